Background: an optimization exercise with open tools, aiming at small area. Do not read the settings as production practice. Where RTL was checked, it was by simulation tests only, not by an equivalence proof against the original. Runs are listed by start time; runs that overlapped did not see each other's results, and the first one shown may already differ from the original design. Not every run is shown, and edits may drop behaviour that the tests do not exercise. No functional check of the RTL was part of runs 5, 11 and 12. The clock cells of runs 5 to 16 come from the design's own scripts or RTL, not from TritonCTS. No driver is modelled on the clock port, so clock power and skew are understated where the tree is cut down; a real chip needs a root buffer or a tree. No activity file was given, so power comes from the tool's default toggle rates.

[design.v]
`timescale 1ns / 1ps
module taxi(
    input CLK,  
    input RST,  
	 input SW0,	 
	 input [1:0] SW,
	 input BTN1,	 
	 input BTN2,	 
	 input BTN3,	 
	 output [1:0] LD6_7,
    output [7:0] DISP1, 
    output [3:0] AN1,
	 output [3:0] LD0_3,
	 output LD5
    );
wire [31:0] N1 = 6;
wire [31:0] N2 = 3;
wire [31:0] N_second = 15;
reg [31:0] cnt1;
reg [31:0] cnt2;
reg [31:0] cnt3;
reg [31:0] count;
reg [7:0] DISP2;
reg [3:0] AN2;
reg [7:0] list [9:0];
reg [31:0] glow [15:0];
reg [5:0] one;
reg [5:0] two;
reg [5:0] three;
reg [5:0] four;
reg [9:0] m;
reg [31:0] km;
reg [7:0] min;
reg [3:0] thousand;
reg [5:0] t_one;
reg [5:0] t_two;
reg [5:0] t_three;
reg [5:0] t_four;
reg [5:0] t_thousand;
reg flag;
initial begin
	list[0] = 8'b11000000;	 
	list[1] = 8'b11111001;	 
	list[2] = 8'b10100100;	 
	list[3] = 8'b10110000;	 
	list[4] = 8'b10011001;	 
	list[5] = 8'b10010010;	 
	list[6] = 8'b10000010;	 
	list[7] = 8'b11111000;	 
	list[8] = 8'b10000000;	 
	list[9] = 8'b10010000;	 
	glow[0] = 4;
	glow[1] = 8;
	glow[2] = 12;
	glow[3] = 16;  
	glow[4] = 1;
	glow[5] = 2;
	glow[6] = 4; 
	glow[7] = 8;  
	glow[8] = 2;
	glow[9] = 4;
	glow[10] = 8;
	glow[11] = 16;  
	glow[12] = 3;
	glow[13] = 6;
	glow[14] = 12;
	glow[15] = 24;  
end
reg BTN3_q;
wire BTN3_rise = BTN3 & ~BTN3_q;
always @ (posedge CLK) begin
	BTN3_q <= BTN3 & ~RST;
end
always @ (posedge CLK) begin
if (RST) begin
	flag <= 1'b0;
	t_thousand <= 0;
	t_one <= 0;
	t_two <= 0;
	t_three <= 0;
	t_four <= 0;
end
else if (BTN3_rise) begin
	if (BTN1) begin
		t_thousand <= 4'b0000;
		t_one <= 0;
		t_two <= 0;
		t_three <= 0;
		t_four <= 0;
	end
	if (!flag) begin
		if (t_four + four > 9) begin
			t_four <= t_four + four - 10;
			if (t_three + three + 1 > 9) begin
				t_three <= t_three + three - 9;
				if (t_two + two + 1 > 9) begin
					t_two <= t_two + two - 9;
					if (t_one + one + 1 > 9) begin
						t_one <= t_one + one - 9;
						if (t_thousand + thousand + 1 > 4'b1111) begin
							t_thousand <= t_thousand + thousand - 4'b1110;
						end
						else
							t_thousand <= t_thousand + thousand;
					end
					else t_one <= t_one + one + 1;
				end
				else t_two <= t_two + two + 1;
			end
			else t_three <= t_three + three + 1;
		end
		else begin
			t_four <= t_four + four;
			if (t_three + three > 9) begin
				t_three <= t_three + three - 10;
				if (t_two + two + 1 > 9) begin
					t_two <= t_two + two - 9;
					if (t_one + one + 1 > 9) begin
						t_one <= t_one + one - 9;
						if (t_thousand + thousand + 1 > 4'b1111) begin
							t_thousand <= t_thousand + thousand - 4'b1110;
						end
						else
							t_thousand <= t_thousand + thousand;
					end
					else t_one <= t_one + one + 1;
				end
				else t_two <= t_two + two + 1;
			end
			else begin
				t_three <= t_three + three;
				if (t_two + two > 9) begin
					t_two <= t_two + two - 10;
					if (t_one + one + 1 > 9) begin
						t_one <= t_one + one - 9;
						if (t_thousand + thousand + 1 > 4'b1111) begin
							t_thousand <= t_thousand + thousand - 4'b1110;
						end
						else
							t_thousand <= t_thousand + thousand;
					end
					else t_one <= t_one + one + 1;
				end
				else begin
					t_two <= t_two + two;
					if (t_one + one > 9) begin
						t_one <= t_one + one - 10;
						if (t_thousand + thousand + 1 > 4'b1111) begin
							t_thousand <= t_thousand + thousand - 4'b1110;
						end
						else
							t_thousand <= t_thousand + thousand;
					end
					else begin
						t_one <= t_one + one;
						if (t_thousand + thousand > 4'b1111) begin
							t_thousand <= t_thousand + thousand - 4'b1111;
						end
						else
							t_thousand <= t_thousand + thousand;
					end
				end
			end
		end
	end
	flag <= ~flag;
end
end
always @ (posedge CLK) begin
if (RST) begin
	cnt1 <= 0;
	count <= 0;
	AN2 <= 4'b1111;
	DISP2 <= 8'b1111_1111;
end
else begin
		if(cnt1 >= N1 - 1) begin
			cnt1 <= 0;
			if (SW == 2'b00) begin  
				if (!BTN2) begin
					case (count%4)
						0: begin
								if (!flag) begin
									if (one == 0) AN2 <= 4'b1111;
									else begin
										AN2 <= 4'b1110;
										DISP2 <= list[one];
									end
								end
								else begin
									AN2 <= 4'b1110;
									DISP2 <= 8'b1011_1111;
								end
							end 
						(glow[4+SW]): begin
								if (!flag) begin
									if ((one == 0)&&(two == 0)) AN2 <= 4'b1111;
									else begin
										AN2 <= 4'b1101;
										DISP2 <= list[two];
									end
								end
								else begin
									AN2 <= 4'b1101;
									DISP2 <= 8'b1011_1111;
								end
							end 
						(glow[8+SW]): begin
								if (!flag) begin
									AN2 <= 4'b1011;
									DISP2 <= list[three]&8'b01111111;
								end
								else begin
									AN2 <= 4'b1011;
									DISP2 <= 8'b1011_1111;
								end
							end 
						(glow[12+SW]): begin
								if (!flag) begin
									AN2 <= 4'b0111;
									DISP2 <= list[four];
								end
								else begin
									AN2 <= 4'b0111;
									DISP2 <= 8'b1011_1111;
								end
							end 
						default: begin  
							AN2 <= 4'b1111;
						end
					endcase
					if (count >= 2**30)
						count <= 0;
					else
						count <= count + 1;
				end
				else begin
					case (count%4)
						0: begin
								if (t_one == 0) AN2 <= 4'b1111;
								else begin
									AN2 <= 4'b1110;
									DISP2 <= list[t_one];
								end
							end 
						(glow[4+SW]): begin
								if ((t_one == 0)&&(t_two == 0)) AN2 <= 4'b1111;
								else begin
									AN2 <= 4'b1101;
									DISP2 <= list[t_two];
								end
							end 
						(glow[8+SW]): begin
								AN2 <= 4'b1011;
								DISP2 <= list[t_three]&8'b01111111;
							end 
						(glow[12+SW]): begin
								AN2 <= 4'b0111;
								DISP2 <= list[t_four];
							end 
						default: begin  
							AN2 <= 4'b1111;
						end
					endcase
					if (count >= 2**30)
						count <= 0;
					else
						count <= count + 1;
				end
			end
			if (SW == 2'b01) begin  
				if (!BTN2) begin
					case (count%8)
						0: begin
								if (!flag) begin
									if (one == 0) AN2 <= 4'b1111;
									else begin
										AN2 <= 4'b1110;
										DISP2 <= list[one];
									end
								end
								else begin
									AN2 <= 4'b1110;
									DISP2 <= 8'b1011_1111;
								end
							end 
						(glow[4+SW]): begin
								if (!flag) begin
									if ((one == 0)&&(two == 0)) AN2 <= 4'b1111;
									else begin
										AN2 <= 4'b1101;
										DISP2 <= list[two];
									end
								end
								else begin
									AN2 <= 4'b1101;
									DISP2 <= 8'b1011_1111;
								end
							end 
						(glow[8+SW]): begin
								if (!flag) begin
									AN2 <= 4'b1011;
									DISP2 <= list[three]&8'b01111111;
								end
								else begin
									AN2 <= 4'b1011;
									DISP2 <= 8'b1011_1111;
								end
							end 
						(glow[12+SW]): begin
								if (!flag) begin
									AN2 <= 4'b0111;
									DISP2 <= list[four];
								end
								else begin
									AN2 <= 4'b0111;
									DISP2 <= 8'b1011_1111;
								end
							end 
						default: begin  
							AN2 <= 4'b1111;
						end
					endcase
					if (count >= 2**30)
						count <= 0;
					else
						count <= count + 1;
				end
				else begin
					case (count%8)
						0: begin
								if (t_one == 0) AN2 <= 4'b1111;
								else begin
									AN2 <= 4'b1110;
									DISP2 <= list[t_one];
								end
							end 
						(glow[4+SW]): begin
								if ((t_one == 0)&&(t_two == 0)) AN2 <= 4'b1111;
								else begin
									AN2 <= 4'b1101;
									DISP2 <= list[t_two];
								end
							end 
						(glow[8+SW]): begin
								AN2 <= 4'b1011;
								DISP2 <= list[t_three]&8'b01111111;
							end 
						(glow[12+SW]): begin
								AN2 <= 4'b0111;
								DISP2 <= list[t_four];
							end 
						default: begin  
							AN2 <= 4'b1111;
						end
					endcase
					if (count >= 2**30)
						count <= 0;
					else
						count <= count + 1;
				end
			end
			if (SW == 2'b10) begin  
				if (!BTN2) begin
					case (count%16)
						0: begin
								if (!flag) begin
									if (one == 0) AN2 <= 4'b1111;
									else begin
										AN2 <= 4'b1110;
										DISP2 <= list[one];
									end
								end
								else begin
									AN2 <= 4'b1110;
									DISP2 <= 8'b1011_1111;
								end
							end 
						(glow[4+SW]): begin
								if (!flag) begin
									if ((one == 0)&&(two == 0)) AN2 <= 4'b1111;
									else begin
										AN2 <= 4'b1101;
										DISP2 <= list[two];
									end
								end
								else begin
									AN2 <= 4'b1101;
									DISP2 <= 8'b1011_1111;
								end
							end 
						(glow[8+SW]): begin
								if (!flag) begin
									AN2 <= 4'b1011;
									DISP2 <= list[three]&8'b01111111;
								end
								else begin
									AN2 <= 4'b1011;
									DISP2 <= 8'b1011_1111;
								end
							end 
						(glow[12+SW]): begin
								if (!flag) begin
									AN2 <= 4'b0111;
									DISP2 <= list[four];
								end
								else begin
									AN2 <= 4'b0111;
									DISP2 <= 8'b1011_1111;
								end
							end 
						default: begin  
							AN2 <= 4'b1111;
						end
					endcase
					if (count >= 2**30)
						count <= 0;
					else
						count <= count + 1;
				end
				else begin
					case (count%16)
						0: begin
								if (t_one == 0) AN2 <= 4'b1111;
								else begin
									AN2 <= 4'b1110;
									DISP2 <= list[t_one];
								end
							end 
						(glow[4+SW]): begin
								if ((t_one == 0)&&(t_two == 0)) AN2 <= 4'b1111;
								else begin
									AN2 <= 4'b1101;
									DISP2 <= list[t_two];
								end
							end 
						(glow[8+SW]): begin
								AN2 <= 4'b1011;
								DISP2 <= list[t_three]&8'b01111111;
							end 
						(glow[12+SW]): begin
								AN2 <= 4'b0111;
								DISP2 <= list[t_four];
							end 
						default: begin  
							AN2 <= 4'b1111;
						end
					endcase
					if (count >= 2**30)
						count <= 0;
					else
						count <= count + 1;
				end
			end
			if (SW == 2'b11) begin  
				if (!BTN2) begin
					case (count%32)
						0: begin
								if (!flag) begin
									if (one == 0) AN2 <= 4'b1111;
									else begin
										AN2 <= 4'b1110;
										DISP2 <= list[one];
									end
								end
								else begin
									AN2 <= 4'b1110;
									DISP2 <= 8'b1011_1111;
								end
							end 
						(glow[4+SW]): begin
								if (!flag) begin
									if ((one == 0)&&(two == 0)) AN2 <= 4'b1111;
									else begin
										AN2 <= 4'b1101;
										DISP2 <= list[two];
									end
								end
								else begin
									AN2 <= 4'b1101;
									DISP2 <= 8'b1011_1111;
								end
							end 
						(glow[8+SW]): begin
								if (!flag) begin
									AN2 <= 4'b1011;
									DISP2 <= list[three]&8'b01111111;
								end
								else begin
									AN2 <= 4'b1011;
									DISP2 <= 8'b1011_1111;
								end
							end 
						(glow[12+SW]): begin
								if (!flag) begin
									AN2 <= 4'b0111;
									DISP2 <= list[four];
								end
								else begin
									AN2 <= 4'b0111;
									DISP2 <= 8'b1011_1111;
								end
							end 
						default: begin  
							AN2 <= 4'b1111;
						end
					endcase
					if (count >= 2**30)
						count <= 0;
					else
						count <= count + 1;
				end
				else begin
					case (count%32)
						0: begin
								if (t_one == 0) AN2 <= 4'b1111;
								else begin
									AN2 <= 4'b1110;
									DISP2 <= list[t_one];
								end
							end 
						(glow[4+SW]): begin
								if ((t_one == 0)&&(t_two == 0)) AN2 <= 4'b1111;
								else begin
									AN2 <= 4'b1101;
									DISP2 <= list[t_two];
								end
							end 
						(glow[8+SW]): begin
								AN2 <= 4'b1011;
								DISP2 <= list[t_three]&8'b01111111;
							end 
						(glow[12+SW]): begin
								AN2 <= 4'b0111;
								DISP2 <= list[t_four];
							end 
						default: begin  
							AN2 <= 4'b1111;
						end
					endcase
					if (count >= 2**30)
						count <= 0;
					else
						count <= count + 1;
				end
			end
		end
		else
			cnt1 <= cnt1+1;
end
end
always @ (posedge CLK) begin
if (RST) begin
	one <= 0;
	two <= 1;
	three <= 0;
	four <= 0;
	thousand <= 4'b0000;
	cnt2 <= 0;
	cnt3 <= 0;
	m <= 0;
	km <= 0;
	min <= 0;
end
else begin
	if (!flag) begin
		if (!SW0) begin
			if (cnt2==N2-1) begin
				cnt2 <= 0;
				if (m == 999) begin
					m <= 0;
					km <= km + 1;
					if (km<=3) begin  
						one <= 0;
						two <= 1;
						three <= 0;
						four <= 0;
					end
					else begin
						if (km<=10) begin  
							if (four + 4 > 9) begin
								four <= four - 6;
								if (three + 3 > 9) begin
									three <= three - 7;
									if (two == 9) begin
										two <= 0;
										if (one == 9) begin
											one <= 0;
											if (thousand == 4'b1111) begin
												thousand <= 4'b0000;
											end
											else
												thousand <= thousand + 1;
										end
										else one <= one + 1;
									end
									else two <= two + 1;
								end
								else three <= three + 3;
							end
							else begin
								four <= four + 4;	
								if (three + 2 > 9) begin
									three <= three - 8;
									if (two == 9) begin
										two <= 0;
										if (one == 9) begin
											one <= 0;
											if (thousand == 4'b1111) begin
												thousand <= 4'b0000;
											end
											else
												thousand <= thousand + 1;
										end
										else one <= one + 1;
									end
									else two <= two + 1;
								end
								else three <= three + 2;
							end
						end
						else begin  
							if (four + 6 > 9) begin
								four <= four - 4;
								if (three + 4 > 9) begin
									three <= three - 6;
									if (two == 9) begin
										two <= 0;
										if (one == 9) begin
											one <= 0;
											if (thousand == 4'b1111) begin
												thousand <= 4'b0000;
											end
											else
												thousand <= thousand + 1;
										end
										else one <= one + 1;
									end
									else two <= two + 1;
								end
								else three <= three + 4;
							end
							else begin
								four <= four + 6;
								if (three + 3 > 9) begin
									three <= three - 7;
									if (two == 9) begin
										two <= 0;
										if (one == 9) begin
											one <= 0;
											if (thousand == 4'b1111) begin
												thousand <= 4'b0000;
											end
											else
												thousand <= thousand + 1;
										end
										else one <= one + 1;
									end
									else two <= two + 1;
								end
								else three <= three + 3;
							end
						end
					end
				end
				else
					m <= m + 1;
			end
			else
				cnt2 <= cnt2+1;
		end
		else begin
			if (cnt3==N_second-1) begin
				cnt3 <= 0;
				if (min == 59) begin
					min <= 0;
					if (four + 5 > 9) begin
						four <= four - 5;
						if (three == 9) begin
							three <= 0;
							if (two == 9) begin
								two <= 0;
								if (one == 9) begin
									one <= 0;
									if (thousand == 4'b1111) begin
										thousand <= 4'b0000;
									end
									else
										thousand <= thousand + 1;
								end
								else one <= one + 1;
							end
							else two <= two + 1;
						end
						else three <= three + 1;
					end
					else four <= four + 5;
				end
				else
					min <= min + 1;
			end
			else
				cnt3 <= cnt3 + 1;
		end
	end
	else begin
		one <= 0;
		two <= 1;
		three <= 0;
		four <= 0;
		thousand <= 4'b0000;
		cnt2 <= 0;
		cnt3 <= 0;
		m <= 0;
		km <= 0;
	end
end
end
assign AN1 = AN2;
assign DISP1 = DISP2;
assign LD0_3 = thousand;
assign LD6_7 = SW;
assign LD5 = SW0;
endmodule
[constraint.sdc]
create_clock -name core_clock -period 10.0 [get_ports {CLK}]
set_input_delay 2.0000 -clock core_clock [delete_from_list [all_inputs] [get_ports {CLK}]]
set_output_delay 2.0000 -clock core_clock [all_outputs]
set_load 0.01 [all_outputs]
[run.sh]
#!/bin/bash
# synth_recipe.tcl (not shown) runs the flow's synth.tcl, then flattens the netlist and writes it again
# the make line also repeats each setting of config.mk as NAME=value (left out here)
make -C /OpenROAD-flow-scripts/flow DESIGN_CONFIG=/design/flow/config.mk WORK_HOME=/design/flow/orfs CLKGATE_MAP_FILE= SYNTH_SCRIPT=/design/flow/synth_recipe.tcl finish
[config.mk]
export PLATFORM = sky130hd
export DESIGN_NAME = taxi
export DESIGN_NICKNAME = taxi
export VERILOG_FILES = /design/flow/design.v
export SDC_FILE = /design/flow/constraint.sdc
export NUM_CORES = 8
export LEC_CHECK = 0
export CAP_MARGIN = 20
export CORE_MARGIN = 2
export CORE_UTILIZATION = 40
export SLEW_MARGIN = 20
==> run notes, run 1 <==
- The final weighted congestion in routability-driven placement is 1.040.
- Static timing analysis puts the maximum clock frequency at 141.0 MHz.
- On the final layout, the worst clock skew is 38.10 ps.
- After filler insertion, the fill cell instance count of the layout stands at 5354.
- Of all flip-flops after synthesis, the portion carrying an async set or reset was 0%.
- For this design, the CTS-stage hold fixing added 0 buffers.
- The mean area per synthesized cell is 7.481 µm².
- The later pin in the worst-skew pair is clocked with a latency of 570 ps.
- Input and output buffers added on the ports amount to 26.
- The relative slew slack is 25.92%.
- The slew of the pin with the lowest slew margin is 1107 ps.
- The end of the critical path is DISP2[4]$_SDFFE_PP1P_.
- In this run the remaining antenna-violating nets after routing total 0.
- The area growth from synthesis to layout is 10.40%.
- TritonCTS created 37 clock buffers.
- Along the worst path, the maximum fanout reaches 15.
- The class of the most critical setup path is primary input to register.
- For the worst setup path, the data arrival time is 7520 ps.
- The number of hold violations in the final report is 0.
- The final max-slew violation count is 0.
- The starting density of the core is 40.51%.
- After global routing the overflow that remains totals 0.
- The total power of the final layout is 3307 µW.
- The flow ran to the end and the layout has no timing, DRC or antenna violations.
- The number of H-tree branching levels is 2.
- The clock edge transition at the registers on the reported setup and hold paths is 60 ps.
- Adding up every negative setup slack in the final design gives 0 ps.
- Row generation in the floorplan step produced 85 rows.
- The final setup violation count is 0.
- Power spread over the standard cell area amounts to 137.1 nW/µm².
- The number of cells traversed by the worst register-to-register path is 17.
- The number of buffers between clock root and the deepest sink is 3.
- The area of the die is 56490 µm².
- The count of distinct cell types in the synthesized netlist is 96.
- The number of antenna violations at the first check in global routing is 1.
- Counting I/O delays and the setup requirement, the final critical path takes 7092 ps.
- Of the available clock period, the critical path in the final layout requires 70.92%.
- Sorting the synthesized cells by area gives the leading types as dfxtp_1 27%, ha_1 7.9%, nor2_1 6.4%, nand2_1 5.0%, a21oi_1 4.9%.
- The data required time at the worst endpoint is 10430 ps.
- The number of max-cap violations is 0.
- The floorplan step set the die height to 237.7 µm.
- The overall routing resource usage is 28.91%.
- The largest net degree at the start of global routing is 58.
- TritonCTS built the clock tree.
- In the routed design, unresolved DRC markers number 0.
- The net count of the finished layout is 3050.
- The area used by multi-input combinational logic is 14960 µm².
- The share of Yosys cell area claimed by the top area cell type is 27.49%.
- In this run the post-CTS setup repair buffer count came out at 0.
- The post-synthesis cell count is 2920.
- The worst register-to-register path has a setup slack of 4710 ps.
- The via count of the first global-routing pass is 21280.
- The first global-routing pass estimated 127100 µm of wire.
- Synthesis inferred 300 register bits.
- Dividing the detail-routed via count by the number of cells gives 6.279.
- Setup repair after global routing left no endpoint under its margin.
- The detailed placement HPWL is 61970 µm.
- The number of placed instances, taps included, is 3557.
- The sequential cell area is 6007 µm².
- The violation count after the first detailed-routing iteration is 2668.
- The finished layout holds 3624 standard cells, fillers aside.
- For this run, the number of Yosys warnings is 1.
- Dividing the detail-routed wire length by the instance count gives 23.07 µm.
- The sequential share of the synthesized area is 27.49%.
- The total via count in the routed design is 22760.
- In this run the horizontal extent of the chip is 237.7 µm.
- The clock sink count is 300.
- The netlist area before placement is 21840 µm².
- The worst setup path startpoint is SW[1].
- The worst hold path class is register to register.
- The cell taking the most area after synthesis is dfxtp_1.
- The main flop type after synthesis is dfxtp_1.
- The top-level port count is 27.
- For this block, the routed nets add up to 83620 µm of wire.
- For this run, the detailed router's first-pass iteration total came to 8.
- VDD sags by at most 0.09881 mV.
- The worst flop-to-flop path startpoint is one[0]$_SDFFE_PN0P_.
- The clock root buffer master is clkbuf_16.
- The post-cts sizing count is 0.
- In this run the static leakage power is 0.009344 µW.
- The post-route netlist has 5.466% of its cells at a drive strength greater than 1.
- The area of the core is 53920 µm².
- The number of flops mapped to enable cells by yosys is 0.
- Cells fill 44.72% of the core in the end.
- STA classifies the critical path startpoint as a primary input.
- The sort of element at the end of the critical path is a register.
-- cells by family after synthesis --
family          Yosys count  share of synthesized area, %
compound gates          814                         24.83
buf+inv                 276                         4.834
simple gates           1163                         25.32
xor+xnor                183                         7.338
other cells               1                       0.01717
flops                   300                         27.49
mux                      41                         1.902
fa+ha+maj               142                         8.271
-- worst min-delay path by stage --
stage | slack, ps | startpoint | endpoint | depth (start not counted)
5_1_grt | 510 | count[30]$_SDFFE_PP0P_ | count[30]$_SDFFE_PP0P_ | 2
3_5_place_dp | 460 | count[30]$_SDFFE_PP0P_ | count[30]$_SDFFE_PP0P_ | 2
6_report | 460 | count[30]$_SDFFE_PP0P_ | count[30]$_SDFFE_PP0P_ | 2
4_1_cts | 470 | count[30]$_SDFFE_PP0P_ | count[30]$_SDFFE_PP0P_ | 2
2_1_floorplan | 430 | count[30]$_SDFFE_PP0P_ | count[30]$_SDFFE_PP0P_ | 2
3_3_place_gp | 440 | count[30]$_SDFFE_PP0P_ | count[30]$_SDFFE_PP0P_ | 2
-- placed cells by master, fill, tap and decap left out, drive strengths merged, types with 28 or more instances in the layout --
cell / instances
or3: 44
o22ai: 28
nand4: 59
inv: 117
nor4: 52
xor2: 109
conb: 28
nand3: 88
nor3: 87
ha: 138
o211ai: 32
a31oi: 34
nand2: 293
clkbuf: 49
and3: 35
xnor2: 74
a21oi: 217
dfxtp: 300
o21ai: 179
nor2: 373
mux2i: 37
buf: 48
-- cells in the mapped netlist (10+ instances only) --
cell,instances
or3_1,44
and2_1,19
a221oi_1,18
o22ai_1,28
and3_1,35
inv_1,114
nand2b_1,17
o221ai_1,23
clkbuf_1,139
a21o_1,23
or2_2,13
a21boi_0,10
o21ai_0,169
and4_1,11
a22oi_1,23
nand3_1,88
xor2_1,109
nand4_1,59
nor4_1,50
o31ai_1,25
or4_1,12
ha_1,138
o311ai_0,16
nand2_1,293
mux2i_1,37
o211ai_1,32
nor3_1,85
a32oi_1,12
a21oi_1,216
o21a_1,10
o21ai_1,10
nor2b_1,25
a22o_1,10
a31oi_1,34
nor2_1,372
a211oi_1,22
buf_1,10
xnor2_1,74
dfxtp_1,300
-- metrics by stage --
stage | setup WS (ps) | hold slack, ps | area [µm²]
after floorplan | 4453 | 432.3 | 21940
after global placement | 2754 | 442.3 | 22870
after detailed placement | 2660 | 458.2 | 22870
after CTS | 3215 | 466.4 | 24110
after global routing | 2458 | 506.2 | 24110
final | 2908 | 461.7 | 24120
-- report_power, final --
group          switching [µW]  internal (µW)  leakage, µW
logic                     483            217      0.00632
clock network             552            796     0.000587
registers                42.9           1220      0.00243
total                    1080           2230      0.00934
-- per-layer routing --
metal	routed length [µm]	track usage, %	up-vias
met2	36350	45.18	1146
met4	4598	14.88	0
li1	-	-	10550
met5	0	0	-
met1	34830	37.13	10820
met3	7848	6.747	238
-- critical path: stages --
cell             delay, ps
clkdlybuf4s50_1        740
inv_1                  160
ha_1                   470
xnor2_1                860
nand3_1                680
a2111oi_0              500
o21ai_0                170
a31oi_1                400
a21o_1                 180
a222oi_1               140
o311ai_1               330
o211ai_1               180
o31a_1                 160
a2111oi_0              480
nor2_1                  80
-- final cells by class --
cell class	count	area share, %
Multi-Input combinational cell	2371	62.02
Timing Repair Buffer	73	2.522
Clock buffer	49	4.322
Tap cell	696	3.611
Antenna cell	1	0.01038
Inverter	117	1.821
Clock inverter	17	0.7886
Sequential cell	300	24.91
==> run 2, diff against run 1 <==
==> design.v (replaced) <==
`timescale 1ns / 1ps
module bcd_add (
    input [3:0] t, input [3:0] f, input cin,
    output [3:0] n, output cout
    );
wire [4:0] s = t + f + cin;
assign cout = s > 9;
assign n = cout ? s - 10 : s;
endmodule
module totals (
    input CLK, input RST, input add, input clr,
    input [3:0] one, input [3:0] two, input [3:0] three, input [3:0] four,
    output reg [3:0] t1, output reg [3:0] t2, output reg [3:0] t3, output reg [3:0] t4
    );
wire c4, c3, c2, c1;
wire [3:0] n1, n2, n3, n4;
bcd_add a4 (.t(t4), .f(four), .cin(1'b0), .n(n4), .cout(c4));
bcd_add a3 (.t(t3), .f(three), .cin(c4), .n(n3), .cout(c3));
bcd_add a2 (.t(t2), .f(two), .cin(c3), .n(n2), .cout(c2));
bcd_add a1 (.t(t1), .f(one), .cin(c2), .n(n1), .cout(c1));
wire en2 = ~(c4 & ~c3);
wire en1 = en2 & ~(c3 & ~c2);
always @(posedge CLK) begin
    if (RST) begin
        t1 <= 0; t2 <= 0; t3 <= 0; t4 <= 0;
    end else begin
        if (add) t4 <= n4; else if (clr) t4 <= 0;
        if (add) t3 <= n3; else if (clr) t3 <= 0;
        if (add & en2) t2 <= n2; else if (clr) t2 <= 0;
        if (add & en1) t1 <= n1; else if (clr) t1 <= 0;
    end
end
endmodule
module timebase (
    input CLK, input RST, input flag, input SW0,
    output kmark, output mmark, output base, output tier2
    );
reg [1:0] cnt2;      
reg [9:0] m;         
reg [3:0] km;
reg [3:0] cnt3;      
reg [5:0] min;       
wire clr = RST | flag;
wire drive = ~flag & ~SW0;
wire wait_ = ~flag & SW0;
wire mend = cnt2[1];
wire send = cnt3 == 4'b1000;
wire m_end = m == 10'b1010110010;
wire min_end = min == 6'b010100;
wire mstep = drive & mend;
wire kstep = mstep & m_end;
wire sstep = wait_ & send;
assign kmark = kstep;
assign mmark = sstep & min_end;
assign base = ~km[3] & ~km[2];
assign tier2 = ~(km[3] & km[1] & km[0]);
always @(posedge CLK) begin
    if (clr) cnt2 <= 0;
    else if (drive) cnt2 <= {cnt2[0], ~cnt2[0] & ~cnt2[1]};
    if (clr | kstep) m <= 0;
    else if (mstep) m <= {m[8:0], ~(m[9] ^ m[6])};
    if (clr) km <= 0;
    else if (kstep & tier2) km <= km + 1;
    if (clr) cnt3 <= 0;
    else if (wait_) cnt3 <= {cnt3[2:0], ~(cnt3[3] ^ cnt3[2])};
    if (RST | (sstep & min_end)) min <= 0;
    else if (sstep) min <= {min[4:0], ~(min[5] ^ min[4])};
end
endmodule
module fare (
    input CLK, input RST, input flag,
    input kmark, input mmark, input base, input tier2,
    output reg [3:0] one, output reg [3:0] two, output reg [3:0] three, output reg [3:0] four,
    output reg [3:0] thousand
    );
wire inc = (kmark & ~base) | mmark;
wire [3:0] a4 = mmark ? 4'd5 : tier2 ? 4'd4 : 4'd6;
wire [3:0] a3 = mmark ? 4'd0 : tier2 ? 4'd2 : 4'd3;
wire [4:0] f4 = four + a4;
wire fc4 = f4 > 9;
wire [4:0] f3 = three + a3 + fc4;
wire fc3 = f3 > 9;
wire fc2 = fc3 & (two == 9);
wire fc1 = fc2 & (one == 9);
always @(posedge CLK) begin
    if (RST | flag) begin
        one <= 0; two <= 1; three <= 0; four <= 0;
        thousand <= 0;
    end else if (kmark & base) begin
        one <= 0; two <= 1; three <= 0; four <= 0;
    end else if (inc) begin
        four <= fc4 ? f4 - 10 : f4;
        three <= fc3 ? f3 - 10 : f3;
        if (fc3) two <= (two == 9) ? 0 : two + 1;
        if (fc2) one <= (one == 9) ? 0 : one + 1;
        if (fc1) thousand <= thousand + 1;
    end
end
endmodule
module display (
    input CLK, input RST, input [1:0] SW, input BTN2, input flag,
    input [3:0] one, input [3:0] two, input [3:0] three, input [3:0] four,
    input [3:0] t1, input [3:0] t2, input [3:0] t3, input [3:0] t4,
    output reg [3:0] AN2, output [7:0] DISP1
    );
reg [2:0] cnt1;      
reg [4:0] count;     
reg [3:0] code;      
wire stepd = cnt1 == 5;
reg lit;
reg [1:0] k;
always @(*) begin
    case (SW)
        2'd0: begin lit = 1'b1;              k = count[1:0]; end
        2'd1: begin lit = ~count[0];         k = count[2:1]; end
        2'd2: begin lit = count[1:0] == 0;   k = count[3:2]; end
        default: begin lit = count[2:0] == 0; k = count[4:3]; end
    endcase
end
wire [3:0] d1 = BTN2 ? t1 : one;
wire [3:0] d2 = BTN2 ? t2 : two;
wire [3:0] d3 = BTN2 ? t3 : three;
wire [3:0] d4 = BTN2 ? t4 : four;
wire dash = ~BTN2 & flag;
wire blank = ~dash & (((k == 0) & (d1 == 0)) | ((k == 1) & (d1 == 0) & (d2 == 0)));
wire [3:0] dsel = (k == 0) ? d1 : (k == 1) ? d2 : (k == 2) ? d3 : d4;
always @(posedge CLK) begin
    if (RST) begin
        cnt1 <= 0;
        count <= 0;
        AN2 <= 4'b1111;
        code <= 4'd15;
    end else if (stepd) begin
        cnt1 <= 0;
        count <= count + 1;
        AN2 <= (lit & ~blank) ? ~(4'b0001 << k) : 4'b1111;
        code <= dash ? 4'd15 : dsel;
    end else
        cnt1 <= cnt1 + 1;
end
wire [3:0] c = code;
wire isdash = c[3] & c[2];
wire sa = (c[3] & c[2]) | (c[2] & ~c[1] & ~c[0]) | (~c[3] & ~c[2] & ~c[1] & c[0]);
wire sb = ~((~c[2]) | (~c[3] & c[1] & c[0]) | (~c[1] & ~c[0]));
wire sc = (c[3] & c[1]) | (~c[2] & c[1] & ~c[0]);
wire sd = (c[2] & ~c[1] & ~c[0]) | (c[2] & c[1] & c[0]) | (~c[3] & ~c[2] & ~c[1] & c[0]);
wire se = (c[0]) | (c[2] & ~c[1]);
wire sf = (~c[2] & c[1]) | (c[1] & c[0]) | (~c[3] & ~c[2] & c[0]);
wire sg = (~c[3] & c[2] & c[1] & c[0]) | (~c[3] & ~c[2] & ~c[1]);
assign DISP1 = {AN2[2] | isdash, sg, sf, se, sd, sc, sb, sa};
endmodule
module taxi(
    input CLK,           
    input RST,           
    input SW0,           
    input [1:0] SW,      
    input BTN1,          
    input BTN2,          
    input BTN3,          
    output [1:0] LD6_7,
    output [7:0] DISP1,
    output [3:0] AN1,
    output [3:0] LD0_3,
    output LD5
    );
reg BTN3_q;
reg flag;            
wire rise = BTN3 & ~BTN3_q;
always @(posedge CLK) begin
    BTN3_q <= BTN3 & ~RST;
    if (RST) flag <= 1'b0;
    else if (rise) flag <= ~flag;
end
wire [3:0] one, two, three, four, thousand;
wire [3:0] t1, t2, t3, t4;
wire kmark, mmark, base, tier2;
totals u_tot (.CLK(CLK), .RST(RST), .add(rise & ~flag), .clr(rise & BTN1),
    .one(one), .two(two), .three(three), .four(four),
    .t1(t1), .t2(t2), .t3(t3), .t4(t4));
timebase u_tb (.CLK(CLK), .RST(RST), .flag(flag), .SW0(SW0),
    .kmark(kmark), .mmark(mmark), .base(base), .tier2(tier2));
fare u_fare (.CLK(CLK), .RST(RST), .flag(flag), .kmark(kmark), .mmark(mmark),
    .base(base), .tier2(tier2),
    .one(one), .two(two), .three(three), .four(four), .thousand(thousand));
display u_disp (.CLK(CLK), .RST(RST), .SW(SW), .BTN2(BTN2), .flag(flag),
    .one(one), .two(two), .three(three), .four(four),
    .t1(t1), .t2(t2), .t3(t3), .t4(t4), .AN2(AN1), .DISP1(DISP1));
assign LD0_3 = thousand;
assign LD6_7 = SW;
assign LD5 = SW0;
endmodule
==> run notes, run 2 <==
- The number of instances on the worst hold path is 1 (-1).
- The power density over cell area is 129.0 nW/µm² (-5.9%).
- The number of antenna violations at the first check in global routing is 0 (-1).
- The overall routing resource usage is 17.47% (-11 points).
- The cell with the most instances after synthesis is dfxtp_1.
- Among all flip-flop cells after synthesis, the most frequent one is dfxtp_1.
- The start point of the worst min-delay path is u_disp.cnt1[0]$_SDFF_PP0_.
- The data required time at the worst endpoint came to 10230 ps (-200 ps).
- More flip-flops sit in one register than any other, and that register is u_tb.m.
- The netlist area before placement is 5080 µm² (-77%).
- The relative slew slack was 34.84% (+8.9 points).
- The final weighted congestion in routability-driven placement came to 0.9694 (-6.8%).
- The number of H-tree branching levels was 3 (+1).
- The capturing point of the worst reg2reg path is u_tot.t1[3]$_SDFFE_PP0P_.
- The total via count in the routed design was 4133 (-82%).
- The number of antenna-violating nets in the routed design is 0 (unchanged).
- The run finished with no timing, DRC or antenna violations.
- The share of Yosys cell area claimed by the top area cell type came to 31.53% (+4.0 points).
- The area of the die is 13620 µm² (-76%).
- The cell type of the slowest stage on the worst timing path is a311o_1.
- The number of flops mapped to enable cells by yosys came to 0 (unchanged).
- The clock tree from TritonCTS is built.
- The final routed wire length divided by cell count came to 14.51 µm (-37%).
- The number of flip-flops in the largest register is 10.
- The number of port buffers was 26 (unchanged).
- The post-cts sizing count is 0 (unchanged).
- The achievable clock frequency is 123.6 MHz (-12%).
- The total negative slack for setup checks came to 0 ps (unchanged).
- The final setup violation count was 0 (unchanged).
- The number of synthesis warnings is 5 (+4).
- The via count of the first global-routing pass is 3877 (-82%).
- The clock sink count is 80 (-73%).
- The overall die width is 116.7 µm (-51%).
- The total detailed-routing wirelength was 11160 µm (-87%).
- The data arrival at the endpoint of the critical path came to 8320 ps (+800 ps).
- The layout cell share with drive strength beyond 1 is 7.203% (+1.7 points).
- The worst register-to-register path begins at u_fare.four[1]$_SDFFE_PP0P_.
- The starting density of the core is 40.58% (+0.073 points).
- The number of standard cells in the final layout excluding fillers is 769 (-79%).
- The largest net degree at the start of global routing is 39 (-33%).
- The slew of the pin with the lowest slew margin came to 975.2 ps (-131.9 ps).
- The sequential cell area is 1602 µm² (-73%).
- The number of synthesized register bits is 80 (-73%).
- The die height was 116.7 µm (-51%).
- The leftover overflow at the end of global routing came to 0 (unchanged).
- Setup repair after global routing left no endpoint under its margin.
- The area of the core is 12520 µm² (-77%).
- By count the netlist is led by 80 x dfxtp_1, 67 x nand2_1, 61 x nor2_1.
- The placed cell count is 754 (-79%).
- The mean area per synthesized cell is 8.625 µm² (+15%).
- Leaving out fill and tap cells, the most frequent cells in the layout are 80 x dfxtp_1, 67 x nand2_1, 61 x nor2_1.
- The violation count after the first detailed-routing iteration is 181 (-93%).
- The count of distinct cell types in the synthesized netlist is 73 (-24%).
- The leading cell type in the layout, fill and taps excluded is dfxtp_1.
- The clock edge transition at the registers on the reported setup and hold paths is 60 ps (about the same).
- The tree is rooted in a clkbuf_16.
- The number of setup buffers added after CTS came to 0 (unchanged).
- The delay of the slowest critical-path stage is 480 ps (-380 ps).
- The worst setup path startpoint is u_fare.four[1]$_SDFFE_PP0P_.
- The final max-slew violation count is 0 (unchanged).
- The sequential share of the synthesized area came to 31.53% (+4.0 points).
- The final antenna diode count is 0 (-1).
- The clock latency reported for the late side of the worst-skew pair was 340 ps (-230 ps).
- The number of cells traversed by the worst register-to-register path was 30 (+13).
- The top-level port count is 27 (unchanged).
- The detailed placement HPWL was 8321 µm (-87%).
- The DRC violation count after routing is 0 (unchanged).
- The count of filler cells inserted in the layout was 1235 (-77%).
- The worst-case clock skew is 6.268 ps (-31.84 ps).
- Compared with the post-synthesis result, the final layout area differs by 12.17%.
- The post-synthesis cell count was 589 (-80%).
- The launching element type of the critical path is a register.
- The final cycle utilization of the critical path is 80.91% (+10 points).
- The worst hold path class is register to register.
- The area used by multi-input combinational logic is 3164 µm² (-79%).
- The setup path with the least slack is of type register to register.
- The net count of the finished layout is 641 (-79%).
- The number of buffers between clock root and the deepest sink is 2 (-1).
- The largest registers in the layout are u_tb.m: 10 flops, u_tb.min: 6 flops, u_disp.count: 5 flops.
- Ranked by total cell area, the synthesized netlist is headed by dfxtp_1 32%, ha_1 7.4%, nand2_1 5.0%, nor2_1 4.5%, a21oi_1 4.4%.
- The cell taking the most area after synthesis is dfxtp_1.
- The largest driver fanout on the critical path is 6 (-9).
- The number of hold violations in the final report is 0 (unchanged).
- The wire length of the first global-routing pass came to 18730 µm (-85%).
- The number of max-cap violations was 0 (unchanged).
- The static leakage came to 0.002183 µW (-77%).
- The detailed-route vias per instance is 5.375 (-14%).
- The standard-cell row count is 41 (-52%).
- The minimum clock period after layout is 8091 ps (+999.6 ps).
- The sort of element at the end of the critical path is a register.
- The setup slack of the most critical reg-to-reg path is 1910 ps (-2800 ps).
- The cell repeated most along the worst path is fa_1.
- The share of synthesized registers carrying an async set or reset was 0% (unchanged).
- The number of hold buffers added after CTS is 0 (unchanged).
- The length of the first detailed-routing pass in iterations was 4 (-4).
- The worst hold path terminates at u_disp.cnt1[0]$_SDFF_PP0_.
- The CTS buffer count is 9 (-76%).
- The maximum resistive drop on vdd came to 0.06316 mV (-36%).
## run 2: area by class of cell
type | instances | area share, %
clock buffer | 9 | 3.953
clock inverter | 6 | 1.625
inverter | 35 | 2.306
multi-input combinational | 440 | 55.53
sequential | 80 | 28.11
tap | 172 | 3.777
timing repair buffer | 27 | 4.699
## run 2: cells by family after synthesis
kind of cell             after synthesis  synth area share [%]
buffers and inverters                 69                 6.182
XOR/XNOR                              22                 3.793
flip-flops                            80                 31.53
AND/OR/NAND/NOR                      223                 22.07
adder cells (fa/ha/maj)               40                 11.33
multiplexers                          30                 8.768
AO/OA/AOI/OAI                        125                 16.33
## run 2: worst max path at each step
stage,to,cells after the start
floorplan,u_tot.t1[3]$_SDFFE_PP0P_,31
global placement,u_fare.thousand[3]$_SDFFE_PP0P_,22
detailed placement,u_fare.thousand[3]$_SDFFE_PP0P_,22
CTS,u_tot.t1[3]$_SDFFE_PP0P_,30
global route,u_tot.t1[3]$_SDFFE_PP0P_,30
finish,u_tot.t1[3]$_SDFFE_PP0P_,30
## run 2: power breakdown
part / leakage (µW) / total, µW / switching [µW] / internal (µW)
logic: 0.00139 / 48.8 / 28.7 / 20.2
clock network: 0.000149 / 358 / 139 / 219
registers: 0.000647 / 329 / 5.40 / 323
## run 2: stage by stage
step / util [%] / hold WS [ps] / setup slack [ps] / area, µm² / total power, µW
2_1_floorplan: - / 421.5 / 2553 / 5080 / 370.5
3_3_place_gp: 42.98 / 430.2 / 2028 / 5380 / 383.4
3_5_place_dp: 42.98 / 451.8 / 1715 / 5380 / 384.7
4_1_cts: 45.52 / 461.0 / 1919 / 5698 / 742.6
5_1_grt: 45.52 / 472.7 / 1323 / 5698 / 761.7
6_report: 45.52 / 462.8 / 1909 / 5698 / 735.2
## run 2: per-layer routing
layer / GRT usage [%] / wire length, µm
met1: 24.20 / 5540
met2: 27.32 / 5050
met3: 3.529 / 404
met4: 5.804 / 160
met5: 0 / 0
## run 2: worst max-delay path, delay by kind of cell, from the launching register on
family	cells	cell delay (ps)
buffers and inverters	3	280
adders and majority gates	11	3700
DFF	1	470
and+or+nand+nor	4	490
xor gates and xnor gates	4	840
muxes	1	290
AOI/OAI and AO/OA	7	1920
==> run 3, diff against run 2 <==
--- a/config.mk
+++ b/config.mk
@@ -10,2 +10,3 @@
 export CORE_UTILIZATION = 40
+export CTS_BUF_LIST = sky130_fd_sc_hd__clkbuf_8
 export SLEW_MARGIN = 20
==> run notes, run 3 <==
- The minimum clock period after layout is 8087 ps (-4.110 ps).
- The total via count in the routed design is 4145 (+0.29%).
- The xor and xnor area share after synthesis is 3.793% (unchanged).
- dfxtp_1 is the most common cell in the netlist.
- The number of setup buffers added after CTS was 0 (unchanged).
- The number of max-cap violations was 0 (unchanged).
- The clock edge transition at the registers on the reported setup and hold paths is 90 ps (+30 ps).
- The fraction of power consumed by the clock network is 41.9% (-6.8 points).
- STA classifies the critical path startpoint as a register.
- The library cell used most frequently in the layout, excluding fill and tap cells, is dfxtp_1.
- The sequential power share was 50.6% (+5.9 points).
- Setup repair after global routing left no endpoint under its margin.
- The largest net degree at the start of global routing is 39 (unchanged).
- The number of flops mapped to enable cells by yosys was 0 (unchanged).
- The DRC violation count after routing came to 0 (unchanged).
- The achievable clock frequency was 123.7 MHz (about the same).
- The cell type group with the largest total delay on the critical path is adder cells.
- The register with the most flip-flops in the final layout is u_tb.m.
- The length of the first detailed-routing pass in iterations is 5 (+1).
- Ranked by instance count, the synthesized netlist is headed by 80 x dfxtp_1, 67 x nand2_1, 61 x nor2_1.
- The worst-case clock skew is 10.16 ps (+3.896 ps).
- The routed metal-1 wire length was 5606 µm (+1.2%).
- The total buffers and inverters traversed by the critical path came to 3 (unchanged).
- The post-synthesis compound-gate area fraction came to 16.33% (unchanged).
- The final max-slew violation count is 0 (unchanged).
- The highest metal layer with signal wires is met4.
- The top cell types in the final layout, fill and taps aside, are 80 x dfxtp_1, 67 x nand2_1, 61 x nor2_1.
- The number of flip-flops in the largest register was 10 (unchanged).
- The area of the die is 13620 µm² (unchanged).
- The cell count along the critical path is 30 (unchanged).
- The amount of wire on met3 after detailed routing is 413 µm (+2.2%).
- The final setup violation count is 0 (unchanged).
- The overall die width was 116.7 µm (unchanged).
- The final antenna diode count is 0 (unchanged).
- The share of Yosys cell area claimed by the top area cell type was 31.53% (unchanged).
- The starting density of the core is 40.58% (unchanged).
- The worst hold path class is register to register.
- The number of antenna violations at the first check in global routing is 0 (unchanged).
- The number of buffers between clock root and the deepest sink came to 2 (unchanged).
- The count of filler cells inserted in the layout came to 1255 (+1.6%).
- The slew of the pin with the lowest slew margin is 973.1 ps (-2.153 ps).
- The top-level port count came to 27 (unchanged).
- The total power of the final layout was 649.6 µW (-12%).
- The netlist area before placement is 5080 µm² (unchanged).
- The data required time at the worst endpoint is 10270 ps (+40 ps).
- The die height is 116.7 µm (unchanged).
- The overall routing resource usage is 17.37% (-0.098 points).
- The clock latency reported for the late side of the worst-skew pair is 370 ps (+30 ps).
- The count of distinct cell types in the synthesized netlist is 73 (unchanged).
- The leftover overflow at the end of global routing was 0 (unchanged).
- The layout cell share with drive strength beyond 1 is 7.203% (unchanged).
- The number of port buffers is 26 (unchanged).
- The clock sink count was 80 (unchanged).
- The proportion of power drawn by combinational gates is 7.5% (+0.9 points).
- The number of hold violations in the final report is 0 (unchanged).
- The routed length on met2 was 4947 µm (-2.0%).
- The net count of the finished layout was 641 (unchanged).
- The data arrival at the endpoint of the critical path is 8350 ps (+30 ps).
- The net switching power figure is 165.6 µW (-4.2%).
- The final design utilization is 44.71% (-0.81 points).
- The most used flip-flop cell after synthesis is dfxtp_1.
- The standard-cell row count is 41 (unchanged).
- The sort of element at the end of the critical path is a register.
- The number of hold buffers added after CTS was 0 (unchanged).
- The maximum resistive drop on vdd is 0.05196 mV (-18%).
- The flow ran to the end and the layout has no timing, DRC or antenna violations.
- The number of H-tree branching levels is 3 (unchanged).
- The number of instances on the worst hold path is 1 (unchanged).
- The detailed-route vias per instance is 5.390 (+0.29%).
- The final routed wire length divided by cell count came to 14.49 µm (-0.13%).
- The number of antenna-violating nets in the routed design is 0 (unchanged).
- The via count of the first global-routing pass was 3841 (-0.93%).
- The final weighted congestion in routability-driven placement came to 0.9694 (unchanged).
- The CTS buffer count is 9 (unchanged).
- The relative slew slack is 34.99% (+0.14 points).
- The growth of design area from synthesis to finish is 10.17%.
- The critical path is of the register to register type.
- The mean area per synthesized cell was 8.625 µm² (unchanged).
- The post-cts sizing count is 0 (unchanged).
- The number of synthesis warnings came to 5 (unchanged).
- The post-synthesis cell count is 589 (unchanged).
- The largest family of logic cells by synthesized area is simple AND/OR/NAND/NOR gates.
- After synthesis, the cell types taking the most area are dfxtp_1 32%, ha_1 7.4%, nand2_1 5.0%, nor2_1 4.5%, a21oi_1 4.4%.
- The cell repeated most along the worst path is fa_1.
- The tree is rooted in a clkbuf_8.
- The area used by multi-input combinational logic is 3164 µm² (unchanged).
- The clock tree from TritonCTS is built.
- The power density over cell area was 116.1 nW/µm² (-10%).
- The area of the core came to 12520 µm² (unchanged).
- The sequential cell area is 1602 µm² (unchanged).
- The violation count after the first detailed-routing iteration is 184 (+1.7%).
- The static leakage came to 0.002136 µW (-2.1%).
- The detailed placement HPWL is 8321 µm (unchanged).
- The number of synthesized register bits is 80 (unchanged).
- The cell type of the slowest stage on the worst timing path is dfxtp_1.
- The wire length of the first global-routing pass is 18600 µm (-0.74%).
- The total negative slack for setup checks came to 0 ps (unchanged).
- The share of total power consumed by net switching came to 25.49% (+2.0 points).
- The area fraction in and, or, nand and nor cells after synthesis is 22.07% (unchanged).
- The final cycle utilization of the critical path is 80.87% (about the same).
- The cell internal power dissipation is 484.0 µW (-14%).
- The number of cells traversed by the worst register-to-register path is 30 (unchanged).
- The adder and majority cell fraction of the synthesized area is 11.33% (unchanged).
- The share of synthesized area spent on multiplexers was 8.768% (unchanged).
- The total detailed-routing wirelength is 11140 µm (-0.13%).
- dfxtp_1 takes more of the synthesized area than any other cell.
- The share of synthesized registers carrying an async set or reset is 0% (unchanged).
- The largest registers in the layout are u_tb.m: 10 flops, u_tb.min: 6 flops, u_disp.count: 5 flops.
- The delay of the slowest critical-path stage came to 480 ps (about the same).
- The sequential share of the synthesized area is 31.53% (unchanged).
- The largest driver fanout on the critical path was 6 (unchanged).
-- run 3: area by class of cell --
cell class | count | area share [%]
Tap cell | 172 | 3.845
Multi-Input combinational cell | 440 | 56.54
Clock inverter | 6 | 1.654
Inverter | 35 | 2.347
Clock buffer | 9 | 2.213
Sequential cell | 80 | 28.62
Timing Repair Buffer | 27 | 4.784
-- run 3: logic make-up after synthesis --
group / Yosys count
flip-flops: 80
AO/OA/AOI/OAI: 125
XOR/XNOR: 22
multiplexers: 30
adder cells (fa/ha/maj): 40
AND/OR/NAND/NOR: 223
buffers and inverters: 69
-- run 3: final timing paths --
kind	start	endpoint	slack (ps)
hold reg to reg	u_disp.cnt1[0]$_SDFF_PP0_	u_disp.cnt1[0]$_SDFF_PP0_	470
setup reg to reg	u_fare.four[1]$_SDFFE_PP0P_	u_tot.t1[3]$_SDFFE_PP0P_	1910
setup / recovery	u_fare.four[1]$_SDFFE_PP0P_	u_tot.t1[3]$_SDFFE_PP0P_	1910
hold / removal	u_disp.cnt1[0]$_SDFF_PP0_	u_disp.cnt1[0]$_SDFF_PP0_	470
-- run 3: per-layer routing --
metal | vias to the layer above | global-route usage (%)
met2 | 59 | 26.78
met4 | 0 | 6.118
met3 | 18 | 3.425
met1 | 1971 | 24.30
met5 | - | 0
li1 | 2097 | -
-- run 3: power by group through the flow --
stage | combinational [µW] | clock, µW | sequential [µW]
final | 48.8 | 272 | 328
after global routing | 54.7 | 292 | 329
after CTS | 49.1 | 278 | 328
after detailed placement | 48.9 | 0 | 336
after global placement | 47.8 | 0 | 336
after floorplan | 37.4 | 0 | 333
-- run 3: metrics by stage --
stage / area, µm² / worst slack [ps] / hold WS (ps) / instances
2_1_floorplan: 5080 / 2553 / 421.5 / 589
3_3_place_gp: 5380 / 2028 / 430.2 / 754
3_5_place_dp: 5380 / 1715 / 451.8 / 754
4_1_cts: 5597 / 1917 / 466.5 / 769
5_1_grt: 5597 / 1324 / 478.9 / 769
6_report: 5597 / 1913 / 469.0 / 769
==> run 4, diff against run 3 <==
==> flow/run.sh (new file) <==
#!/bin/bash
# Layout flow: ORFS's own steps through standard.sh, with
#  - synthesis: ORFS's synth script with an area-oriented ABC script and
#    without the full/half-adder cell extraction (same registers as the
#    standard synthesis; only the mapping of the logic between them differs),
#  - port buffers: the smallest buffer cell,
#  - clock tree: small clock buffers, no dummy loads.
# Each step's full output goes to its own log file in this folder.
set -euo pipefail
W=$(pwd)
F=$W/flow

# synthesis script: the standard flow's synthesis wrapper around a copy of ORFS's synth.tcl
# whose ABC call uses flow/area.abc instead of the speed script
sed -e 's|log_cmd abc {\*}$abc_args|log_cmd abc -script $::env(FLOW_ABC_SCRIPT) {*}[lrange $abc_args 2 end]|' \
    "$FLOW_HOME/scripts/synth.tcl" > "$W/flow_synth.tcl"
grep -q 'FLOW_ABC_SCRIPT' "$W/flow_synth.tcl"
sed -e "s|source \$::env(SCRIPTS_DIR)/synth.tcl|source $W/flow_synth.tcl|" "$W/synth_recipe.tcl" > "$W/flow_synth_recipe.tcl"
grep -q 'flow_synth.tcl' "$W/flow_synth_recipe.tcl"
export FLOW_ABC_SCRIPT=$F/area.abc

bash standard.sh SYNTH_SCRIPT="$W/flow_synth_recipe.tcl" ADDER_MAP_FILE= synth > "$W/log_synth.txt" 2>&1

EXTRA=(BUFFER_PORTS_ARGS="-buffer_cell sky130_fd_sc_hd__buf_1"
       CTS_ARGS="-sink_clustering_enable -repair_clock_nets -dont_use_dummy_load -buf_list sky130_fd_sc_hd__clkbuf_8")
bash standard.sh SYNTH_SCRIPT="$W/flow_synth_recipe.tcl" ADDER_MAP_FILE= "${EXTRA[@]}" floorplan > "$W/log_floorplan.txt" 2>&1
bash standard.sh SYNTH_SCRIPT="$W/flow_synth_recipe.tcl" ADDER_MAP_FILE= "${EXTRA[@]}" place > "$W/log_place.txt" 2>&1
bash standard.sh SYNTH_SCRIPT="$W/flow_synth_recipe.tcl" ADDER_MAP_FILE= "${EXTRA[@]}" cts > "$W/log_cts.txt" 2>&1
bash standard.sh SYNTH_SCRIPT="$W/flow_synth_recipe.tcl" ADDER_MAP_FILE= "${EXTRA[@]}" route > "$W/log_route.txt" 2>&1
bash standard.sh SYNTH_SCRIPT="$W/flow_synth_recipe.tcl" ADDER_MAP_FILE= "${EXTRA[@]}" finish > "$W/log_finish.txt" 2>&1
test -f "$W/out/final.def"
==> flow/area.abc (new file) <==
strash
&get -n
&fraig -x
&put
dc2
strash
&get -n
&dch -f
&nf -R 1000
&put
==> standard.sh (new file) <==
#!/bin/bash
# synth_recipe.tcl (not shown) runs the flow's synth.tcl, then flattens the netlist and writes it again
# the make line also repeats each setting of config.mk as NAME=value (left out here)
make -C /OpenROAD-flow-scripts/flow DESIGN_CONFIG=/design/flow/config.mk WORK_HOME=/design/flow/orfs CLKGATE_MAP_FILE= SYNTH_SCRIPT=/design/flow/synth_recipe.tcl "${@:-finish}"
--- a/config.mk
+++ b/config.mk
@@ -10,3 +10,2 @@
 export CORE_UTILIZATION = 40
-export CTS_BUF_LIST = sky130_fd_sc_hd__clkbuf_8
 export SLEW_MARGIN = 20
removed: run.sh
==> run notes, run 4 <==
- The run finished with no timing, DRC or antenna violations.
- The clock sink count is 80 (unchanged).
- The most numerous cell type found on the critical path is maj3_1.
- The length of the first detailed-routing pass in iterations is 4 (-1).
- The starting density of the core is 41.27% (+0.68 points).
- The detailed-route vias per instance is 5.383 (-0.14%).
- The netlist area before placement is 4260 µm² (-16%).
- The count of filler cells inserted in the layout is 1064 (-15%).
- Setup repair after global routing left no endpoint under its margin.
- The die height is 107.2 µm (-8.1%).
- The proportion of power drawn by combinational gates came to 9.2% (+1.7 points).
- The layout cell share with drive strength beyond 1 is 2.469% (-4.7 points).
- The number of flops mapped to enable cells by yosys is 0 (unchanged).
- The number of H-tree branching levels is 3 (unchanged).
- The data required time at the worst endpoint came to 10280 ps (about the same).
- The number of antenna violations at the first check in global routing was 0 (unchanged).
- The number of max-cap violations is 0 (unchanged).
- The final design utilization is 44.41% (-0.31 points).
- The overall die width came to 107.2 µm (-8.1%).
- The final antenna diode count came to 0 (unchanged).
- u_tb.m holds more flip-flops than any other register.
- The number of flip-flops in the largest register is 10 (unchanged).
- The number of hold buffers added after CTS came to 0 (unchanged).
- The minimum clock period after layout is 7115 ps (-972.5 ps).
- The amount of wire on met3 after detailed routing came to 436 µm (+5.6%).
- The net switching power figure is 146.8 µW (-11%).
- The total detailed-routing wirelength came to 9406 µm (-16%).
- The total via count in the routed design is 3784 (-8.7%).
- The net count of the finished layout was 577 (-10%).
- The area of the die came to 11490 µm² (-16%).
- The post-synthesis cell count is 541 (-8.1%).
- The leftover overflow at the end of global routing is 0 (unchanged).
- The clock latency reported for the late side of the worst-skew pair is 350 ps (-20 ps).
- The clock edge transition at the registers on the reported setup and hold paths came to 70 ps (-20 ps).
- The number of antenna-violating nets in the routed design is 0 (unchanged).
- The overall routing resource usage is 17.23% (-0.14 points).
- The via count of the first global-routing pass was 3515 (-8.5%).
- The number of synthesis warnings was 5 (unchanged).
- The largest driver fanout on the critical path came to 7 (+1).
- Ranked by total cell area, the synthesized netlist is headed by dfxtp_1 38%, a21oi_1 6.8%, nor2_1 6.8%, xnor2_1 6.6%, nand2_1 6.3%.
- The mean area per synthesized cell is 7.875 µm² (-8.7%).
- The final cycle utilization of the critical path is 71.15% (-9.7 points).
- The final max-slew violation count was 0 (unchanged).
- The final weighted congestion in routability-driven placement is 0.8215 (-15%).
- The wire length of the first global-routing pass is 16060 µm (-14%).
- The cell with the most instances after synthesis is dfxtp_1.
- The post-cts sizing count is 0 (unchanged).
- The achievable clock frequency is 140.6 MHz (+14%).
- Counting instances in the post-synthesis netlist gives the leading cell types as 80 x dfxtp_1, 77 x nor2_1, 71 x nand2_1.
- The relative slew slack was 31.83% (-3.2 points).
- The leading cell type in the layout, fill and taps excluded is dfxtp_1.
- The sequential power share is 58.5% (+7.9 points).
- The power density over cell area is 124.4 nW/µm² (+7.2%).
- The detailed placement HPWL was 6883 µm (-17%).
- The share of total power consumed by net switching was 25.75% (+0.26 points).
- The cell internal power dissipation is 423.5 µW (-12%).
- The maximum resistive drop on vdd is 0.05612 mV (+8.0%).
- In the synthesized netlist the dominant register cell turns out to be dfxtp_1.
- The highest metal layer with signal wires is met4.
- The DRC violation count after routing is 0 (unchanged).
- The largest registers in the layout are u_tb.m: 10 flops, u_tb.min: 6 flops, u_disp.count: 5 flops.
- dfxtp_1 takes more of the synthesized area than any other cell.
- The violation count after the first detailed-routing iteration is 197 (+7.1%).
- Relative to the synthesized area, the layout overhead comes to 7.607%.
- In the layout the commonest cells are 80 x dfxtp_1, 77 x nor2_1, 71 x nand2_1.
- The area of the core is 10320 µm² (-18%).
- The cell type of the slowest stage on the worst timing path is a21oi_1.
- The number of buffers between clock root and the deepest sink is 2 (unchanged).
- The largest net degree at the start of global routing was 31 (-21%).
- TritonCTS built the clock tree.
- The standard-cell row count came to 37 (-9.8%).
- The top-level port count is 27 (unchanged).
- The delay of the slowest critical-path stage was 470 ps (about the same).
- CTS placed an instance of clkbuf_8 at the clock tree root.
- The tightest min-delay check is of the register to register type.
- The number of port buffers came to 26 (unchanged).
- The slew of the pin with the lowest slew margin was 1012 ps (+38.74 ps).
- The count of distinct cell types in the synthesized netlist is 40 (-45%).
- The number of setup buffers added after CTS is 0 (unchanged).
- The worst setup path is captured at a register.
- The worst-case clock skew is 18.17 ps (+8.005 ps).
- The CTS buffer count is 9 (unchanged).
- The total negative slack for setup checks is 0 ps (unchanged).
- The routed metal-1 wire length came to 4477 µm (-20%).
- The routed length on met2 came to 4340 µm (-12%).
- The share of Yosys cell area claimed by the top area cell type is 37.59% (+6.1 points).
- The number of synthesized register bits is 80 (unchanged).
- The data arrival at the endpoint of the critical path is 7400 ps (-950 ps).
- The launching element type of the critical path is a register.
- The final routed wire length divided by cell count is 13.38 µm (-7.6%).
- The number of hold violations in the final report was 0 (unchanged).
- The sequential share of the synthesized area is 37.59% (+6.1 points).
- The final setup violation count was 0 (unchanged).
- The critical path in this run is classified as register to register.
- The share of synthesized registers carrying an async set or reset is 0% (unchanged).
- The static leakage is 0.001580 µW (-26%).
- The fraction of power consumed by the clock network is 32.4% (-9.5 points).
run 4: critical path: cells and delay by family, from the launching register on:
kind / cells / cell delay (ps)
AO/OA/AOI/OAI: 10 / 2170
adder cells (fa/ha/maj): 7 / 2740
flip-flops: 1 / 420
XOR/XNOR: 1 / 140
AND/OR/NAND/NOR: 10 / 1580
run 4: final cells by class:
class                           count  area (µm²)  share of cell area (%)
Clock buffer                        9       123.9                   2.702
Inverter                            9       33.78                  0.7369
Multi-Input combinational cell    442        2550                   55.62
Sequential cell                    80        1602                   34.93
Tap cell                          136       170.2                   3.712
Timing Repair Buffer               27       105.1                   2.293
run 4: final timing paths:
check | end | start | slack (ps) | depth (start not counted)
setup / recovery | u_tot.t1[2]$_SDFFE_PP0P_ | u_fare.four[0]$_SDFFE_PP0P_ | 2890 | 28
hold / removal | u_tb.min[2]$_SDFFE_PP0P_ | u_tb.min[2]$_SDFFE_PP0P_ | 460 | 2
setup reg to reg | u_tot.t1[2]$_SDFFE_PP0P_ | u_fare.four[0]$_SDFFE_PP0P_ | 2890 | 28
hold reg to reg | u_tb.min[2]$_SDFFE_PP0P_ | u_tb.min[2]$_SDFFE_PP0P_ | 460 | 2
run 4: per-stage QoR:
step	hold WS, ps	std cells	total power (µW)	worst slack (ps)	area, µm²
2_1_floorplan	422.0	541	377.5	3606	4260
3_3_place_gp	438.2	694	391.5	2842	4461
3_5_place_dp	443.6	694	392.9	2622	4461
4_1_cts	458.9	703	578.1	2869	4584
5_1_grt	502.0	703	593.9	2187	4584
6_report	461.9	703	570.3	2885	4584
run 4: logic make-up (layout without fill, tap and decap cells):
kind of cell	after synthesis	in the layout	share of synthesized area, %
simple gates	238	238	26.05
compound gates	141	141	19.06
flops	80	80	37.59
mux	13	13	4.229
buf+inv	19	45	2.555
xor+xnor	42	42	8.634
fa+ha+maj	8	8	1.880
run 4: per-layer routing:
| layer | vias to the layer above | GRT usage, % |
|---|---|---|
| li1 | 1968 | - |
| met1 | 1728 | 22.12 |
| met2 | 75 | 28.75 |
| met3 | 13 | 2.979 |
| met4 | 0 | 6.679 |
| met5 | - | 0 |
run 4: power by group through the flow:
stage          Sequential, µW  Combinational (µW)  Clock (µW)
2_1_floorplan             339                38.9           0
3_3_place_gp              340                51.5           0
3_5_place_dp              341                52.3           0
4_1_cts                   333                52.7         192
5_1_grt                   334                59.1         200
6_report                  333                52.3         185
==> run 5, diff against run 4 <==
--- a/design.v
+++ b/design.v
@@ -5,5 +5,17 @@
     );
-wire [4:0] s = t + f + cin;
-assign cout = s > 9;
-assign n = cout ? s - 10 : s;
+wire k0, k1, k2, z4;
+wire z0, z1, z2, z3;
+assign z0 = t[0] ^ f[0] ^ cin;
+assign k0 = (t[0] & f[0]) | (t[0] & cin) | (f[0] & cin);
+assign z1 = t[1] ^ f[1] ^ k0;
+assign k1 = (t[1] & f[1]) | (t[1] & k0) | (f[1] & k0);
+assign z2 = t[2] ^ f[2] ^ k1;
+assign k2 = (t[2] & f[2]) | (t[2] & k1) | (f[2] & k1);
+assign z3 = t[3] ^ f[3] ^ k2;
+assign z4 = (t[3] & f[3]) | (t[3] & k2) | (f[3] & k2);
+assign cout = z4 | (z3 & (z2 | z1));
+assign n[0] = z0;
+assign n[1] = z1 ^ cout;
+assign n[2] = z2 ^ (cout & ~z1);
+assign n[3] = (z3 & ~cout) | (z4 & z1);
 endmodule
@@ -22,11 +34,12 @@
 wire en1 = en2 & ~(c3 & ~c2);
-always @(posedge CLK) begin
-    if (RST) begin
-        t1 <= 0; t2 <= 0; t3 <= 0; t4 <= 0;
-    end else begin
-        if (add) t4 <= n4; else if (clr) t4 <= 0;
-        if (add) t3 <= n3; else if (clr) t3 <= 0;
-        if (add & en2) t2 <= n2; else if (clr) t2 <= 0;
-        if (add & en1) t1 <= n1; else if (clr) t1 <= 0;
-    end
+wire ld2 = add & en2;
+wire ld1 = add & en1;
+wire h4 = ~add & ~clr;
+wire h2 = ~ld2 & ~clr;
+wire h1 = ~ld1 & ~clr;
+always @(posedge CLK) begin
+    t4 <= ({4{add}} & n4) | ({4{h4}} & t4);
+    t3 <= ({4{add}} & n3) | ({4{h4}} & t3);
+    t2 <= ({4{ld2}} & n2) | ({4{h2}} & t2);
+    t1 <= ({4{ld1}} & n1) | ({4{h1}} & t1);
 end
@@ -37,32 +50,35 @@
     );
-reg [1:0] cnt2;      
-reg [9:0] m;         
-reg [3:0] km;
-reg [3:0] cnt3;      
-reg [5:0] min;       
-wire clr = RST | flag;
+reg [1:0] cnt2; reg [9:0] m; reg [3:0] km; reg [3:0] cnt3; reg [5:0] min;
 wire drive = ~flag & ~SW0;
 wire wait_ = ~flag & SW0;
-wire mend = cnt2[1];
-wire send = cnt3 == 4'b1000;
-wire m_end = m == 10'b1010110010;
-wire min_end = min == 6'b010100;
-wire mstep = drive & mend;
-wire kstep = mstep & m_end;
-wire sstep = wait_ & send;
-assign kmark = kstep;
-assign mmark = sstep & min_end;
-assign base = ~km[3] & ~km[2];
-assign tier2 = ~(km[3] & km[1] & km[0]);
-always @(posedge CLK) begin
-    if (clr) cnt2 <= 0;
-    else if (drive) cnt2 <= {cnt2[0], ~cnt2[0] & ~cnt2[1]};
-    if (clr | kstep) m <= 0;
-    else if (mstep) m <= {m[8:0], ~(m[9] ^ m[6])};
-    if (clr) km <= 0;
-    else if (kstep & tier2) km <= km + 1;
-    if (clr) cnt3 <= 0;
-    else if (wait_) cnt3 <= {cnt3[2:0], ~(cnt3[3] ^ cnt3[2])};
-    if (RST | (sstep & min_end)) min <= 0;
-    else if (sstep) min <= {min[4:0], ~(min[5] ^ min[4])};
+wire mend = cnt2 == 2;
+wire send = cnt3 == 14;
+assign kmark = drive & mend & (m == 999);
+assign mmark = wait_ & send & (min == 59);
+assign base = km <= 3;
+assign tier2 = km <= 10;
+always @(posedge CLK) begin
+    if (RST | flag) begin
+        cnt2 <= 0; cnt3 <= 0; m <= 0; km <= 0;
+    end else begin
+        if (drive) begin
+            if (mend) begin
+                cnt2 <= 0;
+                if (m == 999) begin
+                    m <= 0;
+                    if (km != 11) km <= km + 1;
+                end else
+                    m <= m + 1;
+            end else
+                cnt2 <= cnt2 + 1;
+        end
+        if (wait_) begin
+            if (send) cnt3 <= 0;
+            else cnt3 <= cnt3 + 1;
+        end
+    end
+end
+always @(posedge CLK) begin
+    if (RST) min <= 0;
+    else if (wait_ & send) min <= (min == 59) ? 0 : min + 1;
 end
@@ -75,24 +91,50 @@
     );
+wire clr = RST | flag;
+wire setf = clr | (kmark & base);
 wire inc = (kmark & ~base) | mmark;
-wire [3:0] a4 = mmark ? 4'd5 : tier2 ? 4'd4 : 4'd6;
-wire [3:0] a3 = mmark ? 4'd0 : tier2 ? 4'd2 : 4'd3;
-wire [4:0] f4 = four + a4;
-wire fc4 = f4 > 9;
-wire [4:0] f3 = three + a3 + fc4;
-wire fc3 = f3 > 9;
-wire fc2 = fc3 & (two == 9);
-wire fc1 = fc2 & (one == 9);
-always @(posedge CLK) begin
-    if (RST | flag) begin
-        one <= 0; two <= 1; three <= 0; four <= 0;
-        thousand <= 0;
-    end else if (kmark & base) begin
-        one <= 0; two <= 1; three <= 0; four <= 0;
+wire p5 = mmark;
+wire p6 = ~mmark & ~tier2;
+wire [3:0] d = four;
+wire s0 = d[0] ^ p5;
+wire k0 = d[0] & p5;
+wire s1 = d[1] ^ p6 ^ k0;
+wire k1 = (d[1] & p6) | (d[1] & k0) | (p6 & k0);
+wire s2 = ~(d[2] ^ k1);
+wire k2 = d[2] | k1;
+wire s3 = d[3] ^ k2;
+wire s4 = d[3] & k2;
+wire fc4 = s4 | (s3 & (s2 | s1));
+wire [3:0] n4 = {(s3 & ~fc4) | (s4 & s1), s2 ^ (fc4 & ~s1), s1 ^ fc4, s0};
+wire [3:0] u = three;
+wire q1 = ~mmark;            
+wire q0 = p6;                
+wire z0 = u[0] ^ q0 ^ fc4;
+wire j0 = (u[0] & q0) | (u[0] & fc4) | (q0 & fc4);
+wire z1 = u[1] ^ q1 ^ j0;
+wire j1 = (u[1] & q1) | (u[1] & j0) | (q1 & j0);
+wire z2 = u[2] ^ j1;
+wire j2 = u[2] & j1;
+wire z3 = u[3] ^ j2;
+wire z4 = u[3] & j2;
+wire fc3 = z4 | (z3 & (z2 | z1));
+wire [3:0] n3 = {(z3 & ~fc3) | (z4 & z1), z2 ^ (fc3 & ~z1), z1 ^ fc3, z0};
+wire e2 = inc & fc3;
+wire e1 = e2 & two[3] & two[0];
+wire e0 = e1 & one[3] & one[0];
+always @(posedge CLK) begin
+    if (setf) begin
+        four <= 0;
+        three <= 0;
     end else if (inc) begin
-        four <= fc4 ? f4 - 10 : f4;
-        three <= fc3 ? f3 - 10 : f3;
-        if (fc3) two <= (two == 9) ? 0 : two + 1;
-        if (fc2) one <= (one == 9) ? 0 : one + 1;
-        if (fc1) thousand <= thousand + 1;
-    end
+        four <= n4;
+        three <= n3;
+    end
+    if (setf) two <= 4'd1;
+    else if (e2) two <= {two[3] ^ (two[0] & (two[3] | (two[1] & two[2]))),
+                         two[2] ^ (two[0] & two[1]), two[1] ^ (two[0] & ~two[3]), ~two[0]};
+    if (setf) one <= 4'd0;
+    else if (e1) one <= {one[3] ^ (one[0] & (one[3] | (one[1] & one[2]))),
+                         one[2] ^ (one[0] & one[1]), one[1] ^ (one[0] & ~one[3]), ~one[0]};
+    if (clr) thousand <= 4'd0;
+    else if (e0) thousand <= thousand + 1;
 end
@@ -103,3 +145,3 @@
     input [3:0] t1, input [3:0] t2, input [3:0] t3, input [3:0] t4,
-    output reg [3:0] AN2, output [7:0] DISP1
+    output [3:0] AN2, output [7:0] DISP1
     );
@@ -107,4 +149,6 @@
 reg [4:0] count;     
+reg off;             
+reg [1:0] pos;       
 reg [3:0] code;      
-wire stepd = cnt1 == 5;
+wire stepd = cnt1[2] & ~cnt1[1];
 reg lit;
@@ -124,18 +168,25 @@
 wire dash = ~BTN2 & flag;
-wire blank = ~dash & (((k == 0) & (d1 == 0)) | ((k == 1) & (d1 == 0) & (d2 == 0)));
-wire [3:0] dsel = (k == 0) ? d1 : (k == 1) ? d2 : (k == 2) ? d3 : d4;
-always @(posedge CLK) begin
+wire z1 = d1 == 0;
+wire z2 = d2 == 0;
+wire blank = ~dash & z1 & (~k[1] & (~k[0] | z2));
+wire [3:0] dsel = k[1] ? (k[0] ? d4 : d3) : (k[0] ? d2 : d1);
+always @(posedge CLK) begin
+    if (RST) cnt1 <= 3'b000;
+    else cnt1 <= {cnt1[1:0], ~cnt1[2]};
     if (RST) begin
-        cnt1 <= 0;
         count <= 0;
-        AN2 <= 4'b1111;
-        code <= 4'd15;
+        off <= 1'b1;
     end else if (stepd) begin
-        cnt1 <= 0;
         count <= count + 1;
-        AN2 <= (lit & ~blank) ? ~(4'b0001 << k) : 4'b1111;
+        off <= ~lit | blank;
+    end
+    if (stepd) begin
+        pos <= k;
         code <= dash ? 4'd15 : dsel;
-    end else
-        cnt1 <= cnt1 + 1;
-end
+    end
+end
+assign AN2[0] = off | pos[1] | pos[0];
+assign AN2[1] = off | pos[1] | ~pos[0];
+assign AN2[2] = off | ~pos[1] | pos[0];
+assign AN2[3] = off | ~pos[1] | ~pos[0];
 wire [3:0] c = code;
@@ -149,3 +200,3 @@
 wire sg = (~c[3] & c[2] & c[1] & c[0]) | (~c[3] & ~c[2] & ~c[1]);
-assign DISP1 = {AN2[2] | isdash, sg, sf, se, sd, sc, sb, sa};
+assign DISP1 = {~pos[1] | pos[0] | isdash, sg, sf, se, sd, sc, sb, sa};
 endmodule
@@ -176,3 +227,3 @@
 wire kmark, mmark, base, tier2;
-totals u_tot (.CLK(CLK), .RST(RST), .add(rise & ~flag), .clr(rise & BTN1),
+totals u_tot (.CLK(CLK), .RST(RST), .add(rise & ~flag & ~RST), .clr(RST | (rise & BTN1)),
     .one(one), .two(two), .three(three), .four(four),
==> flow/run.sh (replaced) <==
#!/bin/bash
# Layout flow: ORFS's own steps through standard.sh, with
#  - synthesis: ORFS's synth script with an area-oriented ABC script
#    (flow/area.abc) and without the full/half-adder cell extraction; the
#    registers are those of the standard synthesis, only the mapping of the
#    logic between them differs,
#  - port buffers: the smallest buffer cell,
#  - clock tree (flow/cts.tcl): the clock port drives a few clock buffers,
#    each at the centre of a group of flip-flops, instead of an H-tree.
# Each step's full output goes to its own log file in this folder.
set -euo pipefail
W=$(pwd)
F=$W/flow

sed -e 's|log_cmd abc {\*}$abc_args|log_cmd abc -script $::env(FLOW_ABC_SCRIPT) {*}[lrange $abc_args 2 end]|' \
    "$FLOW_HOME/scripts/synth.tcl" > "$W/flow_synth.tcl"
grep -q 'FLOW_ABC_SCRIPT' "$W/flow_synth.tcl"
sed -e "s|source \$::env(SCRIPTS_DIR)/synth.tcl|source $W/flow_synth.tcl|" "$W/synth_recipe.tcl" > "$W/flow_synth_recipe.tcl"
grep -q 'flow_synth.tcl' "$W/flow_synth_recipe.tcl"
export FLOW_ABC_SCRIPT=$F/area.abc
export FLOW_CTS_NBUF=${FLOW_CTS_NBUF:-3}
export FLOW_CTS_BUF=${FLOW_CTS_BUF:-sky130_fd_sc_hd__clkbuf_16}
export FLOW_CLK_PORT=CLK

ARGS=(SYNTH_SCRIPT="$W/flow_synth_recipe.tcl" ADDER_MAP_FILE=
      BUFFER_PORTS_ARGS="-buffer_cell sky130_fd_sc_hd__buf_1")
bash standard.sh "${ARGS[@]}" synth > "$W/log_synth.txt" 2>&1
bash standard.sh "${ARGS[@]}" floorplan > "$W/log_floorplan.txt" 2>&1
bash standard.sh "${ARGS[@]}" place > "$W/log_place.txt" 2>&1
bash standard.sh "${ARGS[@]}" RUN_SCRIPT="$F/cts.tcl" RUN_LOG_NAME_STEM=4_1_cts run > "$W/log_cts.txt" 2>&1
R=$W/orfs/results/$FLOW_PLATFORM/taxi/base
test -f "$R/4_1_cts.odb" && test -f "$R/4_cts.sdc"
cp "$R/4_1_cts.odb" "$R/4_cts.odb"
touch "$R/4_cts.sdc"
bash standard.sh "${ARGS[@]}" route > "$W/log_route.txt" 2>&1
bash standard.sh "${ARGS[@]}" finish > "$W/log_finish.txt" 2>&1
test -f "$W/out/final.def"
==> flow/area.abc (replaced) <==
strash
&get -n
&fraig -x
&put
dc2
strash
&get -n
&dc2
&dch -f
&nf -R 1000 -p
&put
==> flow/cts.tcl (new file) <==
# Clock tree: the clock port drives a few clock buffers, each placed at the
# centre of a group of nearby flip-flops and driving that group.
utl::set_metrics_stage "cts__{}"
source $::env(SCRIPTS_DIR)/load.tcl
erase_non_stage_variables cts
load_design 3_place.odb 3_place.sdc

set nbuf $::env(FLOW_CTS_NBUF)
set bufcell $::env(FLOW_CTS_BUF)
set block [ord::get_db_block]
set db [ord::get_db]
set clk_net [$block findNet $::env(FLOW_CLK_PORT)]
set sinks {}
foreach it [$clk_net getITerms] {
  if { [$it isInputSignal] } { lappend sinks $it }
}
puts "clock sinks: [llength $sinks]"
# sink locations
set pts {}
foreach it $sinks {
  set inst [$it getInst]
  set bb [$inst getBBox]
  lappend pts [list [expr {([$bb xMin] + [$bb xMax]) / 2.0}] [expr {([$bb yMin] + [$bb yMax]) / 2.0}]]
}
# k-means with deterministic start: sort by x, pick evenly spaced seeds
set n [llength $pts]
set order [lsort -real -index 0 [lmap p $pts {set p}]]
set cent {}
for {set k 0} {$k < $nbuf} {incr k} {
  lappend cent [lindex $order [expr {int(($k + 0.5) * $n / $nbuf)}]]
}
for {set iter 0} {$iter < 50} {incr iter} {
  set asg {}
  foreach p $pts {
    set best 0; set bd 1e30
    for {set k 0} {$k < $nbuf} {incr k} {
      set c [lindex $cent $k]
      set d [expr {abs([lindex $p 0] - [lindex $c 0]) + abs([lindex $p 1] - [lindex $c 1])}]
      if {$d < $bd} {set bd $d; set best $k}
    }
    lappend asg $best
  }
  set newc {}
  for {set k 0} {$k < $nbuf} {incr k} {
    set sx 0; set sy 0; set cnt 0
    foreach p $pts a $asg {
      if {$a == $k} {set sx [expr {$sx + [lindex $p 0]}]; set sy [expr {$sy + [lindex $p 1]}]; incr cnt}
    }
    if {$cnt > 0} {lappend newc [list [expr {$sx / $cnt}] [expr {$sy / $cnt}]]} else {lappend newc [lindex $cent $k]}
  }
  set cent $newc
}
set master [$db findMaster $bufcell]
for {set k 0} {$k < $nbuf} {incr k} {
  set inst [odb::dbInst_create $block $master "clkbuf_flow_$k"]
  set c [lindex $cent $k]
  $inst setLocation [expr {int([lindex $c 0])}] [expr {int([lindex $c 1])}]
  $inst setPlacementStatus PLACED
  set net [odb::dbNet_create $block "clknet_flow_$k"]
  $net setSigType CLOCK
  [$inst findITerm A] connect $clk_net
  [$inst findITerm X] connect $net
  set cnt 0
  foreach it $sinks a $asg {
    if {$a == $k} { $it disconnect; $it connect $net; incr cnt }
  }
  puts "clock buffer $k at $c drives $cnt sinks"
}
global_connect
set_propagated_clock [all_clocks]
estimate_parasitics -placement

set_placement_padding -global \
  -left $::env(CELL_PAD_IN_SITES_DETAIL_PLACEMENT) \
  -right $::env(CELL_PAD_IN_SITES_DETAIL_PLACEMENT)
detailed_placement
estimate_parasitics -placement
repair_timing_helper
detailed_placement
check_placement -verbose
report_metrics 4 "cts final"
orfs_write_db $::env(RESULTS_DIR)/4_1_cts.odb
orfs_write_sdc $::env(RESULTS_DIR)/4_cts.sdc
==> run notes, run 5 <==
- The placed cell count is 637 (-8.2%).
- The slew of the pin with the lowest slew margin is 860.7 ps (-151.1 ps).
- The slowest stage of the critical path is the maj3_1 cell.
- The clock edge transition at the registers on the reported setup and hold paths is 100 ps (+30 ps).
- Setup repair after global routing left no endpoint under its margin.
- The final cycle utilization of the critical path is 79.32% (+8.2 points).
- The starting density of the core was 40.55% (-0.71 points).
- The sequential share of the synthesized area came to 39.75% (+2.2 points).
- The data required time at the worst endpoint is 10100 ps (-180 ps).
- The routed metal-1 wire length is 3943 µm (-12%).
- The static leakage is 0.001619 µW (+2.4%).
- The area of the core is 10180 µm² (-1.3%).
- Sorting the synthesized cells by how often they occur yields 73 x dfxtp_1, 53 x nor2_1, 43 x o21ai_0.
- STA classifies the critical path startpoint as a register.
- The number of synthesized register bits is 79 (-1.3%).
- The minimum clock period after layout was 7932 ps (+817.4 ps).
- The overall die width is 105.6 µm (-1.5%).
- The total negative slack for setup checks was 0 ps (unchanged).
- The DRC violation count after routing is 0 (unchanged).
- By startpoint and endpoint, the worst setup path is classified as register to register.
- The final antenna diode count was 0 (unchanged).
- The power density over cell area was 113.9 nW/µm² (-8.5%).
- Yosys attributes the largest share of cell area to dfxtp_1 35%, xnor2_1 6.1%, o21ai_0 5.2%, nor2_1 4.8%, a21oi_1 4.7%.
- The final worst slack is 2068 ps (-817.5 ps).
- The tightest min-delay check is of the register to register type.
- The number of antenna-violating nets in the routed design is 0 (unchanged).
- The worst hold margin was 413.7 ps (-48.26 ps).
- The final setup violation count is 0 (unchanged).
- Summed over all instances, the cell type with the most area after synthesis is dfxtp_1.
- The post-cts sizing count is 0 (unchanged).
- The final max-slew violation count came to 0 (unchanged).
- The wire length of the first global-routing pass is 13740 µm (-14%).
- The total detailed-routing wirelength came to 8202 µm (-13%).
- The leftover overflow at the end of global routing is 0 (unchanged).
- The final routed wire length divided by cell count came to 12.82 µm (-4.2%).
- The number of standard cells in the final layout excluding fillers is 640 (-9.0%).
- The die height is 105.6 µm (-1.5%).
- The number of flops mapped to enable cells by yosys came to 6 (+6).
- The standard-cell row count is 37 (unchanged).
- The final design utilization is 43.33% (-1.1 points).
- The number of hold violations in the final report is 0 (unchanged).
- The largest driver fanout on the critical path is 7 (unchanged).
- The cell repeated most along the worst path is maj3_1.
- In the final layout, the registers with the most flip-flops are u_tb.m: 10 flops, u_tb.min: 6 flops, u_disp.count: 5 flops.
- The netlist area before placement is 4130 µm² (-3.1%).
- The overall routing resource usage is 14.17% (-3.1 points).
- Leaving out fill and tap cells, the most frequent cells in the layout are 73 x dfxtp_1, 53 x nor2_1, 43 x o21ai_0.
- The via count of the first global-routing pass is 3125 (-11%).
- The setup slack of the most critical reg-to-reg path was 2070 ps (-820 ps).
- The worst-case clock skew is 7.074 ps (-11.10 ps).
- The violation count after the first detailed-routing iteration was 191 (-3.0%).
- The routed length on met2 came to 3964 µm (-8.7%).
- The relative slew slack was 42.50% (+11 points).
- The sort of element at the end of the critical path is a register.
- The detailed-route vias per instance is 5.267 (-2.1%).
- The share of synthesized registers carrying an async set or reset is 0% (unchanged).
- The delay of the slowest critical-path stage was 440 ps (-30 ps).
- The number of antenna violations at the first check in global routing is 0 (unchanged).
- In the synthesized netlist the dominant register cell turns out to be dfxtp_1.
- The top-level port count is 27 (unchanged).
- The area of the die is 11150 µm² (-2.9%).
- The highest metal layer with signal wires is met4.
- The net count of the finished layout is 514 (-11%).
- The maximum resistive drop on vdd is 0.07899 mV (+41%).
- The mean area per synthesized cell is 8.551 µm² (+8.6%).
- The final weighted congestion in routability-driven placement is 0.7972 (-3.0%).
- Counting flops per register, the top entry is u_tb.m.
- The amount of wire on met3 after detailed routing came to 211 µm (-52%).
- The number of max-cap violations is 0 (unchanged).
- The length of the first detailed-routing pass in iterations is 4 (unchanged).
- The number of setup buffers added after CTS was 0 (unchanged).
- The count of distinct cell types in the synthesized netlist is 45 (+13%).
- The cell with the most instances after synthesis is dfxtp_1.
- The flow ran to the end and the layout has no timing, DRC or antenna violations.
- The leading cell type in the layout, fill and taps excluded is dfxtp_1.
- The kind of cell with the highest combined delay along the critical path is adder cells.
- The growth of design area from synthesis to finish is 6.846%.
- The number of synthesis warnings was 5 (unchanged).
- The number of hold buffers added after CTS is 0 (unchanged).
- The number of flip-flops in the largest register is 10 (unchanged).
- The total via count in the routed design is 3371 (-11%).
- The data arrival at the endpoint of the critical path was 8030 ps (+630 ps).
- The total buffers and inverters traversed by the critical path is 1 (+1).
- The achievable clock frequency was 126.1 MHz (-10%).
- The worst-case setup slack after placement is 2136 ps (-486.7 ps).
- The detailed placement HPWL came to 6150 µm (-11%).
- The number of port buffers is 26 (unchanged).
- The clock latency reported for the late side of the worst-skew pair is 160 ps (-190 ps).
- The post-synthesis cell count is 483 (-11%).
- The largest net degree at the start of global routing is 29 (-6.5%).
- The share of Yosys cell area claimed by the top area cell type is 35.38% (-2.2 points).
- The layout cell share with drive strength beyond 1 was 1.389% (-1.1 points).
-- run 5: path summary, 6_finish.rpt --
kind	from	endpoint	cells after the start
worst max-delay path	u_fare.four[1]$_SDFFE_PP0P_	u_tot.t1[2]$_DFF_P_	25
worst min register to register	u_disp.cnt1[2]$_SDFF_PP0_	u_disp.cnt1[0]$_SDFF_PP0_	1
worst min-delay path	u_disp.cnt1[2]$_SDFF_PP0_	u_disp.cnt1[0]$_SDFF_PP0_	1
worst max register to register	u_fare.four[1]$_SDFFE_PP0P_	u_tot.t1[2]$_DFF_P_	25
-- run 5: kinds of logic after synthesis --
kind of cell	Yosys count	synth area share, %
simple gates	187	22.27
compound gates	125	18.18
flops	79	39.75
xor+xnor	45	9.542
buf+inv	18	2.545
mux	15	4.332
fa+ha+maj	14	3.393
-- run 5: area by class of cell --
class,instances,area (µm²)
flip-flops and latches,79,1642
fillers,1057,5772
inverters,8,30.03
well taps,136,170.2
repair buffers,28,112.6
plain buffers,3,75.07
multi-input cells,386,2384
-- run 5: metal layers --
metal  up-vias  GRT usage [%]
li1       1772              -
met1      1548          18.18
met2        46          27.05
met3         5         0.7421
met4         0          1.410
met5         -              0
-- run 5: power by group --
| part | switching, µW | total (µW) | internal [µW] |
|---|---|---|---|
| Clock | 80.7 | 136 | 55.5 |
| Combinational | 24.9 | 38.2 | 13.3 |
| Sequential | 5.02 | 328 | 323 |
| Total | 111 | 503 | 392 |
-- run 5: through the flow --
step	power (µW)	area [µm²]
after floorplan	361.3	4130
after global placement	372.8	4338
after detailed placement	373.9	4338
after global routing	522.0	4413
final	502.5	4413
==> run 6, diff against run 5 <==
--- a/design.v
+++ b/design.v
@@ -163,11 +163,10 @@
 end
-wire [3:0] d1 = BTN2 ? t1 : one;
-wire [3:0] d2 = BTN2 ? t2 : two;
-wire [3:0] d3 = BTN2 ? t3 : three;
-wire [3:0] d4 = BTN2 ? t4 : four;
 wire dash = ~BTN2 & flag;
-wire z1 = d1 == 0;
-wire z2 = d2 == 0;
-wire blank = ~dash & z1 & (~k[1] & (~k[0] | z2));
-wire [3:0] dsel = k[1] ? (k[0] ? d4 : d3) : (k[0] ? d2 : d1);
+wire f = ~BTN2 & ~flag;
+wire sf0 = f & ~k[1] & ~k[0], sf1 = f & ~k[1] & k[0], sf2 = f & k[1] & ~k[0], sf3 = f & k[1] & k[0];
+wire st0 = BTN2 & ~k[1] & ~k[0], st1 = BTN2 & ~k[1] & k[0], st2 = BTN2 & k[1] & ~k[0], st3 = BTN2 & k[1] & k[0];
+wire [3:0] dsel = ({4{sf0}} & one) | ({4{sf1}} & two) | ({4{sf2}} & three) | ({4{sf3}} & four) |
+                  ({4{st0}} & t1) | ({4{st1}} & t2) | ({4{st2}} & t3) | ({4{st3}} & t4) | {4{dash}};
+wire zf1 = one == 0, zf2 = two == 0, zt1 = t1 == 0, zt2 = t2 == 0;
+wire blank = (sf0 & zf1) | (sf1 & zf1 & zf2) | (st0 & zt1) | (st1 & zt1 & zt2);
 always @(posedge CLK) begin
@@ -184,3 +183,3 @@
         pos <= k;
-        code <= dash ? 4'd15 : dsel;
+        code <= dsel;
     end
==> run notes, run 6 <==
- The detailed-route vias per instance is 5.483 (+4.1%).
- The violation count after the first detailed-routing iteration is 307 (+61%).
- Leaving out fill and tap cells, the most frequent cell in the layout is dfxtp_1.
- The top-level port count is 27 (unchanged).
- The minimum clock period after layout is 7989 ps (+56.95 ps).
- The count of filler cells inserted in the layout is 1002 (-5.2%).
- The met1 global-route usage is 21.29% (+3.1 points).
- The final cycle utilization of the critical path came to 79.89% (+0.57 points).
- The length of the first detailed-routing pass in iterations came to 5 (+1).
- The most flop-heavy register is u_tb.m.
- The number of flip-flops in the largest register was 10 (unchanged).
- The delay of the slowest critical-path stage was 440 ps (about the same).
- The clock latency reported for the late side of the worst-skew pair is 170 ps (about the same).
- By count the netlist is led by 73 x dfxtp_1, 50 x nor2_1, 45 x a21oi_1.
- The relative slew slack is 40.17% (-2.3 points).
- The worst hold margin is 419.5 ps (+5.855 ps).
- The DRC violation count after routing came to 0 (unchanged).
- The area of the die is 11020 µm² (-1.2%).
- The via count of the first global-routing pass is 3167 (+1.3%).
- The total detailed-routing wirelength is 8639 µm (+5.3%).
- The total via count in the routed design is 3460 (+2.6%).
- The netlist area before placement came to 4078 µm² (-1.3%).
- The sequential share of the synthesized area is 40.26% (+0.51 points).
- The cell internal power dissipation is 390.4 µW (-0.39%).
- The share of synthesized registers carrying an async set or reset is 0% (unchanged).
- The number of setup buffers added after CTS came to 0 (unchanged).
- The routing usage on met3 is 0.9357% (+0.19 points).
- The total buffers and inverters traversed by the critical path came to 1 (unchanged).
- The data arrival at the endpoint of the critical path is 8020 ps (about the same).
- The proportion of power drawn by combinational gates is 7.1% (-0.5 points).
- The final antenna diode count is 0 (unchanged).
- The busiest layer in global routing is met2.
- The cell that appears most often on the critical path is maj3_1.
- The global routing usage on met2 is 27.37% (+0.31 points).
- The detailed placement HPWL is 6615 µm (+7.6%).
- The number of synthesized register bits was 79 (unchanged).
- The number of synthesis warnings is 5 (unchanged).
- The number of flops mapped to enable cells by yosys is 6 (unchanged).
- The setup slack of the most critical reg-to-reg path was 2010 ps (-60 ps).
- In the layout the commonest cells are 73 x dfxtp_1, 50 x nor2_1, 45 x a21oi_1.
- The fraction of power consumed by the clock network is 26.6% (-0.5 points).
- The layout cell share with drive strength beyond 1 is 1.606% (+0.22 points).
- The final max-slew violation count is 0 (unchanged).
- The count of distinct cell types in the synthesized netlist was 45 (unchanged).
- The number of port buffers was 26 (unchanged).
- The cell with the most instances after synthesis is dfxtp_1.
- The net switching power figure came to 104.8 µW (-5.3%).
- The number of hold violations in the final report was 0 (unchanged).
- The largest total area in the synthesized netlist belongs to dfxtp_1.
- The post-cts sizing count came to 0 (unchanged).
- The number of hold buffers added after CTS is 0 (unchanged).
- The sort of element at the end of the critical path is a register.
- The largest driver fanout on the critical path is 7 (unchanged).
- The worst hold path class is register to register.
- The sequential power share is 66.3% (+1.0 points).
- The worst-case setup slack after placement was 2075 ps (-60.58 ps).
- The power density over cell area is 113.5 nW/µm² (-0.37%).
- The run finished with no timing, DRC or antenna violations.
- The final setup violation count was 0 (unchanged).
- The largest net degree at the start of global routing is 32 (+10%).
- The final weighted congestion in routability-driven placement came to 0.8768 (+10%).
- The static leakage is 0.001543 µW (-4.7%).
- Grouping stages by cell kind, the critical path spends the most delay in adder cells.
- The total negative slack for setup checks is 0 ps (unchanged).
- The final worst slack is 2011 ps (-56.95 ps).
- The net count of the finished layout is 508 (-1.2%).
- The share of Yosys cell area claimed by the top area cell type is 35.84% (+0.46 points).
- The overall routing resource usage is 15.42% (+1.2 points).
- The largest registers in the layout are u_tb.m: 10 flops, u_tb.min: 6 flops, u_disp.count: 5 flops.
- The slew of the pin with the lowest slew margin was 897.4 ps (+36.63 ps).
- The share of total power consumed by net switching is 21.16% (-0.85 points).
- The worst-case clock skew is 27.46 ps (+20.38 ps).
- The standard-cell row count was 36 (-2.7%).
- The placed cell count came to 628 (-1.4%).
- The achievable clock frequency is 125.2 MHz (-0.71%).
- The final routed wire length divided by cell count came to 13.69 µm (+6.8%).
- The leftover overflow at the end of global routing is 0 (unchanged).
- The mean area per synthesized cell is 8.567 µm² (+0.18%).
- The starting density of the core is 41.53% (+0.97 points).
- The clock edge transition at the registers on the reported setup and hold paths is 110 ps (about the same).
- The class of the most critical setup path is register to register.
- The overall die width came to 105.0 µm (-0.62%).
- The number of standard cells in the final layout excluding fillers was 631 (-1.4%).
- The number of max-cap violations came to 0 (unchanged).
- The main flop type after synthesis is dfxtp_1.
- The post-synthesis cell count came to 476 (-1.4%).
- The number of antenna-violating nets in the routed design is 0 (unchanged).
- For this design, the slowest cell found on the critical path is a21oi_1.
- By area the synthesized netlist is led by dfxtp_1 36%, xnor2_1 6.4%, a21oi_1 5.5%, o21ai_0 4.7%, nor2_1 4.6%.
- The die height is 105.0 µm (-0.62%).
- The number of antenna violations at the first check in global routing came to 0 (unchanged).
- The area of the core is 9819 µm² (-3.6%).
- The data required time at the worst endpoint is 10040 ps (-60 ps).
- The maximum resistive drop on vdd is 0.1169 mV (+48%).
- The wire length of the first global-routing pass is 14880 µm (+8.3%).
- Compared with the post-synthesis result, the final layout area differs by 7.027%.
- The launching element type of the critical path is a register.
- Setup repair after global routing left no endpoint under its margin.
-- run 6: cell count changes in the layout (fill, tap and decap cells not counted), sizes merged, moves of 3 or more --
cell	delta
nand3	+4
nor3	-3
nor2	-3
a222oi	+8
a221oi	+4
a21oi	+6
o21ai	-5
clkinv	-4
xor2	-4
mux2i	-10
nand4	-4
nor2b	+3
mux2	-3
-- run 6: worst paths after layout --
path,end,from,depth (start not counted)
max reg2reg,u_tot.t1[2]$_DFF_P_,u_fare.four[1]$_SDFFE_PP0P_,25
min reg2reg,u_disp.cnt1[0]$_SDFF_PP0_,u_disp.cnt1[2]$_SDFF_PP0_,1
min,u_disp.cnt1[0]$_SDFF_PP0_,u_disp.cnt1[2]$_SDFF_PP0_,1
max,u_tot.t1[2]$_DFF_P_,u_fare.four[1]$_SDFFE_PP0P_,25
-- run 6: final cells by class --
class | instances | area [µm²] | share of cell area, %
Timing Repair Buffer | 29 | 120.1 | 2.752
Sequential cell | 79 | 1642 | 37.61
Buffer | 3 | 75.07 | 1.720
Multi-Input combinational cell | 383 | 2346 | 53.76
Tap cell | 133 | 166.4 | 3.813
Inverter | 4 | 15.01 | 0.3440
-- run 6: through the flow --
| stage | total power (µW) | cell area [µm²] | util, % |
|---|---|---|---|
| floorplan | 360.1 | 4078 | - |
| detailed placement | 371.0 | 4289 | 43.68 |
| global route | 514.0 | 4364 | 44.44 |
| global placement | 370.1 | 4289 | 43.68 |
| finish | 495.1 | 4364 | 44.44 |
-- run 6: routing by layer --
metal	share of wire [%]	vias to the layer above
li1	-	1777
met1	48	1608
met2	48	67
met3	3.3	8
met4	0.86	0
met5	0	-
-- run 6: kinds of logic after synthesis --
| group | Yosys count | share of synthesized area, % |
|---|---|---|
| and+or+nand+nor | 192 | 23.72 |
| AOI/OAI and AO/OA | 133 | 20.25 |
| DFF | 79 | 40.26 |
| xor gates and xnor gates | 42 | 9.021 |
| buffers and inverters | 14 | 2.209 |
| adders and majority gates | 14 | 3.437 |
| muxes | 2 | 1.105 |
-- run 6: power by group through the flow --
stage | combinational (µW) | sequential [µW] | clock, µW
after floorplan | 26.4 | 334 | 0
after global placement | 34.9 | 335 | 0
after detailed placement | 35.6 | 335 | 0
after CTS | 35.7 | 328 | 136
after global routing | 39.9 | 329 | 145
final | 35.3 | 328 | 132
==> run 7, diff against run 6 <==
--- a/design.v
+++ b/design.v
@@ -1,22 +1,2 @@
 `timescale 1ns / 1ps
-module bcd_add (
-    input [3:0] t, input [3:0] f, input cin,
-    output [3:0] n, output cout
-    );
-wire k0, k1, k2, z4;
-wire z0, z1, z2, z3;
-assign z0 = t[0] ^ f[0] ^ cin;
-assign k0 = (t[0] & f[0]) | (t[0] & cin) | (f[0] & cin);
-assign z1 = t[1] ^ f[1] ^ k0;
-assign k1 = (t[1] & f[1]) | (t[1] & k0) | (f[1] & k0);
-assign z2 = t[2] ^ f[2] ^ k1;
-assign k2 = (t[2] & f[2]) | (t[2] & k1) | (f[2] & k1);
-assign z3 = t[3] ^ f[3] ^ k2;
-assign z4 = (t[3] & f[3]) | (t[3] & k2) | (f[3] & k2);
-assign cout = z4 | (z3 & (z2 | z1));
-assign n[0] = z0;
-assign n[1] = z1 ^ cout;
-assign n[2] = z2 ^ (cout & ~z1);
-assign n[3] = (z3 & ~cout) | (z4 & z1);
-endmodule
 module totals (
@@ -26,8 +6,26 @@
     );
+function [4:0] bcd_add;
+    input [3:0] t;
+    input [3:0] f;
+    input cin;
+    reg k0, k1, k2, z0, z1, z2, z3, z4, co;
+    begin
+        z0 = t[0] ^ f[0] ^ cin;
+        k0 = (t[0] & f[0]) | (t[0] & cin) | (f[0] & cin);
+        z1 = t[1] ^ f[1] ^ k0;
+        k1 = (t[1] & f[1]) | (t[1] & k0) | (f[1] & k0);
+        z2 = t[2] ^ f[2] ^ k1;
+        k2 = (t[2] & f[2]) | (t[2] & k1) | (f[2] & k1);
+        z3 = t[3] ^ f[3] ^ k2;
+        z4 = (t[3] & f[3]) | (t[3] & k2) | (f[3] & k2);
+        co = z4 | (z3 & (z2 | z1));
+        bcd_add = {co, (z3 & ~co) | (z4 & z1), z2 ^ (co & ~z1), z1 ^ co, z0};
+    end
+endfunction
 wire c4, c3, c2, c1;
 wire [3:0] n1, n2, n3, n4;
-bcd_add a4 (.t(t4), .f(four), .cin(1'b0), .n(n4), .cout(c4));
-bcd_add a3 (.t(t3), .f(three), .cin(c4), .n(n3), .cout(c3));
-bcd_add a2 (.t(t2), .f(two), .cin(c3), .n(n2), .cout(c2));
-bcd_add a1 (.t(t1), .f(one), .cin(c2), .n(n1), .cout(c1));
+assign {c4, n4} = bcd_add(t4, four, 1'b0);
+assign {c3, n3} = bcd_add(t3, three, c4);
+assign {c2, n2} = bcd_add(t2, two, c3);
+assign {c1, n1} = bcd_add(t1, one, c2);
 wire en2 = ~(c4 & ~c3);
--- a/flow/run.sh
+++ b/flow/run.sh
@@ -25,3 +25,4 @@
 ARGS=(SYNTH_SCRIPT="$W/flow_synth_recipe.tcl" ADDER_MAP_FILE=
-      BUFFER_PORTS_ARGS="-buffer_cell sky130_fd_sc_hd__buf_1")
+      BUFFER_PORTS_ARGS="-buffer_cell sky130_fd_sc_hd__buf_1"
+      MIN_BUF_CELL_AND_PORTS="sky130_fd_sc_hd__buf_1 A X")
 bash standard.sh "${ARGS[@]}" synth > "$W/log_synth.txt" 2>&1
==> flow/area.abc (replaced) <==
strash
&get -n
&fraig -x
&put
dc2
strash
&get -n
&deepsyn -T 60
&put
strash
&get -n
&dch -f
&nf -R 1000 -p
&put
--- a/config.mk
+++ b/config.mk
@@ -11 +11,2 @@
 export SLEW_MARGIN = 20
+export SYNTH_HIERARCHICAL = 1
==> run notes, run 7 <==
- The flow ran to the end and the layout has no timing, DRC or antenna violations.
- The number of synthesis warnings is 11 (+6).
- The starting density of the core is 40.75% (-0.78 points).
- In this run the critical register-to-register path is captured at u_tot.t1[1]$_DFF_P_.
- The maximum resistive drop on vdd was 0.08227 mV (-30%).
- The DRC violation count after routing is 0 (unchanged).
- The main flop type after synthesis is dfxtp_1.
- Setup repair after global routing left no endpoint under its margin.
- The cell type of the slowest stage on the worst timing path is nor2_1.
- The area of the die is 10680 µm² (-3.1%).
- The count of distinct cell types in the synthesized netlist is 46 (+2.2%).
- The top-level port count is 27 (unchanged).
- The number of max-cap violations is 0 (unchanged).
- The number of hold buffers added after CTS came to 0 (unchanged).
- The number of port buffers was 26 (unchanged).
- The area used by multi-input combinational logic is 2218 µm² (-5.4%).
- The number of hold violations in the final report is 0 (unchanged).
- The relative slew slack was 31.58% (-8.6 points).
- The number of flip-flops in the largest register is 10 (unchanged).
- Following the worst setup path forward leads to its endpoint at u_fare.thousand[3]$_SDFFE_PP0P_.
- The overall routing resource usage came to 15.59% (+0.17 points).
- The worst-case clock skew is 15.06 ps (-12.40 ps).
- The power density over cell area is 117.3 nW/µm² (+3.4%).
- The standard-cell row count is 36 (unchanged).
- The sequential share of the synthesized area was 41.60% (+1.3 points).
- The number of antenna violations at the first check in global routing is 0 (unchanged).
- The largest driver fanout on the critical path is 11 (+4).
- The post-cts sizing count is 0 (unchanged).
- The delay of the slowest critical-path stage is 450 ps (about the same).
- The worst-case setup slack after placement is 3192 ps (+1117 ps).
- The length of the first detailed-routing pass in iterations is 4 (-1).
- The largest registers in the layout are u_tb.m: 10 flops, u_tb.min: 6 flops, u_disp.count: 5 flops.
- The final routed wire length divided by cell count is 12.94 µm (-5.5%).
- The clock edge transition at the registers on the reported setup and hold paths came to 100 ps (about the same).
- The achievable clock frequency is 150.1 MHz (+20%).
- The area of the core was 9684 µm² (-1.4%).
- The leftover overflow at the end of global routing came to 0 (unchanged).
- Leaving out fill and tap cells, the most frequent cell in the layout is dfxtp_1.
- The minimum clock period after layout is 6662 ps (-1327 ps).
- The share of Yosys cell area claimed by the top area cell type is 37.03% (+1.2 points).
- The total negative slack for setup checks is 0 ps (unchanged).
- The clock latency reported for the late side of the worst-skew pair is 160 ps (about the same).
- The area after detailed placement is 4188 µm² (-2.4%).
- The number of synthesized register bits is 79 (unchanged).
- In this run the worst setup path begins at SW0.
- The cell taking the most area after synthesis is dfxtp_1.
- The net count of the finished layout is 515 (+1.4%).
- The final cycle utilization of the critical path is 66.62% (-13 points).
- The largest net degree at the start of global routing is 29 (-9.4%).
- The total detailed-routing wirelength came to 8257 µm (-4.4%).
- The final weighted congestion in routability-driven placement was 0.8753 (-0.17%).
- The via count of the first global-routing pass is 3063 (-3.3%).
- The static leakage is 0.001576 µW (+2.1%).
- The wire length of the first global-routing pass is 13880 µm (-6.7%).
- The min-delay analysis places its worst path in the category register to register.
- The number of antenna-violating nets in the routed design was 0 (unchanged).
- The post-synthesis cell count came to 484 (+1.7%).
- The count of filler cells inserted in the layout is 990 (-1.2%).
- The final setup violation count is 0 (unchanged).
- The data required time at the worst endpoint is 10060 ps (+20 ps).
- The data arrival at the endpoint of the critical path is 6720 ps (-1300 ps).
- The final max-slew violation count is 0 (unchanged).
- The launching element type of the critical path is a primary input.
- The mean area per synthesized cell is 8.153 µm² (-4.8%).
- The class of the most critical setup path is primary input to register.
- The startpoint identified for the worst register-to-register timing path is u_fare.four[1]$_SDFFE_PP0P_.
- The total via count in the routed design was 3409 (-1.5%).
- Yosys instantiated no cell more often than dfxtp_1.
- The die height is 103.3 µm (-1.6%).
- The detailed placement HPWL is 6229 µm (-5.8%).
- Ranked by flip-flop count, first place goes to u_tb.m.
- The sequential cell area is 1642 µm² (unchanged).
- In the layout the commonest cells are 73 x dfxtp_1, 57 x nor2_1, 47 x a21oi_1.
- Traced cell by cell, the critical path runs through buf_1, nand4_1, nor3_1, and3_1, nand4_1, nor2_1, o21ai_0, o21ai_0, nand2b_1, and2_0, nor2_1, nor3_1, o211ai_1, nand2b_1, o21ai_0, o21a_1, a211o_1, nand2b_1, nor2b_1, and2_0, and3_1, and2_0, and3_1, nor3_1.
- The final worst slack was 3338 ps (+1327 ps).
- The detailed-route vias per instance is 5.343 (-2.6%).
- By area the synthesized netlist is led by dfxtp_1 37%, a21oi_1 6.0%, nor2_1 5.4%, o21ai_0 5.3%, edfxtp_1 4.6%.
- The share of synthesized registers carrying an async set or reset is 0% (unchanged).
- The netlist area before placement was 3946 µm² (-3.2%).
- The placed cell count is 635 (+1.1%).
- After synthesis, the most frequently instantiated cells are 73 x dfxtp_1, 57 x nor2_1, 47 x a21oi_1.
- The sort of element at the end of the critical path is a register.
- The number of standard cells in the final layout excluding fillers was 638 (+1.1%).
- The overall die width is 103.3 µm (-1.6%).
- The final non-filler cell area came to 4263 µm² (-2.3%).
- The number of setup buffers added after CTS is 0 (unchanged).
- The slew of the pin with the lowest slew margin is 1026 ps (+129.0 ps).
- The layout cell share with drive strength beyond 1 is 0.9901% (-0.62 points).
- The number of cells traversed by the worst register-to-register path is 29 (+16%).
- The violation count after the first detailed-routing iteration is 113 (-63%).
- The setup slack of the most critical reg-to-reg path is 3400 ps (+1390 ps).
- The number of flops mapped to enable cells by yosys is 6 (unchanged).
- The final antenna diode count came to 0 (unchanged).
- Compared with the post-synthesis result, the final layout area differs by 8.022%.
run 7: changes by cell type in the layout (fill, tap and decap cells not counted), moves of 4 or more:
cell / before / now
clkinv_1: 4 / 13
a222oi_1: 8 / 4
maj3_1: 14 / 7
nor2_1: 50 / 57
o21bai_1: 1 / 5
nand4_1: 0 / 5
a211oi_1: 4 / 0
xnor2_1: 30 / 17
nor3_1: 19 / 24
o21ai_0: 38 / 42
run 7: kinds of logic after synthesis:
group	count (synthesis)	synth area share (%)
adders and majority gates	7	1.776
buffers and inverters	23	2.188
muxes	3	0.7926
and+or+nand+nor	206	26.00
DFF	79	41.60
AOI/OAI and AO/OA	140	21.88
xor gates and xnor gates	26	5.770
run 7: report_power, final:
part	internal, µW	switching (µW)	total (µW)
clock network	55.4	79.3	135
registers	323	5.22	328
logic	13.9	23.3	37.2
total	392	108	500
run 7: critical path: cells and delay by family:
kind                   cells  cell delay [ps]
AO/OA/AOI/OAI              6             1200
buffers and inverters      1              240
AND/OR/NAND/NOR           17             3280
run 7: worst min-delay path by stage:
| stage | from | slack, ps | endpoint | depth (start not counted) |
|---|---|---|---|---|
| 3_5_place_dp | u_disp.cnt1[2]$_SDFF_PP0_ | 410 | u_disp.cnt1[0]$_SDFF_PP0_ | 1 |
| 3_3_place_gp | u_disp.cnt1[2]$_SDFF_PP0_ | 400 | u_disp.cnt1[0]$_SDFF_PP0_ | 1 |
| 5_1_grt | u_disp.cnt1[2]$_SDFF_PP0_ | 460 | u_disp.cnt1[0]$_SDFF_PP0_ | 1 |
| 4_1_cts | u_disp.cnt1[2]$_SDFF_PP0_ | 420 | u_disp.cnt1[0]$_SDFF_PP0_ | 1 |
| 6_report | u_disp.cnt1[2]$_SDFF_PP0_ | 420 | u_disp.cnt1[0]$_SDFF_PP0_ | 1 |
| 2_1_floorplan | u_disp.cnt1[2]$_SDFF_PP0_ | 380 | u_disp.cnt1[0]$_SDFF_PP0_ | 1 |
run 7: area by class of cell:
cell class                 count  share of cell area (%)
buffer                         3                   1.761
timing repair buffer          28                   2.642
inverter                      13                   1.145
multi-input combinational    382                   52.04
sequential                    79                   38.51
tap                          133                   3.904
run 7: per-stage QoR:
stage	util [%]	power [µW]	hold slack, ps
2_1_floorplan	-	360.5	381.0
3_3_place_gp	43.24	372.3	399.6
3_5_place_dp	43.24	373.0	407.4
5_1_grt	44.02	522.0	456.3
6_report	44.02	500.1	416.0
run 7: routing by layer:
| metal | vias up | global-route usage [%] | part of all wire (%) |
|---|---|---|---|
| li1 | 1797 | - | - |
| met1 | 1552 | 20.50 | 47 |
| met2 | 51 | 28.42 | 48 |
| met3 | 9 | 1.008 | 3.3 |
| met4 | 0 | 2.935 | 1.7 |
| met5 | - | 0 | 0 |
run 7: modules after synthesis (local to each module, per instance):
| module | copies in the design | cells | cell area (µm²) | flip-flops and latches |
|---|---|---|---|---|
| totals | 1 | 133 | 1046 | 16 |
| timebase | 1 | 112 | 988.4 | 26 |
| fare | 1 | 110 | 872.1 | 20 |
| display | 1 | 117 | 945.9 | 15 |
| taxi | 1 | 12 | 93.84 | 2 |
==> run 8, diff against run 7 <==
--- a/design.v
+++ b/design.v
@@ -48,35 +48,32 @@
     );
-reg [1:0] cnt2; reg [9:0] m; reg [3:0] km; reg [3:0] cnt3; reg [5:0] min;
+reg [1:0] cnt2;      
+reg [9:0] m;         
+reg [3:0] km;
+reg [3:0] cnt3;      
+reg [5:0] min;       
+wire clr = RST | flag;
 wire drive = ~flag & ~SW0;
 wire wait_ = ~flag & SW0;
-wire mend = cnt2 == 2;
-wire send = cnt3 == 14;
-assign kmark = drive & mend & (m == 999);
-assign mmark = wait_ & send & (min == 59);
-assign base = km <= 3;
-assign tier2 = km <= 10;
-always @(posedge CLK) begin
-    if (RST | flag) begin
-        cnt2 <= 0; cnt3 <= 0; m <= 0; km <= 0;
-    end else begin
-        if (drive) begin
-            if (mend) begin
-                cnt2 <= 0;
-                if (m == 999) begin
-                    m <= 0;
-                    if (km != 11) km <= km + 1;
-                end else
-                    m <= m + 1;
-            end else
-                cnt2 <= cnt2 + 1;
-        end
-        if (wait_) begin
-            if (send) cnt3 <= 0;
-            else cnt3 <= cnt3 + 1;
-        end
-    end
-end
-always @(posedge CLK) begin
-    if (RST) min <= 0;
-    else if (wait_ & send) min <= (min == 59) ? 0 : min + 1;
+wire mend = cnt2[1];
+wire send = cnt3 == 4'b1000;
+wire m_end = m == 10'b1010110010;
+wire min_end = min == 6'b010100;
+wire mstep = drive & mend;
+wire kstep = mstep & m_end;
+wire sstep = wait_ & send;
+assign kmark = kstep;
+assign mmark = sstep & min_end;
+assign base = ~km[3] & ~km[2];
+assign tier2 = ~(km[3] & km[1] & km[0]);
+always @(posedge CLK) begin
+    if (clr) cnt2 <= 0;
+    else if (drive) cnt2 <= {cnt2[0], ~cnt2[0] & ~cnt2[1]};
+    if (clr | kstep) m <= 0;
+    else if (mstep) m <= {m[8:0], ~(m[9] ^ m[6])};
+    if (clr) km <= 0;
+    else if (kstep & tier2) km <= km + 1;
+    if (clr) cnt3 <= 0;
+    else if (wait_) cnt3 <= {cnt3[2:0], ~(cnt3[3] ^ cnt3[2])};
+    if (RST | (sstep & min_end)) min <= 0;
+    else if (sstep) min <= {min[4:0], ~(min[5] ^ min[4])};
 end
==> run notes, run 8 <==
- The overall die width is 102.5 µm (-0.78%).
- The run finished with no timing, DRC or antenna violations.
- The worst hold margin is 418.7 ps (+2.628 ps).
- The largest driver fanout on the critical path is 6 (-5).
- The area of the core is 9328 µm² (-3.7%).
- The cell with the most instances after synthesis is dfxtp_1.
- The total negative slack for setup checks is 0 ps (unchanged).
- In the layout the commonest cells are 73 x dfxtp_1, 46 x nor2_1, 41 x nand2_1.
- The main flop type after synthesis is dfxtp_1.
- The largest registers in the layout are u_tb.m: 10 flops, u_tb.min: 6 flops, u_disp.count: 5 flops.
- Ranked by flip-flop count, first place goes to u_tb.m.
- The detailed placement HPWL is 6221 µm (-0.13%).
- The standard-cell row count is 35 (-2.8%).
- The largest net degree at the start of global routing is 30 (+3.4%).
- The minimum clock period after layout is 6547 ps (-114.6 ps).
- STA classifies the critical path startpoint as a register.
- The count of distinct cell types in the synthesized netlist is 46 (unchanged).
- The clock edge transition at the registers on the reported setup and hold paths was 100 ps (about the same).
- The layout cell share with drive strength beyond 1 is 1.247% (+0.26 points).
- The number of setup buffers added after CTS is 0 (unchanged).
- The number of synthesis warnings is 11 (unchanged).
- The final max-slew violation count came to 0 (unchanged).
- The relative slew slack came to 40.90% (+9.3 points).
- The number of hold violations in the final report is 0 (unchanged).
- The top-level port count is 27 (unchanged).
- The post-cts sizing count was 0 (unchanged).
- The number of antenna violations at the first check in global routing was 0 (unchanged).
- The data arrival at the endpoint of the critical path is 6600 ps (-120 ps).
- The post-synthesis cell count is 459 (-5.2%).
- The achievable clock frequency is 152.7 MHz (+1.7%).
- The final antenna diode count was 0 (unchanged).
- After synthesis, the cell types taking the most area are dfxtp_1 38%, a22o_1 6.1%, a21oi_1 5.0%, o21ai_0 4.9%, edfxtp_1 4.6%.
- The slew of the pin with the lowest slew margin came to 884.6 ps (-141.7 ps).
- The share of synthesized registers carrying an async set or reset is 0% (unchanged).
- The number of synthesized register bits was 79 (unchanged).
- The final setup violation count is 0 (unchanged).
- The clock latency reported for the late side of the worst-skew pair was 160 ps (about the same).
- The starting density of the core came to 41.62% (+0.87 points).
- The total detailed-routing wirelength is 8260 µm (about the same).
- The via count of the first global-routing pass was 3096 (+1.1%).
- The cell taking the most area after synthesis is dfxtp_1.
- The total buffers and inverters traversed by the critical path is 1 (unchanged).
- The cell type of the slowest stage on the worst timing path is dfxtp_1.
- The number of max-cap violations is 0 (unchanged).
- The share of Yosys cell area claimed by the top area cell type came to 37.64% (+0.61 points).
- The mean area per synthesized cell is 8.459 µm² (+3.7%).
- STA classifies the critical path endpoint as a register.
- The violation count after the first detailed-routing iteration is 172 (+52%).
- The data required time at the worst endpoint is 10050 ps (about the same).
- The delay of the slowest critical-path stage is 460 ps (about the same).
- The leading cell type in the layout, fill and taps excluded is dfxtp_1.
- The maximum resistive drop on vdd is 0.09174 mV (+12%).
- The length of the first detailed-routing pass in iterations is 6 (+2).
- The static leakage is 0.001544 µW (-2.0%).
- The number of hold buffers added after CTS is 0 (unchanged).
- The final routed wire length divided by cell count is 13.54 µm (+4.6%).
- The number of flip-flops in the largest register is 10 (unchanged).
- The class of the most critical setup path is register to register.
- The number of flops mapped to enable cells by yosys is 6 (unchanged).
- The number of antenna-violating nets in the routed design is 0 (unchanged).
- The detailed-route vias per instance is 5.510 (+3.1%).
- The overall routing resource usage is 16.12% (+0.52 points).
- The die height is 102.5 µm (-0.78%).
- The power density over cell area is 118.6 nW/µm² (+1.1%).
- The sequential share of the synthesized area is 42.28% (+0.68 points).
- The leftover overflow at the end of global routing is 0 (unchanged).
- The area of the die was 10510 µm² (-1.6%).
- The total via count in the routed design came to 3361 (-1.4%).
- The worst hold path class is register to register.
- The DRC violation count after routing is 0 (unchanged).
- The final cycle utilization of the critical path is 65.47% (-1.1 points).
- The final weighted congestion in routability-driven placement is 0.9079 (+3.7%).
- The net count of the finished layout came to 491 (-4.7%).
- The netlist area before placement is 3882 µm² (-1.6%).
- After synthesis, the most frequently instantiated cells are 73 x dfxtp_1, 46 x nor2_1, 41 x nand2_1.
- The wire length of the first global-routing pass came to 14180 µm (+2.1%).
- The cell repeated most along the worst path is maj3_1.
- The growth of design area from synthesis to finish is 8.218%.
- The number of port buffers came to 26 (unchanged).
- Setup repair after global routing left no endpoint under its margin.
- The cell family contributing the most delay on the critical path is adder cells.
- The worst-case clock skew was 8.706 ps (-6.350 ps).
## run 8: cell count changes in the layout (fill, tap and decap cells not counted), moves of 4 or more
cell / change
and3_1: -6
a21oi_1: -8
and2_0: -4
nor3_1: -6
o21ai_0: -4
a22o_1: +18
nor2_1: -11
## run 8: modules after synthesis, one instance, submodules excluded
module | area, µm² | times used | flip-flops and latches | cells
fare | 872.1 | 1 | 20 | 110
timebase | 924.6 | 1 | 26 | 87
totals | 1046 | 1 | 16 | 133
taxi | 93.84 | 1 | 2 | 12
display | 945.9 | 1 | 15 | 117
## run 8: final timing paths
check,depth (start not counted),slack (ps),to,from
hold / removal,1,420,u_disp.cnt1[0]$_SDFF_PP0_,u_disp.cnt1[2]$_SDFF_PP0_
setup reg to reg,29,3450,u_tot.t1[1]$_DFF_P_,u_fare.four[1]$_SDFFE_PP0P_
setup / recovery,29,3450,u_tot.t1[1]$_DFF_P_,u_fare.four[1]$_SDFFE_PP0P_
hold reg to reg,1,420,u_disp.cnt1[0]$_SDFF_PP0_,u_disp.cnt1[2]$_SDFF_PP0_
## run 8: logic make-up after synthesis
family / Yosys count / share of synthesized area [%]
AND/OR/NAND/NOR: 182 / 23.66
AO/OA/AOI/OAI: 140 / 23.59
flip-flops: 79 / 42.28
XOR/XNOR: 25 / 5.640
buffers and inverters: 23 / 2.224
adder cells (fa/ha/maj): 7 / 1.805
multiplexers: 3 / 0.8057
## run 8: power by group
group	switching, µW	total, µW	internal, µW
sequential	5.34	328	323
combinational	23.9	37.7	13.8
clock	77.0	132	55.3
## run 8: worst reg2reg max path: cells and delay by family (launching register included)
family / cells / cell delay (ps)
compound gates: 12 / 1910
xor+xnor: 1 / 180
fa+ha+maj: 7 / 2790
buf+inv: 1 / 70
flops: 1 / 460
simple gates: 8 / 1030
## run 8: layout make-up
type / instances / area [µm²]
buffer: 3 / 75.07
timing repair buffer: 29 / 120.1
inverter: 13 / 48.80
fill: 953 / 5126
multi-input combinational: 357 / 2155
tap: 129 / 161.4
sequential: 79 / 1642
## run 8: layer usage
layer  track usage [%]  up-vias  routed length (µm)  part of all wire (%)
li1                  -     1722                   -                     -
met1             21.80     1536                3909                    47
met2             28.10       86                3776                    46
met3             1.559       17                 376                   4.6
met4             3.385        0                 197                   2.4
met5                 0        -                   0                     0
## run 8: stage by stage
| step | total power [µW] | util (%) | worst slack, ps | cell area, µm² | instances |
|---|---|---|---|---|---|
| after floorplan | 360.5 | - | 4027 | 3882 | 459 |
| after global placement | 372.9 | 44.24 | 3540 | 4126 | 607 |
| final | 498.5 | 45.04 | 3453 | 4202 | 610 |
| after detailed placement | 373.3 | 44.24 | 3479 | 4126 | 607 |
| after global routing | 522.1 | 45.04 | 2882 | 4202 | 610 |
==> run 9, diff against run 8 <==
--- a/config.mk
+++ b/config.mk
@@ -7,6 +7,6 @@
 export LEC_CHECK = 0
-export CAP_MARGIN = 20
+export CAP_MARGIN = 0
 export CORE_MARGIN = 2
 export CORE_UTILIZATION = 40
-export SLEW_MARGIN = 20
+export SLEW_MARGIN = 0
 export SYNTH_HIERARCHICAL = 1
==> run notes, run 9 <==
- The run finished with no timing, DRC or antenna violations.
- The number of hold violations in the final report came to 0 (unchanged).
- The final antenna diode count is 0 (unchanged).
- The maximum resistive drop on vdd was 0.09174 mV (unchanged).
- The data arrival at the endpoint of the critical path is 6600 ps (about the same).
- The cell repeated most along the worst path is maj3_1.
- The number of antenna violations at the first check in global routing is 0 (unchanged).
- The relative slew slack is 40.90% (unchanged).
- The share of synthesized registers carrying an async set or reset was 0% (unchanged).
- The growth of design area from synthesis to finish is 8.218% (unchanged).
- In the layout the commonest cells are 73 x dfxtp_1, 46 x nor2_1, 41 x nand2_1.
- The violation count after the first detailed-routing iteration was 172 (unchanged).
- The clock latency reported for the late side of the worst-skew pair is 160 ps (about the same).
- The length of the first detailed-routing pass in iterations is 6 (unchanged).
- The number of port buffers came to 26 (unchanged).
- The number of max-cap violations is 0 (unchanged).
- The clock edge transition at the registers on the reported setup and hold paths is 100 ps (about the same).
- The number of setup buffers added after CTS is 0 (unchanged).
- The met1 global-route usage is 21.80% (unchanged).
- The slew of the pin with the lowest slew margin came to 884.6 ps (unchanged).
- The busiest layer in global routing is met2.
- The critical path is of the register to register type.
- The sequential share of the synthesized area is 42.28% (unchanged).
- The netlist area before placement is 3882 µm² (unchanged).
- The final cycle utilization of the critical path is 65.47% (unchanged).
- The area of the die is 10510 µm² (unchanged).
- The routing usage on met3 is 1.559% (unchanged).
- The power density over cell area is 118.6 nW/µm² (unchanged).
- The achievable clock frequency was 152.7 MHz (unchanged).
- STA classifies the critical path endpoint as a register.
- The overall die width was 102.5 µm (unchanged).
- The final weighted congestion in routability-driven placement is 0.9079 (unchanged).
- The count of distinct cell types in the synthesized netlist is 46 (unchanged).
- The total via count in the routed design came to 3361 (unchanged).
- The post-cts sizing count is 0 (unchanged).
- The final design utilization is 45.04% (unchanged).
- The detailed placement HPWL was 6221 µm (unchanged).
- The number of hold buffers added after CTS is 0 (unchanged).
- The total detailed-routing wirelength is 8260 µm (unchanged).
- The minimum clock period after layout is 6547 ps (unchanged).
- The via count of the first global-routing pass is 3096 (unchanged).
- The tightest min-delay check is of the register to register type.
- The largest net degree at the start of global routing is 30 (unchanged).
- The largest driver fanout on the critical path is 6 (unchanged).
- Sorting the synthesized cells by area gives the leading types as dfxtp_1 38%, a22o_1 6.1%, a21oi_1 5.0%, o21ai_0 4.9%, edfxtp_1 4.6%.
- The number of antenna-violating nets in the routed design is 0 (unchanged).
- The DRC violation count after routing is 0 (unchanged).
- The area of the core is 9328 µm² (unchanged).
- The net count of the finished layout was 491 (unchanged).
- The startpoint identified for the worst register-to-register timing path is u_fare.four[1]$_SDFFE_PP0P_.
- The leading cell type in the layout, fill and taps excluded is dfxtp_1.
- The detailed-route vias per instance is 5.510 (unchanged).
- Among all stages on the critical path, the largest delay is contributed by dfxtp_1.
- The post-synthesis cell count was 459 (unchanged).
- The top-level port count is 27 (unchanged).
- The layout cell share with drive strength beyond 1 came to 1.247% (unchanged).
- The delay of the slowest critical-path stage is 460 ps (about the same).
- The final setup violation count is 0 (unchanged).
- The number of synthesis warnings was 11 (unchanged).
- The most critical setup path has its startpoint at u_fare.four[1]$_SDFFE_PP0P_.
- The launching element type of the critical path is a register.
- Setup repair after global routing left no endpoint under its margin.
- The total negative slack for setup checks is 0 ps (unchanged).
- The final non-filler cell area is 4202 µm² (unchanged).
- In the final layout, the registers with the most flip-flops are u_tb.m: 10 flops, u_tb.min: 6 flops, u_disp.count: 5 flops.
- The final max-slew violation count is 0 (unchanged).
- The cell with the most instances after synthesis is dfxtp_1.
- The data required time at the worst endpoint is 10050 ps (about the same).
- The wire length of the first global-routing pass is 14180 µm (unchanged).
- The number of synthesized register bits is 79 (unchanged).
- The leftover overflow at the end of global routing is 0 (unchanged).
- The global routing usage on met2 is 28.10% (unchanged).
- The area after detailed placement is 4126 µm² (unchanged).
- The main flop type after synthesis is dfxtp_1.
- The worst-case clock skew was 8.706 ps (unchanged).
- The start point of the worst min-delay path is u_disp.cnt1[2]$_SDFF_PP0_.
- The final routed wire length divided by cell count is 13.54 µm (unchanged).
- The standard-cell row count was 35 (unchanged).
- The synthesized design spends more area on one cell type than any other, namely dfxtp_1.
- The starting density of the core is 41.62% (unchanged).
- The mean area per synthesized cell was 8.459 µm² (unchanged).
- The share of Yosys cell area claimed by the top area cell type is 37.64% (unchanged).
- The number of flops mapped to enable cells by yosys is 6 (unchanged).
- The static leakage is 0.001544 µW (unchanged).
- The most flop-heavy register is u_tb.m.
- Counting instances in the post-synthesis netlist gives the leading cell types as 73 x dfxtp_1, 46 x nor2_1, 41 x nand2_1.
- The number of flip-flops in the largest register was 10 (unchanged).
- The die height is 102.5 µm (unchanged).
- The overall routing resource usage is 16.12% (unchanged).
[run 9: cell counts after synthesis]
Identical to the previous run, type by type.
[run 9: cells by family after synthesis]
family / Yosys count / share of synthesized area (%)
adders and majority gates: 7 / 1.805
buffers and inverters: 23 / 2.224
and+or+nand+nor: 182 / 23.66
muxes: 3 / 0.8057
DFF: 79 / 42.28
AOI/OAI and AO/OA: 140 / 23.59
xor gates and xnor gates: 25 / 5.640
[run 9: path summary, 6_finish.rpt]
kind	to	slack [ps]	cells after the start
hold reg to reg	u_disp.cnt1[0]$_SDFF_PP0_	420	1
setup / recovery	u_tot.t1[1]$_DFF_P_	3450	29
setup reg to reg	u_tot.t1[1]$_DFF_P_	3450	29
hold / removal	u_disp.cnt1[0]$_SDFF_PP0_	420	1
[run 9: power by group]
group / total (µW) / switching (µW) / internal (µW) / leakage [µW]
clock network: 132 / 77.0 / 55.3 / 0.0000370
registers: 328 / 5.34 / 323 / 0.000647
logic: 37.7 / 23.9 / 13.8 / 0.000860
total: 498 / 106 / 392 / 0.00154
[run 9: metrics by stage]
stage	worst slack, ps	hold WS, ps	power [µW]	instances
floorplan	4027	381.0	360.5	459
global placement	3540	400.1	372.9	607
detailed placement	3479	405.0	373.3	607
global route	2882	436.1	522.1	610
finish	3453	418.7	498.5	610
[run 9: critical path: cells and delay by family (launching register included)]
kind | cells | cell delay [ps]
AO/OA/AOI/OAI | 12 | 1910
XOR/XNOR | 1 | 180
flip-flops | 1 | 460
AND/OR/NAND/NOR | 8 | 1030
adder cells (fa/ha/maj) | 7 | 2780
buffers and inverters | 1 | 70
[run 9: modules after synthesis (local to each module, per instance)]
module | copies in the design | cell area (µm²) | cells inside | flops+latches
totals | 1 | 1046 | 133 | 16
display | 1 | 945.9 | 117 | 15
timebase | 1 | 924.6 | 87 | 26
fare | 1 | 872.1 | 110 | 20
taxi | 1 | 93.84 | 12 | 2
[run 9: area by class of cell]
type	instances	area (µm²)
fillers	953	5126
plain buffers	3	75.07
repair buffers	29	120.1
flip-flops and latches	79	1642
multi-input cells	357	2155
inverters	13	48.80
well taps	129	161.4
[run 9: routing by layer]
layer	vias up	wire (µm)
met1	1536	3909
met4	0	197
met5	-	0
met2	86	3776
li1	1722	-
met3	17	376
==> run 10, diff against run 9 <==
--- a/flow/run.sh
+++ b/flow/run.sh
@@ -21,3 +21,3 @@
 export FLOW_CTS_NBUF=${FLOW_CTS_NBUF:-3}
-export FLOW_CTS_BUF=${FLOW_CTS_BUF:-sky130_fd_sc_hd__clkbuf_16}
+export FLOW_CTS_BUF=${FLOW_CTS_BUF:-sky130_fd_sc_hd__buf_12}
 export FLOW_CLK_PORT=CLK
--- a/config.mk
+++ b/config.mk
@@ -7,6 +7,6 @@
 export LEC_CHECK = 0
-export CAP_MARGIN = 0
+export CAP_MARGIN = 20
 export CORE_MARGIN = 2
 export CORE_UTILIZATION = 40
-export SLEW_MARGIN = 0
+export SLEW_MARGIN = 20
 export SYNTH_HIERARCHICAL = 1
==> run notes, run 10 <==
- The most flop-heavy register is u_tb.m.
- The wire length of the first global-routing pass came to 14180 µm (unchanged).
- The detailed-route vias per instance is 5.493 (-0.30%).
- The post-synthesis cell count is 459 (unchanged).
- The worst-case clock skew was 13.74 ps (+5.036 ps).
- By count the netlist is led by 73 x dfxtp_1, 46 x nor2_1, 41 x nand2_1.
- The number of hold violations in the final report came to 0 (unchanged).
- The sequential power share is 66.6% (+0.7 points).
- The final routed wire length divided by cell count was 13.62 µm (+0.56%).
- Among all flip-flop cells after synthesis, the most frequent one is dfxtp_1.
- The minimum clock period after layout came to 6563 ps (+15.89 ps).
- The net count of the finished layout came to 491 (unchanged).
- The post-cts sizing count is 0 (unchanged).
- The number of port buffers is 26 (unchanged).
- The final cycle utilization of the critical path is 65.63% (+0.16 points).
- The cell with the most instances after synthesis is dfxtp_1.
- The total negative slack for setup checks came to 0 ps (unchanged).
- The final weighted congestion in routability-driven placement is 0.9079 (unchanged).
- The setup slack of the most critical reg-to-reg path is 3440 ps (-20 ps).
- The length of the first detailed-routing pass in iterations is 5 (-1).
- The final setup violation count is 0 (unchanged).
- The clock edge transition at the registers on the reported setup and hold paths was 100 ps (about the same).
- The critical path starts at u_fare.four[1]$_SDFFE_PP0P_.
- STA classifies the critical path startpoint as a register.
- The power density over cell area is 117.8 nW/µm² (-0.67%).
- The detailed placement HPWL was 6221 µm (unchanged).
- The layout cell share with drive strength beyond 1 is 1.247% (unchanged).
- The final max-slew violation count is 0 (unchanged).
- The number of antenna violations at the first check in global routing is 0 (unchanged).
- The die height is 102.5 µm (unchanged).
- The largest net degree at the start of global routing is 30 (unchanged).
- The share of Yosys cell area claimed by the top area cell type is 37.64% (unchanged).
- In this design, the critical path's most frequently occurring cell is maj3_1.
- The run finished with no timing, DRC or antenna violations.
- The count of distinct cell types in the synthesized netlist is 46 (unchanged).
- The slew of the pin with the lowest slew margin came to 876.4 ps (-8.265 ps).
- The number of flops mapped to enable cells by yosys is 6 (unchanged).
- The fraction of power consumed by the clock network came to 25.8% (-0.7 points).
- The number of setup buffers added after CTS was 0 (unchanged).
- The sequential share of the synthesized area came to 42.28% (unchanged).
- The achievable clock frequency is 152.4 MHz (-0.24%).
- The worst flop-to-flop path startpoint is u_fare.four[1]$_SDFFE_PP0P_.
- The DRC violation count after routing came to 0 (unchanged).
- The total power of the final layout is 493.3 µW (-1.0%).
- The number of synthesis warnings is 11 (unchanged).
- The mean area per synthesized cell is 8.459 µm² (unchanged).
- The number of hold buffers added after CTS is 0 (unchanged).
- The data arrival at the endpoint of the critical path is 6590 ps (about the same).
- The data required time at the worst endpoint is 10030 ps (-20 ps).
- The static leakage came to 0.001535 µW (-0.57%).
- The cell type of the slowest stage on the worst timing path is dfxtp_1.
- The number of standard cells in the final layout excluding fillers is 610 (unchanged).
- The netlist area before placement is 3882 µm² (unchanged).
- The number of flip-flops in the largest register is 10 (unchanged).
- The via count of the first global-routing pass is 3096 (unchanged).
- The standard-cell row count is 35 (unchanged).
- The net switching power figure is 107.4 µW (+1.1%).
- Setup repair after global routing left no endpoint under its margin.
- The clock latency reported for the late side of the worst-skew pair came to 140 ps (-20 ps).
- The number of cells traversed by the worst register-to-register path is 29 (unchanged).
- The total detailed-routing wirelength is 8306 µm (+0.56%).
- The min-delay analysis places its worst path in the category register to register.
- The area of the core was 9328 µm² (unchanged).
- The top cell types in the final layout, fill and taps aside, are 73 x dfxtp_1, 46 x nor2_1, 41 x nand2_1.
- The critical path in this run is classified as register to register.
- The overall die width came to 102.5 µm (unchanged).
- The largest registers in the layout are u_tb.m: 10 flops, u_tb.min: 6 flops, u_disp.count: 5 flops.
- The leading cell type in the layout, fill and taps excluded is dfxtp_1.
- The total via count in the routed design is 3351 (-0.30%).
- The share of synthesized registers carrying an async set or reset is 0% (unchanged).
- The worst setup path is captured at a register.
- The cell internal power dissipation is 385.9 µW (-1.6%).
- The starting density of the core is 41.62% (unchanged).
- Summed over all instances, the cell type with the most area after synthesis is dfxtp_1.
- The path with the worst hold slack has its endpoint at u_disp.cnt1[0]$_SDFF_PP0_.
- The growth of design area from synthesis to finish is 7.831%.
- The number of instances on the worst hold path came to 1 (unchanged).
- By area the synthesized netlist is led by dfxtp_1 38%, a22o_1 6.1%, a21oi_1 5.0%, o21ai_0 4.9%, edfxtp_1 4.6%.
- The area of the die is 10510 µm² (unchanged).
- The proportion of power drawn by combinational gates is 7.6% (about the same).
- The overall routing resource usage is 16.12% (unchanged).
- The number of max-cap violations was 0 (unchanged).
- The delay of the slowest critical-path stage is 470 ps (about the same).
- The number of antenna-violating nets in the routed design came to 0 (unchanged).
- The leftover overflow at the end of global routing came to 0 (unchanged).
- The share of total power consumed by net switching is 21.77% (+0.47 points).
- The start point of the worst min-delay path is u_disp.cnt1[2]$_SDFF_PP0_.
- The capturing point of the worst reg2reg path is u_tot.t1[1]$_DFF_P_.
- The top-level port count is 27 (unchanged).
- The final antenna diode count came to 0 (unchanged).
- The final design utilization is 44.88% (-0.16 points).
- The maximum resistive drop on vdd is 0.08956 mV (-2.4%).
- The placed cell count is 607 (unchanged).
- The largest driver fanout on the critical path is 6 (unchanged).
- The violation count after the first detailed-routing iteration is 163 (-5.2%).
- The relative slew slack is 41.46% (+0.55 points).
- The number of synthesized register bits is 79 (unchanged).
run 10: cell counts after synthesis:
Identical to the previous run, type by type.
run 10: worst max-delay path by stage:
stage	end	slack [ps]	cells past startpoint
4_1_cts	u_tot.t1[1]$_DFF_P_	3460	29
6_report	u_tot.t1[1]$_DFF_P_	3440	29
3_5_place_dp	u_fare.thousand[3]$_SDFFE_PP0P_	3480	22
2_1_floorplan	u_tot.t1[1]$_DFF_P_	4030	29
3_3_place_gp	u_fare.thousand[3]$_SDFFE_PP0P_	3540	22
5_1_grt	u_tot.t1[1]$_DFF_P_	2880	29
run 10: final cells by class:
type | instances | area (µm²)
Fill cell | 957 | 5141
Multi-Input combinational cell | 357 | 2155
Sequential cell | 79 | 1642
Tap cell | 129 | 161.4
Timing Repair Buffer | 29 | 120.1
Buffer | 3 | 60.06
Inverter | 13 | 48.80
run 10: cell families (layout without fill, tap and decap cells):
family | count (synthesis) | count (layout) | synth area share [%]
AO/OA/AOI/OAI | 140 | 140 | 23.59
multiplexers | 3 | 3 | 0.8057
AND/OR/NAND/NOR | 182 | 182 | 23.66
buffers and inverters | 23 | 45 | 2.224
adder cells (fa/ha/maj) | 7 | 7 | 1.805
flip-flops | 79 | 79 | 42.28
XOR/XNOR | 25 | 25 | 5.640
run 10: metal layers:
metal,vias up,global-route usage (%),part of all wire (%)
met5,-,0,0
met4,0,3.385,2.3
met3,15,1.559,4.2
met2,82,28.10,46
met1,1536,21.80,47
li1,1718,-,-
run 10: power groups by stage:
| stage | Clock (µW) | Sequential [µW] | Combinational [µW] |
|---|---|---|---|
| global route | 142 | 329 | 43.3 |
| CTS | 132 | 328 | 37.8 |
| finish | 127 | 328 | 37.7 |
| floorplan | 0 | 334 | 26.7 |
| global placement | 0 | 336 | 37.4 |
| detailed placement | 0 | 336 | 37.7 |
run 10: Yosys stat by module, one instance, submodules excluded:
module	cell area, µm²	flops+latches	cells
timebase	924.6	26	87
taxi	93.84	2	12
display	945.9	15	117
totals	1046	16	133
fare	872.1	20	110
run 10: per-stage QoR:
step           area [µm²]  hold WS [ps]  worst slack [ps]
6_report             4187         420.0              3437
3_3_place_gp         4126         400.1              3540
3_5_place_dp         4126         405.0              3479
2_1_floorplan        3882         381.0              4027
5_1_grt              4187         436.9              2881
run 10: critical path: cells and delay by family, from the launching register on:
| kind | cells | cell delay [ps] |
|---|---|---|
| compound gates | 12 | 1930 |
| fa+ha+maj | 7 | 2780 |
| simple gates | 8 | 1030 |
| flops | 1 | 470 |
| xor+xnor | 1 | 180 |
| buf+inv | 1 | 70 |
==> run 11, diff against run 10 <==
--- a/design.v
+++ b/design.v
@@ -144,3 +144,2 @@
 reg [4:0] count;     
-reg off;             
 reg [1:0] pos;       
@@ -171,16 +170,14 @@
         count <= 0;
-        off <= 1'b1;
+        pos <= 0;
+        code <= 0;
     end else if (stepd) begin
         count <= count + 1;
-        off <= ~lit | blank;
+        pos <= (lit & ~blank) ? k : 2'd0;
+        code <= lit ? dsel : 4'd0;
     end
-    if (stepd) begin
-        pos <= k;
-        code <= dsel;
-    end
-end
-assign AN2[0] = off | pos[1] | pos[0];
-assign AN2[1] = off | pos[1] | ~pos[0];
-assign AN2[2] = off | ~pos[1] | pos[0];
-assign AN2[3] = off | ~pos[1] | ~pos[0];
+end
+assign AN2[0] = pos[1] | pos[0] | (code == 4'd0);
+assign AN2[1] = pos[1] | ~pos[0];
+assign AN2[2] = ~pos[1] | pos[0];
+assign AN2[3] = ~pos[1] | ~pos[0];
 wire [3:0] c = code;
==> run notes, run 11 <==
- By startpoint and endpoint, the worst setup path is classified as register to register.
- The final design utilization is 44.64% (-0.25 points).
- The starting density of the core is 41.36% (-0.26 points).
- The area after detailed placement is 4076 µm² (-1.2%).
- The worst-case clock skew came to 27.92 ps (+14.18 ps).
- The net count of the finished layout was 494 (+0.61%).
- The number of setup buffers added after CTS is 0 (unchanged).
- The overall routing resource usage was 16.75% (+0.63 points).
- The minimum clock period after layout is 6483 ps (-79.71 ps).
- The proportion of power drawn by combinational gates was 7.5% (about the same).
- The final weighted congestion in routability-driven placement is 0.8012 (-12%).
- The largest registers in the layout are u_tb.m: 10 flops, u_tb.min: 6 flops, u_disp.count: 5 flops.
- The largest driver fanout on the critical path is 6 (unchanged).
- The layout cell share with drive strength beyond 1 was 1.240% (-0.0077 points).
- The achievable clock frequency was 154.2 MHz (+1.2%).
- The length of the first detailed-routing pass in iterations came to 6 (+1).
- The largest individual stage delay along the critical path comes from the cell dfxtp_1.
- The total power of the final layout was 485.5 µW (-1.6%).
- The data arrival at the endpoint of the critical path is 6510 ps (-80 ps).
- The cell taking the most area after synthesis is dfxtp_1.
- The post-cts sizing count is 0 (unchanged).
- Setup repair after global routing left no endpoint under its margin.
- The final cycle utilization of the critical path was 64.83% (-0.80 points).
- The total negative slack for setup checks is 0 ps (unchanged).
- The post-synthesis cell count is 462 (+0.65%).
- The share of total power consumed by net switching is 22.34% (+0.57 points).
- The final non-filler cell area is 4144 µm² (-1.0%).
- The detailed placement HPWL is 6518 µm (+4.8%).
- The flow ran to the end and the layout has no timing, DRC or antenna violations.
- The top-level port count is 27 (unchanged).
- Sorting the synthesized cells by area gives the leading types as dfxtp_1 41%, a22o_1 6.2%, a21oi_1 5.2%, o21ai_0 5.0%, nand2_1 4.2%.
- The sequential power share is 65.8% (-0.8 points).
- The final antenna diode count is 0 (unchanged).
- By instance count, the leading cell after synthesis is dfxtp_1.
- The number of port buffers is 26 (unchanged).
- The detailed-route vias per instance came to 5.512 (+0.34%).
- The maximum resistive drop on vdd is 0.08819 mV (-1.5%).
- The top cell types in the final layout, fill and taps aside, are 78 x dfxtp_1, 43 x nand2_1, 41 x nor2_1.
- In the synthesized netlist, the cells that appear most often are 78 x dfxtp_1, 43 x nand2_1, 41 x nor2_1.
- The slew of the pin with the lowest slew margin is 826.8 ps (-49.54 ps).
- The register with the most flip-flops in the final layout is u_tb.m.
- The standard-cell row count is 35 (unchanged).
- The main flop type after synthesis is dfxtp_1.
- The final routed wire length divided by cell count is 14.21 µm (+4.3%).
- The leftover overflow at the end of global routing is 0 (unchanged).
- The number of synthesized register bits is 78 (-1.3%).
- The static leakage is 0.001520 µW (-1.0%).
- The launching element type of the critical path is a register.
- The clock latency reported for the late side of the worst-skew pair is 150 ps (about the same).
- The cell repeated most along the worst path is maj3_1.
- The worst setup path is captured at a register.
- The number of hold buffers added after CTS is 0 (unchanged).
- The net switching power figure is 108.5 µW (+0.98%).
- The area of the core is 9284 µm² (-0.47%).
- The cell internal power dissipation is 377.0 µW (-2.3%).
- The placed cell count is 609 (+0.33%).
- The number of max-cap violations is 0 (unchanged).
- The overall die width is 102.0 µm (-0.53%).
- The largest net degree at the start of global routing came to 34 (+13%).
- The die height was 102.0 µm (-0.53%).
- The growth of design area from synthesis to finish was 7.918% (about the same).
- The power density over cell area came to 117.2 nW/µm² (-0.58%).
- The fraction of power consumed by the clock network is 26.7% (+0.9 points).
- The number of synthesis warnings came to 11 (unchanged).
- The DRC violation count after routing came to 0 (unchanged).
- The delay of the slowest critical-path stage was 460 ps (about the same).
- The final setup violation count is 0 (unchanged).
- The number of antenna-violating nets in the routed design is 0 (unchanged).
- The clock edge transition at the registers on the reported setup and hold paths was 120 ps (+20 ps).
- The leading cell type in the layout, fill and taps excluded is dfxtp_1.
- The total detailed-routing wirelength was 8708 µm (+4.8%).
- The mean area per synthesized cell is 8.312 µm² (-1.7%).
- The violation count after the first detailed-routing iteration is 187 (+15%).
- The share of Yosys cell area claimed by the top area cell type is 40.66% (+3.0 points).
- The area of the die is 10400 µm² (-1.1%).
- The final max-slew violation count is 0 (unchanged).
- The number of antenna violations at the first check in global routing was 0 (unchanged).
- The data required time at the worst endpoint is 10030 ps (about the same).
- The share of synthesized registers carrying an async set or reset came to 0% (unchanged).
- The netlist area before placement came to 3840 µm² (-1.1%).
- The count of distinct cell types in the synthesized netlist is 45 (-2.2%).
- The number of flops mapped to enable cells by yosys is 0 (-6).
- The sequential share of the synthesized area is 40.66% (-1.6 points).
- The relative slew slack came to 44.88% (+3.4 points).
- The via count of the first global-routing pass is 3201 (+3.4%).
- The total via count in the routed design is 3379 (+0.84%).
- The worst hold path class is register to register.
- The number of standard cells in the final layout excluding fillers is 613 (+0.49%).
- The number of hold violations in the final report was 0 (unchanged).
- The number of flip-flops in the largest register came to 10 (unchanged).
- The wire length of the first global-routing pass came to 14720 µm (+3.8%).
==> run 11: cell types whose count changed after synthesis, sizes merged, moves of 2 or more <==
| cell | previous run | this run |
|---|---|---|
| nor2 | 46 | 41 |
| dfxtp | 73 | 78 |
| a41oi | 0 | 2 |
| nand2 | 41 | 43 |
| o21a | 1 | 4 |
| nand4 | 3 | 1 |
| a21o | 4 | 9 |
| edfxtp | 6 | 0 |
| nor4 | 4 | 6 |
| o21bai | 5 | 2 |
| o31ai | 0 | 2 |
| nand2b | 12 | 14 |
==> run 11: critical path, delay by kind of cell, from the launching register on <==
family,cells,cell delay [ps]
AO/OA/AOI/OAI,12,1900
flip-flops,1,460
buffers and inverters,1,80
adder cells (fa/ha/maj),7,2800
XOR/XNOR,1,180
AND/OR/NAND/NOR,8,970
==> run 11: final timing paths <==
| path | startpoint | end | slack, ps | cells after the start |
|---|---|---|---|---|
| setup / recovery | u_fare.four[1]$_SDFFE_PP0P_ | u_tot.t1[1]$_DFF_P_ | 3520 | 29 |
| hold / removal | u_disp.cnt1[2]$_SDFF_PP0_ | u_disp.cnt1[0]$_SDFF_PP0_ | 410 | 1 |
| setup reg to reg | u_fare.four[1]$_SDFFE_PP0P_ | u_tot.t1[1]$_DFF_P_ | 3520 | 29 |
| hold reg to reg | u_disp.cnt1[2]$_SDFF_PP0_ | u_disp.cnt1[0]$_SDFF_PP0_ | 410 | 1 |
==> run 11: power by group through the flow <==
| stage | clock [µW] | combinational, µW | sequential [µW] |
|---|---|---|---|
| floorplan | 0 | 25.5 | 325 |
| global placement | 0 | 35.3 | 327 |
| detailed placement | 0 | 35.5 | 326 |
| CTS | 133 | 35.7 | 319 |
| global route | 144 | 41.1 | 320 |
| finish | 130 | 36.2 | 319 |
==> run 11: area by class of cell <==
cell class	instances	area [µm²]
plain buffers	3	60.06
fillers	957	5140
inverters	12	45.04
multi-input cells	362	2196
flip-flops and latches	78	1562
well taps	129	161.4
repair buffers	29	120.1
==> run 11: through the flow <==
step,hold slack [ps],setup slack [ps]
floorplan,381.0,4028
global placement,393.7,3439
detailed placement,396.0,3405
global route,432.5,2903
finish,411.8,3517
==> run 11: cell families (layout without fill, tap and decap cells) <==
logic type,Yosys count,after routing,share of synthesized area (%)
multiplexers,1,1,0.2607
adder cells (fa/ha/maj),7,7,1.825
AND/OR/NAND/NOR,180,180,23.79
XOR/XNOR,25,25,5.702
flip-flops,78,78,40.66
buffers and inverters,22,44,2.151
AO/OA/AOI/OAI,149,149,25.61
==> run 11: layer usage <==
layer	vias up	global-route usage (%)	share of wire, %
li1	1738	-	-
met5	-	0	0
met3	10	1.231	3.9
met2	62	29.30	47
met1	1569	23.22	48
met4	0	2.462	1.3
==> run 11: modules after synthesis, one instance, submodules excluded <==
module | cell area, µm² | times used | flip-flops and latches | cells inside
totals | 1046 | 1 | 16 | 133
fare | 872.1 | 1 | 20 | 110
timebase | 924.6 | 1 | 26 | 87
display | 903.4 | 1 | 14 | 120
taxi | 93.84 | 1 | 2 | 12
==> run 12, diff against run 11 <==
--- a/design.v
+++ b/design.v
@@ -163,4 +163,4 @@
                   ({4{st0}} & t1) | ({4{st1}} & t2) | ({4{st2}} & t3) | ({4{st3}} & t4) | {4{dash}};
-wire zf1 = one == 0, zf2 = two == 0, zt1 = t1 == 0, zt2 = t2 == 0;
-wire blank = (sf0 & zf1) | (sf1 & zf1 & zf2) | (st0 & zt1) | (st1 & zt1 & zt2);
+wire z1 = BTN2 ? (t1 == 0) : (one == 0);
+wire blank = ~k[1] & k[0] & (dsel == 0) & z1;
 always @(posedge CLK) begin
==> run notes, run 12 <==
- The leading cell type in the layout, fill and taps excluded is dfxtp_1.
- The overall die width is 102.2 µm (+0.20%).
- The worst setup path is captured at a register.
- The number of flops mapped to enable cells by yosys is 0 (unchanged).
- The DRC violation count after routing is 0 (unchanged).
- The number of antenna violations at the first check in global routing is 0 (unchanged).
- The violation count after the first detailed-routing iteration was 164 (-12%).
- The clock edge transition at the registers on the reported setup and hold paths is 110 ps (about the same).
- The net count of the finished layout came to 500 (+1.2%).
- The final antenna diode count is 0 (unchanged).
- In the final layout, the registers with the most flip-flops are u_tb.m: 10 flops, u_tb.min: 6 flops, u_disp.count: 5 flops.
- The final cycle utilization of the critical path is 65.61% (+0.78 points).
- The cell that appears most often on the critical path is maj3_1.
- By count the netlist is led by 78 x dfxtp_1, 48 x nor2_1, 45 x nand2_1.
- The final design utilization came to 44.65% (about the same).
- The power density over cell area came to 116.0 nW/µm² (-0.98%).
- The share of total power consumed by net switching is 21.50% (-0.85 points).
- The number of antenna-violating nets in the routed design came to 0 (unchanged).
- The number of flip-flops in the largest register is 10 (unchanged).
- The sequential power share came to 66.4% (+0.6 points).
- The maximum resistive drop on vdd came to 0.1174 mV (+33%).
- met2 is the most crowded layer.
- The number of max-cap violations came to 0 (unchanged).
- The sequential cell area was 1562 µm² (unchanged).
- By area the synthesized netlist is led by dfxtp_1 40%, a22o_1 6.8%, o21ai_0 5.5%, a21oi_1 5.2%, nor2_1 4.7%.
- The number of port buffers is 26 (unchanged).
- In the synthesized netlist the dominant register cell turns out to be dfxtp_1.
- The net switching power figure came to 103.4 µW (-4.7%).
- The detailed placement HPWL is 6206 µm (-4.8%).
- The data required time at the worst endpoint is 10020 ps (about the same).
- The detailed-route vias per instance was 5.351 (-2.9%).
- The number of hold violations in the final report came to 0 (unchanged).
- The post-cts sizing count is 0 (unchanged).
- The sequential share of the synthesized area was 40.49% (-0.17 points).
- The minimum clock period after layout is 6561 ps (+78.09 ps).
- The slew of the pin with the lowest slew margin is 1030 ps (+202.9 ps).
- The total buffers and inverters traversed by the critical path came to 1 (unchanged).
- The largest driver fanout on the critical path came to 6 (unchanged).
- The length of the first detailed-routing pass in iterations is 5 (-1).
- The area of the core came to 9284 µm² (unchanged).
- The number of hold buffers added after CTS is 0 (unchanged).
- The via count of the first global-routing pass is 3017 (-5.7%).
- The share of synthesized registers carrying an async set or reset is 0% (unchanged).
- The total via count in the routed design was 3312 (-2.0%).
- The area of the die is 10440 µm² (+0.40%).
- The cell type of the slowest stage on the worst timing path is dfxtp_1.
- The final weighted congestion in routability-driven placement is 0.8480 (+5.8%).
- The proportion of power drawn by combinational gates came to 8.1% (+0.6 points).
- The routing usage on met3 is 1.026% (-0.21 points).
- The count of filler cells inserted in the layout is 941 (-1.7%).
- The achievable clock frequency was 152.4 MHz (-1.2%).
- The wire length of the first global-routing pass is 13750 µm (-6.6%).
- The largest net degree at the start of global routing is 31 (-8.8%).
- The cell internal power dissipation is 377.5 µW (+0.12%).
- The static leakage was 0.001526 µW (+0.39%).
- The total power of the final layout came to 480.9 µW (-0.95%).
- The count of distinct cell types in the synthesized netlist came to 46 (+2.2%).
- The cell family contributing the most delay on the critical path is adder cells.
- Summed over all instances, the cell type with the most area after synthesis is dfxtp_1.
- In the layout the commonest cells are 78 x dfxtp_1, 48 x nor2_1, 45 x nand2_1.
- The overall routing resource usage is 15.61% (-1.1 points).
- The standard-cell row count is 35 (unchanged).
- u_tb.m holds more flip-flops than any other register.
- The total negative slack for setup checks is 0 ps (unchanged).
- The met1 global-route usage was 20.57% (-2.7 points).
- The final routed wire length divided by cell count is 13.17 µm (-7.3%).
- The number of synthesis warnings is 11 (unchanged).
- The final setup violation count is 0 (unchanged).
- The final max-slew violation count came to 0 (unchanged).
- The tightest min-delay check is of the register to register type.
- The data arrival at the endpoint of the critical path is 6590 ps (+80 ps).
- The area used by multi-input combinational logic came to 2212 µm² (+0.74%).
- The run finished with no timing, DRC or antenna violations.
- The fraction of power consumed by the clock network was 25.6% (-1.1 points).
- The layout cell share with drive strength beyond 1 is 0.8163% (-0.42 points).
- The worst-case clock skew is 22.38 ps (-5.543 ps).
- The leftover overflow at the end of global routing is 0 (unchanged).
- STA classifies the critical path startpoint as a register.
- The cell with the most instances after synthesis is dfxtp_1.
- Setup repair after global routing left no endpoint under its margin.
- The netlist area before placement is 3856 µm² (+0.42%).
- The growth of design area from synthesis to finish is 7.495%.
- The post-synthesis cell count is 470 (+1.7%).
- The relative slew slack came to 31.35% (-14 points).
- The total detailed-routing wirelength came to 8153 µm (-6.4%).
- The clock latency reported for the late side of the worst-skew pair came to 140 ps (about the same).
- The starting density of the core came to 41.54% (+0.18 points).
- The die height came to 102.2 µm (+0.20%).
- The delay of the slowest critical-path stage is 480 ps (+20 ps).
- The share of Yosys cell area claimed by the top area cell type is 40.49% (-0.17 points).
- The global routing usage on met2 is 28.29% (-1.0 points).
- The number of synthesized register bits is 78 (unchanged).
- By startpoint and endpoint, the worst setup path is classified as register to register.
- The top-level port count is 27 (unchanged).
- The mean area per synthesized cell is 8.205 µm² (-1.3%).
- The number of setup buffers added after CTS is 0 (unchanged).
==> run 12: layout make-up <==
type | count | area share, %
Multi-Input combinational cell | 370 | 53.37
Sequential cell | 78 | 37.67
Tap cell | 129 | 3.894
Timing Repair Buffer | 27 | 2.535
Buffer | 3 | 1.449
Inverter | 12 | 1.087
==> run 12: path summary, 6_finish.rpt <==
check                                            startpoint                        end  cells past startpoint  slack [ps]
worst max-delay path            u_fare.four[1]$_SDFFE_PP0P_        u_tot.t1[1]$_DFF_P_                     29        3440
worst min-delay path              u_disp.cnt1[2]$_SDFF_PP0_  u_disp.cnt1[0]$_SDFF_PP0_                      1         430
worst min register to register    u_disp.cnt1[2]$_SDFF_PP0_  u_disp.cnt1[0]$_SDFF_PP0_                      1         430
worst max register to register  u_fare.four[1]$_SDFFE_PP0P_        u_tot.t1[1]$_DFF_P_                     29        3440
==> run 12: metal layers <==
layer	up-vias	wire, µm
met4	0	125
met3	9	304
met5	-	0
met1	1516	3880
met2	52	3842
li1	1735	-
==> run 12: logic make-up (layout without fill, tap and decap cells) <==
kind of cell | Yosys count | count (layout) | share of synthesized area [%]
mux | 2 | 2 | 0.5516
buf+inv | 22 | 42 | 2.141
fa+ha+maj | 7 | 7 | 1.817
simple gates | 185 | 185 | 24.01
flops | 78 | 78 | 40.49
compound gates | 150 | 150 | 25.08
xor+xnor | 26 | 26 | 5.905
==> run 12: power groups by stage <==
stage | Clock (µW) | Combinational (µW) | Sequential [µW]
2_1_floorplan | 0 | 27.9 | 325
3_3_place_gp | 0 | 38.5 | 326
3_5_place_dp | 0 | 38.6 | 326
4_1_cts | 131 | 38.8 | 319
5_1_grt | 141 | 43.5 | 320
6_report | 123 | 38.7 | 319
==> run 12: Yosys stat by module, one instance, submodules excluded <==
| module | times used | flip-flops and latches | area [µm²] | cells |
|---|---|---|---|---|
| totals | 1 | 16 | 1046 | 133 |
| timebase | 1 | 26 | 924.6 | 87 |
| display | 1 | 14 | 919.6 | 128 |
| fare | 1 | 20 | 872.1 | 110 |
| taxi | 1 | 2 | 93.84 | 12 |
==> run 12: stage by stage <==
| step | worst slack [ps] | hold WS [ps] | instance area (µm²) | std cells |
|---|---|---|---|---|
| after global placement | 3579 | 400.7 | 4085 | 616 |
| after detailed placement | 3510 | 414.4 | 4085 | 616 |
| after floorplan | 4028 | 381.0 | 3856 | 470 |
| final | 3439 | 434.6 | 4145 | 619 |
| after global routing | 2878 | 451.2 | 4145 | 619 |
==> run 13, diff against run 12 <==
--- a/design.v
+++ b/design.v
@@ -10,12 +10,5 @@
     input cin;
-    reg k0, k1, k2, z0, z1, z2, z3, z4, co;
+    reg z0, z1, z2, z3, z4, co;
     begin
-        z0 = t[0] ^ f[0] ^ cin;
-        k0 = (t[0] & f[0]) | (t[0] & cin) | (f[0] & cin);
-        z1 = t[1] ^ f[1] ^ k0;
-        k1 = (t[1] & f[1]) | (t[1] & k0) | (f[1] & k0);
-        z2 = t[2] ^ f[2] ^ k1;
-        k2 = (t[2] & f[2]) | (t[2] & k1) | (f[2] & k1);
-        z3 = t[3] ^ f[3] ^ k2;
-        z4 = (t[3] & f[3]) | (t[3] & k2) | (f[3] & k2);
+        {z4, z3, z2, z1, z0} = t + f + cin;
         co = z4 | (z3 & (z2 | z1));
@@ -164,3 +157,3 @@
 wire z1 = BTN2 ? (t1 == 0) : (one == 0);
-wire blank = ~k[1] & k[0] & (dsel == 0) & z1;
+wire blank = ~dash & ~k[1] & (dsel == 0) & (~k[0] | z1);
 always @(posedge CLK) begin
--- a/flow/run.sh
+++ b/flow/run.sh
@@ -8,3 +8,4 @@
 #  - clock tree (flow/cts.tcl): the clock port drives a few clock buffers,
-#    each at the centre of a group of flip-flops, instead of an H-tree.
+#    each at the centre of a group of flip-flops, instead of an H-tree;
+#    the buffer size is raised until the estimated clock slew is low enough.
 # Each step's full output goes to its own log file in this folder.
@@ -20,4 +21,4 @@
 export FLOW_ABC_SCRIPT=$F/area.abc
-export FLOW_CTS_NBUF=${FLOW_CTS_NBUF:-3}
-export FLOW_CTS_BUF=${FLOW_CTS_BUF:-sky130_fd_sc_hd__buf_12}
+export FLOW_CTS_OPTIONS="3:sky130_fd_sc_hd__buf_12 4:sky130_fd_sc_hd__buf_8 3:sky130_fd_sc_hd__clkbuf_16 4:sky130_fd_sc_hd__buf_12 4:sky130_fd_sc_hd__clkbuf_16"
+export FLOW_CTS_MAX_SLEW=0.112
 export FLOW_CLK_PORT=CLK
==> flow/cts.tcl (replaced) <==
utl::set_metrics_stage "cts__{}"
source $::env(SCRIPTS_DIR)/load.tcl
erase_non_stage_variables cts
load_design 3_place.odb 3_place.sdc

set block [ord::get_db_block]
set db [ord::get_db]
set clk_net [$block findNet $::env(FLOW_CLK_PORT)]
set sinks {}
foreach it [$clk_net getITerms] {
  if { [$it isInputSignal] } { lappend sinks $it }
}
puts "clock sinks: [llength $sinks]"
set pts {}
foreach it $sinks {
  set bb [[$it getInst] getBBox]
  lappend pts [list [expr {([$bb xMin] + [$bb xMax]) / 2.0}] [expr {([$bb yMin] + [$bb yMax]) / 2.0}]]
}

# k-means on the sink locations, deterministic start
proc clusters { pts nbuf } {
  set n [llength $pts]
  set order [lsort -real -index 0 $pts]
  set cent {}
  for {set k 0} {$k < $nbuf} {incr k} {
    lappend cent [lindex $order [expr {int(($k + 0.5) * $n / $nbuf)}]]
  }
  for {set iter 0} {$iter < 50} {incr iter} {
    set asg {}
    foreach p $pts {
      set best 0; set bd 1e30
      for {set k 0} {$k < $nbuf} {incr k} {
        set c [lindex $cent $k]
        set d [expr {abs([lindex $p 0] - [lindex $c 0]) + abs([lindex $p 1] - [lindex $c 1])}]
        if {$d < $bd} {set bd $d; set best $k}
      }
      lappend asg $best
    }
    set newc {}
    for {set k 0} {$k < $nbuf} {incr k} {
      set sx 0; set sy 0; set cnt 0
      foreach p $pts a $asg {
        if {$a == $k} {set sx [expr {$sx + [lindex $p 0]}]; set sy [expr {$sy + [lindex $p 1]}]; incr cnt}
      }
      if {$cnt > 0} {lappend newc [list [expr {$sx / $cnt}] [expr {$sy / $cnt}]]} else {lappend newc [lindex $cent $k]}
    }
    set cent $newc
  }
  return [list $cent $asg]
}

proc max_clk_slew { sinks } {
  estimate_parasitics -placement
  set mx 0
  foreach it $sinks {
    set p [get_pins [[$it getInst] getName]/[[$it getMTerm] getName]]
    set s [get_property $p slew_max]
    if {$s > $mx} {set mx $s}
  }
  return $mx
}

set_placement_padding -global \
  -left $::env(CELL_PAD_IN_SITES_DETAIL_PLACEMENT) \
  -right $::env(CELL_PAD_IN_SITES_DETAIL_PLACEMENT)
set_propagated_clock [all_clocks]

set max_slew $::env(FLOW_CTS_MAX_SLEW)
set done 0
# options in order of area: {count cell}
foreach opt $::env(FLOW_CTS_OPTIONS) {
  lassign [split $opt :] nbuf cell
  lassign [clusters $pts $nbuf] cent asg
  set bufs {}
  set nets {}
  for {set k 0} {$k < $nbuf} {incr k} {
    set inst [odb::dbInst_create $block [$db findMaster $cell] "clkbuf_flow_$k"]
    set c [lindex $cent $k]
    $inst setLocation [expr {int([lindex $c 0])}] [expr {int([lindex $c 1])}]
    $inst setPlacementStatus PLACED
    set net [odb::dbNet_create $block "clknet_flow_$k"]
    $net setSigType CLOCK
    [$inst findITerm A] connect $clk_net
    [$inst findITerm X] connect $net
    foreach it $sinks a $asg {
      if {$a == $k} { $it disconnect; $it connect $net }
    }
    lappend bufs $inst
    lappend nets $net
  }
  global_connect
  detailed_placement
  set s [max_clk_slew $sinks]
  puts "clock tree: $nbuf x $cell, estimated max clock pin slew $s"
  if {$s <= $max_slew} { set done 1; break }
  if {$opt eq [lindex $::env(FLOW_CTS_OPTIONS) end]} { break }
  # undo and try the next option
  foreach it $sinks { $it disconnect; $it connect $clk_net }
  foreach inst $bufs { odb::dbInst_destroy $inst }
  foreach net $nets { odb::dbNet_destroy $net }
}
puts "clock tree done ($done)"

estimate_parasitics -placement
repair_timing_helper
detailed_placement
check_placement -verbose
report_metrics 4 "cts final"
orfs_write_db $::env(RESULTS_DIR)/4_1_cts.odb
orfs_write_sdc $::env(RESULTS_DIR)/4_cts.sdc
==> run notes, run 13 <==
- The flow ran to the end and the layout has no timing, DRC or antenna violations.
- The area of the die is 10310 µm² (-1.3%).
- The register with the most flip-flops in the final layout is u_tb.m.
- The area of the core is 9240 µm² (-0.47%).
- The delay of the slowest critical-path stage is 420 ps (-60 ps).
- STA classifies the critical path endpoint as a register.
- The sequential share of the synthesized area is 41.05% (+0.56 points).
- The number of antenna violations at the first check in global routing is 0 (unchanged).
- The cell count along the critical path was 25 (-14%).
- The main flop type after synthesis is dfxtp_1.
- The overall die width was 101.5 µm (-0.66%).
- The final setup violation count is 0 (unchanged).
- By area the synthesized netlist is led by dfxtp_1 41%, a22o_1 6.4%, o21ai_0 5.4%, a21oi_1 4.9%, xnor2_1 4.6%.
- The post-cts sizing count is 0 (unchanged).
- The final antenna diode count is 0 (unchanged).
- The largest net degree at the start of global routing is 30 (-3.2%).
- The standard-cell row count is 35 (unchanged).
- The area after detailed placement was 4040 µm² (-1.1%).
- The static leakage is 0.001506 µW (-1.3%).
- The number of synthesized register bits is 78 (unchanged).
- The cell taking the most area after synthesis is dfxtp_1.
- The cell with the most instances after synthesis is dfxtp_1.
- The number of max-cap violations is 0 (unchanged).
- The post-synthesis cell count came to 459 (-2.3%).
- The minimum clock period after layout is 7699 ps (+1138 ps).
- The final weighted congestion in routability-driven placement was 0.8260 (-2.6%).
- The number of flip-flops in the largest register is 10 (unchanged).
- The growth of design area from synthesis to finish is 8.191%.
- The mean area per synthesized cell is 8.287 µm² (+1.0%).
- The slew of the pin with the lowest slew margin came to 864.5 ps (-165.2 ps).
- The number of hold buffers added after CTS is 0 (unchanged).
- The overall routing resource usage is 16.26% (+0.65 points).
- The number of antenna-violating nets in the routed design is 0 (unchanged).
- On the critical path, the stage with the largest delay is an instance of maj3_1.
- The clock latency reported for the late side of the worst-skew pair was 160 ps (+20 ps).
- The leftover overflow at the end of global routing came to 0 (unchanged).
- The final design utilization is 44.54% (-0.11 points).
- The number of instances on the worst hold path is 1 (unchanged).
- The share of Yosys cell area claimed by the top area cell type is 41.05% (+0.56 points).
- The launching element type of the critical path is a register.
- The worst-case clock skew was 16.99 ps (-5.385 ps).
- The die height is 101.5 µm (-0.66%).
- The achievable clock frequency came to 129.9 MHz (-15%).
- The final max-slew violation count is 0 (unchanged).
- The final routed wire length divided by cell count is 13.33 µm (+1.2%).
- The wire length of the first global-routing pass is 14320 µm (+4.1%).
- The tightest min-delay check is of the register to register type.
- The power density over cell area was 116.9 nW/µm² (+0.77%).
- The detailed placement HPWL came to 6297 µm (+1.5%).
- The total negative slack for setup checks is 0 ps (unchanged).
- The netlist area before placement is 3804 µm² (-1.4%).
- The cell type group with the largest total delay on the critical path is adder cells.
- Leaving out fill and tap cells, the most frequent cells in the layout are 78 x dfxtp_1, 44 x nor2_1, 42 x nand2_1.
- The worst setup path is of the register to register kind.
- The final non-filler cell area is 4115 µm² (-0.72%).
- The top-level port count is 27 (unchanged).
- The sequential cell area came to 1562 µm² (unchanged).
- The net count of the finished layout is 490 (-2.0%).
- The number of port buffers is 26 (unchanged).
- The final cycle utilization of the critical path was 76.99% (+11 points).
- The largest driver fanout on the critical path is 7 (+1).
- Setup repair after global routing left no endpoint under its margin.
- The length of the first detailed-routing pass in iterations is 4 (-1).
- The worst hold margin was 411.1 ps (-23.54 ps).
- The largest registers in the layout are u_tb.m: 10 flops, u_tb.min: 6 flops, u_disp.count: 5 flops.
- The share of synthesized registers carrying an async set or reset is 0% (unchanged).
- The number of synthesis warnings was 11 (unchanged).
- The starting density of the core is 41.16% (-0.37 points).
- By count the netlist is led by 78 x dfxtp_1, 44 x nor2_1, 42 x nand2_1.
- The via count of the first global-routing pass is 3151 (+4.4%).
- The detailed-route vias per instance is 5.476 (+2.3%).
- The relative slew slack came to 42.36% (+11 points).
- The data arrival at the endpoint of the critical path is 7740 ps (+1150 ps).
- The number of cells traversed by the worst register-to-register path is 25 (-14%).
- The clock edge transition at the registers on the reported setup and hold paths came to 100 ps (about the same).
- The library cell used most frequently in the layout, excluding fill and tap cells, is dfxtp_1.
- The number of flops mapped to enable cells by yosys is 0 (unchanged).
- The count of distinct cell types in the synthesized netlist is 45 (-2.2%).
- The total buffers and inverters traversed by the critical path is 0 (-1).
- The cell repeated most along the worst path is maj3_1.
- The number of setup buffers added after CTS is 0 (unchanged).
- The area used by multi-input combinational logic is 2152 µm² (-2.7%).
- The number of hold violations in the final report is 0 (unchanged).
- The layout cell share with drive strength beyond 1 is 1.042% (+0.23 points).
- The DRC violation count after routing is 0 (unchanged).
- The maximum resistive drop on vdd is 0.1094 mV (-6.8%).
- The violation count after the first detailed-routing iteration was 252 (+54%).
- The total via count in the routed design came to 3335 (+0.69%).
- The total detailed-routing wirelength is 8118 µm (-0.43%).
- The data required time at the worst endpoint is 10050 ps (+30 ps).
- The count of filler cells inserted in the layout came to 915 (-2.8%).
[run 13: cell count changes after synthesis, moves of 4 or more]
cell / change
nor3_1: +8
xor2_1: -4
nor2_1: -4
o22ai_1: -5
a221oi_1: +4
and3_1: +6
[run 13: per-layer routing]
| layer | global-route usage, % | part of all wire [%] | up-vias |
|---|---|---|---|
| met3 | 1.794 | 4.5 | 11 |
| met5 | 0 | 0 | - |
| met2 | 29.10 | 47 | 58 |
| li1 | - | - | 1715 |
| met4 | 3.222 | 1.8 | 0 |
| met1 | 21.14 | 47 | 1551 |
[run 13: cell type report]
class / instances / area share [%]
plain buffers: 3 / 1.824
inverters: 14 / 1.277
multi-input cells: 357 / 52.30
flip-flops and latches: 78 / 37.94
well taps: 129 / 3.922
repair buffers: 28 / 2.736
[run 13: kinds of logic (layout without fill, tap and decap cells)]
family | Yosys count | after routing | share of synthesized area (%)
compound gates | 141 | 141 | 24.41
mux | 1 | 1 | 0.2960
simple gates | 181 | 181 | 23.75
buf+inv | 24 | 45 | 2.369
xor+xnor | 25 | 25 | 5.757
flops | 78 | 78 | 41.05
fa+ha+maj | 9 | 9 | 2.369
[run 13: path summary, 6_finish.rpt]
| check | startpoint | endpoint | slack, ps |
|---|---|---|---|
| setup / recovery | u_fare.four[0]$_SDFFE_PP0P_ | u_tot.t1[1]$_DFF_P_ | 2300 |
| hold / removal | u_disp.cnt1[2]$_SDFF_PP0_ | u_disp.cnt1[0]$_SDFF_PP0_ | 410 |
| setup reg to reg | u_fare.four[0]$_SDFFE_PP0P_ | u_tot.t1[1]$_DFF_P_ | 2300 |
| hold reg to reg | u_disp.cnt1[2]$_SDFF_PP0_ | u_disp.cnt1[0]$_SDFF_PP0_ | 410 |
[run 13: modules after synthesis, one instance, submodules excluded]
module | copies in the design | cells inside
totals | 1 | 128
display | 1 | 122
timebase | 1 | 87
taxi | 1 | 12
fare | 1 | 110
[run 13: worst reg2reg max path: cells and delay by family, from the launching register on]
family                     cells  cell delay (ps)
adders and majority gates      9             3560
and+or+nand+nor                9             2180
AOI/OAI and AO/OA              7             1470
DFF                            1              370
[run 13: metrics by stage]
| step | total power, µW | setup slack [ps] | instances |
|---|---|---|---|
| finish | 481.1 | 2301 | 609 |
| global route | 505.8 | 1709 | 609 |
| detailed placement | 358.2 | 2418 | 606 |
| global placement | 357.6 | 2729 | 606 |
| floorplan | 346.7 | 3007 | 459 |
[run 13: power by group]
group | switching (µW) | internal (µW)
registers | 3.98 | 314
logic | 21.6 | 11.1
clock network | 74.7 | 55.2
==> run 14, diff against run 13 <==
--- a/design.v
+++ b/design.v
@@ -79,50 +79,26 @@
     );
-wire clr = RST | flag;
-wire setf = clr | (kmark & base);
 wire inc = (kmark & ~base) | mmark;
-wire p5 = mmark;
-wire p6 = ~mmark & ~tier2;
-wire [3:0] d = four;
-wire s0 = d[0] ^ p5;
-wire k0 = d[0] & p5;
-wire s1 = d[1] ^ p6 ^ k0;
-wire k1 = (d[1] & p6) | (d[1] & k0) | (p6 & k0);
-wire s2 = ~(d[2] ^ k1);
-wire k2 = d[2] | k1;
-wire s3 = d[3] ^ k2;
-wire s4 = d[3] & k2;
-wire fc4 = s4 | (s3 & (s2 | s1));
-wire [3:0] n4 = {(s3 & ~fc4) | (s4 & s1), s2 ^ (fc4 & ~s1), s1 ^ fc4, s0};
-wire [3:0] u = three;
-wire q1 = ~mmark;            
-wire q0 = p6;                
-wire z0 = u[0] ^ q0 ^ fc4;
-wire j0 = (u[0] & q0) | (u[0] & fc4) | (q0 & fc4);
-wire z1 = u[1] ^ q1 ^ j0;
-wire j1 = (u[1] & q1) | (u[1] & j0) | (q1 & j0);
-wire z2 = u[2] ^ j1;
-wire j2 = u[2] & j1;
-wire z3 = u[3] ^ j2;
-wire z4 = u[3] & j2;
-wire fc3 = z4 | (z3 & (z2 | z1));
-wire [3:0] n3 = {(z3 & ~fc3) | (z4 & z1), z2 ^ (fc3 & ~z1), z1 ^ fc3, z0};
-wire e2 = inc & fc3;
-wire e1 = e2 & two[3] & two[0];
-wire e0 = e1 & one[3] & one[0];
-always @(posedge CLK) begin
-    if (setf) begin
-        four <= 0;
-        three <= 0;
+wire [3:0] a4 = mmark ? 4'd5 : tier2 ? 4'd4 : 4'd6;
+wire [3:0] a3 = mmark ? 4'd0 : tier2 ? 4'd2 : 4'd3;
+wire [4:0] f4 = four + a4;
+wire fc4 = f4 > 9;
+wire [4:0] f3 = three + a3 + fc4;
+wire fc3 = f3 > 9;
+wire fc2 = fc3 & two[3] & two[0];
+wire fc1 = fc2 & one[3] & one[0];
+always @(posedge CLK) begin
+    if (RST | flag) begin
+        one <= 0; two <= 1; three <= 0; four <= 0;
+        thousand <= 0;
+    end else if (kmark & base) begin
+        one <= 0; two <= 1; three <= 0; four <= 0;
     end else if (inc) begin
-        four <= n4;
-        three <= n3;
+        four <= fc4 ? f4 - 10 : f4;
+        three <= fc3 ? f3 - 10 : f3;
+        if (fc3) two <= {two[3] ^ (two[0] & (two[3] | (two[1] & two[2]))),
+                         two[2] ^ (two[0] & two[1]), two[1] ^ (two[0] & ~two[3]), ~two[0]};
+        if (fc2) one <= {one[3] ^ (one[0] & (one[3] | (one[1] & one[2]))),
+                         one[2] ^ (one[0] & one[1]), one[1] ^ (one[0] & ~one[3]), ~one[0]};
+        if (fc1) thousand <= thousand + 1;
     end
-    if (setf) two <= 4'd1;
-    else if (e2) two <= {two[3] ^ (two[0] & (two[3] | (two[1] & two[2]))),
-                         two[2] ^ (two[0] & two[1]), two[1] ^ (two[0] & ~two[3]), ~two[0]};
-    if (setf) one <= 4'd0;
-    else if (e1) one <= {one[3] ^ (one[0] & (one[3] | (one[1] & one[2]))),
-                         one[2] ^ (one[0] & one[1]), one[1] ^ (one[0] & ~one[3]), ~one[0]};
-    if (clr) thousand <= 4'd0;
-    else if (e0) thousand <= thousand + 1;
 end
@@ -150,6 +126,7 @@
 end
-wire dash = ~BTN2 & flag;
-wire f = ~BTN2 & ~flag;
+wire dash = ~BTN2 & flag & lit;
+wire f = ~BTN2 & ~flag & lit;
+wire tt = BTN2 & lit;
 wire sf0 = f & ~k[1] & ~k[0], sf1 = f & ~k[1] & k[0], sf2 = f & k[1] & ~k[0], sf3 = f & k[1] & k[0];
-wire st0 = BTN2 & ~k[1] & ~k[0], st1 = BTN2 & ~k[1] & k[0], st2 = BTN2 & k[1] & ~k[0], st3 = BTN2 & k[1] & k[0];
+wire st0 = tt & ~k[1] & ~k[0], st1 = tt & ~k[1] & k[0], st2 = tt & k[1] & ~k[0], st3 = tt & k[1] & k[0];
 wire [3:0] dsel = ({4{sf0}} & one) | ({4{sf1}} & two) | ({4{sf2}} & three) | ({4{sf3}} & four) |
@@ -157,3 +134,3 @@
 wire z1 = BTN2 ? (t1 == 0) : (one == 0);
-wire blank = ~dash & ~k[1] & (dsel == 0) & (~k[0] | z1);
+wire blank = ~k[1] & (dsel == 0) & (~k[0] | z1);
 always @(posedge CLK) begin
@@ -168,3 +145,3 @@
         pos <= (lit & ~blank) ? k : 2'd0;
-        code <= lit ? dsel : 4'd0;
+        code <= dsel;
     end
==> run notes, run 14 <==
- The flow ran to the end and the layout has no timing, DRC or antenna violations.
- The worst-case clock skew is 13.55 ps (-3.439 ps).
- The final design utilization is 44.26% (-0.28 points).
- The total detailed-routing wirelength was 8133 µm (+0.18%).
- Setup repair after global routing left no endpoint under its margin.
- The count of distinct cell types in the synthesized netlist is 45 (unchanged).
- The final cycle utilization of the critical path was 76.84% (-0.15 points).
- The data arrival at the endpoint of the critical path is 7690 ps (-50 ps).
- The maximum resistive drop on vdd is 0.08991 mV (-18%).
- The final setup violation count was 0 (unchanged).
- The minimum clock period after layout is 7684 ps (-15.17 ps).
- The total via count in the routed design is 3258 (-2.3%).
- The area of the core is 9196 µm² (-0.47%).
- The most flop-heavy register is u_tb.m.
- Counting stages on the worst path, the most repeated cell is maj3_1.
- The cell type group with the largest total delay on the critical path is adder cells.
- By count the netlist is led by 78 x dfxtp_1, 57 x nand2_1, 42 x nor2_1.
- The routed length on met2 came to 3857 µm (+1.6%).
- The share of Yosys cell area claimed by the top area cell type is 41.27% (+0.22 points).
- The data required time at the worst endpoint is 10010 ps (-40 ps).
- The largest individual stage delay along the critical path comes from the cell maj3_1.
- The netlist area before placement is 3784 µm² (-0.53%).
- The total negative slack for setup checks is 0 ps (unchanged).
- The number of synthesized register bits is 78 (unchanged).
- The via count of the first global-routing pass came to 2987 (-5.2%).
- The leading cell type in the layout, fill and taps excluded is dfxtp_1.
- The number of max-cap violations came to 0 (unchanged).
- The number of flip-flops in the largest register is 10 (unchanged).
- The starting density of the core is 41.14% (about the same).
- The final antenna diode count is 0 (unchanged).
- The number of antenna violations at the first check in global routing is 0 (unchanged).
- The slew of the pin with the lowest slew margin is 999.4 ps (+134.8 ps).
- The worst hold margin is 433.0 ps (+21.94 ps).
- The overall routing resource usage is 15.63% (-0.63 points).
- The area of the die is 10250 µm² (-0.51%).
- The detailed-route vias per instance is 5.522 (+0.84%).
- The violation count after the first detailed-routing iteration is 133 (-47%).
- By area the synthesized netlist is led by dfxtp_1 41%, a22o_1 5.8%, nand2_1 5.7%, a21oi_1 4.8%, o21ai_0 4.6%.
- The routed metal-1 wire length is 3952 µm (+3.8%).
- The count of filler cells inserted in the layout was 910 (-0.55%).
- The number of setup buffers added after CTS came to 0 (unchanged).
- The library cells used most frequently in the layout, excluding fill and tap cells, are 78 x dfxtp_1, 57 x nand2_1, 42 x nor2_1.
- The main flop type after synthesis is dfxtp_1.
- The layout cell share with drive strength beyond 1 is 1.044% (+0.0022 points).
- The length of the first detailed-routing pass in iterations came to 5 (+1).
- The power density over cell area is 123.1 nW/µm² (+5.3%).
- The achievable clock frequency is 130.1 MHz (+0.20%).
- The final weighted congestion in routability-driven placement was 0.8485 (+2.7%).
- The post-synthesis cell count is 458 (-0.22%).
- The die height was 101.3 µm (-0.26%).
- The sort of element at the end of the critical path is a register.
- The detailed placement HPWL is 6108 µm (-3.0%).
- The post-cts sizing count is 0 (unchanged).
- The sequential share of the synthesized area is 41.27% (+0.22 points).
- The wire length of the first global-routing pass is 13610 µm (-4.9%).
- The standard-cell row count is 35 (unchanged).
- The final max-slew violation count was 0 (unchanged).
- The cell taking the most area after synthesis is dfxtp_1.
- The growth of design area from synthesis to finish is 7.573%.
- The launching element type of the critical path is a register.
- In the final layout, the registers with the most flip-flops are u_tb.m: 10 flops, u_tb.min: 6 flops, u_disp.count: 5 flops.
- The mean area per synthesized cell came to 8.261 µm² (-0.31%).
- The total buffers and inverters traversed by the critical path is 0 (unchanged).
- The overall die width is 101.3 µm (-0.26%).
- The leftover overflow at the end of global routing is 0 (unchanged).
- The relative slew slack was 33.38% (-9.0 points).
- The path class of the tightest hold or removal check is register to register.
- The number of hold violations in the final report came to 0 (unchanged).
- The static leakage is 0.001496 µW (-0.65%).
- The clock edge transition at the registers on the reported setup and hold paths was 90 ps (about the same).
- The cell with the most instances after synthesis is dfxtp_1.
- The setup slack of the most critical reg-to-reg path is 2320 ps (+20 ps).
- The class of the most critical setup path is register to register.
- The DRC violation count after routing is 0 (unchanged).
- The share of synthesized registers carrying an async set or reset is 0% (unchanged).
- The highest metal layer carrying signal wires in the routed design is met4.
- The number of synthesis warnings came to 11 (unchanged).
- The final routed wire length divided by cell count is 13.78 µm (+3.4%).
- The net count of the finished layout is 489 (-0.20%).
- The largest net degree at the start of global routing is 25 (-17%).
- The delay of the slowest critical-path stage came to 410 ps (about the same).
- The number of flops mapped to enable cells by yosys was 0 (unchanged).
- The total power of the final layout came to 501.2 µW (+4.2%).
- The clock latency reported for the late side of the worst-skew pair is 130 ps (-30 ps).
- The number of port buffers is 26 (unchanged).
- The number of antenna-violating nets in the routed design was 0 (unchanged).
- The largest driver fanout on the critical path is 6 (-1).
- The amount of wire on met3 after detailed routing is 274 µm (-25%).
- The top-level port count was 27 (unchanged).
- The number of hold buffers added after CTS is 0 (unchanged).
run 14: cell count changes after synthesis, sizes merged, moves of 3 or more:
cell / previous run / this run
nand3: 4 / 9
and3: 13 / 8
clkinv: 14 / 8
a22o: 28 / 25
o21ai: 41 / 35
nand2: 42 / 57
a221oi: 4 / 0
nor3: 25 / 18
run 14: worst register-to-register path, cell delays in order (launching register included):
cell	delay, ps
dfxtp_1	370
nand2_1	140
o21ai_0	160
maj3_1	400
maj3_1	380
nor3_1	260
or2_0	230
nand2b_1	150
a21boi_0	280
o21ai_0	200
maj3_1	410
maj3_1	390
nor3_1	340
nor2_1	170
maj3_1	410
maj3_1	390
o21ai_0	290
o21ai_0	170
nor3_1	290
nand2b_1	250
a21oi_1	130
maj3_1	400
maj3_1	390
maj3_1	390
or3_1	340
a32o_1	250
run 14: per-module statistics from Yosys, one instance, submodules excluded:
module    flip-flops and latches  area (µm²)  times used
fare                          20       858.3           1
taxi                           2       93.84           1
display                       14       878.3           1
totals                        16        1028           1
timebase                      26       924.6           1
run 14: cells by family (layout without fill, tap and decap cells):
logic type               after synthesis  in the layout  share of synthesized area [%]
AO/OA/AOI/OAI                        136            136                          23.91
flip-flops                            78             78                          41.27
AND/OR/NAND/NOR                      193            193                          25.10
adder cells (fa/ha/maj)                9              9                          2.381
XOR/XNOR                              24             24                          5.556
buffers and inverters                 18             39                          1.786
run 14: metrics by stage:
step,worst slack (ps),instance area (µm²),std cells
finish,2316,4070,590
global route,1786,4070,590
detailed placement,2414,3990,586
floorplan,3018,3784,458
global placement,2735,3990,586
run 14: where the power goes:
| part | switching, µW | internal (µW) | total, µW |
|---|---|---|---|
| Sequential | 4.38 | 315 | 319 |
| Combinational | 25.8 | 12.6 | 38.4 |
| Clock | 78.4 | 65.0 | 143 |
| Total | 109 | 393 | 501 |
run 14: final cells by class:
class	count	area [µm²]	share of cell area, %
multi-input combinational	362	2155	52.94
timing repair buffer	27	105.1	2.582
inverter	8	30.03	0.7378
buffer	4	80.08	1.967
sequential	78	1562	38.36
tap	111	138.9	3.412
run 14: worst paths after layout:
kind                                to                         from  depth (start not counted)
max                u_tot.t1[1]$_DFF_P_  u_fare.four[0]$_SDFFE_PP0P_                         25
max reg2reg        u_tot.t1[1]$_DFF_P_  u_fare.four[0]$_SDFFE_PP0P_                         25
min reg2reg  u_disp.cnt1[0]$_SDFF_PP0_    u_disp.cnt1[2]$_SDFF_PP0_                          1
min          u_disp.cnt1[0]$_SDFF_PP0_    u_disp.cnt1[2]$_SDFF_PP0_                          1
run 14: layer usage:
metal | vias to the layer above | track usage, %
met2 | 50 | 28.27
li1 | 1700 | -
met5 | - | 0
met1 | 1504 | 21.33
met4 | 0 | 1.040
met3 | 4 | 1.173
==> run 15, diff against run 14 <==
--- a/flow/run.sh
+++ b/flow/run.sh
@@ -21,4 +21,5 @@
 export FLOW_ABC_SCRIPT=$F/area.abc
-export FLOW_CTS_OPTIONS="3:sky130_fd_sc_hd__buf_12 4:sky130_fd_sc_hd__buf_8 3:sky130_fd_sc_hd__clkbuf_16 4:sky130_fd_sc_hd__buf_12 4:sky130_fd_sc_hd__clkbuf_16"
-export FLOW_CTS_MAX_SLEW=0.112
+export FLOW_CTS_COUNTS="2 3 4"
+export FLOW_CTS_CELLS="sky130_fd_sc_hd__clkbuf_8 sky130_fd_sc_hd__buf_8 sky130_fd_sc_hd__buf_12 sky130_fd_sc_hd__clkbuf_16 sky130_fd_sc_hd__buf_16"
+export FLOW_CTS_MAX_SLEW=0.115
 export FLOW_CLK_PORT=CLK
--- a/flow/cts.tcl
+++ b/flow/cts.tcl
@@ -51,6 +51,6 @@
 
-proc max_clk_slew { sinks } {
-  estimate_parasitics -placement
+proc net_max_slew { net } {
   set mx 0
-  foreach it $sinks {
+  foreach it [$net getITerms] {
+    if { ![$it isInputSignal] } { continue }
     set p [get_pins [[$it getInst] getName]/[[$it getMTerm] getName]]
@@ -68,6 +68,8 @@
 set max_slew $::env(FLOW_CTS_MAX_SLEW)
-set done 0
-# options in order of area: {count cell}
-foreach opt $::env(FLOW_CTS_OPTIONS) {
-  lassign [split $opt :] nbuf cell
+set ladder $::env(FLOW_CTS_CELLS)
+
+# build a tree of nbuf buffers; each buffer is upsized along the ladder until
+# the slew at its flip-flops is low enough; returns {ok area sizes}
+proc build { nbuf sizes_in } {
+  global block db clk_net sinks pts ladder max_slew bufs nets
   lassign [clusters $pts $nbuf] cent asg
@@ -76,2 +78,3 @@
   for {set k 0} {$k < $nbuf} {incr k} {
+    set cell [lindex $ladder [lindex $sizes_in $k]]
     set inst [odb::dbInst_create $block [$db findMaster $cell] "clkbuf_flow_$k"]
@@ -92,7 +95,32 @@
   detailed_placement
-  set s [max_clk_slew $sinks]
-  puts "clock tree: $nbuf x $cell, estimated max clock pin slew $s"
-  if {$s <= $max_slew} { set done 1; break }
-  if {$opt eq [lindex $::env(FLOW_CTS_OPTIONS) end]} { break }
-  # undo and try the next option
+  set sizes $sizes_in
+  while {1} {
+    estimate_parasitics -placement
+    set changed 0
+    set ok 1
+    for {set k 0} {$k < $nbuf} {incr k} {
+      set s [net_max_slew [lindex $nets $k]]
+      if {$s > $max_slew} {
+        set ok 0
+        set z [lindex $sizes $k]
+        if {$z + 1 < [llength $ladder]} {
+          lset sizes $k [expr {$z + 1}]
+          [lindex $bufs $k] swapMaster [$db findMaster [lindex $ladder [expr {$z + 1}]]]
+          set changed 1
+        }
+      }
+    }
+    if {$ok || !$changed} { break }
+    detailed_placement
+  }
+  set area 0
+  foreach inst $bufs {
+    set m [$inst getMaster]
+    set area [expr {$area + [$m getWidth] * [$m getHeight]}]
+  }
+  return [list $ok $area $sizes]
+}
+
+proc unbuild {} {
+  global bufs nets sinks clk_net
   foreach it $sinks { $it disconnect; $it connect $clk_net }
@@ -101,2 +129,23 @@
 }
+
+set best {}
+foreach nbuf $::env(FLOW_CTS_COUNTS) {
+  set zeros {}
+  for {set k 0} {$k < $nbuf} {incr k} { lappend zeros 0 }
+  lassign [build $nbuf $zeros] ok area sizes
+  puts "clock tree: $nbuf buffers, sizes $sizes, area $area, slew ok $ok"
+  if {$ok && ($best eq {} || $area < [lindex $best 1])} { set best [list $nbuf $area $sizes] }
+  unbuild
+}
+if {$best eq {}} {
+  set n [lindex $::env(FLOW_CTS_COUNTS) end]
+  set top [expr {[llength $ladder] - 1}]
+  set sizes {}
+  for {set k 0} {$k < $n} {incr k} { lappend sizes $top }
+  set best [list $n 0 $sizes]
+}
+lassign $best nbuf area sizes
+lassign [build $nbuf $sizes] ok area sizes
+set done $ok
+foreach inst $bufs { puts "clock buffer [$inst getName]: [[$inst getMaster] getName]" }
 puts "clock tree done ($done)"
==> run notes, run 15 <==
- The worst setup path is captured at a register.
- The area of the core is 9196 µm² (unchanged).
- The number of hold buffers added after CTS was 0 (unchanged).
- More flip-flops sit in one register than any other, and that register is u_tb.m.
- The number of flops mapped to enable cells by yosys was 0 (unchanged).
- The DRC violation count after routing came to 0 (unchanged).
- Setup repair after global routing left no endpoint under its margin.
- The final max-slew violation count was 0 (unchanged).
- The final routed wire length divided by cell count is 13.81 µm (+0.20%).
- The achievable clock frequency is 131.1 MHz (+0.71%).
- The clock edge transition at the registers on the reported setup and hold paths is 110 ps (+20 ps).
- The delay of the slowest critical-path stage is 410 ps (about the same).
- By area the synthesized netlist is led by dfxtp_1 41%, a22o_1 5.8%, nand2_1 5.7%, a21oi_1 4.8%, o21ai_0 4.6%.
- The maximum resistive drop on vdd is 0.08988 mV (about the same).
- The leftover overflow at the end of global routing is 0 (unchanged).
- The static leakage is 0.001490 µW (-0.41%).
- The detailed placement HPWL came to 6108 µm (unchanged).
- The final cycle utilization of the critical path was 76.30% (-0.54 points).
- The power density over cell area is 119.7 nW/µm² (-2.8%).
- The cell repeated most along the worst path is maj3_1.
- The library cell used most frequently in the layout, excluding fill and tap cells, is dfxtp_1.
- The die height is 101.3 µm (unchanged).
- The number of antenna-violating nets in the routed design is 0 (unchanged).
- For this run, the leading register cell type out of synthesis is dfxtp_1.
- The highest metal layer with signal wires is met4.
- The overall routing resource usage is 15.60% (-0.029 points).
- The share of Yosys cell area claimed by the top area cell type came to 41.27% (unchanged).
- The sequential share of the synthesized area is 41.27% (unchanged).
- The number of hold violations in the final report is 0 (unchanged).
- The net count of the finished layout is 489 (unchanged).
- The final antenna diode count was 0 (unchanged).
- The violation count after the first detailed-routing iteration is 133 (unchanged).
- The mean area per synthesized cell was 8.261 µm² (unchanged).
- The routed metal-1 wire length was 3952 µm (unchanged).
- The clock latency reported for the late side of the worst-skew pair is 160 ps (+30 ps).
- The largest net degree at the start of global routing is 25 (unchanged).
- The top-level port count came to 27 (unchanged).
- The total negative slack for setup checks is 0 ps (unchanged).
- The data arrival at the endpoint of the critical path came to 7700 ps (about the same).
- The final setup violation count is 0 (unchanged).
- The slew of the pin with the lowest slew margin is 998.5 ps (-0.8678 ps).
- The growth of design area from synthesis to finish is 7.143%.
- The placed cell count is 586 (unchanged).
- The relative slew slack is 33.43% (+0.058 points).
- The final worst slack is 2370 ps (+54.20 ps).
- The area of the die is 10250 µm² (unchanged).
- The worst register-to-register path begins at u_fare.four[1]$_SDFFE_PP0P_.
- The number of antenna violations at the first check in global routing was 0 (unchanged).
- The number of port buffers was 26 (unchanged).
- The total detailed-routing wirelength came to 8149 µm (+0.20%).
- The worst-case clock skew came to 41.88 ps (+28.32 ps).
- The total via count in the routed design is 3287 (+0.89%).
- The overall die width was 101.3 µm (unchanged).
- The number of synthesis warnings is 11 (unchanged).
- The layout cell share with drive strength beyond 1 is 1.044% (unchanged).
- The total power of the final layout is 485.3 µW (-3.2%).
- Summed over all instances, the cell type with the most area after synthesis is dfxtp_1.
- The number of max-cap violations is 0 (unchanged).
- The number of standard cells in the final layout excluding fillers is 590 (unchanged).
- The cell type of the slowest stage on the worst timing path is maj3_1.
- Counting instances in the post-synthesis netlist gives the leading cell types as 78 x dfxtp_1, 57 x nand2_1, 42 x nor2_1.
- The standard-cell row count was 35 (unchanged).
- The data required time at the worst endpoint is 10070 ps (+60 ps).
- The post-synthesis cell count is 458 (unchanged).
- The length of the first detailed-routing pass in iterations came to 5 (unchanged).
- The starting density of the core came to 41.14% (unchanged).
- The largest registers in the layout are u_tb.m: 10 flops, u_tb.min: 6 flops, u_disp.count: 5 flops.
- The wire length of the first global-routing pass is 13590 µm (-0.20%).
- The routed length on met2 is 3824 µm (-0.86%).
- The worst setup path startpoint is u_fare.four[1]$_SDFFE_PP0P_.
- The critical path in this run is classified as register to register.
- The netlist area before placement is 3784 µm² (unchanged).
- The count of distinct cell types in the synthesized netlist is 45 (unchanged).
- The minimum clock period after layout is 7630 ps (-54.20 ps).
- The library cells used most frequently in the layout, excluding fill and tap cells, are 78 x dfxtp_1, 57 x nand2_1, 42 x nor2_1.
- The share of synthesized registers carrying an async set or reset was 0% (unchanged).
- The cell with the most instances after synthesis is dfxtp_1.
- The number of setup buffers added after CTS was 0 (unchanged).
- The number of synthesized register bits is 78 (unchanged).
- The worst hold path class is register to register.
- The number of flip-flops in the largest register is 10 (unchanged).
- The largest driver fanout on the critical path is 6 (unchanged).
- The via count of the first global-routing pass is 2990 (+0.10%).
- The final weighted congestion in routability-driven placement is 0.8485 (unchanged).
- The post-cts sizing count came to 0 (unchanged).
- The detailed-route vias per instance came to 5.571 (+0.89%).
- The amount of wire on met3 after detailed routing came to 297 µm (+8.4%).
- The worst-case setup slack after placement is 2414 ps (unchanged).
- The launching element type of the critical path is a register.
- The startpoint identified for the worst hold timing path is u_disp.cnt1[2]$_SDFF_PP0_.
- The run finished with no timing, DRC or antenna violations.
## run 15: cell counts after synthesis
Identical to the previous run, type by type.
## run 15: modules after synthesis (local to each module, per instance)
module / flops+latches / times used / cells inside
taxi: 2 / 1 / 12
timebase: 26 / 1 / 87
fare: 20 / 1 / 106
display: 14 / 1 / 125
totals: 16 / 1 / 128
## run 15: critical path, delay by kind of cell (launching register included)
kind / cells / cell delay, ps
simple gates: 9 / 2160
fa+ha+maj: 9 / 3560
flops: 1 / 370
compound gates: 7 / 1470
## run 15: report_power, final
group / internal [µW] / total (µW) / leakage [µW] / switching (µW)
Sequential: 315 / 319 / 0.000631 / 4.37
Clock: 48.6 / 128 / 0.0000314 / 79.1
Combinational: 12.6 / 38.4 / 0.000827 / 25.8
## run 15: final cells by class
| class | instances | area [µm²] |
|---|---|---|
| buffer | 4 | 63.81 |
| fill | 914 | 5142 |
| inverter | 8 | 30.03 |
| multi-input combinational | 362 | 2155 |
| sequential | 78 | 1562 |
| tap | 111 | 138.9 |
| timing repair buffer | 27 | 105.1 |
## run 15: final timing paths
path	end	cells after the start	slack, ps
worst max-delay path	u_tot.t1[1]$_DFF_P_	25	2370
worst max register to register	u_tot.t1[1]$_DFF_P_	25	2370
worst min register to register	u_disp.cnt1[0]$_SDFF_PP0_	1	440
worst min-delay path	u_disp.cnt1[0]$_SDFF_PP0_	1	440
## run 15: layer usage
metal	vias up	GRT usage, %
met4	0	1.455
met2	61	27.92
li1	1705	-
met5	-	0
met1	1515	21.38
met3	6	1.173
## run 15: stage by stage
| stage | hold slack, ps | utilization, % | cell area (µm²) |
|---|---|---|---|
| floorplan | 381.0 | - | 3784 |
| global placement | 407.7 | 43.39 | 3990 |
| detailed placement | 409.1 | 43.39 | 3990 |
| global route | 463.5 | 44.08 | 4054 |
| finish | 437.2 | 44.08 | 4054 |
## run 15: cells by family after synthesis
kind of cell	Yosys count	synth area share, %
flip-flops	78	41.27
buffers and inverters	18	1.786
AND/OR/NAND/NOR	193	25.10
AO/OA/AOI/OAI	136	23.91
adder cells (fa/ha/maj)	9	2.381
XOR/XNOR	24	5.556
==> run 16, diff against run 15 <==
--- a/flow/cts.tcl
+++ b/flow/cts.tcl
@@ -20,5 +20,12 @@
 # k-means on the sink locations, deterministic start
-proc clusters { pts nbuf } {
+proc clusters { pts nbuf {init 0} } {
   set n [llength $pts]
-  set order [lsort -real -index 0 $pts]
+  # start points: evenly spaced along x, y, x+y or x-y
+  set keyed {}
+  foreach p $pts {
+    lassign $p x y
+    lappend keyed [list [lindex [list $x $y [expr {$x + $y}] [expr {$x - $y}]] $init] $x $y]
+  }
+  set order {}
+  foreach q [lsort -real -index 0 $keyed] { lappend order [lrange $q 1 2] }
   set cent {}
@@ -72,5 +79,5 @@
 # the slew at its flip-flops is low enough; returns {ok area sizes}
-proc build { nbuf sizes_in } {
+proc build { nbuf init sizes_in } {
   global block db clk_net sinks pts ladder max_slew bufs nets
-  lassign [clusters $pts $nbuf] cent asg
+  lassign [clusters $pts $nbuf $init] cent asg
   set bufs {}
@@ -132,8 +139,10 @@
 foreach nbuf $::env(FLOW_CTS_COUNTS) {
-  set zeros {}
-  for {set k 0} {$k < $nbuf} {incr k} { lappend zeros 0 }
-  lassign [build $nbuf $zeros] ok area sizes
-  puts "clock tree: $nbuf buffers, sizes $sizes, area $area, slew ok $ok"
-  if {$ok && ($best eq {} || $area < [lindex $best 1])} { set best [list $nbuf $area $sizes] }
-  unbuild
+  foreach init {0 1 2 3} {
+    set zeros {}
+    for {set k 0} {$k < $nbuf} {incr k} { lappend zeros 0 }
+    lassign [build $nbuf $init $zeros] ok area sizes
+    puts "clock tree: $nbuf buffers, start $init, sizes $sizes, area $area, slew ok $ok"
+    if {$ok && ($best eq {} || $area < [lindex $best 1])} { set best [list $nbuf $area $sizes $init] }
+    unbuild
+  }
 }
@@ -144,6 +153,6 @@
   for {set k 0} {$k < $n} {incr k} { lappend sizes $top }
-  set best [list $n 0 $sizes]
+  set best [list $n 0 $sizes 0]
 }
-lassign $best nbuf area sizes
-lassign [build $nbuf $sizes] ok area sizes
+lassign $best nbuf area sizes init
+lassign [build $nbuf $init $sizes] ok area sizes
 set done $ok
==> run notes, run 16 <==
- The flow ran to the end and the layout has no timing, DRC or antenna violations.
- The post-synthesis cell count is 458 (unchanged).
- The number of flops mapped to enable cells by yosys is 0 (unchanged).
- The final weighted congestion in routability-driven placement is 0.8485 (unchanged).
- The proportion of power drawn by combinational gates is 8.0% (about the same).
- The achievable clock frequency is 130.5 MHz (-0.44%).
- The maximum resistive drop on vdd is 0.1176 mV (+31%).
- The clock latency reported for the late side of the worst-skew pair was 160 ps (about the same).
- The total detailed-routing wirelength came to 8250 µm (+1.2%).
- The minimum clock period after layout is 7664 ps (+33.87 ps).
- The number of antenna-violating nets in the routed design was 0 (unchanged).
- The share of Yosys cell area claimed by the top area cell type is 41.27% (unchanged).
- The launching element type of the critical path is a register.
- The setup slack of the most critical reg-to-reg path came to 2340 ps (-30 ps).
- The violation count after the first detailed-routing iteration is 189 (+42%).
- The worst-case clock skew came to 32.24 ps (-9.634 ps).
- The share of synthesized registers carrying an async set or reset came to 0% (unchanged).
- The library cell used most frequently in the layout, excluding fill and tap cells, is dfxtp_1.
- The largest driver fanout on the critical path is 6 (unchanged).
- The register with the most flip-flops in the final layout is u_tb.m.
- The DRC violation count after routing is 0 (unchanged).
- The top-level port count was 27 (unchanged).
- The detailed-route vias per instance was 5.576 (about the same).
- The final max-slew violation count was 0 (unchanged).
- The number of hold violations in the final report came to 0 (unchanged).
- The final setup violation count came to 0 (unchanged).
- The number of flip-flops in the largest register is 10 (unchanged).
- The area used by multi-input combinational logic is 2155 µm² (unchanged).
- The number of port buffers is 26 (unchanged).
- The final design utilization is 44.05% (about the same).
- The wire length of the first global-routing pass was 13750 µm (+1.2%).
- Ranked by total cell area, the synthesized netlist is headed by dfxtp_1 41%, a22o_1 5.8%, nand2_1 5.7%, a21oi_1 4.8%, o21ai_0 4.6%.
- The power density over cell area is 118.3 nW/µm² (-1.2%).
- The area of the die is 10250 µm² (unchanged).
- The relative slew slack is 33.49% (+0.061 points).
- The slew of the pin with the lowest slew margin is 997.6 ps (-0.9122 ps).
- The leftover overflow at the end of global routing came to 0 (unchanged).
- The number of standard cells in the final layout excluding fillers is 590 (unchanged).
- The growth of design area from synthesis to finish is 7.077% (about the same).
- The detailed placement HPWL is 6108 µm (unchanged).
- The critical path is of the register to register type.
- The final routed wire length divided by cell count is 13.98 µm (+1.2%).
- In the final layout, the registers with the most flip-flops are u_tb.m: 10 flops, u_tb.min: 6 flops, u_disp.count: 5 flops.
- The worst setup path is captured at a register.
- The overall die width came to 101.3 µm (unchanged).
- The number of hold buffers added after CTS is 0 (unchanged).
- The area of the core is 9196 µm² (unchanged).
- The sequential share of the synthesized area is 41.27% (unchanged).
- The data required time at the worst endpoint is 10050 ps (-20 ps).
- The cell internal power dissipation was 371.6 µW (-1.2%).
- In the layout the commonest cells are 78 x dfxtp_1, 57 x nand2_1, 42 x nor2_1.
- The sequential cell area was 1562 µm² (unchanged).
- The standard-cell row count came to 35 (unchanged).
- The number of antenna violations at the first check in global routing was 0 (unchanged).
- The static leakage was 0.001489 µW (about the same).
- The total via count in the routed design is 3290 (+0.091%).
- The fraction of power consumed by the clock network is 25.4% (-0.9 points).
- The largest net degree at the start of global routing is 30 (+20%).
- The final cycle utilization of the critical path was 76.64% (+0.34 points).
- The number of setup buffers added after CTS is 0 (unchanged).
- The via count of the first global-routing pass is 3013 (+0.77%).
- The main flop type after synthesis is dfxtp_1.
- The final non-filler cell area was 4051 µm² (about the same).
- In the post-synthesis netlist, the cell with the most instances is dfxtp_1.
- The layout cell share with drive strength beyond 1 was 1.044% (unchanged).
- The sequential power share is 66.6% (+0.8 points).
- The net count of the finished layout is 489 (unchanged).
- The final antenna diode count is 0 (unchanged).
- Setup repair after global routing left no endpoint under its margin.
- Of all cell types, the one taking the most synthesized area is dfxtp_1.
- The length of the first detailed-routing pass in iterations came to 8 (+3).
- The area after detailed placement is 3990 µm² (unchanged).
- The overall routing resource usage is 15.79% (+0.19 points).
- The total negative slack for setup checks is 0 ps (unchanged).
- The data arrival at the endpoint of the critical path is 7710 ps (about the same).
- The count of distinct cell types in the synthesized netlist is 45 (unchanged).
- The count of filler cells inserted in the layout was 906 (-0.88%).
- The path class of the tightest hold or removal check is register to register.
- The number of synthesized register bits is 78 (unchanged).
- The netlist area before placement is 3784 µm² (unchanged).
- The post-cts sizing count is 0 (unchanged).
- The starting density of the core was 41.14% (unchanged).
- The mean area per synthesized cell was 8.261 µm² (unchanged).
- The die height is 101.3 µm (unchanged).
- The share of total power consumed by net switching came to 22.48% (-0.039 points).
- The clock edge transition at the registers on the reported setup and hold paths is 100 ps (about the same).
- The number of synthesis warnings is 11 (unchanged).
- The placed cell count is 586 (unchanged).
- After synthesis, the most frequently instantiated cells are 78 x dfxtp_1, 57 x nand2_1, 42 x nor2_1.
- The net switching power figure is 107.7 µW (-1.4%).
- The number of max-cap violations is 0 (unchanged).
run 16: final timing paths:
check                                                 end                   startpoint  depth (start not counted)
worst max-delay path                  u_tot.t1[1]$_DFF_P_  u_fare.four[0]$_SDFFE_PP0P_                         25
worst min-delay path            u_disp.cnt1[0]$_SDFF_PP0_    u_disp.cnt1[2]$_SDFF_PP0_                          1
worst max register to register        u_tot.t1[1]$_DFF_P_  u_fare.four[0]$_SDFFE_PP0P_                         25
worst min register to register  u_disp.cnt1[0]$_SDFF_PP0_    u_disp.cnt1[2]$_SDFF_PP0_                          1
run 16: cell families after synthesis:
family	after synthesis	synth area share (%)
buf+inv	18	1.786
fa+ha+maj	9	2.381
flops	78	41.27
compound gates	136	23.91
simple gates	193	25.10
xor+xnor	24	5.556
run 16: modules after synthesis, one instance, submodules excluded:
module	cell area, µm²	cells	flops+latches
timebase	924.6	87	26
fare	858.3	106	20
totals	1028	128	16
display	878.3	125	14
taxi	93.84	12	2
run 16: worst max-delay path: stages (launching register included):
cell,delay [ps]
dfxtp_1,380
nand2_1,140
o21ai_0,160
maj3_1,400
maj3_1,380
nor3_1,260
or2_0,220
nand2b_1,150
a21boi_0,280
o21ai_0,200
maj3_1,410
maj3_1,390
nor3_1,340
nor2_1,180
maj3_1,410
maj3_1,390
o21ai_0,290
o21ai_0,170
nor3_1,280
nand2b_1,240
a21oi_1,120
maj3_1,400
maj3_1,380
maj3_1,390
or3_1,340
a32o_1,250
run 16: cell type report:
class	count	area share [%]
Sequential cell	78	38.54
Multi-Input combinational cell	362	53.18
Timing Repair Buffer	27	2.594
Tap cell	111	3.428
Buffer	4	1.513
Inverter	8	0.7412
run 16: power by group through the flow:
stage          clock network, µW  logic [µW]  registers (µW)
2_1_floorplan                  0        27.4             325
6_report                     122        38.5             319
3_3_place_gp                   0        38.2             326
4_1_cts                      127        38.6             319
3_5_place_dp                   0        38.3             326
5_1_grt                      136        43.9             320
run 16: metrics by stage:
stage / hold slack (ps) / power (µW) / setup slack [ps]
detailed placement: 409.1 / 364.7 / 2414
floorplan: 381.0 / 352.3 / 3018
global route: 464.8 / 499.6 / 1782
finish: 437.6 / 479.4 / 2336
global placement: 407.7 / 364.3 / 2735
run 16: routing by layer:
layer | vias to the layer above | part of all wire, % | GRT usage [%]
li1 | 1699 | - | -
met5 | - | 0 | 0
met3 | 6 | 3.5 | 0.8282
met1 | 1531 | 47 | 21.24
met2 | 54 | 49 | 28.78
met4 | 0 | 0.97 | 1.871

## separate check: timing with driven ports
In the flow no input, the clock included, has a driving cell. The finished layouts below were timed again as built, in two steps. Step 1 assumes that a clkbuf_16 drives the clock port and a buf_2 every other input. Step 2 also shifts input and output timing later by t, the mid clock arrival at the registers, as if the neighbouring blocks saw the same clock. Three values: ideal, step 1, step 2; two values: the first two.
run | shift t [ns] | setup WS [ns] | worst hold slack (ns) | clock arrival spread, ns | worst data-port slew with drivers (ns)
run 1 | 0.610 | 2.908 / 2.942 / 2.332 | 0.462 / 0.462 / 0.462 | 0.038 / 0.038 | 0.04
run 2 | 0.376 | 1.909 / 1.909 / 1.713 | 0.463 / 0.463 / 0.463 | 0.006 / 0.007 | 0.03
run 3 | 0.398 | 1.913 / 1.913 / 1.715 | 0.469 / 0.469 / 0.469 | 0.010 / 0.010 | 0.03
run 4 | 0.371 | 2.885 / 2.885 / 2.616 | 0.462 / 0.462 / 0.462 | 0.018 / 0.019 | 0.03
run 5 | 0.225 | 2.068 / 2.068 / 2.068 | 0.414 / 0.414 / 0.414 | 0.007 / 0.007 | 0.03
run 6 | 0.220 | 2.011 / 2.011 / 2.011 | 0.420 / 0.420 / 0.420 | 0.027 / 0.028 | 0.03
run 7 | 0.222 | 3.338 / 3.382 / 3.160 | 0.416 / 0.416 / 0.416 | 0.015 / 0.016 | 0.03
run 8 | 0.225 | 3.453 / 3.453 / 3.453 | 0.419 / 0.419 / 0.419 | 0.009 / 0.009 | 0.03
run 9 | 0.225 | 3.453 / 3.453 / 3.453 | 0.419 / 0.419 / 0.419 | 0.009 / 0.009 | 0.03
run 10 | 0.206 | 3.437 / 3.437 / 3.437 | 0.420 / 0.420 / 0.420 | 0.013 / 0.014 | 0.03
run 11 | 0.210 | 3.517 / 3.517 / 3.433 | 0.412 / 0.412 / 0.412 | 0.028 / 0.028 | 0.03
run 12 | 0.203 | 3.439 / 3.438 / 3.438 | 0.435 / 0.435 / 0.435 | 0.022 / 0.023 | 0.04
run 13 | 0.217 | 2.301 / 2.301 / 2.301 | 0.411 / 0.411 / 0.411 | 0.017 / 0.017 | 0.03
run 14 | 0.202 | 2.316 / 2.316 / 2.316 | 0.433 / 0.433 / 0.433 | 0.014 / 0.014 | 0.03
run 15 | 0.216 | 2.370 / 2.371 / 2.371 | 0.437 / 0.437 / 0.437 | 0.042 / 0.043 | 0.03
run 16 | 0.218 | 2.336 / 2.336 / 2.336 | 0.438 / 0.438 / 0.438 | 0.032 / 0.033 | 0.03
After both steps every run listed still meets setup and hold. For run 1, which loses most, drivers alone change the setup slack by +0.034 ns; drivers and shift together by -0.576 ns.
